Background: an optimization exercise with open tools, aiming at small area. Do not read the settings as production practice.
Function was checked by simulation only, so behaviour that the tests miss may differ from the original.
Order is by start time. A run may have started before the one above it ended, and the first run may already hold edits.
Some runs may be left out. An edit can pass the tests and still lose a function that they never use.
Power and IR drop assume default switching activity.

### design.v
module tlb #(
  parameter XLEN = 64,
  parameter TLB_ENTRIES = 8   
) (
  input  wire             clk,
  input  wire             reset_n,
  input  wire             lookup_valid,       
  input  wire [XLEN-1:0]  lookup_vaddr,       
  input  wire             lookup_is_store,    
  input  wire             lookup_is_fetch,    
  output wire             lookup_hit,         
  output wire [XLEN-1:0]  lookup_paddr,       
  output wire             lookup_page_fault,  
  input  wire             update_valid,       
  input  wire [XLEN-1:0]  update_vpn,         
  input  wire [XLEN-1:0]  update_ppn,         
  input  wire [7:0]       update_pte,         
  input  wire [XLEN-1:0]  update_level,       
  input  wire [1:0]       privilege_mode,     
  input  wire             mstatus_sum,        
  input  wire             mstatus_mxr,        
  input  wire             translation_enabled,  
  input  wire             flush_all,          
  input  wire             flush_vaddr,        
  input  wire [XLEN-1:0]  flush_addr          
);
  localparam PAGE_SHIFT = 12;   
  localparam PTE_V = 0;   
  localparam PTE_R = 1;   
  localparam PTE_W = 2;   
  localparam PTE_X = 3;   
  localparam PTE_U = 4;   
  localparam PTE_G = 5;   
  localparam PTE_A = 6;   
  localparam PTE_D = 7;   
  reg                   tlb_valid [0:TLB_ENTRIES-1];
  reg [XLEN-1:0]        tlb_vpn   [0:TLB_ENTRIES-1];   
  reg [XLEN-1:0]        tlb_ppn   [0:TLB_ENTRIES-1];   
  reg [7:0]             tlb_pte   [0:TLB_ENTRIES-1];   
  reg [XLEN-1:0]        tlb_level [0:TLB_ENTRIES-1];   
  reg [$clog2(TLB_ENTRIES)-1:0] tlb_replace_idx;
  function [XLEN-1:0] get_full_vpn;
    input [XLEN-1:0] vaddr;
    begin
      if (XLEN == 32) begin
        get_full_vpn = {{(XLEN-20){1'b0}}, vaddr[31:12]};
      end else begin
        get_full_vpn = {{(XLEN-27){1'b0}}, vaddr[38:12]};
      end
    end
  endfunction
  reg tlb_hit_found;
  reg [$clog2(TLB_ENTRIES)-1:0] tlb_hit_idx;
  reg [XLEN-1:0] tlb_ppn_out;
  reg [7:0] tlb_pte_out;
  reg [XLEN-1:0] tlb_level_out;
  integer i;
  always @(*) begin
    tlb_hit_found = 0;
    tlb_hit_idx = 0;
    tlb_ppn_out = 0;
    tlb_pte_out = 0;
    tlb_level_out = 0;
    if (translation_enabled && lookup_valid) begin
      for (i = 0; i < TLB_ENTRIES; i = i + 1) begin
        if (tlb_valid[i] && (tlb_vpn[i] == get_full_vpn(lookup_vaddr))) begin
          tlb_hit_found = 1;
          tlb_hit_idx = i[$clog2(TLB_ENTRIES)-1:0];
          tlb_ppn_out = tlb_ppn[i];
          tlb_pte_out = tlb_pte[i];
          tlb_level_out = tlb_level[i];
        end
      end
    end
  end
  assign lookup_hit = tlb_hit_found;
  function check_permission;
    input [7:0] pte_flags;
    input is_store;
    input is_fetch;
    input [1:0] priv_mode;
    input sum;
    input mxr;
    begin
      check_permission = 1;
      if (!pte_flags[PTE_V]) begin
        check_permission = 0;
      end
      else if (!pte_flags[PTE_R] && !pte_flags[PTE_W] && !pte_flags[PTE_X]) begin
        check_permission = 0;   
      end
      else if (pte_flags[PTE_W] && !pte_flags[PTE_R]) begin
        check_permission = 0;
      end
      else if (priv_mode == 2'b00) begin   
        if (!pte_flags[PTE_U]) begin
          check_permission = 0;   
        end
      end
      else if (priv_mode == 2'b01) begin   
        if (pte_flags[PTE_U] && !sum) begin
          check_permission = 0;   
        end
      end
      if (check_permission) begin
        if (is_fetch) begin
          check_permission = pte_flags[PTE_X];
        end else if (is_store) begin
          check_permission = pte_flags[PTE_W];
        end else begin
          check_permission = pte_flags[PTE_R] || (pte_flags[PTE_X] && mxr);
        end
      end
    end
  endfunction
  wire perm_ok = check_permission(tlb_pte_out, lookup_is_store, lookup_is_fetch,
                                  privilege_mode, mstatus_sum, mstatus_mxr);
  assign lookup_page_fault = tlb_hit_found && !perm_ok;
  function [XLEN-1:0] construct_pa;
    input [XLEN-1:0] ppn;     
    input [XLEN-1:0] vaddr;   
    input [XLEN-1:0] level;   
    begin
      if (XLEN == 32) begin
        case (level)
          0: construct_pa = {ppn[XLEN-PAGE_SHIFT-1:0], vaddr[PAGE_SHIFT-1:0]};      
          1: construct_pa = {ppn[XLEN-PAGE_SHIFT-1:10], vaddr[PAGE_SHIFT+9:0]};     
          default: construct_pa = {ppn[XLEN-PAGE_SHIFT-1:0], vaddr[PAGE_SHIFT-1:0]};
        endcase
      end else begin
        case (level)
          0: construct_pa = {ppn[XLEN-PAGE_SHIFT-1:0], vaddr[PAGE_SHIFT-1:0]};      
          1: construct_pa = {ppn[XLEN-PAGE_SHIFT-1:9], vaddr[PAGE_SHIFT+8:0]};      
          2: construct_pa = {ppn[XLEN-PAGE_SHIFT-1:18], vaddr[PAGE_SHIFT+17:0]};    
          default: construct_pa = {ppn[XLEN-PAGE_SHIFT-1:0], vaddr[PAGE_SHIFT-1:0]};
        endcase
      end
    end
  endfunction
  assign lookup_paddr = construct_pa(tlb_ppn_out, lookup_vaddr, tlb_level_out);
  always @(posedge clk or negedge reset_n) begin
    if (!reset_n) begin
      tlb_replace_idx <= 0;
      for (i = 0; i < TLB_ENTRIES; i = i + 1) begin
        tlb_valid[i] <= 0;
        tlb_vpn[i] <= 0;
        tlb_ppn[i] <= 0;
        tlb_pte[i] <= 0;
        tlb_level[i] <= 0;
      end
    end else begin
      if (flush_all) begin
        for (i = 0; i < TLB_ENTRIES; i = i + 1) begin
          tlb_valid[i] <= 0;
        end
      end else if (flush_vaddr) begin
        for (i = 0; i < TLB_ENTRIES; i = i + 1) begin
          if (tlb_vpn[i] == get_full_vpn(flush_addr)) begin
            tlb_valid[i] <= 0;
          end
        end
      end
      if (update_valid) begin
        tlb_valid[tlb_replace_idx] <= 1;
        tlb_vpn[tlb_replace_idx] <= update_vpn;
        tlb_ppn[tlb_replace_idx] <= update_ppn;
        tlb_pte[tlb_replace_idx] <= update_pte;
        tlb_level[tlb_replace_idx] <= update_level;
        tlb_replace_idx <= tlb_replace_idx + 1;
      end
    end
  end
endmodule
### run.sh
#!/bin/bash
# synth_recipe.tcl (not shown) runs the flow's synth.tcl, then flattens the netlist and writes it again
# the make line also repeats each setting of config.mk as NAME=value (left out here)
make -C /OpenROAD-flow-scripts/flow DESIGN_CONFIG=/design/flow/config.mk WORK_HOME=/design/flow/orfs CLKGATE_MAP_FILE= SYNTH_SCRIPT=/design/flow/synth_recipe.tcl finish
### constraint.sdc
create_clock -name core_clock -period 12.0 [get_ports {clk}]
set_input_delay 2.4000 -clock core_clock [delete_from_list [all_inputs] [get_ports {clk}]]
set_output_delay 2.4000 -clock core_clock [all_outputs]
set_load 0.01 [all_outputs]
### config.mk
export PLATFORM = sky130hd
export DESIGN_NAME = tlb
export DESIGN_NICKNAME = tlb
export VERILOG_FILES = /design/flow/design.v
export SDC_FILE = /design/flow/constraint.sdc
export NUM_CORES = 4
export LEC_CHECK = 0
export CAP_MARGIN = 20
export CORE_MARGIN = 2
export CORE_UTILIZATION = 40
export SLEW_MARGIN = 20
==> impl_metrics.py, run 1 <==
metrics = {
    "status": {
        "outcome": "no timing/DRC/antenna violations",
    },
    "drt": {
        "routedWlPerCell_um": 26.0,
        "drtPass1Iterations": 5,
        "drc": 0,
        "drt-total-wl_um": 196000,
        "num_vias": 42500,
        "viasPerCell": 5.63,
        "drt_iter0_markers": 3309,
        "ant_nets": 0,
    },
    "clocking": {
        "clock_sinks": 1491,
        "cts_tree": "done",
        "hold_buffers": 0,
        "clockBufferDepth": 3,
        "numCtsBuffers": 163,
        "root_buffer": "clkbuf_16",
        "worst_skew_pair.late_latency_ns": 0.82,
        "cts_resized": 0,
        "clkSlewWorstSetupHoldPaths_ns": 0.06,
        "cts_htree_levels": 4,
        "cts_setup_buffers": 0,
    },
    "synth": {
        "ys_warn_count": 6,
        "syn_avg_cell_area_um2": 13.4,
        "synthArstFlopShare": 1.00,
        "synth-seq-area-share": 0.559,
        "ys_ff_latch": 1491,
        "synth_fp_nets": 5347,
        "synthCells": 5000,
        "synth_edf_count": 0,
        "muxShareOfSynthArea": 0.264,
        "ys_types": 65,
        "synthFlopType": "dfrtp_1",
        "synth_area_mm2": 0.0668,
        "synthSimpleGateAreaFrac": 0.0586,
        "synth-xor-area-share": 0.0569,
        "synth_top_family_by_area": "multiplexers",
        "synth_fa_ha_area_frac": 0.00112,
        "synth_compound_area_frac": 0.0397,
    },
    "layout": {
        "final_layout_size_suffix_gt1_frac": 0.350,
        "nNetsFinal": 5581,
        "fill_cells": 14800,
        "final_common_cell": "mux2_2",
        "syn_to_final_growth_pct": 16.4,
        "final_cells": 7558,
        "final_cell_mix": "mux2_2 (1498), dfrtp_1 (1491), xnor2_1 (433)",
    },
    "timing": {
        "finalCritPeriodShare": 0.938,
        "min_period_ns": 11.26,
        "layout_setup_ws_ns": 0.743,
        "slew_headroom": 0.184,
        "tightest_slew_ns": 1.22,
        "final.setup.tns_ns": 0,
        "rsz0062_at_grt": "false",
        "maxSlewViolCount": 0,
        "hold_violations": 0,
        "skew_ns": 0.0428,
        "setup_viol_count_final": 0,
        "fmax_mhz": 88.8,
    },
    "pwr": {
        "powerDensity_mw_per_mm2": 246,
        "ir_drop_uv": 167,
        "power_leakage_nw": 32.2,
        "power_mw": 19.1,
    },
    "global_route": {
        "antenna_found_initial": 40,
        "grt_max_degree": 179,
        "grt.total_usage": 0.231,
        "gr-total-overflow": 0,
        "grt_pass1_wl_um": 293000,
        "grt_pass1_vias": 43600,
    },
    "floorplan": {
        "die_w_um": 413,
        "die_h_um": 413,
        "coreArea_mm2": 0.165,
        "rows": 149,
        "num_io_pins": 407,
        "start_util": 0.404,
        "dieArea_mm2": 0.170,
    },
    "placed_design": {
        "gp_congestion": 0.946,
        "dp.cells": 7257,
        "io_buffers": 305,
        "post-place-ws_ns": 0.963,
        "dp_hpwl_um": 127000,
    },
    "setup_path": {
        "critPathMaxStageDelay_ns": 0.86,
        "worstSetupStartpointType": "input port",
        "worst-path-buf-inv": 4,
        "cp-startpoint": "lookup_vaddr[28]",
        "required_ns": 9.60,
        "end_kind": "output pin",
        "crit_chain": "clkdlybuf4s50_1 -> buf_4 -> xnor2_1 -> nand4_1 -> nor3_1 -> nand3_4 -> nand2_1 -> nor2_1 -> a2111o_1 -> a2111oi_2 -> a31oi_1 -> nor3_4 -> buf_4 -> mux2_2 -> clkdlybuf4s50_1",
        "path_max_fanout": 16,
        "crit_family": "simple AND/OR/NAND/NOR gates",
        "cpMaxStageDelayCell": "clkdlybuf4s50_1",
        "criticalPathCategory": "in -> out",
        "arrival_ns": 8.86,
        "reg2reg_from": "tlb_replace_idx[2]",
    },
    "min_path": {
        "hold_class": "reg -> reg",
        "min_from": "tlb_ppn[4][14]",
    },
    "run": {
        "cap_violations": 0,
    },
}
-- worst reg2reg max path, cell delays in order (launching register included) --
cell and delay [ns]:
dfrtp_1 0.56, nor2b_1 0.23, nand2_4 0.58, buf_4 0.76, buf_4 0.94, mux2_2 0.45
-- metrics by stage --
stage	util	instance area, um^2	hold slack, ns
after global placement	0.437	72200	0.478
after floorplan	-	66800	0.470
after global routing	0.470	77700	0.506
after detailed placement	0.437	72200	0.485
after CTS	0.470	77700	0.498
final	0.470	77800	0.496
-- final cells by class --
class	instances	area, um^2	area share
flip-flops and latches	1491	37300	0.480
multi-input cells	3162	28200	0.363
clock buffers	242	4800	0.0617
repair buffers	396	3940	0.0507
well taps	2189	2740	0.0352
clock inverters	49	654	0.00842
inverters	20	75.1	0.000966
diodes	9	22.5	0.000290
-- cells in the mapped netlist (48+ instances only) --
library cell,instances,area [um^2]
mux2_2,1498,16900
dfrtp_1,1491,37300
xnor2_1,433,3790
clkbuf_1,225,845
nor4_1,172,1080
nand2_1,161,604
a21oi_1,150,751
nand4_1,148,926
o21ai_0,140,701
nand3_1,85,425
mux2i_1,73,731
buf_1,59,221
nor2_1,48,180
-- registers in the layout, indices dropped and copies added, names as in the netlist --
register	count
tlb_level	512
tlb_ppn	416
tlb_pte	40
tlb_replace_idx	3
tlb_valid	8
tlb_vpn	512
-- worst paths after layout --
path / slack, ns / depth (start not counted) / endpoint
worst min-delay path: 0.50 / 1 / tlb_ppn[4][14]
worst max register to register: 8.37 / 5 / tlb_ppn[2][46]
max in group asynchronous: 8.22 / 3 / tlb_vpn[1][6]
worst max-delay path: 0.74 / 15 / lookup_paddr[19]
min in group asynchronous: 1.55 / 1 / tlb_vpn[7][57]
worst min register to register: 0.50 / 1 / tlb_ppn[4][14]
-- kinds of logic (layout without fill, tap and decap cells) --
family | Yosys count | in the layout
xor gates and xnor gates | 434 | 434
buffers and inverters | 347 | 707
DFF | 1491 | 1491
muxes | 1571 | 1571
adders and majority gates | 6 | 6
AOI/OAI and AO/OA | 430 | 430
and+or+nand+nor | 721 | 721
other | 0 | 9
-- routing by layer --
layer  up-vias  GRT usage  wire length (um)
li1      18600          -                 -
met3       344     0.0584             14400
met4        40     0.0720              5780
met1     22400      0.317             86400
met2      1085      0.358             89400
met5         -          0               270
-- where the power goes --
group / switching, mW / internal, mW
sequential: 1.57 / 7.57
combinational: 1.93 / 3.03
clock: 2.13 / 2.90
total: 5.63 / 13.5
==> run 2, diff against run 1 <==
==> design.v (replaced) <==
module tlb #(
  parameter XLEN = 64,
  parameter TLB_ENTRIES = 8   
) (
  input  wire             clk,
  input  wire             reset_n,
  input  wire             lookup_valid,       
  input  wire [XLEN-1:0]  lookup_vaddr,       
  input  wire             lookup_is_store,    
  input  wire             lookup_is_fetch,    
  output wire             lookup_hit,         
  output wire [XLEN-1:0]  lookup_paddr,       
  output wire             lookup_page_fault,  
  input  wire             update_valid,       
  input  wire [XLEN-1:0]  update_vpn,         
  input  wire [XLEN-1:0]  update_ppn,         
  input  wire [7:0]       update_pte,         
  input  wire [XLEN-1:0]  update_level,       
  input  wire [1:0]       privilege_mode,     
  input  wire             mstatus_sum,        
  input  wire             mstatus_mxr,        
  input  wire             translation_enabled,  
  input  wire             flush_all,          
  input  wire             flush_vaddr,        
  input  wire [XLEN-1:0]  flush_addr          
);
  localparam NE = 8;
  reg  [NE-1:0] tlb_valid;
  reg  [26:0]   tlb_vpn  [0:NE-1];
  reg  [51:0]   tlb_ppn  [0:NE-1];
  reg  [3:0]    tlb_perm [0:NE-1];   
  reg  [1:0]    tlb_lvl  [0:NE-1];   
  reg  [2:0]    tlb_replace_idx;
  wire upd_vpn_ok = ~|update_vpn[63:27];
  wire upd_lvl_hi0 = ~|update_level[63:2];
  wire upd_l1 = upd_lvl_hi0 & (update_level[1:0] == 2'd1);
  wire upd_l2 = upd_lvl_hi0 & (update_level[1:0] == 2'd2);
  wire pv = update_pte[0], pr = update_pte[1], pw = update_pte[2];
  wire px = update_pte[3], pu = update_pte[4];
  wire upd_bad = ~pv | (~pr & ~pw & ~px) | (pw & ~pr);
  wire [3:0] upd_perm = {pu, px, pw | upd_bad, pr & ~upd_bad};
  wire [1:0] upd_lvl  = {upd_l2, upd_l1 | upd_l2};
  wire          lk_en = lookup_valid & translation_enabled;
  wire [26:0]   lk_vpn = lookup_vaddr[38:12];
  wire [26:0]   fl_vpn = flush_addr[38:12];
  wire [NE-1:0] match;
  wire [NE-1:0] fmatch;
  genvar g;
  generate
    for (g = 0; g < NE; g = g + 1) begin : g_cmp
      assign match[g]  = lk_en & tlb_valid[g] & (tlb_vpn[g] == lk_vpn);
      assign fmatch[g] = (tlb_vpn[g] == fl_vpn);
    end
  endgenerate
  wire [NE-1:0] sel;
  assign sel[NE-1] = match[NE-1];
  generate
    for (g = 0; g < NE-1; g = g + 1) begin : g_sel
      assign sel[g] = match[g] & ~|match[NE-1:g+1];
    end
  endgenerate
  reg [51:0] s_ppn;
  reg [3:0]  s_perm;
  reg [1:0]  s_lvl;
  integer i;
  always @(*) begin
    s_ppn  = 52'd0;
    s_perm = 4'd0;
    s_lvl  = 2'd0;
    for (i = 0; i < NE; i = i + 1) begin
      s_ppn  = s_ppn  | ({52{sel[i]}} & tlb_ppn[i]);
      s_perm = s_perm | ({4{sel[i]}}  & tlb_perm[i]);
      s_lvl  = s_lvl  | ({2{sel[i]}}  & tlb_lvl[i]);
    end
  end
  wire hit = |match;
  assign lookup_hit = hit;
  wire fr = s_perm[0], fw = s_perm[1], fx = s_perm[2], fu = s_perm[3];
  wire f_bad = fw & ~fr;
  wire mode_ok = (privilege_mode == 2'b00) ? fu :
                 (privilege_mode == 2'b01) ? (~fu | mstatus_sum) : 1'b1;
  wire acc_ok = lookup_is_fetch ? fx :
                lookup_is_store ? fw : (fr | (fx & mstatus_mxr));
  wire perm_ok = ~f_bad & mode_ok & acc_ok;
  assign lookup_page_fault = hit & ~perm_ok;
  assign lookup_paddr[11:0]  = lookup_vaddr[11:0];
  assign lookup_paddr[20:12] = s_lvl[0] ? lookup_vaddr[20:12] : s_ppn[8:0];
  assign lookup_paddr[29:21] = s_lvl[1] ? lookup_vaddr[29:21] : s_ppn[17:9];
  assign lookup_paddr[63:30] = s_ppn[51:18];
  always @(posedge clk or negedge reset_n) begin
    if (!reset_n) begin
      tlb_replace_idx <= 3'd0;
      tlb_valid <= {NE{1'b0}};
    end else begin
      for (i = 0; i < NE; i = i + 1) begin
        if (update_valid && tlb_replace_idx == i)
          tlb_valid[i] <= upd_vpn_ok;
        else if (flush_all || (flush_vaddr && fmatch[i]))
          tlb_valid[i] <= 1'b0;
      end
      if (update_valid)
        tlb_replace_idx <= tlb_replace_idx + 3'd1;
    end
  end
  always @(posedge clk) begin
    for (i = 0; i < NE; i = i + 1) begin
      if (update_valid && tlb_replace_idx == i) begin
        tlb_vpn[i]  <= update_vpn[26:0];
        tlb_ppn[i]  <= update_ppn[51:0];
        tlb_perm[i] <= upd_perm;
        tlb_lvl[i]  <= upd_lvl;
      end
    end
  end
endmodule
==> run 2 against run 1 <==
Net effect: still clean on timing, DRC and antenna; synthesized cell count fell by 61%; utilization up 2.1 points; final area down 54%; combinational power is 86% lower; non-clock buffer count decreased by 51; final cell count down 57%; critical path type unchanged; critical endpoint is now lookup_page_fault; highest routed layer unchanged.
==> impl_metrics.py, run 2 <==
metrics = {
    "synth": {
        "synthTopCellsByArea": "edfxtp_1 (69%), xnor2_1 (6.7%), xor2_1 (6.1%)",
        "ys_warn_count": 5,
        "synth-seq-area-share": 0.699,
        "synth_area_mm2": 0.0296,
        "synth_top_area_frac": 0.690,
        "synthCells": 1963,
        "ys_ff_latch": 691,
        "synth_edf_count": 680,
        "synth_area_leader_cell": "edfxtp_1",
        "synth.most_common_cell": "edfxtp_1",
        "synth_fp_nets": 2310,
        "ys_types": 49,
        "synth_common_cells": "edfxtp_1 (680), xnor2_1 (227), xor2_1 (205)",
        "synthArstFlopShare": 0.0159,
        "synthFlopType": "edfxtp_1",
        "syn_avg_cell_area_um2": 15.1,
    },
    "timing": {
        "fmax_mhz": 95.3,
        "skew_ns": 0.0371,
        "rsz0062_at_grt": "false",
        "final.setup.tns_ns": 0,
        "slew_headroom": 0.237,
        "tightest_slew_ns": 1.14,
        "min_period_ns": 10.49,
        "hold_violations": 0,
        "finalCritPeriodShare": 0.874,
        "setup_viol_count_final": 0,
        "maxSlewViolCount": 0,
    },
    "min_path": {
        "holdPathStages": 1,
        "min_from": "tlb_replace_idx[0]",
        "hold_class": "reg -> reg",
        "holdPathEnd": "tlb_replace_idx[0]",
    },
    "placed_design": {
        "gp_congestion": 0.936,
        "io_buffers": 305,
        "dp_hpwl_um": 62700,
        "dp.cells": 3134,
    },
    "pwr": {
        "powerDensity_mw_per_mm2": 168,
        "power_leakage_nw": 11.4,
        "ir_drop_uv": 137,
    },
    "layout": {
        "syn_to_final_growth_pct": 21.3,
        "top_register": "tlb_ppn",
        "final_cells": 3261,
        "final_layout_size_suffix_gt1_frac": 0.0800,
        "largest_reg_flops": 416,
        "final_cell_mix": "edfxtp_1 (680), clkdlybuf4s50_1 (305), xnor2_1 (227)",
        "final_common_cell": "edfxtp_1",
        "nNetsFinal": 2598,
        "reg_top3": "tlb_ppn: 416 flops, tlb_vpn: 216 flops, tlb_perm: 32 flops",
        "fill_cells": 6189,
    },
    "setup_path": {
        "criticalPathCategory": "in -> out",
        "crit_family": "simple AND/OR/NAND/NOR gates",
        "required_ns": 9.60,
        "crit_chain": "clkdlybuf4s50_1 -> xor2_1 -> nor4_1 -> nand4_1 -> nor4_2 -> inv_1 -> nor3_4 -> buf_4 -> a22oi_1 -> and3_1 -> nand2b_1 -> a31oi_1 -> clkdlybuf4s50_1",
        "path_max_fanout": 46,
        "arrival_ns": 8.09,
        "reg2reg_depth": 3,
        "worst-path-buf-inv": 4,
        "cp_common_cell": "clkdlybuf4s50_1",
        "r2r_setup_slack_ns": 9.36,
        "r2r_end": "tlb_vpn[0][7]",
        "worstSetupStartpointType": "input port",
        "end_kind": "output pin",
        "critPathMaxStageDelay_ns": 0.98,
        "reg2reg_from": "tlb_replace_idx[2]",
        "cpMaxStageDelayCell": "clkdlybuf4s50_1",
    },
    "floorplan": {
        "rows": 99,
        "die_h_um": 276,
        "coreArea_mm2": 0.0731,
        "num_io_pins": 407,
        "die_w_um": 276,
        "dieArea_mm2": 0.0762,
        "start_util": 0.405,
    },
    "global_route": {
        "grt_max_degree": 68,
        "grt_pass1_wl_um": 136000,
        "antenna_found_initial": 14,
        "grt_pass1_vias": 18400,
        "gr-total-overflow": 0,
        "grt.total_usage": 0.248,
    },
    "clocking": {
        "cts_tree": "done",
        "hold_buffers": 0,
        "cts_resized": 0,
        "clkSlewWorstSetupHoldPaths_ns": 0.06,
        "worst_skew_pair.late_latency_ns": 0.62,
        "clock_sinks": 691,
        "root_buffer": "clkbuf_16",
        "cts_htree_levels": 3,
        "numCtsBuffers": 74,
        "clockBufferDepth": 3,
        "cts_setup_buffers": 0,
    },
    "drt": {
        "num_vias": 18600,
        "drt-total-wl_um": 96800,
        "drtPass1Iterations": 19,
        "drt_iter0_markers": 2133,
        "drc": 0,
        "ant_nets": 0,
        "routedWlPerCell_um": 29.7,
        "viasPerCell": 5.70,
    },
    "status": {
        "outcome": "no timing/DRC/antenna violations",
    },
    "run": {
        "cap_violations": 0,
    },
}
==> run 2: cell type report <==
| class | instances | area, um^2 | share of cell area |
|---|---|---|---|
| inverter | 9 | 33.8 | 0.000941 |
| antenna | 3 | 7.51 | 0.000209 |
| clock buffer | 91 | 1980 | 0.0551 |
| timing repair buffer | 345 | 3350 | 0.0934 |
| tap | 959 | 1200 | 0.0334 |
| multi-input combinational | 1130 | 8290 | 0.231 |
| sequential | 691 | 20700 | 0.577 |
| clock inverter | 33 | 340 | 0.00948 |
==> run 2: through the flow <==
stage	cell area [um^2]	worst slack, ns	util	hold WS [ns]	power, mW
floorplan	29600	4.62	-	0.494	3.52
global placement	33600	1.30	0.459	0.520	3.86
detailed placement	33600	1.57	0.459	0.541	3.87
CTS	35900	1.54	0.491	0.549	6.06
global route	35900	1.41	0.491	0.569	6.21
finish	35900	1.51	0.491	0.551	6.02
==> run 2: power breakdown <==
group	internal, mW	switching [mW]	leakage [nW]	total, mW
sequential	3.01	0.116	6.31	3.13
combinational	0.225	0.475	3.98	0.700
clock	1.26	0.936	1.13	2.20
==> run 2: how the worst max path moves through the flow <==
| stage | from | endpoint | slack, ns | cells past startpoint |
|---|---|---|---|---|
| 6_report | lookup_vaddr[35] | lookup_page_fault | 1.51 | 13 |
| 4_1_cts | lookup_vaddr[35] | lookup_page_fault | 1.54 | 13 |
| 3_5_place_dp | lookup_vaddr[35] | lookup_page_fault | 1.57 | 13 |
| 3_3_place_gp | lookup_vaddr[35] | lookup_page_fault | 1.30 | 13 |
| 2_1_floorplan | lookup_vaddr[13] | lookup_paddr[12] | 4.62 | 12 |
| 5_1_grt | lookup_vaddr[35] | lookup_page_fault | 1.41 | 13 |
==> run 2: worst register-to-register path: stages, from the launching register on <==
cell and delay, ns:
dfrtp_1 0.45, nor2b_1 0.24, and2_4 0.56, buf_4 0.90
==> run 2: per-layer routing <==
layer  track usage  vias up  wire [um]
met5             0        -        136
met4        0.0731       20       2650
met3        0.0592      141       7830
met2         0.403      832      46300
met1         0.333     9496      39900
li1              -     8097          -
==> run 2: logic make-up after synthesis <==
group / Yosys count / share of synthesized area
simple gates: 468 / 0.0842
xor+xnor: 432 / 0.128
compound gates: 203 / 0.0526
fa+ha+maj: 6 / 0.00254
mux: 21 / 0.0103
buf+inv: 142 / 0.0235
flops: 691 / 0.699
==> run 3, diff against run 2 <==
--- a/design.v
+++ b/design.v
@@ -28,8 +28,7 @@
   reg  [NE-1:0] tlb_valid;
   reg  [26:0]   tlb_vpn  [0:NE-1];
   reg  [51:0]   tlb_ppn  [0:NE-1];
-  reg  [3:0]    tlb_perm [0:NE-1];   
-  reg  [1:0]    tlb_lvl  [0:NE-1];   
+  reg  [3:0]    tlb_kind [0:NE-1];   
   reg  [2:0]    tlb_replace_idx;
   wire upd_vpn_ok = ~|update_vpn[63:27];
   wire upd_lvl_hi0 = ~|update_level[63:2];
@@ -38,8 +37,10 @@
   wire pv = update_pte[0], pr = update_pte[1], pw = update_pte[2];
   wire px = update_pte[3], pu = update_pte[4];
   wire upd_bad = ~pv | (~pr & ~pw & ~px) | (pw & ~pr);
-  wire [3:0] upd_perm = {pu, px, pw | upd_bad, pr & ~upd_bad};
-  wire [1:0] upd_lvl  = {upd_l2, upd_l1 | upd_l2};
+  wire [3:0] upd_perm = {pu & ~upd_bad, px & ~upd_bad, pw | upd_bad, pr & ~upd_bad};
+  wire       upd_sup  = upd_l1 | upd_l2;
+  wire [3:0] upd_kind = upd_sup ? {upd_l2, 3'b110} : upd_perm;
+  wire [51:0] upd_ppn = {update_ppn[51:4], upd_sup ? upd_perm : update_ppn[3:0]};
   wire          lk_en = lookup_valid & translation_enabled;
   wire [26:0]   lk_vpn = lookup_vaddr[38:12];
   wire [26:0]   fl_vpn = flush_addr[38:12];
@@ -60,19 +61,19 @@
     end
   endgenerate
   reg [51:0] s_ppn;
-  reg [3:0]  s_perm;
-  reg [1:0]  s_lvl;
+  reg [3:0]  s_kind;
   integer i;
   always @(*) begin
     s_ppn  = 52'd0;
-    s_perm = 4'd0;
-    s_lvl  = 2'd0;
+    s_kind = 4'd0;
     for (i = 0; i < NE; i = i + 1) begin
       s_ppn  = s_ppn  | ({52{sel[i]}} & tlb_ppn[i]);
-      s_perm = s_perm | ({4{sel[i]}}  & tlb_perm[i]);
-      s_lvl  = s_lvl  | ({2{sel[i]}}  & tlb_lvl[i]);
+      s_kind = s_kind | ({4{sel[i]}}  & tlb_kind[i]);
     end
   end
+  wire       s_sup  = ~s_kind[0] & s_kind[1] & s_kind[2];   
+  wire       s_l2   = s_sup & s_kind[3];
+  wire [3:0] s_perm = s_sup ? s_ppn[3:0] : s_kind;
   wire hit = |match;
   assign lookup_hit = hit;
   wire fr = s_perm[0], fw = s_perm[1], fx = s_perm[2], fu = s_perm[3];
@@ -84,8 +85,8 @@
   wire perm_ok = ~f_bad & mode_ok & acc_ok;
   assign lookup_page_fault = hit & ~perm_ok;
   assign lookup_paddr[11:0]  = lookup_vaddr[11:0];
-  assign lookup_paddr[20:12] = s_lvl[0] ? lookup_vaddr[20:12] : s_ppn[8:0];
-  assign lookup_paddr[29:21] = s_lvl[1] ? lookup_vaddr[29:21] : s_ppn[17:9];
+  assign lookup_paddr[20:12] = s_sup ? lookup_vaddr[20:12] : s_ppn[8:0];
+  assign lookup_paddr[29:21] = s_l2 ? lookup_vaddr[29:21] : s_ppn[17:9];
   assign lookup_paddr[63:30] = s_ppn[51:18];
   always @(posedge clk or negedge reset_n) begin
     if (!reset_n) begin
@@ -106,9 +107,8 @@
     for (i = 0; i < NE; i = i + 1) begin
       if (update_valid && tlb_replace_idx == i) begin
         tlb_vpn[i]  <= update_vpn[26:0];
-        tlb_ppn[i]  <= update_ppn[51:0];
-        tlb_perm[i] <= upd_perm;
-        tlb_lvl[i]  <= upd_lvl;
+        tlb_ppn[i]  <= upd_ppn;
+        tlb_kind[i] <= upd_kind;
       end
     end
   end
==> flow/run.sh (new file) <==
#!/bin/bash
bash standard.sh > standard.log 2>&1
==> standard.sh (new file) <==
#!/bin/bash
# synth_recipe.tcl (not shown) runs the flow's synth.tcl, then flattens the netlist and writes it again
# the make line also repeats each setting of config.mk as NAME=value (left out here)
make -C /OpenROAD-flow-scripts/flow DESIGN_CONFIG=/design/flow/config.mk WORK_HOME=/design/flow/orfs CLKGATE_MAP_FILE= SYNTH_SCRIPT=/design/flow/synth_recipe.tcl "${@:-finish}"
removed: run.sh
==> run 3 against run 2 <==
Net effect: still clean; register-to-register slack improved by 0.08 ns; clock power about the same; utilization fell by 0.24 points; final cell count is 0.52% higher; clock skew shrank 0.011 ns; hold slack worse by 0.024 ns; power shrank 1.1%; first-iteration DRC count down 6.7%; synthesized cell count is 0.31% higher; wire length decreased by 3.1%; area after synthesis down 0.86%; die area shrank 0.85%; critical path type unchanged; critical endpoint is now lookup_paddr[25]; largest power group unchanged; highest routed layer unchanged.
==> impl_metrics.py, run 3 <==
metrics = {
    "setup_path": {
        "crit_chain": "clkdlybuf4s50_1 -> xnor2_1 -> nand4_1 -> nor3_1 -> and3_2 -> nor3_1 -> buf_4 -> a21boi_0 -> a2111oi_2 -> nor3_2 -> o21ai_2 -> buf_4 -> nor2_1 -> a31oi_1 -> clkdlybuf4s50_1",
        "r2r_setup_slack_ns": 9.44,
        "reg2reg_from": "tlb_replace_idx[2]",
        "criticalPathCategory": "in -> out",
        "cpMaxStageDelayCell": "clkdlybuf4s50_1",
        "arrival_ns": 8.23,
        "r2r_end": "tlb_ppn[2][0]",
        "required_ns": 9.60,
        "reg2reg_depth": 3,
        "end_kind": "output pin",
        "worstSetupStartpointType": "input port",
        "crit_family": "simple AND/OR/NAND/NOR gates",
        "critPathMaxStageDelay_ns": 0.75,
        "worst-path-buf-inv": 4,
        "path_depth": 15,
        "path_max_fanout": 20,
    },
    "global_route": {
        "gr-total-overflow": 0,
        "grt_pass1_vias": 18700,
        "grt_pass1_wl_um": 131000,
        "grt.total_usage": 0.244,
        "grt_max_degree": 89,
        "antenna_found_initial": 15,
    },
    "layout": {
        "final_common_cell": "edfxtp_1",
        "final_cells": 3278,
        "top_register": "tlb_ppn",
        "fin_area_mm2": 0.0356,
        "final_util": 0.489,
        "final_layout_size_suffix_gt1_frac": 0.0747,
        "largest_reg_flops": 416,
        "syn_to_final_growth_pct": 21.3,
        "final_cell_mix": "edfxtp_1 (664), clkdlybuf4s50_1 (305), xnor2_1 (241)",
        "fill_cells": 6250,
        "reg_top3": "tlb_ppn: 416 flops, tlb_vpn: 216 flops, tlb_kind: 32 flops",
        "nNetsFinal": 2605,
    },
    "synth": {
        "synth_edf_count": 664,
        "synthCells": 1969,
        "synth-seq-area-share": 0.689,
        "synth_area_mm2": 0.0293,
        "ys_warn_count": 4,
        "synth_area_leader_cell": "edfxtp_1",
        "synth_fp_nets": 2316,
        "synthTopCellsByArea": "edfxtp_1 (68%), xnor2_1 (7.2%), xor2_1 (5.8%)",
        "synth_common_cells": "edfxtp_1 (664), xnor2_1 (241), xor2_1 (193)",
        "synthFlopType": "edfxtp_1",
        "synthArstFlopShare": 0.0163,
        "syn_avg_cell_area_um2": 14.9,
        "ys_types": 75,
        "synth.most_common_cell": "edfxtp_1",
        "ys_ff_latch": 675,
        "synth_top_area_frac": 0.679,
    },
    "timing": {
        "final.setup.tns_ns": 0,
        "min_period_ns": 10.63,
        "slew_headroom": 0.242,
        "skew_ns": 0.0264,
        "hold_violations": 0,
        "setup_viol_count_final": 0,
        "hold_ws_ns": 0.527,
        "maxSlewViolCount": 0,
        "layout_setup_ws_ns": 1.37,
        "tightest_slew_ns": 1.13,
        "finalCritPeriodShare": 0.886,
        "rsz0062_at_grt": "false",
        "fmax_mhz": 94.1,
    },
    "pwr": {
        "power_mw": 5.96,
        "power_leakage_nw": 11.2,
        "powerDensity_mw_per_mm2": 167,
        "ir_drop_uv": 133,
    },
    "status": {
        "outcome": "no timing/DRC/antenna violations",
    },
    "drt": {
        "viasPerCell": 5.67,
        "drc": 0,
        "num_vias": 18600,
        "drtPass1Iterations": 5,
        "drt-total-wl_um": 93800,
        "routedWlPerCell_um": 28.6,
        "drt_iter0_markers": 1991,
        "ant_nets": 0,
    },
    "floorplan": {
        "die_h_um": 275,
        "die_w_um": 275,
        "dieArea_mm2": 0.0756,
        "num_io_pins": 407,
        "start_util": 0.403,
        "coreArea_mm2": 0.0728,
        "rows": 99,
    },
    "min_path": {
        "holdPathEnd": "tlb_replace_idx[0]",
        "min_from": "tlb_replace_idx[0]",
        "holdPathStages": 1,
        "hold_class": "reg -> reg",
    },
    "clocking": {
        "worst_skew_pair.late_latency_ns": 0.63,
        "clkSlewWorstSetupHoldPaths_ns": 0.05,
        "cts_resized": 0,
        "hold_buffers": 0,
        "numCtsBuffers": 72,
        "clock_sinks": 675,
        "clockBufferDepth": 3,
        "cts_setup_buffers": 0,
        "cts_htree_levels": 3,
        "root_buffer": "clkbuf_16",
        "cts_tree": "done",
    },
    "placed_design": {
        "post-place-ws_ns": 1.42,
        "dp_hpwl_um": 60900,
        "io_buffers": 305,
        "placed_area_mm2": 0.0332,
        "dp.cells": 3143,
        "gp_congestion": 0.941,
    },
    "run": {
        "cap_violations": 0,
    },
}
run 3: changes by cell type in the layout (fill, tap and decap cells not counted), moves of 14 or more:
cell | before | now
xnor2_1 | 227 | 241
nand3_1 | 115 | 53
edfxtp_1 | 680 | 664
nor2_1 | 6 | 22
a222oi_1 | 54 | 2
o21ai_0 | 10 | 59
a21oi_1 | 67 | 5
a22oi_1 | 6 | 91
mux2_4 | 18 | 0
run 3: area by class of cell:
class / count / area [um^2] / share of cell area
inverters: 16 / 60.1 / 0.00169
well taps: 959 / 1200 / 0.0337
flip-flops and latches: 675 / 20200 / 0.568
repair buffers: 339 / 3310 / 0.0929
clock inverters: 42 / 449 / 0.0126
diodes: 2 / 5.00 / 0.000141
multi-input cells: 1154 / 8450 / 0.237
clock buffers: 91 / 1910 / 0.0538
run 3: kinds of logic (layout without fill, tap and decap cells):
family | after synthesis | in the layout | share of synthesized area
other cells | 0 | 2 | 0
xor+xnor | 434 | 434 | 0.130
flops | 675 | 675 | 0.689
fa+ha+maj | 6 | 6 | 0.00256
mux | 15 | 15 | 0.00567
compound gates | 265 | 265 | 0.0668
buf+inv | 140 | 488 | 0.0252
simple gates | 434 | 434 | 0.0814
run 3: layer usage:
layer | up-vias | track usage | routed length (um)
met5 | - | 0 | 99
met4 | 16 | 0.0906 | 3740
met3 | 189 | 0.0606 | 8640
met2 | 850 | 0.402 | 44600
met1 | 9414 | 0.312 | 36700
li1 | 8122 | - | -
run 3: how the worst max path moves through the flow:
stage                           from                to  slack, ns
finish              lookup_vaddr[33]  lookup_paddr[25]       1.37
global route        lookup_vaddr[33]  lookup_paddr[25]       1.28
CTS                 lookup_vaddr[33]  lookup_paddr[25]       1.40
detailed placement  lookup_vaddr[33]  lookup_paddr[25]       1.42
global placement    lookup_vaddr[33]  lookup_paddr[25]       1.48
floorplan           lookup_vaddr[36]  lookup_paddr[28]       4.35
run 3: worst reg2reg max path: cells and delay by family, from the launching register on:
| family | cells | cell delay, ns |
|---|---|---|
| buf+inv | 1 | 0.82 |
| flops | 1 | 0.46 |
| simple gates | 2 | 0.86 |
run 3: report_power, final:
| group | switching (mW) | internal (mW) |
|---|---|---|
| Combinational | 0.456 | 0.224 |
| Sequential | 0.117 | 2.94 |
| Clock | 0.944 | 1.27 |
==> run 4, diff against run 3 <==
==> flow/run.sh (replaced) <==
#!/bin/bash
# Standard ORFS layout with two changes that only affect area:
#  - ports are buffered with the smallest buffer (sky130_fd_sc_hd__buf_1)
#  - CTS uses small clock buffers and inserts no dummy loads
# Each step's full log stays in orfs/logs/; make's own output goes to make.log.
set -euo pipefail
bash standard.sh \
  BUFFER_PORTS_ARGS="-buffer_cell sky130_fd_sc_hd__buf_1" \
  CTS_ARGS="-sink_clustering_enable -repair_clock_nets -dont_use_dummy_load -buf_list {sky130_fd_sc_hd__clkbuf_4 sky130_fd_sc_hd__clkbuf_8}" \
  finish > make.log 2>&1
==> run 4 against run 3 <==
Net effect: still clean; area after synthesis did not move; final cell count fell by 0.31%; die area did not move; sequential power barely moved; clock skew rose by 0.061 ns; synthesized cell count did not move; non-clock buffer count rose by 13; clock-buffer cell count rose by 18; critical path depth fell by 1; critical path type unchanged.
==> impl_metrics.py, run 4 <==
metrics = {
    "status": {
        "outcome": "no timing/DRC/antenna violations",
    },
    "synth": {
        "ys_warn_count": 4,
        "synth_area_mm2": 0.0293,
        "synth-seq-area-share": 0.689,
        "synth_fp_nets": 2316,
        "ys_ff_latch": 675,
        "synthArstFlopShare": 0.0163,
        "syn_avg_cell_area_um2": 14.9,
        "synthTopCellsByArea": "edfxtp_1 (68%), xnor2_1 (7.2%), xor2_1 (5.8%)",
        "synth_top_area_frac": 0.679,
        "synth.most_common_cell": "edfxtp_1",
        "synth_area_leader_cell": "edfxtp_1",
        "synthFlopType": "edfxtp_1",
        "synth_edf_count": 664,
        "synth_common_cells": "edfxtp_1 (664), xnor2_1 (241), xor2_1 (193)",
        "synthCells": 1969,
        "ys_types": 75,
    },
    "global_route": {
        "antenna_found_initial": 15,
        "grt.total_usage": 0.245,
        "gr-total-overflow": 0,
        "grt_max_degree": 83,
        "grt_pass1_vias": 18900,
        "grt_pass1_wl_um": 131000,
    },
    "setup_path": {
        "arrival_ns": 7.48,
        "reg2reg_from": "tlb_replace_idx[0]",
        "criticalPathCategory": "in -> out",
        "critPathMaxStageDelay_ns": 0.88,
        "worstSetupStartpointType": "input port",
        "cpMaxStageDelayCell": "nor4_1",
        "crit_chain": "buf_1 -> xor2_1 -> nor4_1 -> nand2_1 -> nor3_4 -> buf_4 -> or4b_4 -> nor2_4 -> buf_4 -> and2_1 -> o21ai_2 -> nor2_1 -> a31oi_1 -> buf_1",
        "end_kind": "output pin",
        "r2r_setup_slack_ns": 9.33,
        "required_ns": 9.60,
        "reg2reg_depth": 5,
        "r2r_end": "tlb_valid[6]",
        "path_max_fanout": 54,
    },
    "placed_design": {
        "gp_congestion": 0.959,
        "dp_hpwl_um": 62100,
        "io_buffers": 305,
        "post-place-ws_ns": 2.14,
    },
    "timing": {
        "rsz0062_at_grt": "false",
        "fmax_mhz": 101,
        "finalCritPeriodShare": 0.823,
        "slew_headroom": 0.182,
        "layout_setup_ws_ns": 2.12,
        "maxSlewViolCount": 0,
        "min_period_ns": 9.88,
        "setup_viol_count_final": 0,
        "hold_violations": 0,
        "tightest_slew_ns": 1.23,
        "hold_ws_ns": 0.544,
        "final.setup.tns_ns": 0,
        "skew_ns": 0.0875,
    },
    "layout": {
        "final_layout_size_suffix_gt1_frac": 0.0872,
        "nNetsFinal": 2655,
        "final_cell_mix": "edfxtp_1 (664), buf_1 (304), xnor2_1 (241)",
        "top_register": "tlb_ppn",
        "fill_cells": 6538,
        "final_common_cell": "edfxtp_1",
        "reg_top3": "tlb_ppn: 416 flops, tlb_vpn: 216 flops, tlb_kind: 32 flops",
        "final_util": 0.452,
        "syn_to_final_growth_pct": 12.2,
        "largest_reg_flops": 416,
    },
    "drt": {
        "drtPass1Iterations": 7,
        "drt-total-wl_um": 93800,
        "viasPerCell": 5.76,
        "ant_nets": 0,
        "drc": 0,
        "num_vias": 18800,
        "routedWlPerCell_um": 28.7,
        "drt_iter0_markers": 1811,
    },
    "clocking": {
        "clockBufferDepth": 3,
        "hold_buffers": 0,
        "cts_tree": "done",
        "clock_sinks": 675,
        "worst_skew_pair.late_latency_ns": 0.75,
        "root_buffer": "clkbuf_8",
        "numCtsBuffers": 109,
        "cts_setup_buffers": 0,
        "clkSlewWorstSetupHoldPaths_ns": 0.05,
        "cts_resized": 0,
        "cts_htree_levels": 3,
    },
    "run": {
        "cap_violations": 0,
    },
    "floorplan": {
        "die_h_um": 275,
        "die_w_um": 275,
        "rows": 99,
        "coreArea_mm2": 0.0728,
        "start_util": 0.403,
        "num_io_pins": 407,
        "dieArea_mm2": 0.0756,
    },
    "min_path": {
        "min_from": "tlb_replace_idx[0]",
        "holdPathEnd": "tlb_replace_idx[0]",
        "holdPathStages": 1,
        "hold_class": "reg -> reg",
    },
    "pwr": {
        "ir_drop_uv": 92.3,
        "powerDensity_mw_per_mm2": 161,
        "power_leakage_nw": 10.2,
        "power_mw": 5.29,
    },
}
## run 4: cell counts after synthesis
No cell type changed its count.
## run 4: how the worst max path moves through the flow
stage	endpoint	start
after floorplan	lookup_paddr[28]	lookup_vaddr[36]
after global placement	lookup_page_fault	lookup_vaddr[19]
after detailed placement	lookup_paddr[29]	lookup_vaddr[31]
after CTS	lookup_paddr[29]	lookup_vaddr[31]
after global routing	lookup_paddr[29]	lookup_vaddr[33]
final	lookup_paddr[29]	lookup_vaddr[31]
## run 4: per-layer routing
metal | track usage | vias up | part of all wire
met4 | 0.0893 | 24 | 0.038
li1 | - | 8130 | -
met1 | 0.311 | 9584 | 0.39
met2 | 0.409 | 874 | 0.48
met3 | 0.0601 | 207 | 0.088
met5 | 0 | - | 0.0017
## run 4: cell type report
class	instances	area, um^2	area share
Multi-Input combinational cell	1154	8450	0.257
Antenna cell	3	7.51	0.000228
Tap cell	959	1200	0.0364
Clock buffer	109	1500	0.0456
Sequential cell	675	20200	0.614
Timing Repair Buffer	352	1500	0.0455
Inverter	16	60.1	0.00182
## run 4: cell families (layout without fill, tap and decap cells)
group / count (synthesis) / after routing / synth area share
AOI/OAI and AO/OA: 265 / 265 / 0.0668
xor gates and xnor gates: 434 / 434 / 0.130
adders and majority gates: 6 / 6 / 0.00256
buffers and inverters: 140 / 477 / 0.0252
DFF: 675 / 675 / 0.689
muxes: 15 / 15 / 0.00567
other: 0 / 3 / 0
and+or+nand+nor: 434 / 434 / 0.0814
## run 4: critical path, delay by kind of cell
family,cells,cell delay [ns]
buffers and inverters,4,1.77
XOR/XNOR,1,0.28
AND/OR/NAND/NOR,7,2.00
AO/OA/AOI/OAI,2,0.94
## run 4: report_power, final
group | switching [mW] | internal, mW | leakage, nW
sequential | 0.120 | 2.94 | 6.18
clock | 0.798 | 0.793 | 0.784
combinational | 0.462 | 0.173 | 3.20
## run 4: per-stage QoR
step                cells  cell area, um^2
CTS                  3265            32900
detailed placement   3156            31400
finish               3268            32900
global placement     3156            31400
floorplan            1969            29300
global route         3268            32900
==> run 5, diff against run 4 <==
==> flow/run.sh (replaced) <==
#!/bin/bash
# Standard ORFS layout with two changes that only affect area:
#  - ports are buffered with the smallest buffer (sky130_fd_sc_hd__buf_1)
#  - CTS uses small leaf clock buffers in clusters of at most 9 flip-flops,
#    and inserts no dummy loads
# Each step's full log stays in orfs/logs/; make's own output goes to make.log.
set -euo pipefail
bash standard.sh \
  BUFFER_PORTS_ARGS="-buffer_cell sky130_fd_sc_hd__buf_1" \
  CTS_ARGS="-sink_clustering_enable -repair_clock_nets -dont_use_dummy_load -buf_list {sky130_fd_sc_hd__clkbuf_4} -root_buf sky130_fd_sc_hd__clkbuf_16 -tree_buf sky130_fd_sc_hd__clkbuf_8 -sink_clustering_size 9 -sink_clustering_max_diameter 80" \
  finish > make.log 2>&1
==> run 5 against run 4 <==
Net effect: area after synthesis stayed put; flip-flop and latch count stayed put; register-to-register slack better by 0.02 ns; final cell count is 0.73% lower; highest routed layer unchanged; still clean.
==> impl_metrics.py, run 5 <==
metrics = {
    "global_route": {
        "grt_pass1_wl_um": 131000,
        "grtUsageMet3": 0.0587,
        "gr-usage-met1": 0.314,
        "grt_busiest_layer": "met2",
        "grt_max_degree": 83,
        "antenna_found_initial": 15,
        "gr-total-overflow": 0,
        "grt_pass1_vias": 18700,
        "use_met2": 0.406,
        "grt.total_usage": 0.245,
    },
    "layout": {
        "top_register": "tlb_ppn",
        "final_cell_mix": "edfxtp_1 (664), buf_1 (305), xnor2_1 (241)",
        "nNetsFinal": 2630,
        "largest_reg_flops": 416,
        "reg_top3": "tlb_ppn: 416 flops, tlb_vpn: 216 flops, tlb_kind: 32 flops",
        "final_util": 0.442,
        "final_cells": 3244,
        "syn_to_final_growth_pct": 9.78,
        "final_common_cell": "edfxtp_1",
        "final_layout_size_suffix_gt1_frac": 0.0767,
        "fin_area_mm2": 0.0322,
    },
    "floorplan": {
        "num_io_pins": 407,
        "die_w_um": 275,
        "die_h_um": 275,
        "start_util": 0.403,
        "coreArea_mm2": 0.0728,
        "rows": 99,
        "dieArea_mm2": 0.0756,
    },
    "drt": {
        "drtPass1Iterations": 5,
        "drt_iter0_markers": 1794,
        "drc": 0,
        "routedWlPerCell_um": 28.9,
        "num_vias": 18800,
        "ant_nets": 0,
        "drt-total-wl_um": 93800,
        "viasPerCell": 5.80,
    },
    "synth": {
        "ys_types": 75,
        "synth_area_mm2": 0.0293,
        "synth_top_area_frac": 0.679,
        "synth_edf_count": 664,
        "synth-seq-area-share": 0.689,
        "synthTopCellsByArea": "edfxtp_1 (68%), xnor2_1 (7.2%), xor2_1 (5.8%)",
        "syn_avg_cell_area_um2": 14.9,
        "ys_warn_count": 4,
        "synth_common_cells": "edfxtp_1 (664), xnor2_1 (241), xor2_1 (193)",
        "synth_fp_nets": 2316,
        "synth_area_leader_cell": "edfxtp_1",
        "ys_ff_latch": 675,
        "synthArstFlopShare": 0.0163,
        "synth.most_common_cell": "edfxtp_1",
        "synthCells": 1969,
        "synthFlopType": "edfxtp_1",
    },
    "pwr": {
        "power_leakage_nw": 9.84,
        "power_mw": 4.86,
        "ir_drop_uv": 97.9,
        "powerDensity_mw_per_mm2": 151,
    },
    "status": {
        "outcome": "no timing/DRC/antenna violations",
    },
    "placed_design": {
        "io_buffers": 305,
        "post-place-ws_ns": 2.14,
        "placed_area_mm2": 0.0314,
        "dp_hpwl_um": 62100,
        "gp_congestion": 0.959,
        "dp.cells": 3156,
    },
    "setup_path": {
        "worstSetupStartpointType": "input port",
        "arrival_ns": 7.56,
        "criticalPathCategory": "in -> out",
        "required_ns": 9.60,
        "path_max_fanout": 54,
        "end_kind": "output pin",
    },
    "clocking": {
        "cts_setup_buffers": 0,
        "root_buffer": "clkbuf_16",
        "numCtsBuffers": 84,
        "hold_buffers": 0,
        "clock_sinks": 675,
        "clockBufferDepth": 3,
        "cts_tree": "done",
        "cts_resized": 0,
        "worst_skew_pair.late_latency_ns": 0.61,
        "clkSlewWorstSetupHoldPaths_ns": 0.09,
        "cts_htree_levels": 3,
    },
    "timing": {
        "final.setup.tns_ns": 0,
        "finalCritPeriodShare": 0.830,
        "tightest_slew_ns": 1.20,
        "hold_violations": 0,
        "layout_setup_ws_ns": 2.04,
        "hold_ws_ns": 0.550,
        "maxSlewViolCount": 0,
        "skew_ns": 0.0438,
        "setup_viol_count_final": 0,
        "slew_headroom": 0.201,
        "fmax_mhz": 100,
        "min_period_ns": 9.96,
        "rsz0062_at_grt": "false",
    },
    "run": {
        "cap_violations": 0,
    },
    "min_path": {
        "hold_class": "reg -> reg",
    },
}
[run 5: cell types whose count changed in the layout (fill, tap and decap cells not counted)]
| cell | before | now |
|---|---|---|
| buf_1 | 304 | 305 |
| clkbuf_16 | 0 | 9 |
| clkbuf_2 | 1 | 0 |
| clkbuf_4 | 0 | 75 |
| clkbuf_8 | 109 | 0 |
| diode_2 | 3 | 4 |
[run 5: cell type report]
cell class	instances	area, um^2
multi-input combinational	1154	8450
timing repair buffer	352	1500
inverter	16	60.1
clock buffer	84	788
tap	959	1200
sequential	675	20200
antenna	4	10.0
fill	6592	40600
[run 5: cell families (layout without fill, tap and decap cells)]
group,after synthesis,count (layout),synth area share
AND/OR/NAND/NOR,434,434,0.0814
AO/OA/AOI/OAI,265,265,0.0668
XOR/XNOR,434,434,0.130
flip-flops,675,675,0.689
adder cells (fa/ha/maj),6,6,0.00256
other,0,4,0
buffers and inverters,140,452,0.0252
multiplexers,15,15,0.00567
[run 5: metal layers]
metal,up-vias,wire length (um)
li1,8129,-
met1,9566,36700
met2,918,44600
met3,196,8590
met4,22,3740
met5,-,143
[run 5: worst paths after layout]
check	depth (start not counted)	slack [ns]	startpoint	end
max	14	2.04	lookup_vaddr[31]	lookup_paddr[29]
max reg2reg	5	9.35	tlb_replace_idx[0]	tlb_valid[6]
min reg2reg	1	0.55	tlb_replace_idx[0]	tlb_replace_idx[0]
max in group asynchronous	1	9.38	reset_n	tlb_replace_idx[0]
min	1	0.55	tlb_replace_idx[0]	tlb_replace_idx[0]
min in group asynchronous	1	1.97	reset_n	tlb_valid[0]
[run 5: report_power, final]
group          switching, mW  internal (mW)  total (mW)
clock                  0.744          0.426        1.17
sequential             0.121           2.93        3.05
combinational          0.462          0.173       0.634
total                   1.33           3.53        4.86
[run 5: worst max-delay path, cell delays in order]
cell	delay, ns
buf_1	0.77
xor2_1	0.27
nor4_1	0.93
nand2_1	0.25
nor3_4	0.22
buf_4	0.35
or4b_4	0.23
nor2_4	0.04
buf_4	0.34
and2_1	0.32
o21ai_2	0.78
nor2_1	0.09
a31oi_1	0.22
buf_1	0.29
==> run 6, diff against run 5 <==
--- a/config.mk
+++ b/config.mk
@@ -7,5 +7,5 @@
 export LEC_CHECK = 0
 export CAP_MARGIN = 20
 export CORE_MARGIN = 2
-export CORE_UTILIZATION = 40
+export CORE_UTILIZATION = 70
 export SLEW_MARGIN = 20
==> run 6 against run 5 <==
Net effect: register-to-register slack worse by 0.02 ns; utilization up 32 points; critical endpoint is now lookup_page_fault; synthesized cell count unchanged.
==> impl_metrics.py, run 6 <==
metrics = {
    "clocking": {
        "cts_htree_levels": 3,
        "cts_tree": "done",
        "hold_buffers": 0,
        "cts_resized": 0,
        "cts_setup_buffers": 0,
        "clkSlewWorstSetupHoldPaths_ns": 0.10,
        "clock_sinks": 675,
        "root_buffer": "clkbuf_16",
        "numCtsBuffers": 84,
        "clockBufferDepth": 3,
        "worst_skew_pair.late_latency_ns": 0.60,
    },
    "synth": {
        "synth-seq-area-share": 0.689,
        "synth_top_area_frac": 0.679,
        "ys_ff_latch": 675,
        "synth.most_common_cell": "edfxtp_1",
        "synthFlopType": "edfxtp_1",
        "ys_warn_count": 4,
        "synth_edf_count": 664,
        "synth_common_cells": "edfxtp_1 (664), xnor2_1 (241), xor2_1 (193)",
        "synth_fp_nets": 2316,
        "synth_area_mm2": 0.0293,
        "ys_types": 75,
        "synthArstFlopShare": 0.0163,
        "synthTopCellsByArea": "edfxtp_1 (68%), xnor2_1 (7.2%), xor2_1 (5.8%)",
        "syn_avg_cell_area_um2": 14.9,
        "synthCells": 1969,
        "synth_area_leader_cell": "edfxtp_1",
    },
    "timing": {
        "tightest_slew_ns": 1.16,
        "min_period_ns": 9.99,
        "final.setup.tns_ns": 0,
        "slew_headroom": 0.217,
        "fmax_mhz": 100,
        "skew_ns": 0.0398,
        "rsz0062_at_grt": "false",
        "finalCritPeriodShare": 0.832,
        "hold_ws_ns": 0.570,
        "maxSlewViolCount": 0,
        "layout_setup_ws_ns": 2.01,
        "hold_violations": 0,
        "setup_viol_count_final": 0,
    },
    "layout": {
        "regArea_mm2": 0.0202,
        "final_layout_size_suffix_gt1_frac": 0.0743,
        "largest_reg_flops": 416,
        "multi_input_area_mm2": 0.00845,
        "final_util": 0.759,
        "nNetsFinal": 2624,
        "syn_to_final_growth_pct": 7.82,
        "fill_cells": 2564,
        "final_cell_mix": "edfxtp_1 (664), buf_1 (305), xnor2_1 (241)",
        "top_register": "tlb_ppn",
        "final_common_cell": "edfxtp_1",
        "reg_top3": "tlb_ppn: 416 flops, tlb_vpn: 216 flops, tlb_kind: 32 flops",
    },
    "drt": {
        "drc": 0,
        "drt_iter0_markers": 2762,
        "ant_nets": 0,
        "viasPerCell": 6.73,
        "drtPass1Iterations": 5,
        "routedWlPerCell_um": 30.3,
        "drt-total-wl_um": 85500,
        "num_vias": 19000,
    },
    "global_route": {
        "grt.total_usage": 0.391,
        "grt_max_degree": 59,
        "grt_pass1_wl_um": 121000,
        "gr-total-overflow": 0,
        "antenna_found_initial": 3,
        "grt_pass1_vias": 18300,
    },
    "setup_path": {
        "criticalPathCategory": "in -> out",
        "cp_common_cell": "buf_1",
        "worstSetupStartpointType": "input port",
        "r2r_setup_slack_ns": 9.33,
        "path_max_fanout": 25,
        "crit_chain": "buf_1 -> buf_4 -> xor2_1 -> nor4_1 -> nand3_1 -> or3_1 -> nor4b_4 -> and2_2 -> a222oi_1 -> nor3b_1 -> a221oi_1 -> a211oi_1 -> o31a_1 -> buf_1",
        "end_kind": "output pin",
        "r2r_end": "tlb_valid[7]",
        "critPathMaxStageDelay_ns": 0.77,
        "reg2reg_from": "tlb_vpn[7][13]",
        "required_ns": 9.60,
        "cpMaxStageDelayCell": "nor4_1",
        "reg2reg_depth": 6,
        "arrival_ns": 7.59,
    },
    "min_path": {
        "holdPathEnd": "tlb_replace_idx[0]",
        "holdPathStages": 1,
        "hold_class": "reg -> reg",
        "min_from": "tlb_replace_idx[0]",
    },
    "run": {
        "cap_violations": 0,
    },
    "pwr": {
        "power_leakage_nw": 9.81,
        "power_mw": 4.83,
        "ir_drop_uv": 129,
        "powerDensity_mw_per_mm2": 153,
    },
    "floorplan": {
        "start_util": 0.704,
        "die_h_um": 209,
        "die_w_um": 209,
        "coreArea_mm2": 0.0417,
        "num_io_pins": 407,
        "rows": 75,
        "dieArea_mm2": 0.0436,
    },
    "placed_design": {
        "io_buffers": 305,
        "post-place-ws_ns": 2.25,
        "gp_congestion": 1.02,
        "dp_hpwl_um": 56300,
    },
    "status": {
        "outcome": "no timing/DRC/antenna violations",
    },
}
-- run 6: cell counts after synthesis --
Identical to the previous run, type by type.
-- run 6: layout make-up --
class                      count  area share
inverter                      16     0.00190
clock buffer                  84      0.0249
sequential                   675       0.639
timing repair buffer         346      0.0459
multi-input combinational   1154       0.267
tap                          539      0.0213
antenna                        2    0.000158
-- run 6: layer usage --
metal	wire length, um	global-route usage	up-vias
met5	28	0	-
met4	4760	0.200	4
met3	9840	0.0954	243
met2	40100	0.611	1263
met1	30700	0.521	9346
li1	-	-	8097
-- run 6: logic make-up after synthesis --
| group | after synthesis | share of synthesized area |
|---|---|---|
| muxes | 15 | 0.00567 |
| xor gates and xnor gates | 434 | 0.130 |
| and+or+nand+nor | 434 | 0.0814 |
| DFF | 675 | 0.689 |
| adders and majority gates | 6 | 0.00256 |
| buffers and inverters | 140 | 0.0252 |
| AOI/OAI and AO/OA | 265 | 0.0668 |
-- run 6: worst max-delay path, delay by kind of cell --
family                    cells  cell delay (ns)
buffers and inverters         3             0.97
and+or+nand+nor               6             3.07
xor gates and xnor gates      1             0.10
AOI/OAI and AO/OA             4             1.01
-- run 6: per-stage QoR --
stage | area (um^2) | cells
2_1_floorplan | 29300 | 1969
6_report | 31600 | 2816
3_5_place_dp | 30800 | 2730
5_1_grt | 31600 | 2815
3_3_place_gp | 30800 | 2730
4_1_cts | 31600 | 2814
-- run 6: where the power goes --
part	switching (mW)	internal [mW]
logic	0.463	0.172
registers	0.120	2.93
clock network	0.712	0.426
-- run 6: worst max-delay path by stage --
stage	from	end	slack (ns)
after floorplan	lookup_vaddr[36]	lookup_paddr[28]	4.35
final	lookup_vaddr[18]	lookup_page_fault	2.01
after CTS	lookup_vaddr[21]	lookup_paddr[21]	2.26
after global routing	lookup_vaddr[18]	lookup_page_fault	1.92
after detailed placement	lookup_vaddr[21]	lookup_paddr[21]	2.25
after global placement	lookup_vaddr[21]	lookup_paddr[21]	2.25
==> run 7, diff against run 6 <==
--- a/flow/run.sh
+++ b/flow/run.sh
@@ -7,5 +7,5 @@
 set -euo pipefail
 bash standard.sh \
   BUFFER_PORTS_ARGS="-buffer_cell sky130_fd_sc_hd__buf_1" \
-  CTS_ARGS="-sink_clustering_enable -repair_clock_nets -dont_use_dummy_load -buf_list {sky130_fd_sc_hd__clkbuf_4} -root_buf sky130_fd_sc_hd__clkbuf_16 -tree_buf sky130_fd_sc_hd__clkbuf_8 -sink_clustering_size 9 -sink_clustering_max_diameter 80" \
+  CTS_ARGS="-sink_clustering_enable -repair_clock_nets -dont_use_dummy_load -buf_list {sky130_fd_sc_hd__clkbuf_8} -root_buf sky130_fd_sc_hd__clkbuf_16 -tree_buf sky130_fd_sc_hd__clkbuf_8 -sink_clustering_size 14 -sink_clustering_max_diameter 80" \
   finish > make.log 2>&1
--- a/config.mk
+++ b/config.mk
@@ -7,5 +7,5 @@
 export LEC_CHECK = 0
 export CAP_MARGIN = 20
 export CORE_MARGIN = 2
-export CORE_UTILIZATION = 70
+export CORE_UTILIZATION = 40
 export SLEW_MARGIN = 20
==> run 7 against run 6 <==
Net effect: critical path depth unchanged; clock-buffer cell count decreased by 30; flip-flop and latch count unchanged; hold slack got worse by 0.024 ns; sequential power about the same; highest routed layer unchanged; still clean on timing, DRC and antenna; register-to-register slack about the same; maximum frequency increased by 1.5%; synthesized cell count unchanged; wire length increased by 9.0%; first-iteration DRC count decreased by 38%.
==> impl_metrics.py, run 7 <==
metrics = {
    "clocking": {
        "cts_setup_buffers": 0,
        "hold_buffers": 0,
        "cts_htree_levels": 2,
        "cts_tree": "done",
        "worst_skew_pair.late_latency_ns": 0.59,
        "clkSlewWorstSetupHoldPaths_ns": 0.09,
        "numCtsBuffers": 54,
        "clock_sinks": 675,
        "clockBufferDepth": 3,
        "cts_resized": 0,
        "root_buffer": "clkbuf_16",
    },
    "synth": {
        "synthFlopType": "edfxtp_1",
        "synthCells": 1969,
        "ys_warn_count": 4,
        "syn_avg_cell_area_um2": 14.9,
        "synthArstFlopShare": 0.0163,
        "synth_common_cells": "edfxtp_1 (664), xnor2_1 (241), xor2_1 (193)",
        "ys_types": 75,
        "synth.most_common_cell": "edfxtp_1",
        "synth-seq-area-share": 0.689,
        "synthTopCellsByArea": "edfxtp_1 (68%), xnor2_1 (7.2%), xor2_1 (5.8%)",
        "synth_area_leader_cell": "edfxtp_1",
        "synth_top_area_frac": 0.679,
        "synth_fp_nets": 2316,
        "ys_ff_latch": 675,
        "synth_edf_count": 664,
        "synth_area_mm2": 0.0293,
    },
    "layout": {
        "nNetsFinal": 2600,
        "final_cell_mix": "edfxtp_1 (664), buf_1 (305), xnor2_1 (241)",
        "regArea_mm2": 0.0202,
        "reg_top3": "tlb_ppn: 416 flops, tlb_vpn: 216 flops, tlb_kind: 32 flops",
        "largest_reg_flops": 416,
        "final_layout_size_suffix_gt1_frac": 0.0644,
        "top_register": "tlb_ppn",
        "multi_input_area_mm2": 0.00845,
        "fill_cells": 6559,
        "final_common_cell": "edfxtp_1",
        "syn_to_final_growth_pct": 9.82,
    },
    "pwr": {
        "clock_power_share": 0.240,
        "powerDensity_mw_per_mm2": 150,
        "comb_power_share": 0.131,
        "power_leakage_nw": 9.79,
        "ir_drop_uv": 114,
        "seqPwrFrac": 0.630,
        "p_switching_mw": 1.30,
        "swShare": 0.268,
        "internal-power_mw": 3.55,
    },
    "global_route": {
        "grt_max_degree": 83,
        "grt_pass1_wl_um": 130000,
        "antenna_found_initial": 15,
        "grt_pass1_vias": 18400,
        "gr-total-overflow": 0,
        "grt.total_usage": 0.242,
    },
    "setup_path": {
        "criticalPathCategory": "in -> out",
        "crit_chain": "buf_1 -> xor2_1 -> nor4_1 -> nand2_1 -> nor3_4 -> buf_4 -> or4b_4 -> nor2_4 -> buf_4 -> and2_1 -> o21ai_2 -> nor2_1 -> a31oi_1 -> buf_1",
        "end_kind": "output pin",
        "required_ns": 9.60,
        "worstSetupStartpointType": "input port",
        "worst-path-buf-inv": 4,
        "cpMaxStageDelayCell": "nor4_1",
        "crit_family": "simple AND/OR/NAND/NOR gates",
        "path_max_fanout": 54,
        "critPathMaxStageDelay_ns": 0.84,
        "arrival_ns": 7.44,
    },
    "drt": {
        "num_vias": 18400,
        "ant_nets": 0,
        "drt_iter0_markers": 1718,
        "drtPass1Iterations": 5,
        "drc": 0,
        "drt-total-wl_um": 93100,
        "viasPerCell": 5.74,
        "routedWlPerCell_um": 29.0,
    },
    "floorplan": {
        "num_io_pins": 407,
        "start_util": 0.403,
        "coreArea_mm2": 0.0728,
        "dieArea_mm2": 0.0756,
        "die_w_um": 275,
        "die_h_um": 275,
        "rows": 99,
    },
    "timing": {
        "hold_violations": 0,
        "setup_viol_count_final": 0,
        "finalCritPeriodShare": 0.820,
        "slew_headroom": 0.188,
        "fmax_mhz": 102,
        "skew_ns": 0.0394,
        "final.setup.tns_ns": 0,
        "min_period_ns": 9.84,
        "tightest_slew_ns": 1.22,
        "rsz0062_at_grt": "false",
        "layout_setup_ws_ns": 2.16,
        "maxSlewViolCount": 0,
    },
    "run": {
        "cap_violations": 0,
    },
    "status": {
        "outcome": "no timing/DRC/antenna violations",
    },
    "placed_design": {
        "io_buffers": 305,
        "gp_congestion": 0.959,
        "dp_hpwl_um": 62100,
        "post-place-ws_ns": 2.14,
    },
    "min_path": {
        "hold_class": "reg -> reg",
    },
}
-- run 7: kinds of logic (layout without fill, tap and decap cells) --
kind of cell | after synthesis | count (layout) | synth area share
AOI/OAI and AO/OA | 265 | 265 | 0.0668
xor gates and xnor gates | 434 | 434 | 0.130
adders and majority gates | 6 | 6 | 0.00256
DFF | 675 | 675 | 0.689
buffers and inverters | 140 | 422 | 0.0252
other | 0 | 4 | 0
and+or+nand+nor | 434 | 434 | 0.0814
muxes | 15 | 15 | 0.00567
-- run 7: cell type report --
cell class,instances,share of cell area
sequential,675,0.627
multi-input combinational,1154,0.262
timing repair buffer,352,0.0465
tap,959,0.0372
clock buffer,54,0.0248
inverter,16,0.00186
antenna,4,0.000311
-- run 7: final timing paths --
| check | from | endpoint | slack (ns) | cells after the start |
|---|---|---|---|---|
| worst max-delay path | lookup_vaddr[31] | lookup_paddr[29] | 2.16 | 14 |
| worst min-delay path | tlb_replace_idx[0] | tlb_replace_idx[0] | 0.55 | 1 |
| worst max register to register | tlb_replace_idx[0] | tlb_valid[6] | 9.33 | 5 |
| worst min register to register | tlb_replace_idx[0] | tlb_replace_idx[0] | 0.55 | 1 |
| max in group asynchronous | reset_n | tlb_valid[7] | 9.38 | 1 |
| min in group asynchronous | reset_n | tlb_replace_idx[2] | 1.97 | 1 |
-- run 7: per-stage QoR --
step | hold WS, ns | std cells | cell area (um^2) | total power [mW] | utilization
detailed placement | 0.528 | 3156 | 31400 | 3.74 | 0.431
CTS | 0.544 | 3210 | 32200 | 4.87 | 0.442
finish | 0.547 | 3214 | 32200 | 4.85 | 0.443
floorplan | 0.491 | 1969 | 29300 | 3.45 | -
global route | 0.580 | 3213 | 32200 | 5.00 | 0.442
global placement | 0.515 | 3156 | 31400 | 3.72 | 0.431
-- run 7: routing by layer --
metal / global-route usage / vias to the layer above / wire length (um)
met3: 0.0510 / 173 / 8100
met4: 0.0920 / 24 / 3600
li1: - / 8026 / -
met1: 0.313 / 9368 / 37000
met5: 0 / - / 162
met2: 0.403 / 844 / 44300
-- run 7: power by group through the flow --
| stage | clock network, mW | registers (mW) | logic [mW] |
|---|---|---|---|
| final | 1.16 | 3.05 | 0.634 |
| after global placement | 0 | 3.09 | 0.629 |
| after detailed placement | 0 | 3.11 | 0.635 |
| after CTS | 1.19 | 3.05 | 0.637 |
| after global routing | 1.26 | 3.08 | 0.670 |
| after floorplan | 0 | 3.10 | 0.352 |
==> run 8, diff against run 7 <==
--- a/config.mk
+++ b/config.mk
@@ -7,5 +7,5 @@
 export LEC_CHECK = 0
 export CAP_MARGIN = 20
 export CORE_MARGIN = 2
-export CORE_UTILIZATION = 40
+export CORE_UTILIZATION = 70
 export SLEW_MARGIN = 20
==> run 8 against run 7 <==
Net effect: die area is 42% lower; maximum frequency is 1.9% lower; non-clock buffer count is 6 lower; clock skew is 0.032 ns higher; clock-buffer cell count stayed put; area after synthesis stayed put; final cell count is 13% lower; hold slack better by 0.020 ns; first-iteration DRC count is 59% higher; via count is 3.0% higher; combinational power hardly changed; critical path type unchanged.
==> impl_metrics.py, run 8 <==
metrics = {
    "status": {
        "outcome": "no timing/DRC/antenna violations",
    },
    "synth": {
        "synth_fp_nets": 2316,
        "synth_edf_count": 664,
        "ys_warn_count": 4,
        "ys_ff_latch": 675,
        "synth_common_cells": "edfxtp_1 (664), xnor2_1 (241), xor2_1 (193)",
        "synth_area_leader_cell": "edfxtp_1",
        "synth_area_mm2": 0.0293,
        "synthFlopType": "edfxtp_1",
        "synthArstFlopShare": 0.0163,
        "synthCells": 1969,
        "synth_top_area_frac": 0.679,
        "synth.most_common_cell": "edfxtp_1",
        "synth-seq-area-share": 0.689,
        "ys_types": 75,
        "syn_avg_cell_area_um2": 14.9,
        "synthTopCellsByArea": "edfxtp_1 (68%), xnor2_1 (7.2%), xor2_1 (5.8%)",
    },
    "setup_path": {
        "cpMaxStageDelayCell": "nor4_1",
        "crit_chain": "buf_1 -> buf_4 -> xor2_1 -> nor4_1 -> nand3_1 -> or3_1 -> nor4b_4 -> and2_2 -> a222oi_1 -> nor3b_1 -> a221oi_1 -> a211oi_1 -> o31a_1 -> buf_1",
        "critPathMaxStageDelay_ns": 0.80,
        "path_max_fanout": 25,
        "worstSetupStartpointType": "input port",
        "criticalPathCategory": "in -> out",
        "required_ns": 9.60,
        "cp_common_cell": "buf_1",
        "arrival_ns": 7.63,
        "end_kind": "output pin",
    },
    "timing": {
        "slew_headroom": 0.232,
        "final.setup.tns_ns": 0,
        "finalCritPeriodShare": 0.836,
        "fmax_mhz": 99.7,
        "setup_viol_count_final": 0,
        "hold_violations": 0,
        "rsz0062_at_grt": "false",
        "hold_ws_ns": 0.567,
        "maxSlewViolCount": 0,
        "tightest_slew_ns": 1.14,
        "min_period_ns": 10.03,
        "skew_ns": 0.0718,
    },
    "placed_design": {
        "io_buffers": 305,
        "dp.cells": 2730,
        "gp_congestion": 1.02,
        "placed_area_mm2": 0.0308,
        "dp_hpwl_um": 56300,
    },
    "global_route": {
        "grt_pass1_wl_um": 121000,
        "antenna_found_initial": 2,
        "grt.total_usage": 0.391,
        "gr-total-overflow": 0,
        "grt_pass1_vias": 18100,
        "grt_max_degree": 59,
    },
    "clocking": {
        "root_buffer": "clkbuf_16",
        "clkSlewWorstSetupHoldPaths_ns": 0.09,
        "numCtsBuffers": 54,
        "cts_tree": "done",
        "cts_setup_buffers": 0,
        "cts_resized": 0,
        "worst_skew_pair.late_latency_ns": 0.58,
        "cts_htree_levels": 2,
        "hold_buffers": 0,
        "clock_sinks": 675,
        "clockBufferDepth": 3,
    },
    "layout": {
        "fill_cells": 2564,
        "fin_area_mm2": 0.0317,
        "reg_top3": "tlb_ppn: 416 flops, tlb_vpn: 216 flops, tlb_kind: 32 flops",
        "final_util": 0.760,
        "syn_to_final_growth_pct": 7.87,
        "top_register": "tlb_ppn",
        "largest_reg_flops": 416,
        "final_cell_mix": "edfxtp_1 (664), buf_1 (305), xnor2_1 (241)",
        "nNetsFinal": 2594,
        "final_layout_size_suffix_gt1_frac": 0.0619,
        "final_cells": 2787,
        "final_common_cell": "edfxtp_1",
    },
    "floorplan": {
        "die_w_um": 209,
        "rows": 75,
        "dieArea_mm2": 0.0436,
        "coreArea_mm2": 0.0417,
        "die_h_um": 209,
        "start_util": 0.704,
        "num_io_pins": 407,
    },
    "pwr": {
        "p_switching_mw": 1.28,
        "swShare": 0.265,
        "internal-power_mw": 3.55,
        "seqPwrFrac": 0.633,
        "power_leakage_nw": 9.76,
        "powerDensity_mw_per_mm2": 152,
        "ir_drop_uv": 154,
        "comb_power_share": 0.131,
        "clock_power_share": 0.236,
    },
    "drt": {
        "drc": 0,
        "drt_iter0_markers": 2737,
        "drtPass1Iterations": 8,
        "routedWlPerCell_um": 30.7,
        "drt-total-wl_um": 85600,
        "viasPerCell": 6.81,
        "num_vias": 19000,
        "ant_nets": 0,
    },
    "min_path": {
        "hold_class": "reg -> reg",
    },
    "run": {
        "cap_violations": 0,
    },
}
-- run 8: cell type report --
type                       instances  area [um^2]  area share
sequential                       675        20200       0.639
clock buffer                      54          800      0.0253
tap                              539          674      0.0213
timing repair buffer             346         1450      0.0459
antenna                            3         7.51    0.000237
multi-input combinational       1154         8450       0.267
inverter                          16         60.1     0.00190
-- run 8: logic make-up after synthesis --
logic type                 count (synthesis)  synth area share
adders and majority gates                  6           0.00256
DFF                                      675             0.689
AOI/OAI and AO/OA                        265            0.0668
buffers and inverters                    140            0.0252
muxes                                     15           0.00567
and+or+nand+nor                          434            0.0814
xor gates and xnor gates                 434             0.130
-- run 8: final timing paths --
| kind | from | end | slack, ns | depth (start not counted) |
|---|---|---|---|---|
| hold reg to reg | tlb_replace_idx[0] | tlb_replace_idx[0] | 0.57 | 1 |
| min in group asynchronous | reset_n | tlb_valid[7] | 1.88 | 1 |
| max in group asynchronous | reset_n | tlb_valid[0] | 9.57 | 1 |
| setup / recovery | lookup_vaddr[18] | lookup_page_fault | 1.97 | 14 |
| setup reg to reg | tlb_replace_idx[2] | tlb_vpn[0][3] | 9.37 | 3 |
| hold / removal | tlb_replace_idx[0] | tlb_replace_idx[0] | 0.57 | 1 |
-- run 8: power by group through the flow --
stage	Sequential (mW)	Clock [mW]	Combinational (mW)
CTS	3.05	1.14	0.626
detailed placement	3.10	0	0.622
floorplan	3.10	0	0.352
finish	3.06	1.14	0.634
global placement	3.09	0	0.612
global route	3.07	1.21	0.660
-- run 8: per-stage QoR --
step                power, mW  worst slack, ns
global placement         3.70             2.25
global route             4.95             1.90
detailed placement       3.72             2.25
floorplan                3.45             4.35
CTS                      4.82             2.24
finish                   4.83             1.97
-- run 8: metal layers --
| metal | track usage | vias up | part of all wire |
|---|---|---|---|
| met5 | 0 | - | 0.00014 |
| met4 | 0.183 | 2 | 0.049 |
| met3 | 0.0824 | 216 | 0.12 |
| met2 | 0.624 | 1329 | 0.47 |
| met1 | 0.525 | 9432 | 0.36 |
| li1 | - | 8011 | - |
-- run 8: worst max-delay path: cells and delay by family --
family | cells | cell delay [ns]
AOI/OAI and AO/OA | 4 | 1.01
buffers and inverters | 3 | 0.96
and+or+nand+nor | 6 | 3.12
xor gates and xnor gates | 1 | 0.10
==> run 9, diff against run 8 <==
--- a/config.mk
+++ b/config.mk
@@ -5,7 +5,7 @@
 export SDC_FILE = /design/flow/constraint.sdc
 export NUM_CORES = 4
 export LEC_CHECK = 0
-export CAP_MARGIN = 20
+export CAP_MARGIN = 0
 export CORE_MARGIN = 2
 export CORE_UTILIZATION = 70
-export SLEW_MARGIN = 20
+export SLEW_MARGIN = 0
==> run 9 against run 8 <==
Net effect: power about the same; via count shrank 0.21%; utilization about the same; maximum frequency is essentially flat; flip-flop and latch count stayed put.
==> impl_metrics.py, run 9 <==
metrics = {
    "status": {
        "outcome": "no timing/DRC/antenna violations",
    },
    "drt": {
        "drc": 0,
        "drt-total-wl_um": 85600,
        "num_vias": 19000,
        "routedWlPerCell_um": 30.7,
        "viasPerCell": 6.80,
        "drt_iter0_markers": 2705,
        "drtPass1Iterations": 6,
        "ant_nets": 0,
    },
    "layout": {
        "final_common_cell": "edfxtp_1",
        "top_register": "tlb_ppn",
        "fin_area_mm2": 0.0317,
        "largest_reg_flops": 416,
        "final_util": 0.760,
        "final_cell_mix": "edfxtp_1 (664), buf_1 (305), xnor2_1 (241)",
        "nNetsFinal": 2594,
        "reg_top3": "tlb_ppn: 416 flops, tlb_vpn: 216 flops, tlb_kind: 32 flops",
        "syn_to_final_growth_pct": 7.85,
        "final_layout_size_suffix_gt1_frac": 0.0615,
        "final_cells": 2787,
    },
    "pwr": {
        "internal-power_mw": 3.55,
        "ir_drop_uv": 154,
        "p_switching_mw": 1.28,
        "swShare": 0.265,
        "power_mw": 4.83,
        "powerDensity_mw_per_mm2": 153,
        "clock_power_share": 0.236,
        "seqPwrFrac": 0.633,
        "comb_power_share": 0.131,
        "power_leakage_nw": 9.76,
    },
    "placed_design": {
        "dp_hpwl_um": 56300,
        "dp.cells": 2730,
        "placed_area_mm2": 0.0308,
        "io_buffers": 305,
        "gp_congestion": 1.02,
    },
    "timing": {
        "rsz0062_at_grt": "false",
        "finalCritPeriodShare": 0.836,
        "slew_headroom": 0.234,
        "tightest_slew_ns": 1.14,
        "min_period_ns": 10.03,
        "hold_violations": 0,
        "fmax_mhz": 99.7,
        "setup_viol_count_final": 0,
        "skew_ns": 0.0704,
        "maxSlewViolCount": 0,
        "final.setup.tns_ns": 0,
    },
    "setup_path": {
        "cp_common_cell": "buf_1",
        "criticalPathCategory": "in -> out",
        "crit_chain": "buf_1 -> buf_4 -> xor2_1 -> nor4_1 -> nand3_1 -> or3_1 -> nor4b_4 -> and2_2 -> a222oi_1 -> nor3b_1 -> a221oi_1 -> a211oi_1 -> o31a_1 -> buf_1",
        "arrival_ns": 7.63,
        "worstSetupStartpointType": "input port",
        "required_ns": 9.60,
        "critPathMaxStageDelay_ns": 0.80,
        "cpMaxStageDelayCell": "nor4_1",
        "crit_family": "simple AND/OR/NAND/NOR gates",
        "path_max_fanout": 25,
        "worst-path-buf-inv": 3,
        "end_kind": "output pin",
    },
    "synth": {
        "synth-xor-area-share": 0.130,
        "synthSimpleGateAreaFrac": 0.0814,
        "ys_types": 75,
        "synth_compound_area_frac": 0.0668,
        "syn_avg_cell_area_um2": 14.9,
        "synth_fa_ha_area_frac": 0.00256,
        "synthCells": 1969,
        "synth_top_area_frac": 0.679,
        "synth-seq-area-share": 0.689,
        "synth_edf_count": 664,
        "synth_area_mm2": 0.0293,
        "ys_ff_latch": 675,
        "muxShareOfSynthArea": 0.00567,
        "synth.most_common_cell": "edfxtp_1",
        "ys_warn_count": 4,
        "synthArstFlopShare": 0.0163,
        "synthFlopType": "edfxtp_1",
        "synth_common_cells": "edfxtp_1 (664), xnor2_1 (241), xor2_1 (193)",
        "synth_top_family_by_area": "XOR/XNOR gates",
        "synth_area_leader_cell": "edfxtp_1",
        "synth_fp_nets": 2316,
        "synthTopCellsByArea": "edfxtp_1 (68%), xnor2_1 (7.2%), xor2_1 (5.8%)",
    },
    "global_route": {
        "gr-total-overflow": 0,
        "antenna_found_initial": 2,
        "grt_max_degree": 59,
        "grt.total_usage": 0.391,
        "grt_pass1_vias": 18100,
        "grt_pass1_wl_um": 121000,
    },
    "floorplan": {
        "dieArea_mm2": 0.0436,
        "start_util": 0.704,
        "die_w_um": 209,
        "die_h_um": 209,
        "coreArea_mm2": 0.0417,
        "num_io_pins": 407,
        "rows": 75,
    },
    "clocking": {
        "worst_skew_pair.late_latency_ns": 0.58,
        "cts_htree_levels": 2,
        "clock_sinks": 675,
        "numCtsBuffers": 54,
        "cts_setup_buffers": 0,
        "clockBufferDepth": 3,
        "hold_buffers": 0,
        "clkSlewWorstSetupHoldPaths_ns": 0.09,
        "cts_tree": "done",
        "root_buffer": "clkbuf_16",
        "cts_resized": 0,
    },
    "min_path": {
        "hold_class": "reg -> reg",
    },
    "run": {
        "cap_violations": 0,
    },
}
==> run 9: cell count changes in the layout (fill, tap and decap cells not counted) <==
cell | before | now
nor4_2 | 3 | 2
nor4_1 | 83 | 84
==> run 9: worst register-to-register path: cells and delay by family, from the launching register on <==
family | cells | cell delay (ns)
simple gates | 2 | 0.95
buf+inv | 1 | 0.79
flops | 1 | 0.46
==> run 9: per-stage QoR <==
stage | worst slack, ns | hold WS [ns]
after floorplan | 4.35 | 0.491
after global placement | 2.25 | 0.513
after detailed placement | 2.25 | 0.549
after CTS | 2.24 | 0.565
after global routing | 1.90 | 0.592
final | 1.97 | 0.574
==> run 9: path summary, 6_finish.rpt <==
check	from	to	slack, ns	cells after the start
max in group asynchronous	reset_n	tlb_valid[0]	9.57	1
setup / recovery	lookup_vaddr[18]	lookup_page_fault	1.97	14
setup reg to reg	tlb_replace_idx[2]	tlb_vpn[0][13]	9.38	3
hold / removal	tlb_replace_idx[0]	tlb_replace_idx[0]	0.57	1
min in group asynchronous	reset_n	tlb_valid[7]	1.89	1
hold reg to reg	tlb_replace_idx[0]	tlb_replace_idx[0]	0.57	1
==> run 9: final cells by class <==
cell class | count | area [um^2]
timing repair buffer | 346 | 1450
clock buffer | 54 | 800
tap | 539 | 674
multi-input combinational | 1154 | 8440
fill | 2565 | 10000
sequential | 675 | 20200
antenna | 3 | 7.51
inverter | 16 | 60.1
==> run 9: cell families after synthesis <==
logic type,Yosys count
fa+ha+maj,6
mux,15
buf+inv,140
xor+xnor,434
flops,675
compound gates,265
simple gates,434
==> run 9: power by group through the flow <==
stage,sequential (mW),clock (mW),combinational (mW)
floorplan,3.10,0,0.352
global placement,3.09,0,0.612
detailed placement,3.10,0,0.622
CTS,3.05,1.14,0.626
global route,3.07,1.21,0.660
finish,3.06,1.14,0.634
==> run 9: per-layer routing <==
| metal | up-vias | track usage | share of wire |
|---|---|---|---|
| met5 | - | 0 | 0.00014 |
| met4 | 2 | 0.183 | 0.050 |
| met3 | 224 | 0.0824 | 0.12 |
| met2 | 1306 | 0.624 | 0.47 |
| met1 | 9411 | 0.525 | 0.36 |
| li1 | 8008 | - | - |
==> run 10, diff against run 9 <==
--- a/flow/run.sh
+++ b/flow/run.sh
@@ -1,7 +1,7 @@
 #!/bin/bash
 # Standard ORFS layout with two changes that only affect area:
 #  - ports are buffered with the smallest buffer (sky130_fd_sc_hd__buf_1)
-#  - CTS uses small leaf clock buffers in clusters of at most 9 flip-flops,
+#  - CTS uses clkbuf_8 leaf clock buffers in clusters of at most 14 flip-flops,
 #    and inserts no dummy loads
 # Each step's full log stays in orfs/logs/; make's own output goes to make.log.
 set -euo pipefail
--- a/config.mk
+++ b/config.mk
@@ -5,7 +5,7 @@
 export SDC_FILE = /design/flow/constraint.sdc
 export NUM_CORES = 4
 export LEC_CHECK = 0
-export CAP_MARGIN = 0
+export CAP_MARGIN = 20
 export CORE_MARGIN = 2
 export CORE_UTILIZATION = 70
-export SLEW_MARGIN = 0
+export SLEW_MARGIN = 20
==> run 10 against run 9 <==
Net effect: still clean on timing, DRC and antenna; die area unchanged; combinational power hardly changed; hold slack lost 0.0079 ns; flip-flop and latch count is the same; maximum frequency hardly changed; power about the same; area after synthesis unchanged; sequential share of layout area about the same; clock-buffer cell count did not move.
==> impl_metrics.py, run 10 <==
metrics = {
    "status": {
        "outcome": "no timing/DRC/antenna violations",
    },
    "run": {
        "cap_violations": 0,
    },
    "drt": {
        "maxUsedRoutingLayer": "met5",
        "num_vias": 19000,
        "drt_iter0_markers": 2737,
        "drt-met1-wl_um": 30600,
        "routedWlPerCell_um": 30.7,
        "drc": 0,
        "ant_nets": 0,
        "viasPerCell": 6.81,
        "dr_wl_met2_um": 40700,
        "drt-total-wl_um": 85600,
        "dr_wl_met3_um": 10100,
        "drtPass1Iterations": 8,
    },
    "layout": {
        "regArea_mm2": 0.0202,
        "largest_reg_flops": 416,
        "multi_input_area_mm2": 0.00845,
        "final_cell_mix": "edfxtp_1 (664), buf_1 (305), xnor2_1 (241)",
        "syn_to_final_growth_pct": 7.87,
        "top_register": "tlb_ppn",
        "reg_top3": "tlb_ppn: 416 flops, tlb_vpn: 216 flops, tlb_kind: 32 flops",
        "fin_area_mm2": 0.0317,
        "final_util": 0.760,
        "nNetsFinal": 2594,
        "final_layout_size_suffix_gt1_frac": 0.0619,
        "final_common_cell": "edfxtp_1",
        "fill_cells": 2564,
    },
    "timing": {
        "rsz0062_at_grt": "false",
        "min_period_ns": 10.03,
        "hold_violations": 0,
        "finalCritPeriodShare": 0.836,
        "fmax_mhz": 99.7,
        "maxSlewViolCount": 0,
        "final.setup.tns_ns": 0,
        "tightest_slew_ns": 1.14,
        "hold_ws_ns": 0.567,
        "skew_ns": 0.0718,
        "slew_headroom": 0.232,
        "layout_setup_ws_ns": 1.97,
        "setup_viol_count_final": 0,
    },
    "synth": {
        "ys_types": 75,
        "syn_avg_cell_area_um2": 14.9,
        "synthSimpleGateAreaFrac": 0.0814,
        "synth_common_cells": "edfxtp_1 (664), xnor2_1 (241), xor2_1 (193)",
        "synth_top_family_by_area": "XOR/XNOR gates",
        "ys_ff_latch": 675,
        "synthCells": 1969,
        "ys_warn_count": 4,
        "muxShareOfSynthArea": 0.00567,
        "synth_compound_area_frac": 0.0668,
        "synthArstFlopShare": 0.0163,
        "synth_top_area_frac": 0.679,
        "synthFlopType": "edfxtp_1",
        "synth-xor-area-share": 0.130,
        "synth.most_common_cell": "edfxtp_1",
        "synth_area_mm2": 0.0293,
        "synthTopCellsByArea": "edfxtp_1 (68%), xnor2_1 (7.2%), xor2_1 (5.8%)",
        "synth_area_leader_cell": "edfxtp_1",
        "synth_fa_ha_area_frac": 0.00256,
        "synth_fp_nets": 2316,
        "synth-seq-area-share": 0.689,
        "synth_edf_count": 664,
    },
    "placed_design": {
        "placed_area_mm2": 0.0308,
        "io_buffers": 305,
        "post-place-ws_ns": 2.25,
        "dp_hpwl_um": 56300,
        "gp_congestion": 1.02,
    },
    "setup_path": {
        "r2r_setup_slack_ns": 9.37,
        "crit_chain": "buf_1 -> buf_4 -> xor2_1 -> nor4_1 -> nand3_1 -> or3_1 -> nor4b_4 -> and2_2 -> a222oi_1 -> nor3b_1 -> a221oi_1 -> a211oi_1 -> o31a_1 -> buf_1",
        "critPathMaxStageDelay_ns": 0.80,
        "reg2reg_depth": 3,
        "worst-path-buf-inv": 3,
        "r2r_end": "tlb_vpn[0][3]",
        "path_depth": 14,
        "cp_common_cell": "buf_1",
        "cp-startpoint": "lookup_vaddr[18]",
        "crit_family": "simple AND/OR/NAND/NOR gates",
        "arrival_ns": 7.63,
        "criticalPathCategory": "in -> out",
        "worstSetupStartpointType": "input port",
        "reg2reg_from": "tlb_replace_idx[2]",
        "cpMaxStageDelayCell": "nor4_1",
        "path_max_fanout": 25,
        "required_ns": 9.60,
        "crit_end": "lookup_page_fault",
        "end_kind": "output pin",
    },
    "pwr": {
        "power_leakage_nw": 9.76,
        "ir_drop_uv": 154,
        "powerDensity_mw_per_mm2": 152,
    },
    "clocking": {
        "clock_sinks": 675,
        "cts_htree_levels": 2,
        "worst_skew_pair.late_latency_ns": 0.58,
        "cts_resized": 0,
        "cts_tree": "done",
        "cts_setup_buffers": 0,
        "numCtsBuffers": 54,
        "clkSlewWorstSetupHoldPaths_ns": 0.09,
        "root_buffer": "clkbuf_16",
        "clockBufferDepth": 3,
        "hold_buffers": 0,
    },
    "min_path": {
        "min_from": "tlb_replace_idx[0]",
        "hold_class": "reg -> reg",
    },
    "floorplan": {
        "die_w_um": 209,
        "die_h_um": 209,
        "dieArea_mm2": 0.0436,
        "start_util": 0.704,
        "coreArea_mm2": 0.0417,
        "num_io_pins": 407,
        "rows": 75,
    },
    "global_route": {
        "antenna_found_initial": 2,
        "grt.total_usage": 0.391,
        "gr-total-overflow": 0,
        "grt_max_degree": 59,
        "grt_pass1_wl_um": 121000,
        "grt_pass1_vias": 18100,
    },
}
==> run 10: cell families (layout without fill, tap and decap cells) <==
family	Yosys count	in the layout
AO/OA/AOI/OAI	265	265
XOR/XNOR	434	434
adder cells (fa/ha/maj)	6	6
buffers and inverters	140	416
flip-flops	675	675
multiplexers	15	15
other	0	3
AND/OR/NAND/NOR	434	434
==> run 10: worst reg2reg max path: stages (launching register included) <==
cell,delay [ns]
dfrtp_1,0.46
nor2b_1,0.25
and2_4,0.70
buf_4,0.79
==> run 10: routing by layer <==
metal | global-route usage | vias up
met4 | 0.183 | 2
met2 | 0.624 | 1329
met3 | 0.0824 | 216
li1 | - | 8011
met5 | 0 | -
met1 | 0.525 | 9432
==> run 10: worst min path at each step <==
stage	to	depth (start not counted)
after detailed placement	tlb_replace_idx[0]	1
final	tlb_replace_idx[0]	1
after CTS	tlb_replace_idx[0]	1
after global routing	tlb_replace_idx[0]	1
after global placement	tlb_replace_idx[0]	1
after floorplan	tlb_replace_idx[0]	1
==> run 10: area by class of cell <==
class,count,area share
sequential,675,0.639
multi-input combinational,1154,0.267
timing repair buffer,346,0.0459
clock buffer,54,0.0253
tap,539,0.0213
inverter,16,0.00190
antenna,3,0.000237
==> run 10: where the power goes <==
| group | leakage (nW) | switching [mW] | internal [mW] |
|---|---|---|---|
| registers | 6.18 | 0.121 | 2.93 |
| clock network | 0.414 | 0.695 | 0.443 |
| logic | 3.17 | 0.462 | 0.172 |
==> run 10: through the flow <==
step                std cells  total power, mW
global route             2785             4.95
CTS                      2784             4.82
floorplan                1969             3.45
global placement         2730             3.70
detailed placement       2730             3.72
finish                   2787             4.83
==> run 11, diff against run 10 <==
==> flow/run.sh (replaced) <==
#!/bin/bash
# Standard ORFS layout with these changes, which only affect area:
#  - synthesis maps logic with an area-oriented ABC script (flow/synth.tcl
#    wraps synth_recipe.tcl and swaps in flow/abc_area.script)
#  - ports are buffered with the smallest buffer (sky130_fd_sc_hd__buf_1)
#  - CTS uses clkbuf_8 leaf clock buffers in clusters of at most 14
#    flip-flops, and inserts no dummy loads
# Each step's full log stays in orfs/logs/; make's own output goes to make.log.
set -euo pipefail
export FLOW_ABC_SCRIPT=$PWD/flow/abc_area.script
export FLOW_SYNTH_TCL=$PWD/synth_recipe.tcl
bash standard.sh \
  SYNTH_SCRIPT=$PWD/flow/synth.tcl \
  BUFFER_PORTS_ARGS="-buffer_cell sky130_fd_sc_hd__buf_1" \
  CTS_ARGS="-sink_clustering_enable -repair_clock_nets -dont_use_dummy_load -buf_list {sky130_fd_sc_hd__clkbuf_8} -root_buf sky130_fd_sc_hd__clkbuf_16 -tree_buf sky130_fd_sc_hd__clkbuf_8 -sink_clustering_size 14 -sink_clustering_max_diameter 80" \
  finish > make.log 2>&1
==> flow/abc_area.script (new file) <==
&get -n
&st
&syn2
&dch -f
&nf -R 1000 -F 8 -A 4
&put
==> flow/synth.tcl (new file) <==
# The standard synthesis (synth_recipe.tcl), with one change: the ABC
# mapping step uses an area-oriented script (flow/abc_area.script) in place
# of ORFS's abc_speed.script. Registers are mapped exactly as before.
proc abc {args} {
  set i [lsearch -exact $args -script]
  if { $i >= 0 } {
    lset args [expr { $i + 1 }] $::env(FLOW_ABC_SCRIPT)
  }
  yosys abc {*}$args
}
source $::env(FLOW_SYNTH_TCL)
==> run 11 against run 10 <==
Net effect: critical path depth increased by 2; final cell count decreased by 5.0%; sequential power about the same; clock skew decreased by 0.044 ns; synthesized cell count decreased by 11%; power decreased by 0.69%; register-to-register slack about the same; sequential share of layout area increased by 1.9 points; clock power about the same; critical path type unchanged; via count decreased by 4.8%; still clean; hold slack got worse by 0.034 ns.
==> impl_metrics.py, run 11 <==
metrics = {
    "clocking": {
        "clockBufferDepth": 3,
        "cts_resized": 0,
        "clock_sinks": 675,
        "cts_htree_levels": 2,
        "clkSlewWorstSetupHoldPaths_ns": 0.09,
        "cts_setup_buffers": 0,
        "root_buffer": "clkbuf_16",
        "worst_skew_pair.late_latency_ns": 0.59,
        "numCtsBuffers": 54,
        "cts_tree": "done",
        "hold_buffers": 0,
    },
    "global_route": {
        "grt_pass1_vias": 17500,
        "grt_max_degree": 61,
        "grt.total_usage": 0.370,
        "gr-total-overflow": 0,
        "grt_pass1_wl_um": 110000,
        "antenna_found_initial": 5,
    },
    "layout": {
        "final_common_cell": "edfxtp_1",
        "final_layout_size_suffix_gt1_frac": 0.0472,
        "nNetsFinal": 2469,
        "syn_to_final_growth_pct": 10.1,
        "top_register": "tlb_ppn",
        "reg_top3": "tlb_ppn: 416 flops, tlb_vpn: 216 flops, tlb_kind: 32 flops",
        "fill_cells": 2340,
        "largest_reg_flops": 416,
        "final_util": 0.778,
        "final_cell_mix": "edfxtp_1 (664), buf_1 (305), xnor2_1 (214)",
    },
    "drt": {
        "drt_iter0_markers": 2573,
        "routedWlPerCell_um": 29.0,
        "num_vias": 18100,
        "viasPerCell": 6.82,
        "drt-total-wl_um": 76900,
        "drc": 0,
        "drtPass1Iterations": 8,
        "ant_nets": 0,
    },
    "synth": {
        "synth.most_common_cell": "edfxtp_1",
        "synth_fp_nets": 2092,
        "synth-seq-area-share": 0.724,
        "syn_avg_cell_area_um2": 16.0,
        "synth_area_mm2": 0.0279,
        "synthFlopType": "edfxtp_1",
        "ys_warn_count": 4,
        "ys_types": 41,
        "synthArstFlopShare": 0.0163,
        "synth_common_cells": "edfxtp_1 (664), xnor2_1 (214), xor2_1 (179)",
        "ys_ff_latch": 675,
        "synth_area_leader_cell": "edfxtp_1",
        "synth_edf_count": 664,
        "synthCells": 1745,
        "synthTopCellsByArea": "edfxtp_1 (71%), xnor2_1 (6.7%), xor2_1 (5.6%)",
        "synth_top_area_frac": 0.714,
    },
    "floorplan": {
        "dieArea_mm2": 0.0415,
        "num_io_pins": 407,
        "die_h_um": 204,
        "rows": 73,
        "coreArea_mm2": 0.0395,
        "start_util": 0.706,
        "die_w_um": 204,
    },
    "pwr": {
        "powerDensity_mw_per_mm2": 156,
        "ir_drop_uv": 187,
        "power_leakage_nw": 9.38,
    },
    "placed_design": {
        "dp_hpwl_um": 50500,
        "gp_congestion": 1.02,
        "io_buffers": 305,
    },
    "setup_path": {
        "path_max_fanout": 48,
        "arrival_ns": 8.21,
        "worstSetupStartpointType": "input port",
        "end_kind": "output pin",
        "criticalPathCategory": "in -> out",
        "required_ns": 9.60,
    },
    "timing": {
        "min_period_ns": 10.61,
        "rsz0062_at_grt": "false",
        "fmax_mhz": 94.2,
        "setup_viol_count_final": 0,
        "tightest_slew_ns": 1.33,
        "finalCritPeriodShare": 0.884,
        "slew_headroom": 0.105,
        "hold_violations": 0,
        "final.setup.tns_ns": 0,
        "skew_ns": 0.0280,
        "maxSlewViolCount": 0,
    },
    "run": {
        "cap_violations": 0,
    },
    "min_path": {
        "hold_class": "reg -> reg",
    },
    "status": {
        "outcome": "no timing/DRC/antenna violations",
    },
}
==> run 11: worst paths after layout <==
check,slack (ns),from,depth (start not counted),endpoint
hold reg to reg,0.53,tlb_valid[0],2,tlb_valid[0]
max in group asynchronous,9.77,reset_n,1,tlb_valid[5]
min in group asynchronous,1.82,reset_n,1,tlb_valid[4]
hold / removal,0.53,tlb_valid[0],2,tlb_valid[0]
setup reg to reg,9.38,tlb_replace_idx[0],5,tlb_vpn[7][4]
setup / recovery,1.39,lookup_vaddr[37],16,lookup_paddr[21]
==> run 11: worst max-delay path, cell delays in order <==
cell and delay (ns):
buf_1 0.61, xnor2_1 0.29, nand3_1 0.15, nor3_1 0.06, nand4_1 0.18, o21ai_0 0.28, nand3b_1 0.53, nor3_2 0.79
buf_4 0.69, a222oi_1 0.23, and4_1 0.27, nor4_2 0.68, buf_4 0.34, nor2_1 0.11, a21oi_1 0.33, buf_1 0.20
==> run 11: cells by family (layout without fill, tap and decap cells) <==
| kind of cell | after synthesis | count (layout) | share of synthesized area |
|---|---|---|---|
| other cells | 0 | 4 | 0 |
| compound gates | 193 | 193 | 0.0591 |
| xor+xnor | 393 | 393 | 0.123 |
| buf+inv | 54 | 429 | 0.00887 |
| mux | 10 | 10 | 0.00399 |
| fa+ha+maj | 6 | 6 | 0.00269 |
| simple gates | 414 | 414 | 0.0784 |
| flops | 675 | 675 | 0.724 |
==> run 11: metal layers <==
metal | global-route usage | part of all wire
met4 | 0.169 | 0.047
met3 | 0.0596 | 0.10
met5 | 0 | 0.00039
met2 | 0.607 | 0.49
met1 | 0.494 | 0.36
==> run 11: where the power goes <==
group / internal [mW] / switching (mW)
sequential: 2.94 / 0.130
clock: 0.442 / 0.684
combinational: 0.164 / 0.435
==> run 11: per-stage QoR <==
stage | instances | total power [mW] | instance area (um^2) | worst slack, ns | hold WS [ns]
2_1_floorplan | 1745 | 3.42 | 27900 | 0.470 | 0.473
3_3_place_gp | 2591 | 3.68 | 29900 | 1.69 | 0.499
3_5_place_dp | 2591 | 3.71 | 29900 | 1.61 | 0.512
4_1_cts | 2645 | 4.79 | 30700 | 1.57 | 0.530
5_1_grt | 2645 | 4.92 | 30700 | 1.28 | 0.587
6_report | 2649 | 4.79 | 30800 | 1.39 | 0.532
==> run 11: layout make-up <==
| cell class | count | area, um^2 | share of cell area |
|---|---|---|---|
| antenna | 4 | 10.0 | 0.000325 |
| clock buffer | 54 | 800 | 0.0260 |
| inverter | 42 | 170 | 0.00553 |
| multi-input combinational | 1016 | 7550 | 0.245 |
| sequential | 675 | 20200 | 0.657 |
| tap | 525 | 657 | 0.0214 |
| timing repair buffer | 333 | 1360 | 0.0441 |
==> run 12, diff against run 11 <==
--- a/flow/synth.tcl
+++ b/flow/synth.tcl
@@ -6,6 +6,8 @@
   if { $i >= 0 } {
     lset args [expr { $i + 1 }] $::env(FLOW_ABC_SCRIPT)
   }
+  puts "abc: using script $::env(FLOW_ABC_SCRIPT)"
+
   yosys abc {*}$args
 }
 source $::env(FLOW_SYNTH_TCL)
==> run 12 against run 11 <==
Net effect: utilization stayed put; worst setup slack unchanged; largest power group unchanged; highest routed layer unchanged; final area unchanged; clock-buffer cell count did not move; area after synthesis unchanged.
==> impl_metrics.py, run 12 <==
metrics = {
    "status": {
        "outcome": "no timing/DRC/antenna violations",
    },
    "layout": {
        "reg_top3": "tlb_ppn: 416 flops, tlb_vpn: 216 flops, tlb_kind: 32 flops",
        "fill_cells": 2340,
        "syn_to_final_growth_pct": 10.1,
        "nNetsFinal": 2469,
        "top_register": "tlb_ppn",
        "final_cell_mix": "edfxtp_1 (664), buf_1 (305), xnor2_1 (214)",
        "final_common_cell": "edfxtp_1",
        "final_layout_size_suffix_gt1_frac": 0.0472,
        "largest_reg_flops": 416,
    },
    "drt": {
        "ant_nets": 0,
        "num_vias": 18100,
        "drtPass1Iterations": 8,
        "drc": 0,
        "drt_iter0_markers": 2573,
        "routedWlPerCell_um": 29.0,
        "viasPerCell": 6.82,
        "drt-total-wl_um": 76900,
    },
    "synth": {
        "synthSimpleGateAreaFrac": 0.0784,
        "synth.most_common_cell": "edfxtp_1",
        "synth_fa_ha_area_frac": 0.00269,
        "synth_top_area_frac": 0.714,
        "ys_ff_latch": 675,
        "synthTopCellsByArea": "edfxtp_1 (71%), xnor2_1 (6.7%), xor2_1 (5.6%)",
        "muxShareOfSynthArea": 0.00399,
        "synth_fp_nets": 2092,
        "synthArstFlopShare": 0.0163,
        "synth-seq-area-share": 0.724,
        "synthCells": 1745,
        "synth_edf_count": 664,
        "synth_area_mm2": 0.0279,
        "synth-xor-area-share": 0.123,
        "synthFlopType": "edfxtp_1",
        "synth_compound_area_frac": 0.0591,
        "synth_area_leader_cell": "edfxtp_1",
        "ys_types": 41,
        "synth_common_cells": "edfxtp_1 (664), xnor2_1 (214), xor2_1 (179)",
        "synth_top_family_by_area": "XOR/XNOR gates",
        "ys_warn_count": 4,
        "syn_avg_cell_area_um2": 16.0,
    },
    "clocking": {
        "worst_skew_pair.late_latency_ns": 0.59,
        "hold_buffers": 0,
        "cts_resized": 0,
        "cts_setup_buffers": 0,
        "clockBufferDepth": 3,
        "clkSlewWorstSetupHoldPaths_ns": 0.09,
        "clock_sinks": 675,
        "numCtsBuffers": 54,
        "cts_htree_levels": 2,
        "root_buffer": "clkbuf_16",
        "cts_tree": "done",
    },
    "global_route": {
        "grt.total_usage": 0.370,
        "antenna_found_initial": 5,
        "grt_pass1_vias": 17500,
        "grt_max_degree": 61,
        "gr-total-overflow": 0,
        "grt_pass1_wl_um": 110000,
    },
    "floorplan": {
        "rows": 73,
        "num_io_pins": 407,
        "die_h_um": 204,
        "start_util": 0.706,
        "die_w_um": 204,
        "coreArea_mm2": 0.0395,
        "dieArea_mm2": 0.0415,
    },
    "setup_path": {
        "path_max_fanout": 48,
        "reg2reg_from": "tlb_replace_idx[0]",
        "end_kind": "output pin",
        "arrival_ns": 8.21,
        "worstSetupStartpointType": "input port",
        "required_ns": 9.60,
        "criticalPathCategory": "in -> out",
        "cp-startpoint": "lookup_vaddr[37]",
    },
    "timing": {
        "hold_violations": 0,
        "slew_headroom": 0.105,
        "final.setup.tns_ns": 0,
        "min_period_ns": 10.61,
        "setup_viol_count_final": 0,
        "tightest_slew_ns": 1.33,
        "finalCritPeriodShare": 0.884,
        "fmax_mhz": 94.2,
        "rsz0062_at_grt": "false",
        "skew_ns": 0.0280,
        "maxSlewViolCount": 0,
    },
    "placed_design": {
        "dp_hpwl_um": 50500,
        "gp_congestion": 1.02,
        "io_buffers": 305,
    },
    "pwr": {
        "power_leakage_nw": 9.38,
        "power_mw": 4.79,
        "powerDensity_mw_per_mm2": 156,
        "ir_drop_uv": 187,
    },
    "min_path": {
        "min_from": "tlb_valid[0]",
        "hold_class": "reg -> reg",
    },
    "run": {
        "cap_violations": 0,
    },
}
==> run 12: path summary, 6_finish.rpt <==
kind | to | slack, ns | depth (start not counted)
worst max-delay path | lookup_paddr[21] | 1.39 | 16
worst min-delay path | tlb_valid[0] | 0.53 | 2
worst max register to register | tlb_vpn[7][4] | 9.38 | 5
worst min register to register | tlb_valid[0] | 0.53 | 2
max in group asynchronous | tlb_valid[5] | 9.77 | 1
min in group asynchronous | tlb_valid[4] | 1.82 | 1
==> run 12: critical path, stage by stage <==
cell	delay, ns
buf_1	0.61
xnor2_1	0.29
nand3_1	0.15
nor3_1	0.06
nand4_1	0.18
o21ai_0	0.28
nand3b_1	0.53
nor3_2	0.79
buf_4	0.69
a222oi_1	0.23
and4_1	0.27
nor4_2	0.68
buf_4	0.34
nor2_1	0.11
a21oi_1	0.33
buf_1	0.20
==> run 12: area by class of cell <==
type	count	area, um^2	share of cell area
inverter	42	170	0.00553
multi-input combinational	1016	7550	0.245
clock buffer	54	800	0.0260
tap	525	657	0.0214
timing repair buffer	333	1360	0.0441
sequential	675	20200	0.657
antenna	4	10.0	0.000325
==> run 12: cell families after synthesis <==
kind of cell	Yosys count
simple gates	414
flops	675
fa+ha+maj	6
compound gates	193
buf+inv	54
xor+xnor	393
mux	10
==> run 12: layer usage <==
| layer | routed length [um] | global-route usage | up-vias |
|---|---|---|---|
| met3 | 7960 | 0.0596 | 195 |
| li1 | - | - | 7702 |
| met1 | 27500 | 0.494 | 8890 |
| met4 | 3610 | 0.169 | 4 |
| met2 | 37700 | 0.607 | 1281 |
| met5 | 30 | 0 | - |
==> run 12: power by group <==
part	switching, mW	leakage, nW	internal (mW)	total (mW)
combinational	0.435	2.79	0.164	0.599
clock	0.684	0.414	0.442	1.13
sequential	0.130	6.18	2.94	3.07
==> run 12: per-stage QoR <==
stage,setup WS (ns),instance area (um^2),hold slack (ns),util,std cells
after floorplan,0.470,27900,0.473,-,1745
after global placement,1.69,29900,0.499,0.757,2591
after detailed placement,1.61,29900,0.512,0.757,2591
after CTS,1.57,30700,0.530,0.777,2645
after global routing,1.28,30700,0.587,0.777,2645
final,1.39,30800,0.532,0.778,2649
==> run 13, diff against run 12 <==
--- a/design.v
+++ b/design.v
@@ -29,7 +29,16 @@
   reg  [26:0]   tlb_vpn  [0:NE-1];
   reg  [51:0]   tlb_ppn  [0:NE-1];
   reg  [3:0]    tlb_kind [0:NE-1];   
-  reg  [2:0]    tlb_replace_idx;
+  reg  [3:0]    tlb_replace_jc;
+  wire [NE-1:0] rp_sel;
+  assign rp_sel[0] = ~tlb_replace_jc[3] & ~tlb_replace_jc[0];
+  assign rp_sel[1] =  tlb_replace_jc[0] & ~tlb_replace_jc[1];
+  assign rp_sel[2] =  tlb_replace_jc[1] & ~tlb_replace_jc[2];
+  assign rp_sel[3] =  tlb_replace_jc[2] & ~tlb_replace_jc[3];
+  assign rp_sel[4] =  tlb_replace_jc[3] &  tlb_replace_jc[0];
+  assign rp_sel[5] = ~tlb_replace_jc[0] &  tlb_replace_jc[1];
+  assign rp_sel[6] = ~tlb_replace_jc[1] &  tlb_replace_jc[2];
+  assign rp_sel[7] = ~tlb_replace_jc[2] &  tlb_replace_jc[3];
   wire upd_vpn_ok = ~|update_vpn[63:27];
   wire upd_lvl_hi0 = ~|update_level[63:2];
   wire upd_l1 = upd_lvl_hi0 & (update_level[1:0] == 2'd1);
@@ -90,22 +99,22 @@
   assign lookup_paddr[63:30] = s_ppn[51:18];
   always @(posedge clk or negedge reset_n) begin
     if (!reset_n) begin
-      tlb_replace_idx <= 3'd0;
+      tlb_replace_jc <= 4'd0;
       tlb_valid <= {NE{1'b0}};
     end else begin
       for (i = 0; i < NE; i = i + 1) begin
-        if (update_valid && tlb_replace_idx == i)
+        if (update_valid && rp_sel[i])
           tlb_valid[i] <= upd_vpn_ok;
         else if (flush_all || (flush_vaddr && fmatch[i]))
           tlb_valid[i] <= 1'b0;
       end
       if (update_valid)
-        tlb_replace_idx <= tlb_replace_idx + 3'd1;
+        tlb_replace_jc <= {tlb_replace_jc[2:0], ~tlb_replace_jc[3]};
     end
   end
   always @(posedge clk) begin
     for (i = 0; i < NE; i = i + 1) begin
-      if (update_valid && tlb_replace_idx == i) begin
+      if (update_valid && rp_sel[i]) begin
         tlb_vpn[i]  <= update_vpn[26:0];
         tlb_ppn[i]  <= upd_ppn;
         tlb_kind[i] <= upd_kind;
==> run 13 against run 12 <==
Net effect: hold slack gained 0.0043 ns; synthesized cell count down 0.57%; wire length is 1.4% higher; largest cell class unchanged; clock-buffer cell count is the same; flip-flop and latch count up 1; sequential power down 7.8%; still clean; utilization hardly changed; power down 9.3%; worst setup slack improved by 0.13 ns; critical path depth up 2; largest power group unchanged.
==> impl_metrics.py, run 13 <==
metrics = {
    "status": {
        "outcome": "no timing/DRC/antenna violations",
    },
    "setup_path": {
        "arrival_ns": 8.08,
        "required_ns": 9.60,
        "end_kind": "output pin",
        "path_max_fanout": 41,
        "cpMaxStageDelayCell": "nor4_1",
        "crit_family": "simple AND/OR/NAND/NOR gates",
        "crit_chain": "buf_1 -> clkinv_1 -> o2bb2ai_1 -> a221oi_1 -> nand4_1 -> nor4_1 -> nand2_1 -> nor2_4 -> buf_4 -> a222oi_1 -> and4_1 -> nor3_2 -> nor2_1 -> a21oi_1 -> a21oi_1 -> a211oi_1 -> o21a_1 -> buf_1",
        "worst-path-buf-inv": 4,
        "critPathMaxStageDelay_ns": 0.73,
        "criticalPathCategory": "in -> out",
        "worstSetupStartpointType": "input port",
    },
    "drt": {
        "drtPass1Iterations": 9,
        "drc": 0,
        "viasPerCell": 6.84,
        "drt_iter0_markers": 2859,
        "ant_nets": 0,
        "drt-total-wl_um": 78000,
        "num_vias": 18000,
        "routedWlPerCell_um": 29.5,
    },
    "clocking": {
        "root_buffer": "clkbuf_16",
        "cts_tree": "done",
        "cts_htree_levels": 2,
        "clockBufferDepth": 3,
        "worst_skew_pair.late_latency_ns": 0.57,
        "cts_setup_buffers": 0,
        "numCtsBuffers": 54,
        "hold_buffers": 0,
        "clkSlewWorstSetupHoldPaths_ns": 0.10,
        "clock_sinks": 676,
        "cts_resized": 0,
    },
    "timing": {
        "maxSlewViolCount": 0,
        "fmax_mhz": 95.4,
        "finalCritPeriodShare": 0.873,
        "setup_viol_count_final": 0,
        "skew_ns": 0.0291,
        "min_period_ns": 10.48,
        "hold_violations": 0,
        "slew_headroom": 0.213,
        "hold_ws_ns": 0.536,
        "final.setup.tns_ns": 0,
        "rsz0062_at_grt": "false",
        "tightest_slew_ns": 1.17,
    },
    "layout": {
        "nNetsFinal": 2456,
        "fill_cells": 2269,
        "top_register": "tlb_ppn",
        "final_layout_size_suffix_gt1_frac": 0.0487,
        "largest_reg_flops": 416,
        "syn_to_final_growth_pct": 10.4,
        "final_util": 0.778,
        "final_cells": 2640,
        "reg_top3": "tlb_ppn: 416 flops, tlb_vpn: 216 flops, tlb_kind: 32 flops",
        "final_cell_mix": "edfxtp_1 (664), buf_1 (305), xnor2_1 (223)",
        "final_common_cell": "edfxtp_1",
    },
    "synth": {
        "synth-xor-area-share": 0.123,
        "muxShareOfSynthArea": 0.00471,
        "synth_fa_ha_area_frac": 0,
        "synth-seq-area-share": 0.726,
        "synth_area_mm2": 0.0279,
        "synth.most_common_cell": "edfxtp_1",
        "synthFlopType": "edfxtp_1",
        "synth_area_leader_cell": "edfxtp_1",
        "synth_fp_nets": 2076,
        "synth_top_area_frac": 0.715,
        "ys_types": 38,
        "synth_top_family_by_area": "XOR/XNOR gates",
        "synthTopCellsByArea": "edfxtp_1 (72%), xnor2_1 (7.0%), xor2_1 (5.3%)",
        "ys_warn_count": 4,
        "synthSimpleGateAreaFrac": 0.0784,
        "syn_avg_cell_area_um2": 16.1,
        "synthCells": 1735,
        "synth_compound_area_frac": 0.0594,
        "synth_common_cells": "edfxtp_1 (664), xnor2_1 (223), xor2_1 (169)",
        "synth_edf_count": 664,
        "synthArstFlopShare": 0.0178,
        "ys_ff_latch": 676,
    },
    "placed_design": {
        "io_buffers": 305,
        "dp_hpwl_um": 50700,
        "dp.cells": 2584,
        "gp_congestion": 0.979,
    },
    "pwr": {
        "power_leakage_nw": 9.40,
        "powerDensity_mw_per_mm2": 141,
        "ir_drop_uv": 198,
    },
    "global_route": {
        "grt.total_usage": 0.379,
        "antenna_found_initial": 3,
        "grt_pass1_wl_um": 113000,
        "grt_max_degree": 60,
        "gr-total-overflow": 0,
        "grt_pass1_vias": 17700,
    },
    "floorplan": {
        "coreArea_mm2": 0.0395,
        "die_h_um": 204,
        "die_w_um": 204,
        "num_io_pins": 407,
        "rows": 73,
        "dieArea_mm2": 0.0414,
        "start_util": 0.705,
    },
    "min_path": {
        "hold_class": "reg -> reg",
    },
    "run": {
        "cap_violations": 0,
    },
}
-- run 13: layout make-up --
type | count | area (um^2) | area share
Sequential cell | 676 | 20200 | 0.658
Multi-Input combinational cell | 1011 | 7530 | 0.245
Timing Repair Buffer | 336 | 1400 | 0.0454
Clock buffer | 54 | 800 | 0.0260
Tap cell | 525 | 657 | 0.0214
Inverter | 36 | 138 | 0.00447
Antenna cell | 2 | 5.00 | 0.000163
-- run 13: tightest hold or removal path, cell delays in order (launching register included) --
cell and delay, ns:
dfrtp_1 0.36, nand4_1 0.07, o21ai_0 0.07
-- run 13: worst paths after layout --
path,from,end,slack [ns],cells past startpoint
max,lookup_vaddr[15],lookup_page_fault,1.52,18
min,tlb_valid[1],tlb_valid[1],0.54,2
max reg2reg,tlb_replace_jc[1],tlb_vpn[2][25],9.11,3
min reg2reg,tlb_valid[1],tlb_valid[1],0.54,2
max in group asynchronous,reset_n,tlb_valid[1],9.64,1
min in group asynchronous,reset_n,tlb_valid[4],1.87,1
-- run 13: cell families (layout without fill, tap and decap cells) --
logic type	count (synthesis)	count (layout)
muxes	12	12
buffers and inverters	48	426
AOI/OAI and AO/OA	192	192
other	0	2
and+or+nand+nor	415	415
DFF	676	676
xor gates and xnor gates	392	392
-- run 13: report_power, final --
part | switching, mW | internal (mW)
Combinational | 0.271 | 0.113
Sequential | 0.0670 | 2.76
Clock | 0.691 | 0.443
-- run 13: per-stage QoR --
stage,total power [mW],worst slack [ns],area [um^2]
after global routing,4.45,1.14,30800
after global placement,3.24,1.73,29900
after detailed placement,3.26,1.65,30000
after floorplan,3.06,0.816,27900
after CTS,4.34,1.64,30800
final,4.35,1.52,30800
-- run 13: metal layers --
| layer | vias to the layer above | wire, um | global-route usage |
|---|---|---|---|
| met5 | - | 13 | 0 |
| met4 | 2 | 3510 | 0.155 |
| met3 | 175 | 8200 | 0.0687 |
| met2 | 1277 | 38300 | 0.618 |
| met1 | 8910 | 27900 | 0.512 |
| li1 | 7681 | - | - |
==> run 14, diff against run 13 <==
--- a/design.v
+++ b/design.v
@@ -29,16 +29,7 @@
   reg  [26:0]   tlb_vpn  [0:NE-1];
   reg  [51:0]   tlb_ppn  [0:NE-1];
   reg  [3:0]    tlb_kind [0:NE-1];   
-  reg  [3:0]    tlb_replace_jc;
-  wire [NE-1:0] rp_sel;
-  assign rp_sel[0] = ~tlb_replace_jc[3] & ~tlb_replace_jc[0];
-  assign rp_sel[1] =  tlb_replace_jc[0] & ~tlb_replace_jc[1];
-  assign rp_sel[2] =  tlb_replace_jc[1] & ~tlb_replace_jc[2];
-  assign rp_sel[3] =  tlb_replace_jc[2] & ~tlb_replace_jc[3];
-  assign rp_sel[4] =  tlb_replace_jc[3] &  tlb_replace_jc[0];
-  assign rp_sel[5] = ~tlb_replace_jc[0] &  tlb_replace_jc[1];
-  assign rp_sel[6] = ~tlb_replace_jc[1] &  tlb_replace_jc[2];
-  assign rp_sel[7] = ~tlb_replace_jc[2] &  tlb_replace_jc[3];
+  reg  [2:0]    tlb_replace_idx;
   wire upd_vpn_ok = ~|update_vpn[63:27];
   wire upd_lvl_hi0 = ~|update_level[63:2];
   wire upd_l1 = upd_lvl_hi0 & (update_level[1:0] == 2'd1);
@@ -99,22 +90,22 @@
   assign lookup_paddr[63:30] = s_ppn[51:18];
   always @(posedge clk or negedge reset_n) begin
     if (!reset_n) begin
-      tlb_replace_jc <= 4'd0;
+      tlb_replace_idx <= 3'd0;
       tlb_valid <= {NE{1'b0}};
     end else begin
       for (i = 0; i < NE; i = i + 1) begin
-        if (update_valid && rp_sel[i])
+        if (update_valid && tlb_replace_idx == i)
           tlb_valid[i] <= upd_vpn_ok;
         else if (flush_all || (flush_vaddr && fmatch[i]))
           tlb_valid[i] <= 1'b0;
       end
       if (update_valid)
-        tlb_replace_jc <= {tlb_replace_jc[2:0], ~tlb_replace_jc[3]};
+        tlb_replace_idx <= tlb_replace_idx + 3'd1;
     end
   end
   always @(posedge clk) begin
     for (i = 0; i < NE; i = i + 1) begin
-      if (update_valid && rp_sel[i]) begin
+      if (update_valid && tlb_replace_idx == i) begin
         tlb_vpn[i]  <= update_vpn[26:0];
         tlb_ppn[i]  <= upd_ppn;
         tlb_kind[i] <= upd_kind;
--- a/flow/run.sh
+++ b/flow/run.sh
@@ -12,5 +12,5 @@
 bash standard.sh \
   SYNTH_SCRIPT=$PWD/flow/synth.tcl \
   BUFFER_PORTS_ARGS="-buffer_cell sky130_fd_sc_hd__buf_1" \
-  CTS_ARGS="-sink_clustering_enable -repair_clock_nets -dont_use_dummy_load -buf_list {sky130_fd_sc_hd__clkbuf_8} -root_buf sky130_fd_sc_hd__clkbuf_16 -tree_buf sky130_fd_sc_hd__clkbuf_8 -sink_clustering_size 14 -sink_clustering_max_diameter 80" \
+  CTS_ARGS="-sink_clustering_enable -repair_clock_nets -dont_use_dummy_load -buf_list {sky130_fd_sc_hd__clkbuf_16} -sink_clustering_size 28 -sink_clustering_max_diameter 100" \
   finish > make.log 2>&1
==> run 14 against run 13 <==
Net effect: maximum frequency shrank 2.3%; wire length shrank 1.4%; clock skew rose by 0.040 ns; sequential power is 8.5% higher; die area up 0.21%; utilization shrank 0.29 points; final cell count fell by 0.68%; hold slack got worse by 0.0076 ns.
==> impl_metrics.py, run 14 <==
metrics = {
    "status": {
        "outcome": "no timing/DRC/antenna violations",
    },
    "timing": {
        "rsz0062_at_grt": "false",
        "setup_viol_count_final": 0,
        "skew_ns": 0.0695,
        "tightest_slew_ns": 1.30,
        "hold_violations": 0,
        "min_period_ns": 10.73,
        "finalCritPeriodShare": 0.894,
        "final.setup.tns_ns": 0,
        "slew_headroom": 0.124,
        "fmax_mhz": 93.2,
        "maxSlewViolCount": 0,
    },
    "layout": {
        "reg_top3": "tlb_ppn: 416 flops, tlb_vpn: 216 flops, tlb_kind: 32 flops",
        "final_common_cell": "edfxtp_1",
        "fin_area_mm2": 0.0307,
        "nNetsFinal": 2443,
        "syn_to_final_growth_pct": 9.73,
        "largest_reg_flops": 416,
        "fill_cells": 2351,
        "final_cell_mix": "edfxtp_1 (664), buf_1 (305), xnor2_1 (214)",
        "final_util": 0.775,
        "top_register": "tlb_ppn",
        "final_layout_size_suffix_gt1_frac": 0.0353,
    },
    "synth": {
        "muxShareOfSynthArea": 0.00399,
        "synthFlopType": "edfxtp_1",
        "synth_compound_area_frac": 0.0591,
        "synth_common_cells": "edfxtp_1 (664), xnor2_1 (214), xor2_1 (179)",
        "synthSimpleGateAreaFrac": 0.0784,
        "synthArstFlopShare": 0.0163,
        "synth_area_mm2": 0.0279,
        "synthCells": 1745,
        "synth_fp_nets": 2092,
        "ys_types": 41,
        "synthTopCellsByArea": "edfxtp_1 (71%), xnor2_1 (6.7%), xor2_1 (5.6%)",
        "syn_avg_cell_area_um2": 16.0,
        "synth_area_leader_cell": "edfxtp_1",
        "synth.most_common_cell": "edfxtp_1",
        "synth_top_area_frac": 0.714,
        "synth_fa_ha_area_frac": 0.00269,
        "synth-seq-area-share": 0.724,
        "synth-xor-area-share": 0.123,
        "ys_warn_count": 4,
        "ys_ff_latch": 675,
        "synth_top_family_by_area": "XOR/XNOR gates",
        "synth_edf_count": 664,
    },
    "drt": {
        "drt-total-wl_um": 76900,
        "drt_iter0_markers": 2665,
        "drc": 0,
        "num_vias": 17900,
        "viasPerCell": 6.83,
        "ant_nets": 0,
        "drtPass1Iterations": 9,
        "routedWlPerCell_um": 29.3,
    },
    "placed_design": {
        "dp_hpwl_um": 50500,
        "io_buffers": 305,
        "placed_area_mm2": 0.0299,
        "gp_congestion": 1.02,
    },
    "floorplan": {
        "coreArea_mm2": 0.0395,
        "die_w_um": 204,
        "num_io_pins": 407,
        "die_h_um": 204,
        "start_util": 0.706,
        "rows": 73,
        "dieArea_mm2": 0.0415,
    },
    "setup_path": {
        "cp-startpoint": "lookup_vaddr[37]",
        "critPathMaxStageDelay_ns": 0.87,
        "r2r_end": "tlb_ppn[5][50]",
        "reg2reg_depth": 4,
        "crit_chain": "buf_1 -> xnor2_1 -> nand3_1 -> nor3_1 -> nand4_1 -> o21ai_0 -> nand3b_1 -> nor3_2 -> buf_4 -> a222oi_1 -> and4_1 -> nor4_2 -> buf_4 -> nor2_1 -> a21oi_1 -> buf_1",
        "reg2reg_from": "tlb_replace_idx[1]",
        "path_max_fanout": 48,
        "end_kind": "output pin",
        "criticalPathCategory": "in -> out",
        "crit_end": "lookup_paddr[21]",
        "worstSetupStartpointType": "input port",
        "r2r_setup_slack_ns": 9.35,
        "arrival_ns": 8.33,
        "required_ns": 9.60,
        "cpMaxStageDelayCell": "nor3_2",
    },
    "clocking": {
        "clock_sinks": 675,
        "cts_tree": "done",
        "cts_resized": 0,
        "worst_skew_pair.late_latency_ns": 0.60,
        "clkSlewWorstSetupHoldPaths_ns": 0.10,
        "cts_htree_levels": 1,
        "hold_buffers": 0,
        "root_buffer": "clkbuf_16",
        "cts_setup_buffers": 0,
        "clockBufferDepth": 3,
        "numCtsBuffers": 28,
    },
    "global_route": {
        "gr-usage-met1": 0.499,
        "grt.total_usage": 0.368,
        "grt_pass1_wl_um": 110000,
        "grtUsageMet3": 0.0481,
        "antenna_found_initial": 4,
        "grt_max_degree": 61,
        "gr-total-overflow": 0,
        "grt_busiest_layer": "met2",
        "use_met2": 0.609,
        "grt_pass1_vias": 17400,
    },
    "pwr": {
        "power_leakage_nw": 9.31,
        "ir_drop_uv": 161,
        "powerDensity_mw_per_mm2": 154,
        "power_mw": 4.73,
    },
    "min_path": {
        "hold_class": "reg -> reg",
        "holdPathStages": 2,
    },
    "run": {
        "cap_violations": 0,
    },
}
## run 14: final cells by class
type                    instances  area (um^2)  area share
multi-input cells            1016         7550       0.246
inverters                      42          170     0.00555
clock buffers                  28          701      0.0229
flip-flops and latches        675        20200       0.660
repair buffers                333         1360      0.0442
diodes                          3         7.51    0.000245
well taps                     525          657      0.0214
## run 14: critical path, delay by kind of cell
kind	cells	cell delay [ns]
XOR/XNOR	1	0.27
AO/OA/AOI/OAI	3	0.86
buffers and inverters	4	1.86
AND/OR/NAND/NOR	8	2.86
## run 14: stage by stage
| stage | std cells | hold WS, ns | setup WS [ns] |
|---|---|---|---|
| 6_report | 2622 | 0.529 | 1.27 |
| 5_1_grt | 2620 | 0.590 | 1.21 |
| 4_1_cts | 2619 | 0.534 | 1.53 |
| 3_5_place_dp | 2591 | 0.512 | 1.61 |
| 3_3_place_gp | 2591 | 0.499 | 1.69 |
| 2_1_floorplan | 1745 | 0.473 | 0.470 |
## run 14: worst min path at each step
| stage | slack (ns) | to | startpoint |
|---|---|---|---|
| floorplan | 0.47 | tlb_valid[7] | tlb_valid[7] |
| global placement | 0.50 | tlb_valid[4] | tlb_valid[4] |
| detailed placement | 0.51 | tlb_valid[0] | tlb_valid[0] |
| CTS | 0.53 | tlb_valid[0] | tlb_valid[0] |
| global route | 0.59 | tlb_replace_idx[0] | tlb_replace_idx[0] |
| finish | 0.53 | tlb_valid[0] | tlb_valid[0] |
## run 14: power by group
group	leakage, nW	internal (mW)	switching [mW]
Sequential	6.18	2.94	0.131
Clock	0.345	0.418	0.648
Combinational	2.79	0.164	0.434
Total	9.31	3.52	1.21
## run 14: logic make-up (layout without fill, tap and decap cells)
logic type,count (synthesis),in the layout
adder cells (fa/ha/maj),6,6
XOR/XNOR,393,393
AND/OR/NAND/NOR,414,414
buffers and inverters,54,403
AO/OA/AOI/OAI,193,193
other,0,3
multiplexers,10,10
flip-flops,675,675
## run 14: per-layer routing
layer,up-vias,share of wire
met1,8884,0.36
met4,6,0.046
met3,166,0.10
met2,1207,0.49
li1,7657,-
met5,-,0.00052
==> run 15, diff against run 14 <==
--- a/flow/run.sh
+++ b/flow/run.sh
@@ -12,5 +12,5 @@
 bash standard.sh \
   SYNTH_SCRIPT=$PWD/flow/synth.tcl \
   BUFFER_PORTS_ARGS="-buffer_cell sky130_fd_sc_hd__buf_1" \
-  CTS_ARGS="-sink_clustering_enable -repair_clock_nets -dont_use_dummy_load -buf_list {sky130_fd_sc_hd__clkbuf_16} -sink_clustering_size 28 -sink_clustering_max_diameter 100" \
+  CTS_ARGS="-sink_clustering_enable -repair_clock_nets -dont_use_dummy_load -buf_list {sky130_fd_sc_hd__clkbuf_4} -root_buf sky130_fd_sc_hd__clkbuf_16 -tree_buf sky130_fd_sc_hd__clkbuf_8 -sink_clustering_size 8 -sink_clustering_max_diameter 60" \
   finish > make.log 2>&1
==> run 15 against run 14 <==
Net effect: clock skew down 0.042 ns; combinational power is essentially flat; final cell count rose by 2.6%; clock power up 9%; hold slack improved by 0.0058 ns; sequential share of layout area is 0.36 points lower; sequential power is essentially flat; worst setup slack improved by 0.061 ns; critical path type unchanged; critical endpoint unchanged; largest power group unchanged.
==> impl_metrics.py, run 15 <==
metrics = {
    "pwr": {
        "clock_power_share": 0.242,
        "powerDensity_mw_per_mm2": 157,
        "seqPwrFrac": 0.635,
        "power_leakage_nw": 9.46,
        "ir_drop_uv": 172,
        "internal-power_mw": 3.57,
        "comb_power_share": 0.124,
        "swShare": 0.262,
        "p_switching_mw": 1.27,
        "power_mw": 4.83,
    },
    "global_route": {
        "antenna_found_initial": 4,
        "grt_pass1_vias": 17800,
        "grt_max_degree": 61,
        "grt.total_usage": 0.372,
        "grt_pass1_wl_um": 111000,
        "gr-total-overflow": 0,
    },
    "layout": {
        "multi_input_area_mm2": 0.00755,
        "final_common_cell": "edfxtp_1",
        "regArea_mm2": 0.0202,
        "final_util": 0.779,
        "final_layout_size_suffix_gt1_frac": 0.0648,
        "top_register": "tlb_ppn",
        "fill_cells": 2346,
        "largest_reg_flops": 416,
        "final_cells": 2690,
        "fin_area_mm2": 0.0308,
        "syn_to_final_growth_pct": 10.3,
        "final_cell_mix": "edfxtp_1 (664), buf_1 (305), xnor2_1 (214)",
        "nNetsFinal": 2509,
        "reg_top3": "tlb_ppn: 416 flops, tlb_vpn: 216 flops, tlb_kind: 32 flops",
    },
    "setup_path": {
        "path_max_fanout": 48,
        "end_kind": "output pin",
        "criticalPathCategory": "in -> out",
        "required_ns": 9.60,
        "arrival_ns": 8.27,
        "worstSetupStartpointType": "input port",
    },
    "placed_design": {
        "io_buffers": 305,
        "post-place-ws_ns": 1.61,
        "dp_hpwl_um": 50500,
        "dp.cells": 2591,
        "gp_congestion": 1.02,
        "placed_area_mm2": 0.0299,
    },
    "timing": {
        "slew_headroom": 0.0782,
        "min_period_ns": 10.67,
        "hold_violations": 0,
        "skew_ns": 0.0271,
        "final.setup.tns_ns": 0,
        "tightest_slew_ns": 1.37,
        "maxSlewViolCount": 0,
        "finalCritPeriodShare": 0.889,
        "hold_ws_ns": 0.535,
        "setup_viol_count_final": 0,
        "layout_setup_ws_ns": 1.33,
        "rsz0062_at_grt": "false",
        "fmax_mhz": 93.8,
    },
    "floorplan": {
        "dieArea_mm2": 0.0415,
        "num_io_pins": 407,
        "rows": 73,
        "die_h_um": 204,
        "start_util": 0.706,
        "die_w_um": 204,
        "coreArea_mm2": 0.0395,
    },
    "clocking": {
        "root_buffer": "clkbuf_16",
        "numCtsBuffers": 94,
        "cts_setup_buffers": 0,
        "worst_skew_pair.late_latency_ns": 0.57,
        "cts_tree": "done",
        "hold_buffers": 0,
        "cts_htree_levels": 3,
        "cts_resized": 0,
        "clkSlewWorstSetupHoldPaths_ns": 0.09,
        "clock_sinks": 675,
        "clockBufferDepth": 3,
    },
    "synth": {
        "synth_area_leader_cell": "edfxtp_1",
        "syn_avg_cell_area_um2": 16.0,
        "synth_area_mm2": 0.0279,
        "synthFlopType": "edfxtp_1",
        "ys_ff_latch": 675,
        "synth_top_area_frac": 0.714,
        "synthTopCellsByArea": "edfxtp_1 (71%), xnor2_1 (6.7%), xor2_1 (5.6%)",
        "synth_common_cells": "edfxtp_1 (664), xnor2_1 (214), xor2_1 (179)",
        "synthCells": 1745,
        "ys_types": 41,
        "synth-seq-area-share": 0.724,
        "synth_fp_nets": 2092,
        "ys_warn_count": 4,
        "synth.most_common_cell": "edfxtp_1",
        "synth_edf_count": 664,
        "synthArstFlopShare": 0.0163,
    },
    "drt": {
        "drt-total-wl_um": 77000,
        "ant_nets": 0,
        "drt_iter0_markers": 2423,
        "routedWlPerCell_um": 28.6,
        "drc": 0,
        "drtPass1Iterations": 7,
        "num_vias": 18100,
        "viasPerCell": 6.74,
    },
    "min_path": {
        "hold_class": "reg -> reg",
    },
    "run": {
        "cap_violations": 0,
    },
    "status": {
        "outcome": "no timing/DRC/antenna violations",
    },
}
[run 15: cell type report]
cell class,count,share of cell area
timing repair buffer,333,0.0440
tap,525,0.0213
sequential,675,0.656
inverter,42,0.00552
antenna,5,0.000406
clock buffer,94,0.0280
multi-input combinational,1016,0.245
[run 15: path summary, 6_finish.rpt]
path / from / endpoint / slack [ns] / cells after the start
min reg2reg: tlb_valid[0] / tlb_valid[0] / 0.53 / 2
min in group asynchronous: reset_n / tlb_valid[0] / 1.81 / 1
max: lookup_vaddr[37] / lookup_paddr[21] / 1.33 / 16
max reg2reg: tlb_replace_idx[0] / tlb_vpn[7][13] / 9.37 / 5
min: tlb_valid[0] / tlb_valid[0] / 0.53 / 2
max in group asynchronous: reset_n / tlb_replace_idx[2] / 9.78 / 1
[run 15: cells by family after synthesis]
logic type	synth area share
fa+ha+maj	0.00269
mux	0.00399
compound gates	0.0591
flops	0.724
buf+inv	0.00887
simple gates	0.0784
xor+xnor	0.123
[run 15: routing by layer]
layer	vias up	track usage	routed length (um)
met5	-	0	29
met4	4	0.188	3760
met1	8928	0.489	27800
met3	192	0.0686	7640
li1	7832	-	-
met2	1181	0.605	37700
[run 15: critical path: stages]
cell and delay (ns):
buf_1 0.62, xnor2_1 0.26, nand3_1 0.15, nor3_1 0.06, nand4_1 0.19, o21ai_0 0.28, nand3b_1 0.53, nor3_2 0.83
buf_4 0.68, a222oi_1 0.23, and4_1 0.27, nor4_2 0.70, buf_4 0.35, nor2_1 0.11, a21oi_1 0.35, buf_1 0.20
[run 15: power by group through the flow]
stage	sequential, mW	combinational, mW	clock, mW
2_1_floorplan	3.10	0.320	0
3_3_place_gp	3.10	0.583	0
3_5_place_dp	3.12	0.593	0
4_1_cts	3.06	0.595	1.18
5_1_grt	3.09	0.636	1.26
6_report	3.07	0.598	1.17
==> run 16, diff against run 15 <==
--- a/flow/run.sh
+++ b/flow/run.sh
@@ -12,5 +12,5 @@
 bash standard.sh \
   SYNTH_SCRIPT=$PWD/flow/synth.tcl \
   BUFFER_PORTS_ARGS="-buffer_cell sky130_fd_sc_hd__buf_1" \
-  CTS_ARGS="-sink_clustering_enable -repair_clock_nets -dont_use_dummy_load -buf_list {sky130_fd_sc_hd__clkbuf_4} -root_buf sky130_fd_sc_hd__clkbuf_16 -tree_buf sky130_fd_sc_hd__clkbuf_8 -sink_clustering_size 8 -sink_clustering_max_diameter 60" \
+  CTS_ARGS="-sink_clustering_enable -repair_clock_nets -dont_use_dummy_load -buf_list {sky130_fd_sc_hd__clkbuf_8} -root_buf sky130_fd_sc_hd__clkbuf_16 -tree_buf sky130_fd_sc_hd__clkbuf_8 -sink_clustering_size 16 -sink_clustering_max_diameter 60" \
   finish > make.log 2>&1
==> run 16 against run 15 <==
Net effect: combinational power hardly changed; critical path type unchanged; final cell count decreased by 1.7%; still clean; area after synthesis unchanged; critical path depth unchanged; global-route usage down 0.36 points; first-iteration DRC count up 2.1%.
==> impl_metrics.py, run 16 <==
metrics = {
    "pwr": {
        "ir_drop_uv": 206,
        "comb_power_share": 0.126,
        "p_switching_mw": 1.24,
        "internal-power_mw": 3.52,
        "powerDensity_mw_per_mm2": 155,
        "seqPwrFrac": 0.644,
        "power_leakage_nw": 9.36,
        "clock_power_share": 0.230,
        "swShare": 0.260,
    },
    "timing": {
        "finalCritPeriodShare": 0.887,
        "min_period_ns": 10.65,
        "fmax_mhz": 93.9,
        "hold_violations": 0,
        "maxSlewViolCount": 0,
        "rsz0062_at_grt": "false",
        "skew_ns": 0.0375,
        "layout_setup_ws_ns": 1.35,
        "setup_viol_count_final": 0,
        "slew_headroom": 0.175,
        "final.setup.tns_ns": 0,
        "hold_ws_ns": 0.530,
        "tightest_slew_ns": 1.23,
    },
    "setup_path": {
        "end_kind": "output pin",
        "criticalPathCategory": "in -> out",
        "worstSetupStartpointType": "input port",
        "r2r_end": "tlb_vpn[4][11]",
        "reg2reg_depth": 5,
        "critPathMaxStageDelay_ns": 0.80,
        "reg2reg_from": "tlb_replace_idx[0]",
        "path_max_fanout": 48,
        "required_ns": 9.60,
        "arrival_ns": 8.25,
        "crit_chain": "buf_1 -> xnor2_1 -> nand3_1 -> nor3_1 -> nand4_1 -> o21ai_0 -> nand3b_1 -> nor3_2 -> buf_4 -> a222oi_1 -> and4_1 -> nor4_2 -> buf_4 -> nor2_1 -> a21oi_1 -> buf_1",
        "cpMaxStageDelayCell": "nor3_2",
        "r2r_setup_slack_ns": 9.39,
    },
    "drt": {
        "drtPass1Iterations": 9,
        "ant_nets": 0,
        "viasPerCell": 6.79,
        "drt-total-wl_um": 76400,
        "num_vias": 18000,
        "routedWlPerCell_um": 28.9,
        "drt_iter0_markers": 2475,
        "drc": 0,
    },
    "synth": {
        "synth-seq-area-share": 0.724,
        "synth.most_common_cell": "edfxtp_1",
        "synth_top_area_frac": 0.714,
        "ys_warn_count": 4,
        "synthArstFlopShare": 0.0163,
        "syn_avg_cell_area_um2": 16.0,
        "synth_fp_nets": 2092,
        "synth_common_cells": "edfxtp_1 (664), xnor2_1 (214), xor2_1 (179)",
        "ys_ff_latch": 675,
        "ys_types": 41,
        "synth_area_leader_cell": "edfxtp_1",
        "synthCells": 1745,
        "synth_area_mm2": 0.0279,
        "synthFlopType": "edfxtp_1",
        "synth_edf_count": 664,
        "synthTopCellsByArea": "edfxtp_1 (71%), xnor2_1 (6.7%), xor2_1 (5.6%)",
    },
    "global_route": {
        "antenna_found_initial": 4,
        "grt_pass1_vias": 17400,
        "grt_max_degree": 61,
        "grt.total_usage": 0.369,
        "gr-total-overflow": 0,
        "grt_pass1_wl_um": 110000,
    },
    "status": {
        "outcome": "no timing/DRC/antenna violations",
    },
    "layout": {
        "final_common_cell": "edfxtp_1",
        "largest_reg_flops": 416,
        "final_layout_size_suffix_gt1_frac": 0.0458,
        "top_register": "tlb_ppn",
        "reg_top3": "tlb_ppn: 416 flops, tlb_vpn: 216 flops, tlb_kind: 32 flops",
        "syn_to_final_growth_pct": 9.94,
        "fill_cells": 2355,
        "nNetsFinal": 2466,
        "final_cell_mix": "edfxtp_1 (664), buf_1 (305), xnor2_1 (214)",
    },
    "clocking": {
        "cts_tree": "done",
        "hold_buffers": 0,
        "cts_htree_levels": 2,
        "clockBufferDepth": 3,
        "worst_skew_pair.late_latency_ns": 0.58,
        "cts_resized": 0,
        "cts_setup_buffers": 0,
        "root_buffer": "clkbuf_16",
        "clkSlewWorstSetupHoldPaths_ns": 0.10,
        "numCtsBuffers": 51,
        "clock_sinks": 675,
    },
    "placed_design": {
        "post-place-ws_ns": 1.61,
        "io_buffers": 305,
        "dp_hpwl_um": 50500,
        "gp_congestion": 1.02,
    },
    "floorplan": {
        "start_util": 0.706,
        "die_w_um": 204,
        "dieArea_mm2": 0.0415,
        "die_h_um": 204,
        "rows": 73,
        "num_io_pins": 407,
        "coreArea_mm2": 0.0395,
    },
    "min_path": {
        "min_from": "tlb_valid[0]",
        "holdPathStages": 2,
        "holdPathEnd": "tlb_valid[0]",
        "hold_class": "reg -> reg",
    },
    "run": {
        "cap_violations": 0,
    },
}
-- run 16: changes by cell type in the layout (fill, tap and decap cells not counted) --
cell	before	now
clkbuf_8	0	46
clkbuf_4	85	0
diode_2	5	3
clkbuf_16	9	5
-- run 16: power groups by stage --
stage                     clock network, mW  logic (mW)  registers [mW]
after floorplan                           0       0.320            3.10
after global placement                    0       0.583            3.10
after detailed placement                  0       0.593            3.12
after CTS                              1.10       0.596            3.06
after global routing                   1.17       0.636            3.09
final                                  1.09       0.598            3.07
-- run 16: cell families (layout without fill, tap and decap cells) --
kind of cell | count (synthesis) | after routing | synth area share
AOI/OAI and AO/OA | 193 | 193 | 0.0591
xor gates and xnor gates | 393 | 393 | 0.123
adders and majority gates | 6 | 6 | 0.00269
buffers and inverters | 54 | 426 | 0.00887
DFF | 675 | 675 | 0.724
muxes | 10 | 10 | 0.00399
other | 0 | 3 | 0
and+or+nand+nor | 414 | 414 | 0.0784
-- run 16: stage by stage --
step	power [mW]	util	instance area [um^2]	cells
floorplan	3.42	-	27900	1745
global placement	3.68	0.757	29900	2591
detailed placement	3.71	0.757	29900	2591
global route	4.89	0.776	30700	2642
CTS	4.76	0.776	30700	2642
finish	4.76	0.776	30700	2645
-- run 16: final cells by class --
cell class	count	area [um^2]	share of cell area
diodes	3	7.51	0.000244
clock buffers	51	758	0.0247
inverters	42	170	0.00554
multi-input cells	1016	7550	0.246
flip-flops and latches	675	20200	0.658
well taps	525	657	0.0214
repair buffers	333	1360	0.0441
-- run 16: layer usage --
metal	vias up	share of wire	track usage
met1	8898	0.36	0.494
met3	175	0.10	0.0572
met5	-	0.00020	0
met2	1184	0.49	0.602
met4	2	0.048	0.176
li1	7696	-	-
-- run 16: worst max path at each step --
stage                     startpoint           endpoint  slack [ns]  cells past startpoint
finish              lookup_vaddr[37]   lookup_paddr[21]        1.35                     16
global route        lookup_vaddr[28]   lookup_paddr[21]        1.31                     16
CTS                 lookup_vaddr[28]   lookup_paddr[21]        1.59                     16
detailed placement  lookup_vaddr[28]   lookup_paddr[21]        1.61                     16
global placement    lookup_vaddr[28]   lookup_paddr[21]        1.69                     16
floorplan           lookup_vaddr[37]  lookup_page_fault        0.47                     14
-- run 16: critical path: cells and delay by family --
family	cells	cell delay, ns
simple gates	8	2.80
buf+inv	4	1.86
compound gates	3	0.86
xor+xnor	1	0.26
==> run 17, diff against run 16 <==
--- a/flow/run.sh
+++ b/flow/run.sh
@@ -3,7 +3,7 @@
 #  - synthesis maps logic with an area-oriented ABC script (flow/synth.tcl
 #    wraps synth_recipe.tcl and swaps in flow/abc_area.script)
 #  - ports are buffered with the smallest buffer (sky130_fd_sc_hd__buf_1)
-#  - CTS uses clkbuf_8 leaf clock buffers in clusters of at most 14
+#  - CTS uses clkbuf_8 leaf clock buffers in clusters of at most 16
 #    flip-flops, and inserts no dummy loads
 # Each step's full log stays in orfs/logs/; make's own output goes to make.log.
 set -euo pipefail
==> run 17 against run 16 <==
Net effect: combinational power hardly changed; non-clock buffer count is the same; largest cell class unchanged; power unchanged; clock-buffer cell count did not move; global-route usage stayed put.
==> impl_metrics.py, run 17 <==
metrics = {
    "layout": {
        "nNetsFinal": 2466,
        "final_cell_mix": "edfxtp_1 (664), buf_1 (305), xnor2_1 (214)",
        "final_util": 0.776,
        "final_common_cell": "edfxtp_1",
        "reg_top3": "tlb_ppn: 416 flops, tlb_vpn: 216 flops, tlb_kind: 32 flops",
        "top_register": "tlb_ppn",
        "final_layout_size_suffix_gt1_frac": 0.0458,
        "syn_to_final_growth_pct": 9.94,
        "largest_reg_flops": 416,
        "final_cells": 2645,
    },
    "global_route": {
        "grt_pass1_vias": 17400,
        "grt_max_degree": 61,
        "gr-total-overflow": 0,
        "grt.total_usage": 0.369,
        "grt_pass1_wl_um": 110000,
        "antenna_found_initial": 4,
    },
    "placed_design": {
        "io_buffers": 305,
        "post-place-ws_ns": 1.61,
        "gp_congestion": 1.02,
        "dp.cells": 2591,
        "dp_hpwl_um": 50500,
    },
    "timing": {
        "maxSlewViolCount": 0,
        "fmax_mhz": 93.9,
        "setup_viol_count_final": 0,
        "rsz0062_at_grt": "false",
        "hold_violations": 0,
        "layout_setup_ws_ns": 1.35,
        "min_period_ns": 10.65,
        "finalCritPeriodShare": 0.887,
        "tightest_slew_ns": 1.23,
        "skew_ns": 0.0375,
        "slew_headroom": 0.175,
        "final.setup.tns_ns": 0,
    },
    "drt": {
        "routedWlPerCell_um": 28.9,
        "drtPass1Iterations": 9,
        "drc": 0,
        "ant_nets": 0,
        "drt_iter0_markers": 2475,
        "drt-total-wl_um": 76400,
        "num_vias": 18000,
        "viasPerCell": 6.79,
    },
    "floorplan": {
        "start_util": 0.706,
        "num_io_pins": 407,
        "dieArea_mm2": 0.0415,
        "coreArea_mm2": 0.0395,
        "die_h_um": 204,
        "die_w_um": 204,
        "rows": 73,
    },
    "synth": {
        "ys_ff_latch": 675,
        "synth_area_leader_cell": "edfxtp_1",
        "synth_fp_nets": 2092,
        "synth_common_cells": "edfxtp_1 (664), xnor2_1 (214), xor2_1 (179)",
        "synthFlopType": "edfxtp_1",
        "synthArstFlopShare": 0.0163,
        "ys_warn_count": 4,
        "synthTopCellsByArea": "edfxtp_1 (71%), xnor2_1 (6.7%), xor2_1 (5.6%)",
        "synthCells": 1745,
        "synth.most_common_cell": "edfxtp_1",
        "synth_area_mm2": 0.0279,
        "synth_top_area_frac": 0.714,
        "synth-seq-area-share": 0.724,
        "syn_avg_cell_area_um2": 16.0,
        "synth_edf_count": 664,
        "ys_types": 41,
    },
    "setup_path": {
        "worstSetupStartpointType": "input port",
        "end_kind": "output pin",
        "path_max_fanout": 48,
        "arrival_ns": 8.25,
        "required_ns": 9.60,
        "criticalPathCategory": "in -> out",
    },
    "status": {
        "outcome": "no timing/DRC/antenna violations",
    },
    "clocking": {
        "hold_buffers": 0,
        "clkSlewWorstSetupHoldPaths_ns": 0.10,
        "root_buffer": "clkbuf_16",
        "cts_setup_buffers": 0,
        "clock_sinks": 675,
        "numCtsBuffers": 51,
        "cts_htree_levels": 2,
        "clockBufferDepth": 3,
        "cts_resized": 0,
        "cts_tree": "done",
        "worst_skew_pair.late_latency_ns": 0.58,
    },
    "pwr": {
        "p_switching_mw": 1.24,
        "power_leakage_nw": 9.36,
        "swShare": 0.260,
        "clock_power_share": 0.230,
        "comb_power_share": 0.126,
        "powerDensity_mw_per_mm2": 155,
        "power_mw": 4.76,
        "ir_drop_uv": 206,
        "seqPwrFrac": 0.644,
        "internal-power_mw": 3.52,
    },
    "run": {
        "cap_violations": 0,
    },
    "min_path": {
        "hold_class": "reg -> reg",
    },
}
[run 17: cell counts after synthesis]
No cell type changed its count.
[run 17: worst max-delay path: stages]
cell	delay, ns
buf_1	0.61
xnor2_1	0.26
nand3_1	0.14
nor3_1	0.06
nand4_1	0.20
o21ai_0	0.29
nand3b_1	0.54
nor3_2	0.80
buf_4	0.70
a222oi_1	0.23
and4_1	0.27
nor4_2	0.68
buf_4	0.35
nor2_1	0.11
a21oi_1	0.34
buf_1	0.20
[run 17: area by class of cell]
type,count,area (um^2)
diodes,3,7.51
well taps,525,657
multi-input cells,1016,7550
repair buffers,333,1360
flip-flops and latches,675,20200
fillers,2355,8840
clock buffers,51,758
inverters,42,170
[run 17: cells by family (layout without fill, tap and decap cells)]
group                      Yosys count  count (layout)  synth area share
buffers and inverters               54             426           0.00887
xor gates and xnor gates           393             393             0.123
adders and majority gates            6               6           0.00269
DFF                                675             675             0.724
and+or+nand+nor                    414             414            0.0784
AOI/OAI and AO/OA                  193             193            0.0591
muxes                               10              10           0.00399
other                                0               3                 0
[run 17: per-stage QoR]
step | area [um^2] | hold WS (ns)
after CTS | 30700 | 0.533
after floorplan | 27900 | 0.473
final | 30700 | 0.530
after global placement | 29900 | 0.499
after detailed placement | 29900 | 0.512
after global routing | 30700 | 0.585
[run 17: power by group through the flow]
stage | clock [mW] | combinational, mW | sequential, mW
4_1_cts | 1.10 | 0.596 | 3.06
3_3_place_gp | 0 | 0.583 | 3.10
5_1_grt | 1.17 | 0.636 | 3.09
2_1_floorplan | 0 | 0.320 | 3.10
3_5_place_dp | 0 | 0.593 | 3.12
6_report | 1.09 | 0.598 | 3.07
[run 17: final timing paths]
path	from	end	slack, ns	depth (start not counted)
hold reg to reg	tlb_valid[0]	tlb_valid[0]	0.53	2
setup / recovery	lookup_vaddr[37]	lookup_paddr[21]	1.35	16
min in group asynchronous	reset_n	tlb_valid[7]	1.82	1
max in group asynchronous	reset_n	tlb_replace_idx[1]	9.74	1
hold / removal	tlb_valid[0]	tlb_valid[0]	0.53	2
setup reg to reg	tlb_replace_idx[0]	tlb_vpn[4][11]	9.39	5
[run 17: per-layer routing]
| layer | routed length, um | track usage |
|---|---|---|
| met1 | 27800 | 0.494 |
| met2 | 37300 | 0.602 |
| met3 | 7620 | 0.0572 |
| met4 | 3680 | 0.176 |
| met5 | 15 | 0 |

re-timing with driven ports:
The flow's constraints put no driver on any port. The routed layouts listed below were extracted and timed again, unchanged, in two steps. Step 1 sets driving cells, clkbuf_16 on the clock port and buf_2 on the other inputs (assumed; they add their load-dependent delay and slew). Step 2 adds t to the input delays and takes it off the output delays; t is the mean of the earliest and latest rising clock arrival at the registers after step 1. Input paths then give back, and output paths get back, about the clock's delay inside the block. Slacks: ideal ports / drivers / drivers and shift; pairs: ideal ports / drivers.
run | shift t [ns] | slack for setup (ns) | hold WS [ns] | worst register clock-pin slew, ns
run 1 | 0.883 | 0.743 / 0.716 / 0.716 | 0.496 / 0.496 / 0.496 | 0.07 / 0.07
run 2 | 0.668 | 1.510 / 1.484 / 1.484 | 0.551 / 0.551 / 0.551 | 0.07 / 0.07
run 3 | 0.683 | 1.370 / 1.334 / 1.334 | 0.527 / 0.527 / 0.527 | 0.07 / 0.07
run 4 | 0.755 | 2.121 / 2.089 / 2.089 | 0.544 / 0.544 / 0.544 | 0.06 / 0.06
run 5 | 0.653 | 2.042 / 2.010 / 2.010 | 0.550 / 0.550 / 0.550 | 0.12 / 0.12
run 6 | 0.635 | 2.013 / 1.982 / 1.982 | 0.570 / 0.570 / 0.570 | 0.11 / 0.11
run 7 | 0.643 | 2.160 / 2.127 / 2.127 | 0.547 / 0.547 / 0.547 | 0.10 / 0.10
run 8 | 0.611 | 1.968 / 1.937 / 1.937 | 0.567 / 0.567 / 0.567 | 0.10 / 0.10
run 9 | 0.609 | 1.974 / 1.942 / 1.942 | 0.574 / 0.574 / 0.574 | 0.10 / 0.10
run 10 | 0.611 | 1.968 / 1.937 / 1.937 | 0.567 / 0.567 / 0.567 | 0.10 / 0.10
run 11 | 0.620 | 1.389 / 1.360 / 1.360 | 0.532 / 0.532 / 0.532 | 0.10 / 0.10
run 12 | 0.620 | 1.389 / 1.360 / 1.360 | 0.532 / 0.532 / 0.532 | 0.10 / 0.10
run 13 | 0.622 | 1.523 / 1.498 / 1.498 | 0.536 / 0.536 / 0.536 | 0.10 / 0.10
run 14 | 0.625 | 1.274 / 1.245 / 1.245 | 0.529 / 0.529 / 0.529 | 0.12 / 0.12
run 15 | 0.621 | 1.335 / 1.306 / 1.306 | 0.535 / 0.535 / 0.535 | 0.10 / 0.10
run 16 | 0.619 | 1.352 / 1.324 / 1.324 | 0.530 / 0.530 / 0.530 | 0.10 / 0.10
run 17 | 0.619 | 1.352 / 1.324 / 1.324 | 0.530 / 0.530 / 0.530 | 0.10 / 0.10
After both steps every run listed still meets setup and hold. For run 3, which loses most, drivers alone change the setup slack by -0.036 ns; drivers and shift together by -0.036 ns.
